From an optimization exercise on the open Yosys and OpenROAD flow, aimed at small area; shortcuts taken in it are not production practice.
The RTL was checked by simulation tests, not by an equivalence proof against the original design.
Runs are listed by start time; runs that overlapped did not see each other's results, and the first one shown may already differ from the original design.
The series may have gaps, and a smaller design here may also do less where the tests do not look.
Power and IR drop assume default switching activity.

==> flow/design.v <==
`timescale 1ns / 1ps
module decoder(
    input [1:0] in,
    output reg [3:0] out
    );
    always @(*) begin
        case(in)
            2'b00: out = 4'b1000;
            2'b01: out = 4'b0100;
            2'b10: out = 4'b0010;
            2'b11: out = 4'b0001;
        endcase
    end
endmodule
`timescale 1ns / 1ps
module ARITHMATIC_UNIT #(parameter width = 16)(
    input [width - 1:0] A,
    input [width - 1:0] B,
    input [1:0] ALU_FUN,
    input clk,rst,
    input Arith_Enable,
    output reg [width - 1:0] Arith_OUT,
    output reg Carry_OUT,
    output reg Arith_Flag
    );
    always@(posedge clk or negedge rst) begin
        if (!rst) begin
            Arith_OUT <= 0;
            Arith_Flag <= 0;
            Carry_OUT <= 0;        
        end
        else if (Arith_Enable) begin
            Arith_OUT <= 0;
            Carry_OUT <= 0;
            Arith_Flag <= 1;
            case (ALU_FUN)
                2'b00:
                begin
                    {Carry_OUT,Arith_OUT} <= A+B;
                end
                2'b01:
                begin
                    {Carry_OUT,Arith_OUT} <= A-B;
                end
                2'b10:
                begin
                    {Carry_OUT,Arith_OUT} <= A*B;
                end                
                2'b11:
                begin
                    {Carry_OUT,Arith_OUT} <= (B == 0) ? {1'b0, {width{1'b1}}} : A/B;
                end                
            endcase
        end
        else begin
            Arith_OUT <= 0;
            Arith_Flag <= 0;
            Carry_OUT <= 0;            
        end
    end
endmodule
`timescale 1ns / 1ps
module Logic_Unit #(parameter width = 16)(
    input [width - 1:0] A,
    input [width - 1:0] B,
    input [1:0] ALU_FUN,
    input clk,rst,
    input Logic_Enable,
    output reg [width - 1:0] Logic_OUT,
    output reg Logic_Flag
    );
 always@(posedge clk or negedge rst) begin
        if (!rst) begin
            Logic_OUT <= 0;
            Logic_Flag <= 0;
        end
        else if (Logic_Enable) begin
            Logic_OUT <= 0;
            Logic_Flag <= 1;
            case (ALU_FUN)
                2'b00:
                begin
                    Logic_OUT <= A&B;
                end
                2'b01:
                begin
                    Logic_OUT <= A|B;
                end
                2'b10:
                begin
                    Logic_OUT <= ~(A&B);
                end                
                2'b11:
                begin
                    Logic_OUT <= ~(A|B);
                end                
            endcase
        end
        else begin
            Logic_OUT <= 0;
            Logic_Flag <= 0;
        end
    end
endmodule
`timescale 1ns / 1ps
module CMP_Unit #(parameter width = 16)(
    input [width - 1:0] A,
    input [width - 1:0] B,
    input [1:0] ALU_FUN,
    input clk,rst,
    input CMP_Enable,
    output reg [width - 1:0] CMP_OUT,
    output reg CMP_Flag
    );
always@(posedge clk or negedge rst) begin
        if (!rst) begin
            CMP_OUT <= 0;
            CMP_Flag <= 0;
        end
        else if (CMP_Enable) begin
            CMP_OUT <= 0;
            CMP_Flag <= 1;
            case (ALU_FUN)
                2'b00:
                begin
                    CMP_OUT <= 0;
                end
                2'b01:
                begin
                    CMP_OUT <= (A==B);
                end
                2'b10:
                begin
                    CMP_OUT <= (A>B)? 2:0;
                end                
                2'b11:
                begin
                    CMP_OUT <= (A<B)? 3:0;
                end                
            endcase
        end
        else begin
            CMP_OUT <= 0;
            CMP_Flag <= 0;
        end
    end
endmodule
`timescale 1ns / 1ps
module Shift_Unit #(parameter width = 16)(
    input [width - 1:0] A,
    input [width - 1:0] B,
    input [1:0] ALU_FUN,
    input clk,rst,
    input Shift_Enable,
    output reg [width - 1:0] Shift_OUT,
    output reg Shift_Flag
    );
always@(posedge clk or negedge rst) begin
        if (!rst) begin
            Shift_OUT <= 0;
            Shift_Flag <= 0;
        end
        else if (Shift_Enable) begin
            Shift_OUT <= 0;
            Shift_Flag <= 1;
            case (ALU_FUN)
                2'b00:
                begin
                    Shift_OUT <= A>>1;
                end
                2'b01:
                begin
                    Shift_OUT <= A<<1;
                end
                2'b10:
                begin
                    Shift_OUT <= B>>1;
                end                
                2'b11:
                begin
                    Shift_OUT <= B<<1;
                end                
            endcase
        end
        else begin
            Shift_OUT <= 0;
            Shift_Flag <= 0;
        end
    end
endmodule
`timescale 1ns / 1ps
module ALU_TOP #(parameter width = 16)(
    input [width - 1:0] A,
    input [width - 1:0] B,
    input [3:0] ALU_FUN,
    input clk,rst,
    output  [width - 1:0] Arith_OUT,
    output  Carry_OUT,
    output  Arith_Flag,
    output  [width - 1:0] Logic_OUT,
    output  Logic_Flag,
    output  [width - 1:0] CMP_OUT,
    output  CMP_Flag,
    output  [width - 1:0] Shift_OUT,
    output  Shift_Flag
    );
wire [3:0] enables;
decoder d0 (ALU_FUN[3:2],enables);
ARITHMATIC_UNIT #(width) d1 (A,B,ALU_FUN[1:0],clk,rst,enables[3],Arith_OUT,Carry_OUT,Arith_Flag);
Logic_Unit #(width) d2 (A,B,ALU_FUN[1:0],clk,rst,enables[2],Logic_OUT,Logic_Flag);
CMP_Unit #(width) d3 (A,B,ALU_FUN[1:0],clk,rst,enables[1],CMP_OUT,CMP_Flag);
Shift_Unit #(width) d4 (A,B,ALU_FUN[1:0],clk,rst,enables[0],Shift_OUT,Shift_Flag);
endmodule
==> flow/run.sh <==
#!/bin/bash
# synth_recipe.tcl (not shown) runs the flow's synth.tcl, then flattens the netlist and writes it again
# the make line also repeats each setting of config.mk as NAME=value (left out here)
make -C /OpenROAD-flow-scripts/flow DESIGN_CONFIG=/design/flow/config.mk WORK_HOME=/design/flow/orfs CLKGATE_MAP_FILE= SYNTH_SCRIPT=/design/flow/synth_recipe.tcl finish
==> flow/config.mk <==
export PLATFORM = sky130hd
export DESIGN_NAME = ALU_TOP
export DESIGN_NICKNAME = ALU_TOP
export VERILOG_FILES = /design/flow/design.v
export SDC_FILE = /design/flow/constraint.sdc
export NUM_CORES = 4
export LEC_CHECK = 0
export CAP_MARGIN = 20
export CORE_MARGIN = 2
export CORE_UTILIZATION = 40
export SLEW_MARGIN = 20
==> flow/constraint.sdc <==
create_clock -name core_clock -period 33.0 [get_ports {clk}]
set_input_delay 6.6000 -clock core_clock [delete_from_list [all_inputs] [get_ports {clk}]]
set_output_delay 6.6000 -clock core_clock [all_outputs]
set_load 0.01 [all_outputs]
==> impl_results.md, run 1 <==
- Post-synth top area share: 19.2%
- IO buf count: slightly above 90
- P per Cell Area: around 43 nW/um2
- DRT iter0 DRCs: between 1000 and 1500
- Fin area: 19700 um2
- Die W: 206 um
- Sequential share of power: slightly below 9%
- Crit path DAT: 32.25 ns
- Total power: 0.000847 W
- H-tree Lvls: 2
- Largest net degree at the start of global routing: 67
- Post-route ant nets: 0
- Share of layout cells above drive strength 1: 15.8%
- Final hold vios: 0
- Leakage power: 9.23 nW
- Post-synth EDFFs: 0
- Clock Tree Buf Depth: 2
- CP Max Fanout: 10
- Number of global-route vias before repair: 16200
- Hpwl dp: 47100 um
- Synth cell types: 94
- Synth Warn #: 5
- # rows: 74
- Num CTS Buffers: 5
- Comb pwr share: 84.8%
- Fill count: slightly below 4000
- Setup ws final: around 0.93 ns
- Pre-antenna DRT Iters: 6
- Top-Level Pins: ~110
- Worst VDD drop: 52.6 uV
- Sw Ratio: between 50% and 60%
- Slowest cell on crit path: or4_4
- Crit end category: flop
- Fin. max-slew vios: 0
- Period utilization: a little over nine tenths
- WHS: 6.41 ns
- Ys async rst share: 100%
- Final setup viols: 0
- Relative slew margins: between 20% and 30%
- Core area: between 40000 and 50000 um2
- Outcome: finished clean
- Cell count after synthesis: 2100
- Clock sink count: 55
- GPL Wtd Cong: 0.948
- Maximum clock frequency: 31.2 MHz
- Post-synthesis register bit count: 55
- Internal power: around 0.00041 W
- Routed len/inst: 21.6 um
- Global-route wire length before repair: 91900 um
- Sw Pwr: 0.000433 W
- Fin nets: 2679
- Post-Syn Area: 16400 um2
- Most frequent CP cell: ha_1
- Slew @ Worst Pin: about 1.2 ns
- Area growth syn-to-layout: 20.5%
- DR vias: 16600
- Startpoint types: input pin
- Seq/Total Area, Yosys: 8.41%
- Clock share of power: around 6.4%
- Antenna violations before repair: 0
- Largest cells by area after synthesis: ha_1 (19%), fa_1 (12%), dfrtp_1 (8.4%)
- Hold WC Path Type: in -> async
- Slowest stage delay, CP: 0.54 ns
- DR vias/cell: 5.87
- Final min period: 32.07 ns
- Synth area leader: ha_1
- Die height: 206 um
- GRT overflow: 0
- Initial Util: 40.3%
- Final wirelength: a little over 60000 um
- Final Core Density: roughly 49%
- DP Worst Slack: -0.535 ns
- Die Area: 42600 um2
- Gr usage total: about 28%
- Root Driver: clkbuf_16
- Critical Path RT: between 30 and 40 ns
- Crit Path Category: in -> reg
- DRC viols: 0
- Worst-path clk slew: 0.07 ns
- Max Cap Violations: 0
- CTS tree: done
- Ys flop type: dfrtp_1
- Post-placement cell area: between 15000 and 20000 um2
- Syn avg cell area: approximately 8 um2
- # diodes: 0
[through the flow]
stage / std cells / TNS, ns
2_1_floorplan: 2114 / 0
3_3_place_gp: 2781 / 0
3_5_place_dp: 2781 / -0.535
4_1_cts: 2796 / 0
5_1_grt: 2827 / -0.284
6_report: 2827 / 0
[what timing repair did]
action,CTS,global route
pin swaps,3,54
gates resized for setup,9,117
buffers inserted,7,30
setup endpoints to repair,1,2
cloned,0,1
hold buffers,0,0
[registers in the layout, summed over array words and instances (netlist names)]
signal         count
d1.Arith_Flag      1
d3.CMP_Flag        1
d4.Shift_OUT      16
d4.Shift_Flag      1
d1.Carry_OUT       1
d2.Logic_OUT      16
d2.Logic_Flag      1
d3.CMP_OUT         2
d1.Arith_OUT      16
[per-layer routing]
metal / vias to the layer above / GRT usage (%) / part of all wire [%]
met5: - / 0 / 0
met4: 0 / 11.8 / 3.9
met3: 135 / 4.05 / 8.0
met2: 776 / 46.7 / 46
met1: 7920 / 36.9 / 42
li1: 7750 / - / -
[final cells by class]
cell class / instances / area (um2) / area share [%]
Inverter: 202 / 763 / 3.87
Tap cell: 532 / 666 / 3.37
Clock inverter: 3 / 28.8 / 0.146
Sequential cell: 55 / 1380 / 6.98
Multi-Input combinational cell: 1755 / 14400 / 73.2
Timing Repair Buffer: 275 / 2320 / 11.8
Clock buffer: 5 / 125 / 0.634
[worst max-delay path: cells and delay by family]
family	cells	cell delay (ns)
compound gates	64	12.84
fa+ha+maj	15	4.40
simple gates	30	5.39
buf+inv	10	1.85
mux	4	1.09
[worst paths after layout]
path | start | end | slack, ns
setup / recovery | B[5] | d1.Arith_OUT[0] | 0.93
hold / removal | rst | d1.Arith_OUT[14] | 6.41
max in group asynchronous | rst | d2.Logic_OUT[4] | 26.15
min in group core_clock | ALU_FUN[0] | d1.Arith_OUT[1] | 6.77
[power groups by stage]
stage | Clock, W | Combinational, W | Sequential (W)
2_1_floorplan | 0 | 0.000495 | 0.0000787
3_3_place_gp | 0 | 0.000673 | 0.0000757
3_5_place_dp | 0 | 0.000685 | 0.0000759
4_1_cts | 0.0000561 | 0.000691 | 0.0000746
5_1_grt | 0.0000593 | 0.000783 | 0.0000751
6_report | 0.0000544 | 0.000718 | 0.0000745
[synth_stat cells, types with 40 or more instances]
cell,n
nor2_1,205
a21oi_1,130
o21a_1,44
dfrtp_1,55
ha_1,251
fa_1,96
clkbuf_1,71
xor2_1,40
xnor2_1,99
nor3_1,61
nand2_1,221
o21ai_0,71
inv_1,197
[cell usage in the layout (no fill, tap or decap), types with 8 or more instances in the layout]
master           instances
o21a_1                  44
a31oi_1                 17
o22ai_1                 11
mux4_2                  14
a21oi_1                115
nand3_1                 31
nand2b_1                12
o211ai_1                28
dlymetal6s2s_1           9
xor2_1                  40
nor2b_1                 35
and2_1                  11
nor4_1                   8
xnor2_1                 99
a21boi_0                10
or2_2                   16
ha_4                    14
nor2_1                 201
nor3_1                  57
a21o_1                  35
ha_1                   236
dfrtp_1                 55
nand4_1                 15
clkdlybuf4s50_1         80
a211oi_1                20
fa_1                    96
buf_4                  179
mux2i_1                 19
o31ai_1                  9
conb_1                  15
or3_1                   25
a21oi_2                 14
inv_1                  196
o21bai_1                 8
mux2_2                  18
o21ai_0                 63
nand2_1                218
and3_1                  13
[cell families (layout without fill, tap and decap cells)]
kind of cell | after synthesis | after routing | share of synthesized area [%]
AND/OR/NAND/NOR | 692 | 692 | 19.8
buffers and inverters | 305 | 485 | 7.48
adder cells (fa/ha/maj) | 347 | 347 | 30.9
multiplexers | 56 | 56 | 4.65
AO/OA/AOI/OAI | 505 | 506 | 21.2
XOR/XNOR | 139 | 139 | 7.44
flip-flops | 55 | 55 | 8.41
other | 1 | 15 | 0.0229
## Run 2: large edit since run 1, in outline
flow/design.v: 213 -> 2400 lines; modules unchanged: 1
  hm_nand2: new, 3 lines
  hm_nor2: new, 3 lines
  hm_xor2: new, 3 lines
  hm_xnor2: new, 3 lines
  hm_a21oi: new, 3 lines
  hm_o21ai: new, 3 lines
  hm_inv: new, 3 lines
  hm_mux2i: new, 3 lines
  ARITHMATIC_UNIT: edited, 46 -> 43 lines
  ARITH_ARRAY: new, 2226 lines, shown in part
  Logic_Unit: edited, 42 -> 20 lines
  CMP_Unit: edited, 42 -> 24 lines
  Shift_Unit: edited, 42 -> 21 lines
  ALU_TOP: edited, 22 -> 23 lines
==> module hm_nand2 as of run 2 <==
module hm_nand2 (input A, B, output Y);
  assign Y = ~(A & B);
endmodule
==> module hm_nor2 as of run 2 <==
module hm_nor2 (input A, B, output Y);
  assign Y = ~(A | B);
endmodule
==> module hm_xor2 as of run 2 <==
module hm_xor2 (input A, B, output X);
  assign X = A ^ B;
endmodule
==> module hm_xnor2 as of run 2 <==
module hm_xnor2 (input A, B, output Y);
  assign Y = ~(A ^ B);
endmodule
==> module hm_a21oi as of run 2 <==
module hm_a21oi (input A1, A2, B1, output Y);
  assign Y = ~((A1 & A2) | B1);
endmodule
==> module hm_o21ai as of run 2 <==
module hm_o21ai (input A1, A2, B1, output Y);
  assign Y = ~((A1 | A2) & B1);
endmodule
==> module hm_inv as of run 2 <==
module hm_inv (input A, output Y);
  assign Y = ~A;
endmodule
==> module hm_mux2i as of run 2 <==
module hm_mux2i (input A0, A1, S, output Y);
  assign Y = ~(S ? A1 : A0);
endmodule
==> module ARITHMATIC_UNIT as of run 2 <==
module ARITHMATIC_UNIT #(parameter width = 16)(
    input [width - 1:0] A,
    input [width - 1:0] B,
    input [3:0] ALU_FUN,
    input clk,rst,
    input Arith_Enable,
    output reg [width - 1:0] Arith_OUT,
    output reg Carry_OUT,
    output reg Arith_Flag,
    output A_lt_B,
    output A_eq_B
    );
    wire div = ALU_FUN[1] & ALU_FUN[0];
    wire mul = ALU_FUN[1] & ~ALU_FUN[0];
    wire [15:0] Q;
    wire [16:0] P;
    ARITH_ARRAY arr (.A(A), .B(B), .div(div), .mul(mul), .Q(Q), .P(P));
    wire sub = ALU_FUN[0] | ALU_FUN[3];
    wire [16:0] c;
    wire [15:0] s;
    assign c[0] = sub;
    genvar k;
    generate for (k = 0; k < 16; k = k + 1) begin : add
        wire y = B[k] ^ sub;
        assign s[k] = A[k] ^ y ^ c[k];
        assign c[k+1] = (A[k] & y) | (A[k] & c[k]) | (y & c[k]);
    end endgenerate
    wire s16 = c[16] ^ sub;
    assign A_lt_B = s16;
    assign A_eq_B = ~|s;
    always@(posedge clk or negedge rst) begin
        if (!rst) begin
            Arith_OUT <= 0;
            Arith_Flag <= 0;
            Carry_OUT <= 0;
        end
        else begin
            Arith_Flag <= Arith_Enable;
            Arith_OUT <= {width{Arith_Enable}} & (ALU_FUN[1] ? (ALU_FUN[0] ? Q : P[15:0]) : s);
            Carry_OUT <= Arith_Enable & (ALU_FUN[1] ? (~ALU_FUN[0] & P[16]) : s16);
        end
    end
endmodule
==> module ARITH_ARRAY as of run 2, first 69 of 2226 lines <==
module ARITH_ARRAY (
    input [15:0] A, input [15:0] B, input div, input mul,
    output [15:0] Q, output [16:0] P);
  wire muln = ~mul;
  wire e_1 = div ? B[1] : ~A[1];
  wire en_1 = ~e_1;
  wire e_2 = div ? B[2] : ~A[2];
  wire en_2 = ~e_2;
  wire e_3 = div ? B[3] : ~A[3];
  wire en_3 = ~e_3;
  wire e_4 = div ? B[4] : ~A[4];
  wire en_4 = ~e_4;
  wire e_5 = div ? B[5] : ~A[5];
  wire en_5 = ~e_5;
  wire e_6 = div ? B[6] : ~A[6];
  wire en_6 = ~e_6;
  wire e_7 = div ? B[7] : ~A[7];
  wire en_7 = ~e_7;
  wire e_8 = div ? B[8] : ~A[8];
  wire en_8 = ~e_8;
  wire e_9 = div ? B[9] : ~A[9];
  wire en_9 = ~e_9;
  wire e_10 = div ? B[10] : ~A[10];
  wire en_10 = ~e_10;
  wire e_11 = div ? B[11] : ~A[11];
  wire en_11 = ~e_11;
  wire e_12 = div ? B[12] : ~A[12];
  wire en_12 = ~e_12;
  wire e_13 = div ? B[13] : ~A[13];
  wire en_13 = ~e_13;
  wire e_14 = div ? B[14] : ~A[14];
  wire en_14 = ~e_14;
  wire e_15 = div ? B[15] : ~A[15];
  wire en_15 = ~e_15;
  wire n_0 = ~div & ~B[0];
  wire nn_0 = ~n_0;
  wire hz_0 = 1'b1;
  wire hzn_0 = ~hz_0;
  wire n_1 = ~div & ~B[1];
  wire nn_1 = ~n_1;
  wire hz_1 = ~|B[15:15];
  wire hzn_1 = ~hz_1;
  wire n_2 = ~div & ~B[2];
  wire nn_2 = ~n_2;
  wire hz_2 = ~|B[15:14];
  wire hzn_2 = ~hz_2;
  wire n_3 = ~div & ~B[3];
  wire nn_3 = ~n_3;
  wire hz_3 = ~|B[15:13];
  wire hzn_3 = ~hz_3;
  wire n_4 = ~div & ~B[4];
  wire nn_4 = ~n_4;
  wire hz_4 = ~|B[15:12];
  wire hzn_4 = ~hz_4;
  wire n_5 = ~div & ~B[5];
  wire nn_5 = ~n_5;
  wire hz_5 = ~|B[15:11];
  wire hzn_5 = ~hz_5;
  wire n_6 = ~div & ~B[6];
  wire nn_6 = ~n_6;
  wire hz_6 = ~|B[15:10];
  wire hzn_6 = ~hz_6;
  wire n_7 = ~div & ~B[7];
  wire nn_7 = ~n_7;
  wire hz_7 = ~|B[15:9];
  wire hzn_7 = ~hz_7;
  wire n_8 = ~div & ~B[8];
  wire nn_8 = ~n_8;
  wire hz_8 = ~|B[15:8];
==> module Logic_Unit as of run 2 <==
module Logic_Unit #(parameter width = 16)(
    input [width - 1:0] A,
    input [width - 1:0] B,
    input [1:0] ALU_FUN,
    input clk,rst,
    input Logic_Enable,
    output reg [width - 1:0] Logic_OUT,
    output reg Logic_Flag
    );
 always@(posedge clk or negedge rst) begin
        if (!rst) begin
            Logic_OUT <= 0;
            Logic_Flag <= 0;
        end
        else begin
            Logic_Flag <= Logic_Enable;
            Logic_OUT <= {width{Logic_Enable}} & ((ALU_FUN[0] ? (A | B) : (A & B)) ^ {width{ALU_FUN[1]}});
        end
    end
endmodule
==> module CMP_Unit as of run 2 <==
module CMP_Unit #(parameter width = 16)(
    input [1:0] ALU_FUN,
    input A_lt_B,
    input A_eq_B,
    input clk,rst,
    input CMP_Enable,
    output [width - 1:0] CMP_OUT,
    output reg CMP_Flag
    );
reg [1:0] cmp;
wire A_gt_B = ~A_lt_B & ~A_eq_B;
assign CMP_OUT = {{(width-2){1'b0}}, cmp};
always@(posedge clk or negedge rst) begin
        if (!rst) begin
            cmp <= 0;
            CMP_Flag <= 0;
        end
        else begin
            CMP_Flag <= CMP_Enable;
            cmp[0] <= CMP_Enable & ((ALU_FUN == 2'b01 & A_eq_B) | (ALU_FUN == 2'b11 & A_lt_B));
            cmp[1] <= CMP_Enable & ((ALU_FUN == 2'b10 & A_gt_B) | (ALU_FUN == 2'b11 & A_lt_B));
        end
    end
endmodule
==> module Shift_Unit as of run 2 <==
module Shift_Unit #(parameter width = 16)(
    input [width - 1:0] A,
    input [width - 1:0] B,
    input [1:0] ALU_FUN,
    input clk,rst,
    input Shift_Enable,
    output reg [width - 1:0] Shift_OUT,
    output reg Shift_Flag
    );
wire [width - 1:0] u = ALU_FUN[1] ? B : A;
always@(posedge clk or negedge rst) begin
        if (!rst) begin
            Shift_OUT <= 0;
            Shift_Flag <= 0;
        end
        else begin
            Shift_Flag <= Shift_Enable;
            Shift_OUT <= {width{Shift_Enable}} & (ALU_FUN[0] ? {u[width-2:0], 1'b0} : {1'b0, u[width-1:1]});
        end
    end
endmodule
==> module ALU_TOP as of run 2 <==
module ALU_TOP #(parameter width = 16)(
    input [width - 1:0] A,
    input [width - 1:0] B,
    input [3:0] ALU_FUN,
    input clk,rst,
    output  [width - 1:0] Arith_OUT,
    output  Carry_OUT,
    output  Arith_Flag,
    output  [width - 1:0] Logic_OUT,
    output  Logic_Flag,
    output  [width - 1:0] CMP_OUT,
    output  CMP_Flag,
    output  [width - 1:0] Shift_OUT,
    output  Shift_Flag
    );
wire [3:0] enables;
wire A_lt_B, A_eq_B;
decoder d0 (ALU_FUN[3:2],enables);
ARITHMATIC_UNIT #(width) d1 (A,B,ALU_FUN,clk,rst,enables[3],Arith_OUT,Carry_OUT,Arith_Flag,A_lt_B,A_eq_B);
Logic_Unit #(width) d2 (A,B,ALU_FUN[1:0],clk,rst,enables[2],Logic_OUT,Logic_Flag);
CMP_Unit #(width) d3 (ALU_FUN[1:0],A_lt_B,A_eq_B,clk,rst,enables[1],CMP_OUT,CMP_Flag);
Shift_Unit #(width) d4 (A,B,ALU_FUN[1:0],clk,rst,enables[0],Shift_OUT,Shift_Flag);
endmodule
removed: flow/run.sh
==> flow/flow/run.sh (new file) <==
#!/bin/bash
# Own layout flow: the standard flow (standard.sh) with two changes:
#  - synthesis uses flow/my_synth.tcl, which is synth_recipe.tcl plus one step that
#    maps the hm_* gate modules of ARITH_ARRAY onto the matching sky130 cells
#    (flow/hm_map.v) before Yosys's synth, so ABC keeps the array's carry chains;
#  - BUFFER_PORTS_ARGS (if set below) picks the port buffer cell.
# Each tool's full output goes to the ORFS logs under orfs/logs/, and the make
# output to flow_make.log in this folder.
set -euo pipefail
HERE=$(pwd)
export HM_MAP=$HERE/flow/hm_map.v
sed "s#SYNTH_SCRIPT=[^ ]*#SYNTH_SCRIPT=$HERE/flow/my_synth.tcl#" standard.sh > my_standard.sh
grep -q "SYNTH_SCRIPT=$HERE/flow/my_synth.tcl" my_standard.sh
ARGS=()
if [ -f flow/buffer_ports_args ]; then ARGS+=("BUFFER_PORTS_ARGS=$(cat flow/buffer_ports_args)"); fi
bash my_standard.sh "${ARGS[@]}" finish > flow_make.log 2>&1
==> flow/flow/buffer_ports_args (new file) <==
-buffer_cell sky130_fd_sc_hd__buf_1
==> flow/flow/hm_map.v (new file) <==
module hm_nand2 (A, B, Y);
  input A, B;
  output Y;
  sky130_fd_sc_hd__nand2_1 _TECHMAP_REPLACE_ (.A(A), .B(B), .Y(Y));
endmodule

module hm_nor2 (A, B, Y);
  input A, B;
  output Y;
  sky130_fd_sc_hd__nor2_1 _TECHMAP_REPLACE_ (.A(A), .B(B), .Y(Y));
endmodule

module hm_xor2 (A, B, X);
  input A, B;
  output X;
  sky130_fd_sc_hd__xor2_1 _TECHMAP_REPLACE_ (.A(A), .B(B), .X(X));
endmodule

module hm_xnor2 (A, B, Y);
  input A, B;
  output Y;
  sky130_fd_sc_hd__xnor2_1 _TECHMAP_REPLACE_ (.A(A), .B(B), .Y(Y));
endmodule

module hm_a21oi (A1, A2, B1, Y);
  input A1, A2, B1;
  output Y;
  sky130_fd_sc_hd__a21oi_1 _TECHMAP_REPLACE_ (.A1(A1), .A2(A2), .B1(B1), .Y(Y));
endmodule

module hm_o21ai (A1, A2, B1, Y);
  input A1, A2, B1;
  output Y;
  sky130_fd_sc_hd__o21ai_1 _TECHMAP_REPLACE_ (.A1(A1), .A2(A2), .B1(B1), .Y(Y));
endmodule

module hm_inv (A, Y);
  input A;
  output Y;
  sky130_fd_sc_hd__inv_1 _TECHMAP_REPLACE_ (.A(A), .Y(Y));
endmodule

module hm_mux2i (A0, A1, S, Y);
  input A0, A1, S;
  output Y;
  sky130_fd_sc_hd__mux2i_1 _TECHMAP_REPLACE_ (.A0(A0), .A1(A1), .S(S), .Y(Y));
endmodule
==> flow/flow/my_synth.tcl (new file) <==
# Standard synthesis (synth_recipe.tcl) with one extra step: before Yosys's synth
# command, the small gate modules hm_* of ARITH_ARRAY are replaced by the
# matching sky130 cells (flow/hm_map.v), so that ABC keeps the array's structure.
set ::hm_done 0
proc synth {args} {
  if {!$::hm_done} {
    set ::hm_done 1
    yosys techmap -map $::env(HM_MAP)
  }
  yosys synth -nofsm -noshare {*}$args
}
source $::env(SCRIPTS_DIR)/synth.tcl
# left out here: clear keep_hierarchy, flatten, clean up, hide names made inside functions, write 1_2_yosys.v
==> flow/standard.sh (new file) <==
#!/bin/bash
# synth_recipe.tcl (not shown) runs the flow's synth.tcl, then flattens the netlist and writes it again
# the make line also repeats each setting of config.mk as NAME=value (left out here)
make -C /OpenROAD-flow-scripts/flow DESIGN_CONFIG=/design/flow/config.mk WORK_HOME=/design/flow/orfs CLKGATE_MAP_FILE= SYNTH_SCRIPT=/design/flow/synth_recipe.tcl "${@:-finish}"
==> run 2 against run 1 <==
- global-route usage fell by 2.7 points
- critical path depth rose by 25
- sequential cell count stayed put
- cell count decreased by 28%
- critical path type unchanged
- still clean on timing, DRC and antenna
- sequential share of layout area grew 4.4 points
- die area decreased by 38%
- maximum frequency increased by 3.7%
- count of clock-buffer cells in the layout stayed put
- highest routed layer is now met5
- sequential power hardly changed
==> impl_results.md, run 2 <==
- Outcome: finished clean
- Final min period: slightly above 30 ns
- Die height: 162 um
- GPL Wtd Cong: 0.935
- IO buf count: between 90 and 100
- Sw Pwr: roughly 0.00043 W
- Largest regs: d1.Arith_OUT: 16 flops, d2.Logic_OUT: 16 flops, d4.Shift_OUT: 16 flops
- Final wirelength: around 34000 um
- DRC viols: 0
- Most frequent cells in the layout: nor2_1 (328), nand2_1 (312), xnor2_1 (136)
- Crit path DAT: slightly above 30 ns
- DR vias/cell: 5.29
- WP buf/inv: 8
- Seq/Total Area, Yosys: 13.7%
- Area growth syn-to-layout: 20.8%
- Syn avg cell area: 6.40 um2
- Slowest cell on crit path: or3_1
- Largest net degree at the start of global routing: 68
- CTS tree: done
- Share of layout cells above drive strength 1: 13.7%
- P per Cell Area: 66.1 nW/um2
- Synth cell types: 46
- WHS: 6.41 ns
- Synth area leader: dfrtp_1
- Final hold vios: 0
- Clock sink count: 55
- Post-synthesis mux area share: 4.17%
- Sw Ratio: 53.2%
- Ys async rst share: 100%
- Sequential share of power: approximately a tenth
- Worst VDD drop: 56.9 uV
- Critical Path RT: about 33 ns
- Family with the most delay on the worst path: compound AO/OA/AOI/OAI gates
- Ys flop type: dfrtp_1
- Clock share of power: 7.3%
- Root Driver: clkbuf_16
- Final setup viols: 0
- H-tree Lvls: 2
- Comb pwr share: 83.3%
- # diodes: 0
- Routed len/inst: 16.8 um
- Pre-antenna DRT Iters: 8
- Global-route wire length before repair: 53400 um
- Fill count: 2444
- Initial Util: 40.9%
- Hpwl dp: between 20000 and 30000 um
- Worst-path clk slew: 0.07 ns
- Period utilization: approximately 94%
- Post-Synth Adder-Cell Area: around 6.5%
- Compound-cell area share of the yosys netlist: 14.3%
- Most frequent CP cell: a21oi_2
- Crit Path Category: in -> reg
- Fin nets: between 1500 and 2000
- Slowest stage delay, CP: 0.40 ns
- Relative slew margins: 36.4%
- # rows: 57
- Clock Tree Buf Depth: 2
- Maximum clock frequency: 32.3 MHz
- Crit end category: flop
- Top-Level Pins: 107
- Post-placement cell area: 11100 um2
- Multi-input logic area: 8700 um2
- Gr usage total: 25.6%
- Commonest non-fill, non-tap cell in the layout: nor2_1
- GRT overflow: 0
- CP Max Fanout: 12
- Number of global-route vias before repair: 9946
- Synth Warn #: 5
- Fin. max-slew vios: 0
- Synth top cells by count: nor2_1 (328), nand2_1 (313), xnor2_1 (156)
- Startpoint types: input pin
- Register area: between 1000 and 1500 um2
- Post-CTS Hold Fix Bufs: 0
- Post-Syn Area: ~10000 um2
- Core area: 24500 um2
- Die Area: 26300 um2
- Post-synthesis register bit count: 55
- Most frequent cell after synthesis: nor2_1
- Max Cap Violations: 0
- DR vias: 10800
- Post-synth top area share: 13.7%
- Num CTS Buffers: 5
- Largest family of logic cells by synthesized area: simple AND/OR/NAND/NOR gates
- Simple-gate share of the synthesized area: 28.1%
- Hold WC Path Type: in -> async
- Die W: ~160 um
- Fin area: 12100 um2
- DRT iter0 DRCs: 976
- Cell count after synthesis: 1565
- Antenna violations before repair: 1
- Post-route ant nets: 0
- Leakage power: about 5.3 nW
- Slew @ Worst Pin: about 0.95 ns
- Post-Synth XOR/XNOR Area: 26.4%
- Internal power: between 0.0003 and 0.0004 W
- Largest cells by area after synthesis: dfrtp_1 (14%), xnor2_1 (14%), xor2_1 (13%)
- Post-synth EDFFs: 0
-- run 2: cell types whose count changed in the layout (fill, tap and decap cells not counted), moves of 64 or more --
cell / change
ha_1: -218
nor2_1: +127
inv_1: -99
nand2_1: +94
xor2_1: +91
buf_1: +89
buf_4: -81
fa_1: -81
clkdlybuf4s50_1: -80
o21ai_1: +64
-- run 2: logic make-up (layout without fill, tap and decap cells) --
| kind of cell | count (synthesis) | after routing |
|---|---|---|
| muxes | 28 | 28 |
| adders and majority gates | 46 | 46 |
| AOI/OAI and AO/OA | 268 | 268 |
| DFF | 55 | 55 |
| other | 1 | 14 |
| and+or+nand+nor | 704 | 704 |
| xor gates and xnor gates | 302 | 302 |
| buffers and inverters | 161 | 294 |
-- run 2: power groups by stage --
stage                      clock, W  combinational [W]  sequential (W)
after CTS                 0.0000594           0.000612       0.0000748
after global placement            0           0.000591       0.0000761
after global routing      0.0000624           0.000734       0.0000753
after detailed placement          0           0.000595       0.0000761
after floorplan                   0           0.000457       0.0000792
final                     0.0000586           0.000666       0.0000748
-- run 2: cell type report --
| cell class | instances | area share [%] |
|---|---|---|
| multi-input combinational | 1362 | 71.9 |
| inverter | 97 | 3.01 |
| tap | 324 | 3.35 |
| clock buffer | 5 | 1.03 |
| timing repair buffer | 190 | 8.97 |
| sequential | 55 | 11.4 |
| clock inverter | 2 | 0.310 |
-- run 2: metrics by stage --
stage	setup WS (ns)	setup TNS, ns	power [W]	utilization (%)	instances
2_1_floorplan	0.0328	0	0.000536	-	1578
3_3_place_gp	-0.300	-0.300	0.000667	45.4	2007
3_5_place_dp	-1.61	-8.93	0.000671	45.4	2007
4_1_cts	0.0367	0	0.000746	46.6	2019
5_1_grt	-0.157	-0.157	0.000872	49.4	2035
6_report	2.07	0	0.000799	49.4	2035
-- run 2: worst paths after layout --
| check | start | to | slack [ns] | cells past startpoint |
|---|---|---|---|---|
| setup / recovery | B[14] | d1.Carry_OUT | 2.07 | 148 |
| hold / removal | rst | d4.Shift_OUT[12] | 6.41 | 2 |
| max in group asynchronous | rst | d1.Arith_Flag | 26.15 | 2 |
| min in group core_clock | ALU_FUN[2] | d3.CMP_Flag | 6.62 | 2 |
-- run 2: what timing repair did --
| action | CTS | global route |
|---|---|---|
| gates cloned | 0 | 0 |
| buffers inserted | 5 | 16 |
| setup endpoints to repair | 14 | 17 |
| pin swaps | 2 | 8 |
| resized for setup | 18 | 104 |
-- run 2: routing by layer --
metal / part of all wire [%] / track usage [%] / up-vias / wire [um]
li1: - / - / 5262 / -
met1: 43 / 33.9 / 4967 / 14600
met2: 46 / 43.0 / 450 / 15600
met3: 7.5 / 2.76 / 78 / 2570
met4: 4.0 / 9.65 / 2 / 1350
met5: 0.038 / 0 / - / 13
==> run 3, diff against run 2 <==
removed: flow/flow/buffer_ports_args
==> run 3 against run 2 <==
- critical path type unchanged
- non-clock buffer count increased by 7
- synthesized cell count unchanged
- clock power decreased by 6.3%
- cell count increased by 0.39%
- area after synthesis unchanged
- routed wire length increased by 3.0%
- global-route usage increased by 0.29 points
- core utilization increased by 2.1 points
==> impl_results.md, run 3 <==
- Final hold vios: 0
- Die Area: 26300 um2
- Largest regs: d1.Arith_OUT: 16 flops, d2.Logic_OUT: 16 flops, d4.Shift_OUT: 16 flops
- Most frequent cells in the layout: nor2_1 (328), nand2_1 (311), xnor2_1 (139)
- Seq/Total Area, Yosys: between 10% and 20%
- Largest family of logic cells by synthesized area: simple AND/OR/NAND/NOR gates
- Syn avg cell area: 6.40 um2
- Global-route wire length before repair: 54000 um
- Final min period: roughly 31 ns
- IO buf count: slightly above 90
- Placed Cells: slightly above 2000
- Crit Path Category: in -> reg
- Fin. max-slew vios: 0
- Crit end category: flop
- Setup TNS: 0 ns
- Num CTS Buffers: 5
- Sw Ratio: 52.4%
- Fin nets: 1789
- Root Driver: clkbuf_16
- Post-route ant nets: 0
- Final setup viols: 0
- Compound-cell area share of the yosys netlist: between 10 and 15%
- Fill count: 2403
- Non-Filler Instances: between 2000 and 2500
- Synth cell types: 46
- Internal power: 0.000377 W
- Share of layout cells above drive strength 1: around 14%
- Max Cap Violations: 0
- Most frequent CP cell: a21oi_2
- Slew @ Worst Pin: 1.13 ns
- Post-Synth XOR/XNOR Area: 26.4%
- Hpwl dp: approximately 27000 um
- Post-Syn Area: 10000 um2
- # rows: 57
- Post-synth top area share: 13.7%
- Simple-gate share of the synthesized area: between 20 and 30%
- GRT met3 Usage: 3.04%
- Area growth syn-to-layout: 25.8%
- Top-Level Pins: 107
- Period utilization: 94.4%
- Clock sink count: 55
- Maximum clock frequency: 32.1 MHz
- Slowest cell on crit path: clkdlybuf4s50_1
- Post-synth EDFFs: 0
- Hold WC Path Type: in -> async
- Synth area leader: dfrtp_1
- Synth top cells by count: nor2_1 (328), nand2_1 (313), xnor2_1 (156)
- DRC viols: 0
- H-tree Lvls: 2
- Number of global-route vias before repair: 9645
- Worst-path clk slew: 0.08 ns
- Antenna violations before repair: 0
- Sw Pwr: slightly above 0.0004 W
- CP Max Fanout: 14
- GPL Wtd Cong: 0.957
- Outcome: finished clean
- Crit path DAT: 31.29 ns
- Post-CTS Hold Fix Bufs: 0
- Clock share of power: 6.9%
- Most Crowded Layer GR: met2
- P per Cell Area: 62.9 nW/um2
- Gr usage total: 25.9%
- Ys flop type: dfrtp_1
- Post-synthesis register bit count: 55
- Die height: 162 um
- Commonest non-fill, non-tap cell in the layout: nor2_1
- Most frequent cell after synthesis: nor2_1
- DR vias: 10800
- Synth Warn #: 5
- Routed len/inst: 17.2 um
- Met1 global-route usage: 35.5%
- Relative slew margins: roughly 24%
- Largest cells by area after synthesis: dfrtp_1 (14%), xnor2_1 (14%), xor2_1 (13%)
- Pre-antenna DRT Iters: 5
- Core area: 24500 um2
- Largest net degree at the start of global routing: ~70
- Post-Synth Adder-Cell Area: under 10%
- Final wirelength: 35200 um
- Startpoint types: input pin
- Worst VDD drop: between 40 and 50 uV
- Sequential share of power: 9.5%
- GRT overflow: 0
- Critical Path RT: 33.15 ns
- Post-synthesis mux area share: 4.17%
- Clock Tree Buf Depth: 2
- Slowest stage delay, CP: between 0.4 and 0.5 ns
- # diodes: 0
- Grt met2 use: 42.7%
- DRT iter0 DRCs: 879
- Die W: between 150 and 200 um
- Initial Util: 40.9%
- Ys async rst share: 100%
- DR vias/cell: 5.28
- Comb pwr share: 83.6%
- Cell count after synthesis: 1565
- CTS tree: done
- Leakage power: 5.56 nW
[run 3: cell counts after synthesis]
Identical to the previous run, type by type.
[run 3: final cells by class]
cell class	count	area (um2)	area share (%)
timing repair buffer	197	1690	13.5
clock inverter	2	16.3	0.129
tap	324	405	3.22
multi-input combinational	1362	8600	68.3
inverter	97	364	2.89
sequential	55	1380	10.9
clock buffer	6	139	1.10
[run 3: power by group through the flow]
| stage | Clock (W) | Combinational, W | Sequential, W |
|---|---|---|---|
| 6_report | 0.0000549 | 0.000663 | 0.0000749 |
| 5_1_grt | 0.0000581 | 0.000726 | 0.0000754 |
| 4_1_cts | 0.0000556 | 0.000621 | 0.0000749 |
| 3_5_place_dp | 0 | 0.000601 | 0.0000762 |
| 3_3_place_gp | 0 | 0.000595 | 0.0000762 |
| 2_1_floorplan | 0 | 0.000457 | 0.0000792 |
[run 3: final timing paths]
kind / start / endpoint / depth (start not counted)
min in group core_clock: ALU_FUN[0] / d1.Arith_OUT[4] / 5
hold / removal: rst / d4.Shift_OUT[7] / 2
setup / recovery: B[14] / d1.Carry_OUT / 152
max in group asynchronous: rst / d1.Arith_OUT[10] / 2
[run 3: logic make-up (layout without fill, tap and decap cells)]
kind of cell | after synthesis | count (layout)
adder cells (fa/ha/maj) | 46 | 46
flip-flops | 55 | 55
AO/OA/AOI/OAI | 268 | 268
buffers and inverters | 161 | 302
other | 1 | 14
XOR/XNOR | 302 | 302
AND/OR/NAND/NOR | 704 | 704
multiplexers | 28 | 28
[run 3: through the flow]
stage          utilization (%)  total power (W)  cell area (um2)  setup WS, ns  hold WS [ns]
2_1_floorplan                -         0.000536            10100        0.0328          6.30
3_3_place_gp              48.0         0.000672            11700        -0.357          6.76
3_5_place_dp              48.0         0.000677            11700         -1.49          6.77
4_1_cts                   49.1         0.000751            12000        0.0313          6.46
5_1_grt                   51.5         0.000860            12600        -0.274          6.50
6_report                  51.5         0.000793            12600          1.86          6.43
[run 3: timing repair]
item | CTS | global route
resized for setup | 20 | 88
hold endpoints to repair | 0 | 0
endpoints found under the setup margin | 10 | 17
pin swaps | 1 | 17
setup buffers | 4 | 14
[run 3: layer usage]
metal	vias up	wire, um
met4	0	1380
li1	5292	-
met3	71	2540
met2	447	15900
met5	-	0
met1	4979	15300
[run 3: worst max-delay path, delay by kind of cell]
family	cells	cell delay (ns)
and+or+nand+nor	30	4.08
buffers and inverters	9	1.87
AOI/OAI and AO/OA	92	14.25
muxes	5	1.33
xor gates and xnor gates	16	3.11
==> run 4, diff against run 3 <==
==> flow/flow/buffer_ports_args (new file) <==
-buffer_cell sky130_fd_sc_hd__buf_1
--- a/flow/config.mk
+++ b/flow/config.mk
@@ -10,2 +10,3 @@
 export CORE_UTILIZATION = 40
+export GPL_TIMING_DRIVEN = 0
 export SLEW_MARGIN = 20
==> run 4 against run 3 <==
- critical endpoint unchanged
- total power increased by 6.9%
- die area unchanged
- still clean on timing, DRC and antenna
- cell count increased by 0.88%
- sequential cell count unchanged
- setup slack got worse by 0.69 ns
==> impl_results.md, run 4 <==
- Post-synth top area share: between 10% and 20%
- Worst-path clk slew: about 0.07 ns
- Top-Level Pins: 107
- Most frequent cells in the layout: nor2_1 (325), nand2_1 (312), xnor2_1 (130)
- DR vias: 10900
- Slew @ Worst Pin: 0.869 ns
- CTS tree: done
- Metal3 WL: 2140 um
- Synth Warn #: 5
- Family with the most delay on the worst path: compound AO/OA/AOI/OAI gates
- Critical Path RT: 33.15 ns
- Final setup viols: 0
- Max Cap Violations: 0
- WP buf/inv: 15
- GRT overflow: 0
- Post-placement cell area: 10800 um2
- IO buf count: 79
- Post-Syn Area: 10000 um2
- DRC viols: 0
- DRT iter0 DRCs: 793
- Largest regs: d1.Arith_OUT: 16 flops, d2.Logic_OUT: 16 flops, d4.Shift_OUT: 16 flops
- Antenna violations before repair: 1
- Post-Synth XOR/XNOR Area: 26.4%
- Placed Cells: 1985
- Simple-gate share of the synthesized area: about 28%
- Commonest non-fill, non-tap cell in the layout: nor2_1
- Slowest stage delay, CP: 0.32 ns
- Ys async rst share: 100%
- DR vias/cell: about 5.3
- Largest family of logic cells by synthesized area: simple AND/OR/NAND/NOR gates
- Hold WC Path Type: in -> async
- Crit Path Category: in -> reg
- DP Worst Slack: -8.22 ns
- Post-synthesis register bit count: 55
- Number of global-route vias before repair: 9826
- Final min period: 31.83 ns
- Fill count: around 2400
- Final wirelength: 34600 um
- Clock Tree Buf Depth: 2
- Hpwl dp: 26100 um
- Compound-cell area share of the yosys netlist: 14.3%
- CP Max Fanout: 10
- Seq/Total Area, Yosys: 13.7%
- Gr usage total: 25.4%
- Area growth syn-to-layout: 26.2%
- Post-route ant nets: 0
- Cell count after synthesis: around 1600
- Non-Filler Instances: 2061
- Startpoint types: input pin
- Die Area: ~26000 um2
- DR top layer: met5
- Crit path DAT: 31.98 ns
- Period utilization: 96.5%
- Slowest cell on crit path: or3_1
- # diodes: 0
- Largest net degree at the start of global routing: 34
- Post-synth EDFFs: 0
- Synth top cells by count: nor2_1 (328), nand2_1 (313), xnor2_1 (156)
- Fin. max-slew vios: 0
- Routed len/inst: approximately 17 um
- Syn avg cell area: approximately 6.4 um2
- Fin area: 12600 um2
- Die W: 162 um
- Wl on met1: 15100 um
- Synth area leader: dfrtp_1
- Synth cell types: 46
- Most frequent cell after synthesis: nor2_1
- Total power: about 0.00085 W
- Global-route wire length before repair: 53200 um
- Share of layout cells above drive strength 1: 15.7%
- Root Driver: clkbuf_16
- Num CTS Buffers: 5
- Die height: 162 um
- Initial Util: 40.9%
- Worst VDD drop: 59.6 uV
- Post-synthesis mux area share: 4.17%
- Fin nets: 1807
- Post-Synth Adder-Cell Area: around 6.5%
- Setup ws final: 1.17 ns
- Relative slew margins: 42.1%
- H-tree Lvls: 2
- Ys flop type: dfrtp_1
- Clock sink count: 55
- Metal2 WL: 16200 um
- Pre-antenna DRT Iters: 5
- Final hold vios: 0
- P per Cell Area: 67.1 nW/um2
- Crit end category: flop
- GPL Wtd Cong: 0.956
- # rows: 57
- Core area: 24500 um2
- Leakage power: between 5 and 6 nW
- Final Core Density: 51.7%
- Maximum clock frequency: ~31 MHz
- Outcome: finished clean
- Most frequent CP cell: a21oi_4
- Largest cells by area after synthesis: dfrtp_1 (14%), xnor2_1 (14%), xor2_1 (13%)
run 4: cell counts after synthesis:
No cell type changed its count.
run 4: through the flow:
stage | TNS (ns) | hold WS (ns)
after detailed placement | -114.03 | 6.60
after CTS | 0 | 6.29
after global placement | -109.46 | 6.92
after global routing | -0.343 | 6.32
after floorplan | 0 | 6.30
final | 0 | 6.27
run 4: logic make-up (layout without fill, tap and decap cells):
logic type               after synthesis  in the layout
flip-flops                            55             55
AO/OA/AOI/OAI                        268            268
multiplexers                          28             28
adder cells (fa/ha/maj)               46             46
XOR/XNOR                             302            302
AND/OR/NAND/NOR                      704            704
other                                  1             14
buffers and inverters                161            320
run 4: repair_timing:
item,4_1_cts,5_1_grt
endpoints found under the hold margin,0,0
endpoints found under the setup margin,17,17
gates resized for setup,110,89
cloned,0,0
pin swaps,16,42
setup buffers,24,44
hold buffers,0,0
run 4: final cells by class:
cell class / count / area, um2 / share of cell area, %
plain buffers: 64 / 307 / 2.43
clock buffers: 5 / 125 / 0.990
clock inverters: 3 / 22.5 / 0.178
inverters: 97 / 368 / 2.91
multi-input cells: 1362 / 9160 / 72.5
flip-flops and latches: 55 / 1380 / 10.9
well taps: 324 / 405 / 3.21
repair buffers: 151 / 872 / 6.90
run 4: path summary, 6_finish.rpt:
check,start,endpoint,cells past startpoint,slack [ns]
min in group core_clock,ALU_FUN[2],d3.CMP_Flag,2,6.61
hold / removal,rst,d2.Logic_OUT[7],1,6.27
setup / recovery,B[15],d1.Carry_OUT,150,1.17
max in group asynchronous,rst,d1.Arith_OUT[11],2,26.19
run 4: where the power goes:
part	switching [W]	internal, W	leakage, nW
registers	0.00000162	0.0000732	0.740
clock network	0.0000230	0.0000285	0.0746
logic	0.000433	0.000289	4.64
run 4: per-layer routing:
layer / up-vias / GRT usage (%)
li1: 5302 / -
met1: 5107 / 34.2
met2: 392 / 43.3
met3: 76 / 1.69
met4: 2 / 8.53
met5: - / 0
==> run 5, diff against run 4 <==
--- a/flow/config.mk
+++ b/flow/config.mk
@@ -9,3 +9,3 @@
 export CORE_MARGIN = 2
-export CORE_UTILIZATION = 40
+export CORE_UTILIZATION = 60
 export GPL_TIMING_DRIVEN = 0
==> run 5 against run 4 <==
- count of clock-buffer cells in the layout unchanged
- first-iteration DRC count is 30% higher
- synthesized cell count unchanged
- sequential share of layout area up 0.13 points
- cell count down 4.6%
- combinational power fell by 1%
- die area is 33% lower
- via count increased by 4.5%
==> impl_results.md, run 5 <==
- Critical Path Start: B[15]
- Num CTS Buffers: 5
- Seq/Total Area, Yosys: 13.7%
- Top-Level Pins: around 110
- Largest cells by area after synthesis: dfrtp_1 (14%), xnor2_1 (14%), xor2_1 (13%)
- Largest family of logic cells by synthesized area: simple AND/OR/NAND/NOR gates
- Period utilization: 97.2%
- Fill count: 1361
- # diodes: 0
- Clock Tree Buf Depth: 2
- Final min period: 32.07 ns
- DR vias/cell: 5.78
- Synth cell types: 46
- Ys flop type: dfrtp_1
- Core area: 16500 um2
- Post-synthesis mux area share: 4.17%
- Pre-antenna DRT Iters: 5
- Slew @ Worst Pin: 0.975 ns
- Sequential share of power: 8.9%
- Post-Syn Area: roughly 10000 um2
- Slowest cell on crit path: mux2i_2
- Worst VDD drop: 71.1 uV
- Share of layout cells above drive strength 1: about 16%
- Max Cap Violations: 0
- Most frequent CP cell: a21oi_2
- Post-Synth Adder-Cell Area: 6.55%
- Fin nets: 1817
- Clock share of power: 6.3%
- CP Max Fanout: 8
- Synth Warn #: 5
- Post-synth top area share: a little over an eighth
- Setup TNS: 0 ns
- Final setup viols: 0
- Die height: 133 um
- GRT overflow: 0
- Synth area leader: dfrtp_1
- IO buf count: 79
- Die Area: about 18000 um2
- WHS: 6.25 ns
- Non-Filler Instances: 1967
- DRT iter0 DRCs: 1032
- Placed Cells: about 1900
- Leakage power: approximately 5.5 nW
- Initial Util: ~60%
- Outcome: finished clean
- Post-synth EDFFs: 0
- Worst-path clk slew: 0.07 ns
- Largest net degree at the start of global routing: 36
- Setup ws final: 0.927 ns
- Gr usage total: 36.6%
- Antenna violations before repair: 0
- Post-route ant nets: 0
- Largest regs: d1.Arith_OUT: 16 flops, d2.Logic_OUT: 16 flops, d4.Shift_OUT: 16 flops
- Relative slew margins: between 30% and 40%
- Root Driver: clkbuf_16
- Maximum clock frequency: 31.2 MHz
- Crit Path Category: in -> reg
- Cell count after synthesis: approximately 1600
- DP Worst Slack: -7.72 ns
- Ys async rst share: 100%
- Critical Path RT: roughly 33 ns
- Global-route wire length before repair: a little over 50000 um
- Simple-gate share of the synthesized area: 28.1%
- Crit path DAT: 32.22 ns
- GPL Wtd Cong: 0.984
- Slowest stage delay, CP: 0.34 ns
- Clock sink count: 55
- # rows: between 40 and 50
- Final wirelength: between 30000 and 40000 um
- Synth top cells by count: nor2_1 (328), nand2_1 (313), xnor2_1 (156)
- Hold WC Path Type: in -> async
- H-tree Lvls: 2
- Sw Ratio: 53.5%
- Hpwl dp: 24800 um
- Post-Synth XOR/XNOR Area: 26.4%
- Number of global-route vias before repair: 10300
- Sw Pwr: around 0.00045 W
- DR vias: 11400
- Most frequent cell after synthesis: nor2_1
- Comb pwr share: 84.8%
- P per Cell Area: 67.3 nW/um2
- Internal power: approximately 0.00039 W
- Most frequent cells in the layout: nor2_1 (327), nand2_1 (312), xnor2_1 (134)
- Startpoint types: input pin
- Compound-cell area share of the yosys netlist: 14.3%
- DRC viols: 0
- Post-synthesis register bit count: 55
- Post-CTS Hold Fix Bufs: 0
- Commonest non-fill, non-tap cell in the layout: nor2_1
- Crit end category: flop
- Syn avg cell area: around 6.4 um2
- Area growth syn-to-layout: 24.7%
- Routed len/inst: 17.4 um
- Final hold vios: 0
- CTS tree: done
- Die W: 133 um
- Fin. max-slew vios: 0
==> run 5: changes by cell type in the layout (fill, tap and decap cells not counted), moves of 3 or more <==
cell     change
buf_4        +8
o21ai_2      +8
a21oi_2      +7
a21oi_4      -7
o21ai_4      -7
xnor2_1      +4
xnor2_2      -4
mux2i_2      -3
mux2i_4      +3
==> run 5: worst max-delay path by stage <==
stage / end
after floorplan: d1.Carry_OUT
after global placement: d1.Carry_OUT
after detailed placement: d1.Carry_OUT
after CTS: d1.Carry_OUT
after global routing: d1.Carry_OUT
final: d1.Carry_OUT
==> run 5: power by group through the flow <==
stage          clock (W)  combinational (W)  sequential (W)
3_5_place_dp           0           0.000581       0.0000758
2_1_floorplan          0           0.000457       0.0000792
4_1_cts        0.0000541           0.000628       0.0000746
3_3_place_gp           0           0.000571       0.0000758
5_1_grt        0.0000573           0.000770       0.0000750
6_report       0.0000534           0.000713       0.0000745
==> run 5: kinds of logic after synthesis <==
group           Yosys count
compound gates          268
simple gates            704
other cells               1
buf+inv                 161
flops                    55
mux                      28
xor+xnor                302
fa+ha+maj                46
==> run 5: worst max-delay path: cells and delay by family <==
kind / cells / cell delay [ns]
compound gates: 90 / 15.00
simple gates: 30 / 4.23
xor+xnor: 15 / 3.11
mux: 6 / 1.88
buf+inv: 8 / 1.36
==> run 5: stage by stage <==
stage	util [%]	power, W	instance area (um2)
final	75.9	0.000841	12500
after global routing	75.9	0.000902	12500
after CTS	70.0	0.000756	11500
after detailed placement	65.1	0.000657	10700
after global placement	64.6	0.000647	10600
after floorplan	-	0.000536	10100
==> run 5: area by class of cell <==
cell class | count | area, um2 | share of cell area, %
inverter | 97 | 368 | 2.95
multi-input combinational | 1362 | 9050 | 72.4
buffer | 64 | 307 | 2.45
tap | 220 | 275 | 2.20
clock buffer | 5 | 125 | 1.00
timing repair buffer | 161 | 963 | 7.71
sequential | 55 | 1380 | 11.0
clock inverter | 3 | 28.8 | 0.230
==> run 5: what timing repair did <==
item	in CTS	in global routing
resized for setup	102	81
setup endpoints to repair	17	17
buffers inserted	22	55
pin swaps	13	56
==> run 5: per-layer routing <==
| layer | up-vias | wire length (um) | share of wire, % | GRT usage, % |
|---|---|---|---|---|
| met1 | 5284 | 13800 | 40 | 48.2 |
| met3 | 155 | 3190 | 9.3 | 5.33 |
| met2 | 613 | 15400 | 45 | 60.4 |
| met4 | 0 | 1840 | 5.4 | 15.4 |
| li1 | 5316 | - | - | - |
| met5 | - | 0 | 0 | 0 |
==> run 6, diff against run 5 <==
--- a/flow/config.mk
+++ b/flow/config.mk
@@ -9,4 +9,4 @@
 export CORE_MARGIN = 2
-export CORE_UTILIZATION = 60
-export GPL_TIMING_DRIVEN = 0
+export CORE_UTILIZATION = 40
+export SETUP_SLACK_MARGIN = -1.0
 export SLEW_MARGIN = 20
==> run 6 against run 5 <==
- area after synthesis is the same
- hold slack gained 0.17 ns
- critical path type unchanged
- critical endpoint unchanged
- critical path depth grew 3
- non-clock buffer count shrank 57
- total power shrank 10%
- still clean
==> impl_results.md, run 6 <==
- Final hold vios: 0
- Routed len/inst: 17.0 um
- Crit Path Category: in -> reg
- Seq/Total Area, Yosys: 13.7%
- Post-Synth XOR/XNOR Area: a little over a quarter
- Leakage power: 5.14 nW
- Clock Tree Buf Depth: 2
- Cell count after synthesis: 1565
- CTS tree: done
- IO buf count: 92
- Most frequent cells in the layout: nor2_1 (328), nand2_1 (312), xnor2_1 (146)
- Slowest cell on crit path: or3_1
- Commonest non-fill, non-tap cell in the layout: nor2_1
- Pre-antenna DRT Iters: 6
- CP Max Fanout: 14
- Post-placement cell area: roughly 11000 um2
- DR vias: 10700
- Outcome: finished clean
- Slew @ Worst Pin: 1.00 ns
- Post-route ant nets: 0
- Max Cap Violations: 0
- Core area: between 20000 and 25000 um2
- Final min period: 31.74 ns
- DRC viols: 0
- Crit end category: flop
- Setup TNS: 0 ns
- Final setup viols: 0
- Maximum clock frequency: ~32 MHz
- Non-Filler Instances: 2013
- Num CTS Buffers: 5
- Crit path DAT: 31.88 ns
- Die Area: 26300 um2
- Ys async rst share: 100%
- Most frequent cell after synthesis: nor2_1
- Antenna violations before repair: 1
- # rows: 57
- GPL Wtd Cong: 0.939
- Largest family of logic cells by synthesized area: simple AND/OR/NAND/NOR gates
- Startpoint types: input pin
- Period utilization: a little over nine tenths
- Synth Warn #: 5
- Global-route wire length before repair: 53500 um
- Hold WC Path Type: in -> async
- Fin area: 11700 um2
- Post-synth top area share: 13.7%
- Post-synthesis register bit count: 55
- Post-Synth Adder-Cell Area: ~6.5%
- Top-Level Pins: 107
- Critical Path RT: 33.14 ns
- Gr usage total: approximately 26%
- Final Core Density: 47.7%
- Clock sink count: 55
- Placed Cells: 2003
- Most frequent CP cell: a21oi_2
- P per Cell Area: 64.9 nW/um2
- Worst-path clk slew: 0.07 ns
- Number of global-route vias before repair: 10000
- Post-Syn Area: 10000 um2
- Area growth syn-to-layout: 16.5%
- Fin nets: roughly 1800
- Total power: approximately 0.00076 W
- Share of layout cells above drive strength 1: 11.0%
- Post-synthesis mux area share: 4.17%
- Synth top cells by count: nor2_1 (328), nand2_1 (313), xnor2_1 (156)
- Synth area leader: dfrtp_1
- Syn avg cell area: 6.40 um2
- Final wirelength: 34100 um
- Slowest stage delay, CP: 0.39 ns
- Relative slew margins: 32.6%
- Post-synth EDFFs: 0
- Largest net degree at the start of global routing: 68
- Simple-gate share of the synthesized area: 28.1%
- Worst VDD drop: 45.2 uV
- Largest regs: d1.Arith_OUT: 16 flops, d2.Logic_OUT: 16 flops, d4.Shift_OUT: 16 flops
- GRT overflow: 0
- DR vias/cell: approximately 5.3
- Root Driver: clkbuf_16
- Ys flop type: dfrtp_1
- Initial Util: 40.9%
- Fin. max-slew vios: 0
- H-tree Lvls: 2
- Largest cells by area after synthesis: dfrtp_1 (14%), xnor2_1 (14%), xor2_1 (13%)
- Hpwl dp: 26400 um
- DRT iter0 DRCs: 874
- Die height: roughly 160 um
- # diodes: 0
- Compound-cell area share of the yosys netlist: 14.3%
- Die W: 162 um
- Synth cell types: 46
## run 6: changes by cell type in the layout (fill, tap and decap cells not counted), moves of 7 or more
cell      before  now
a21oi_1       67   87
a21oi_2       35   28
a21oi_4       13    0
buf_4         91   76
clkbuf_1      40    0
mux2i_4       12    3
o21ai_1       60   76
o21ai_4       12    0
xnor2_1      134  146
xnor2_2       22    9
xor2_1       124  138
xor2_2        22    7
## run 6: cell families after synthesis
group           count (synthesis)
mux                            28
compound gates                268
flops                          55
xor+xnor                      302
simple gates                  704
buf+inv                       161
other cells                     1
fa+ha+maj                      46
## run 6: final timing paths
check / start / endpoint
max in group asynchronous: rst / d2.Logic_OUT[0]
min in group core_clock: ALU_FUN[2] / d3.CMP_Flag
max: B[14] / d1.Carry_OUT
min: rst / d4.Shift_OUT[12]
## run 6: critical path, delay by kind of cell
| kind | cells | cell delay [ns] |
|---|---|---|
| AOI/OAI and AO/OA | 93 | 14.75 |
| xor gates and xnor gates | 14 | 2.89 |
| buffers and inverters | 9 | 1.61 |
| muxes | 7 | 2.02 |
| and+or+nand+nor | 29 | 3.97 |
## run 6: report_power, final
part	total [W]	switching, W	internal (W)
sequential	0.0000746	0.00000144	0.0000732
combinational	0.000625	0.000381	0.000243
clock	0.0000576	0.0000222	0.0000353
## run 6: routing by layer
layer / share of wire [%] / GRT usage (%) / up-vias
met4: 4.1 / 9.53 / 2
met1: 44 / 34.2 / 4959
li1: - / - / 5219
met2: 45 / 42.8 / 446
met3: 6.9 / 2.43 / 90
met5: 0.038 / 0 / -
## run 6: area by class of cell
cell class / instances / area [um2]
flip-flops and latches: 55 / 1380
multi-input cells: 1362 / 8440
clock buffers: 5 / 125
inverters: 97 / 364
clock inverters: 2 / 37.5
fillers: 2486 / 12800
well taps: 324 / 405
repair buffers: 168 / 920
## run 6: repair_timing
action / CTS / global route
pin swaps: 0 / 2
gates resized for setup: 9 / 76
setup endpoints to repair: 1 / 17
hold buffers: 0 / 0
buffers inserted: 0 / 3
## run 6: through the flow
step | worst slack [ns] | hold slack, ns
after global routing | -1.24 | 6.50
after detailed placement | -1.48 | 6.76
after CTS | -0.922 | 6.44
after floorplan | -0.612 | 6.30
after global placement | -0.283 | 6.76
final | 1.26 | 6.43
==> run 7, diff against run 6 <==
--- a/flow/config.mk
+++ b/flow/config.mk
@@ -10,3 +10,3 @@
 export CORE_UTILIZATION = 40
-export SETUP_SLACK_MARGIN = -1.0
+export PLACE_DENSITY = 0.75
 export SLEW_MARGIN = 20
==> run 7 against run 6 <==
- combinational power increased by 4.3%
- final area is 1.7% higher
- sequential share of layout area shrank 0.20 points
- largest power group unchanged
- cell count is 0.25% higher
- still clean
- sequential power rose by 0.5%
- hold slack got worse by 0.023 ns
- non-clock buffer count rose by 3
- critical endpoint unchanged
- sequential cell count is the same
- critical path type unchanged
- highest routed layer is now met4
==> impl_results.md, run 7 <==
- Root Driver: clkbuf_16
- Relative slew margins: 18.9%
- Critical Path RT: 33.16 ns
- Post-synthesis register bit count: 55
- Synth cell types: 46
- GRT overflow: 0
- DR vias/cell: 5.45
- Max Cap Violations: 0
- DRC viols: 0
- Final hold vios: 0
- Post-route ant nets: 0
- Largest cells by area after synthesis: dfrtp_1 (14%), xnor2_1 (14%), xor2_1 (13%)
- Setup ws final: 1.60 ns
- DR vias: 11000
- Clock Tree Buf Depth: 2
- IO buf count: 92
- Final Core Density: 48.5%
- Number of global-route vias before repair: 9846
- DP Worst Slack: -1.38 ns
- Slew @ Worst Pin: ~1.2 ns
- Seq/Total Area, Yosys: 13.7%
- Outcome: finished clean
- Worst VDD drop: 60.2 uV
- Post-CTS Hold Fix Bufs: 0
- Antenna violations before repair: 0
- Num CTS Buffers: 5
- Die Area: 26300 um2
- Ys async rst share: 100%
- P per Cell Area: ~66 nW/um2
- Initial Util: 40.9%
- Synth Warn #: 5
- Global-route wire length before repair: 50500 um
- Hpwl dp: 24900 um
- Synth area leader: dfrtp_1
- Setup TNS: 0 ns
- Worst-path clk slew: about 0.07 ns
- Startpoint types: input pin
- Synth top cells by count: nor2_1 (328), nand2_1 (313), xnor2_1 (156)
- Clock sink count: 55
- Most frequent cells in the layout: nor2_1 (328), nand2_1 (312), xnor2_1 (141)
- Pre-antenna DRT Iters: 5
- Crit path DAT: 31.56 ns
- Non-Filler Instances: about 2000
- Share of layout cells above drive strength 1: 12.2%
- Final setup viols: 0
- Placed Cells: 2000
- # rows: 57
- Largest regs: d1.Arith_OUT: 16 flops, d2.Logic_OUT: 16 flops, d4.Shift_OUT: 16 flops
- Most frequent CP cell: a21oi_2
- Die height: 162 um
- Leakage power: 5.21 nW
- Slowest cell on crit path: or3_1
- GPL Wtd Cong: 1.03
- CP Max Fanout: 12
- CTS tree: done
- Commonest non-fill, non-tap cell in the layout: nor2_1
- Final min period: 31.40 ns
- Syn avg cell area: roughly 6.4 um2
- Fin. max-slew vios: 0
- Crit Path Category: in -> reg
- Largest net degree at the start of global routing: 57
- Core area: 24500 um2
- Maximum clock frequency: 31.8 MHz
- Fin nets: around 1800
- Top-Level Pins: 107
- Die W: around 160 um
- Most frequent cell after synthesis: nor2_1
- Hold WC Path Type: in -> async
- Gr usage total: 24.0%
- Cell count after synthesis: 1565
- Ys flop type: dfrtp_1
- Post-synth EDFFs: 0
- DRT iter0 DRCs: 1129
- Fill count: ~2300
- Final wirelength: between 30000 and 40000 um
- Routed len/inst: roughly 16 um
- Post-synth top area share: 13.7%
- H-tree Lvls: 2
- Crit end category: flop
- Post-Syn Area: between 10000 and 15000 um2
- Period utilization: 95.2%
- Slowest stage delay, CP: 0.40 ns
- Area growth syn-to-layout: 18.5%
-- run 7: cell counts after synthesis --
No cell type changed its count.
-- run 7: path summary, 6_finish.rpt --
| path | from | endpoint | slack, ns | cells past startpoint |
|---|---|---|---|---|
| worst max-delay path | B[14] | d1.Carry_OUT | 1.60 | 155 |
| worst min-delay path | rst | d3.CMP_Flag | 6.40 | 2 |
| max in group asynchronous | rst | d2.Logic_Flag | 26.16 | 2 |
| min in group core_clock | ALU_FUN[2] | d3.CMP_Flag | 6.63 | 2 |
-- run 7: kinds of logic (layout without fill, tap and decap cells) --
group           count (synthesis)  after routing  synth area share, %
fa+ha+maj                      46             46                 6.55
xor+xnor                      302            302                 26.4
compound gates                268            268                 14.3
buf+inv                       161            276                 6.70
other cells                     1             15               0.0375
mux                            28             28                 4.17
flops                          55             55                 13.7
simple gates                  704            704                 28.1
-- run 7: where the power goes --
group / internal (W) / total [W] / switching [W] / leakage (nW)
Combinational: 0.000257 / 0.000652 / 0.000395 / 4.40
Sequential: 0.0000731 / 0.0000750 / 0.00000185 / 0.740
Clock: 0.0000289 / 0.0000538 / 0.0000248 / 0.0723
-- run 7: final cells by class --
type | instances | area, um2 | share of cell area (%)
Clock buffer | 5 | 125 | 1.05
Timing Repair Buffer | 171 | 942 | 7.94
Antenna cell | 1 | 2.50 | 0.0211
Clock inverter | 3 | 27.5 | 0.232
Inverter | 97 | 364 | 3.07
Sequential cell | 55 | 1380 | 11.6
Tap cell | 324 | 405 | 3.42
Multi-Input combinational cell | 1362 | 8620 | 72.7
-- run 7: metrics by stage --
stage,area (um2),hold slack (ns),total power [W]
global placement,11000,6.75,0.000649
CTS,11300,6.43,0.000731
detailed placement,11000,6.75,0.000659
finish,11900,6.40,0.000781
floorplan,10100,6.30,0.000536
global route,11900,6.48,0.000842
-- run 7: critical path: cells and delay by family --
kind                   cells  cell delay, ns
AO/OA/AOI/OAI             92           14.17
XOR/XNOR                  17            3.40
multiplexers               4            1.21
buffers and inverters     11            1.98
AND/OR/NAND/NOR           31            4.10
-- run 7: per-layer routing --
layer | track usage [%] | wire length, um | share of wire [%]
met1 | 31.1 | 13500 | 41
met2 | 39.5 | 15000 | 45
met3 | 2.78 | 2910 | 8.7
met4 | 12.3 | 1860 | 5.6
met5 | 0 | 0 | 0
-- run 7: repair_timing --
| item | in CTS | in global routing |
|---|---|---|
| setup buffers | 5 | 4 |
| pin swaps | 2 | 5 |
| gates resized for setup | 20 | 90 |
| endpoints found under the hold margin | 0 | 0 |
| setup endpoints to repair | 9 | 17 |
==> run 8, diff against run 7 <==
--- a/flow/config.mk
+++ b/flow/config.mk
@@ -11,2 +11,3 @@
 export PLACE_DENSITY = 0.75
+export SETUP_SLACK_MARGIN = -1.0
 export SLEW_MARGIN = 20
==> run 8 against run 7 <==
- combinational power down 4.0%
- largest power group unchanged
- critical path type unchanged
- clock power about the same
- non-clock buffer count down 11
- die area unchanged
==> impl_results.md, run 8 <==
- Core area: 24500 um2
- Final setup viols: 0
- # rows: 57
- Final wirelength: 33000 um
- Ys flop type: dfrtp_1
- Area growth syn-to-layout: 15.5%
- Period utilization: 96.5%
- Die W: 162 um
- Clock Tree Buf Depth: 2
- GRT overflow: 0
- Gr usage total: 24.3%
- Post-placement cell area: approximately 11000 um2
- Final hold vios: 0
- Crit Path Category: in -> reg
- Relative slew margins: 30.9%
- Max Cap Violations: 0
- Slowest cell on crit path: or3_1
- Post-synthesis register bit count: 55
- Crit end category: flop
- CP Max Fanout: 14
- Slew @ Worst Pin: 1.03 ns
- IO buf count: 92
- Setup ws final: about 1.1 ns
- Most frequent CP cell: o21ai_1
- Routed len/inst: 16.4 um
- Post-route ant nets: 0
- DRC viols: 0
- Post-CTS Hold Fix Bufs: 0
- Fin. max-slew vios: 0
- Most frequent cells in the layout: nor2_1 (328), nand2_1 (312), xnor2_1 (147)
- Largest cells by area after synthesis: dfrtp_1 (14%), xnor2_1 (14%), xor2_1 (13%)
- Post-synth top area share: 13.7%
- Syn avg cell area: ~6.4 um2
- Top-Level Pins: 107
- Crit path DAT: around 32 ns
- Setup TNS: 0 ns
- Total power: 0.000754 W
- Largest net degree at the start of global routing: 68
- Worst VDD drop: approximately 60 uV
- Synth Warn #: 5
- Fill count: between 2000 and 2500
- DR vias/cell: ~5.4
- Leakage power: 5.09 nW
- Final min period: 31.86 ns
- Seq/Total Area, Yosys: 13.7%
- Die Area: 26300 um2
- Non-Filler Instances: between 2000 and 2500
- DR vias: 10900
- Synth cell types: 46
- DP Worst Slack: -1.11 ns
- Global-route wire length before repair: 51200 um
- Hold WC Path Type: in -> async
- Antenna violations before repair: 0
- Startpoint types: input pin
- Cell count after synthesis: 1565
- Post-synth EDFFs: 0
- Commonest non-fill, non-tap cell in the layout: nor2_1
- Die height: around 160 um
- # diodes: 0
- Placed Cells: approximately 2000
- Critical Path RT: 33.15 ns
- Number of global-route vias before repair: around 10000
- H-tree Lvls: 2
- Slowest stage delay, CP: 0.39 ns
- DRT iter0 DRCs: 986
- Synth top cells by count: nor2_1 (328), nand2_1 (313), xnor2_1 (156)
- Outcome: finished clean
- Share of layout cells above drive strength 1: 10.2%
- GPL Wtd Cong: 0.993
- Num CTS Buffers: 5
- Most frequent cell after synthesis: nor2_1
- Post-Syn Area: 10000 um2
- Maximum clock frequency: approximately 31 MHz
- Fin area: 11600 um2
- Pre-antenna DRT Iters: 7
- Hpwl dp: 25400 um
- Largest regs: d1.Arith_OUT: 16 flops, d2.Logic_OUT: 16 flops, d4.Shift_OUT: 16 flops
- Synth area leader: dfrtp_1
- Root Driver: clkbuf_16
- Initial Util: 40.9%
- Worst-path clk slew: 0.07 ns
- Fin nets: 1752
- Ys async rst share: 100%
- P per Cell Area: 65.2 nW/um2
- Clock sink count: 55
- CTS tree: done
==> run 8: layout make-up <==
type / instances / area, um2 / area share (%)
clock inverter: 3 / 27.5 / 0.238
inverter: 97 / 364 / 3.15
tap: 324 / 405 / 3.51
timing repair buffer: 160 / 860 / 7.44
sequential: 55 / 1380 / 11.9
clock buffer: 5 / 125 / 1.08
multi-input combinational: 1362 / 8400 / 72.7
==> run 8: cell families (layout without fill, tap and decap cells) <==
kind of cell / after synthesis / count (layout) / synth area share [%]
multiplexers: 28 / 28 / 4.17
AO/OA/AOI/OAI: 268 / 268 / 14.3
other: 1 / 14 / 0.0375
flip-flops: 55 / 55 / 13.7
XOR/XNOR: 302 / 302 / 26.4
adder cells (fa/ha/maj): 46 / 46 / 6.55
buffers and inverters: 161 / 265 / 6.70
AND/OR/NAND/NOR: 704 / 704 / 28.1
==> run 8: what timing repair did <==
item | CTS | global route
setup endpoints to repair | 0 | 17
buffers inserted | 0 | 1
gates resized for setup | 0 | 77
==> run 8: worst paths after layout <==
kind | end | slack [ns] | cells after the start | startpoint
min in group core_clock | d3.CMP_Flag | 6.63 | 2 | ALU_FUN[2]
min | d1.Arith_OUT[4] | 6.40 | 2 | rst
max in group asynchronous | d4.Shift_OUT[7] | 26.17 | 2 | rst
max | d1.Carry_OUT | 1.14 | 154 | B[14]
==> run 8: layer usage <==
metal	GRT usage, %	vias up	wire (um)
li1	-	5220	-
met1	31.3	4957	13200
met2	40.4	553	15000
met3	2.63	121	3060
met4	12.3	0	1690
met5	0	-	0
==> run 8: power by group <==
part	internal (W)	total (W)	switching (W)	leakage [nW]
Sequential	0.0000732	0.0000750	0.00000182	0.740
Clock	0.0000289	0.0000535	0.0000246	0.0723
Combinational	0.000242	0.000626	0.000384	4.28
==> run 8: worst max-delay path, delay by kind of cell <==
kind | cells | cell delay [ns]
AO/OA/AOI/OAI | 93 | 15.13
XOR/XNOR | 17 | 3.45
buffers and inverters | 9 | 1.63
multiplexers | 4 | 1.07
AND/OR/NAND/NOR | 31 | 4.14
==> run 8: per-stage QoR <==
stage | hold WS, ns | util, %
final | 6.40 | 47.3
after global routing | 6.48 | 47.3
after CTS | 6.43 | 45.7
after detailed placement | 6.74 | 45.0
after global placement | 6.75 | 45.0
after floorplan | 6.30 | -
## Run 9: large edit since run 8, in outline
flow/design.v: 2400 -> 2493 lines; modules unchanged: 13
  ARITHMATIC_UNIT: edited, 43 -> 35 lines
  ARITH_ARRAY: edited, 2226 -> 2327 lines, shown in part
==> module ARITHMATIC_UNIT as of run 9 <==
module ARITHMATIC_UNIT #(parameter width = 16)(
    input [width - 1:0] A,
    input [width - 1:0] B,
    input [3:0] ALU_FUN,
    input clk,rst,
    input Arith_Enable,
    output reg [width - 1:0] Arith_OUT,
    output reg Carry_OUT,
    output reg Arith_Flag,
    output A_lt_B,
    output A_eq_B
    );
    wire div = ALU_FUN[1] & ALU_FUN[0];
    wire mul = ALU_FUN[1] & ~ALU_FUN[0];
    wire as0 = ~ALU_FUN[1] | ALU_FUN[3];
    wire mul0 = mul & ~ALU_FUN[3];
    wire sub = ALU_FUN[0] | ALU_FUN[3];
    wire [15:0] Q;
    wire [16:0] P;
    ARITH_ARRAY arr (.A(A), .B(B), .div(div), .mul(mul), .as0(as0), .mul0(mul0), .sub(sub), .Q(Q), .P(P));
    assign A_lt_B = P[16];
    assign A_eq_B = ~|P[15:0];
    always@(posedge clk or negedge rst) begin
        if (!rst) begin
            Arith_OUT <= 0;
            Arith_Flag <= 0;
            Carry_OUT <= 0;
        end
        else begin
            Arith_Flag <= Arith_Enable;
            Arith_OUT <= {width{Arith_Enable}} & (div ? Q : P[15:0]);
            Carry_OUT <= Arith_Enable & ~div & P[16];
        end
    end
endmodule
==> module ARITH_ARRAY, changes in run 9, first 50 of 2600 lines <==
@@ -1,5 +1,41 @@
 module ARITH_ARRAY (
-    input [15:0] A, input [15:0] B, input div, input mul,
+    input [15:0] A, input [15:0] B, input div, input mul, input as0, input mul0, input sub,
     output [15:0] Q, output [16:0] P);
   wire muln = ~mul;
+  wire [15:0] An = ~A;
+  wire x0_0 = A[0] & ~mul0;
+  wire y0_0 = mul0 ? (A[0] & B[0]) : (B[0] ^ sub);
+  wire y0n_0 = ~y0_0;
+  wire y0_1 = mul0 ? (A[1] & B[0]) : (B[1] ^ sub);
+  wire y0n_1 = ~y0_1;
+  wire y0_2 = mul0 ? (A[2] & B[0]) : (B[2] ^ sub);
+  wire y0n_2 = ~y0_2;
+  wire y0_3 = mul0 ? (A[3] & B[0]) : (B[3] ^ sub);
+  wire y0n_3 = ~y0_3;
+  wire y0_4 = mul0 ? (A[4] & B[0]) : (B[4] ^ sub);
+  wire y0n_4 = ~y0_4;
+  wire y0_5 = mul0 ? (A[5] & B[0]) : (B[5] ^ sub);
+  wire y0n_5 = ~y0_5;
+  wire y0_6 = mul0 ? (A[6] & B[0]) : (B[6] ^ sub);
+  wire y0n_6 = ~y0_6;
+  wire y0_7 = mul0 ? (A[7] & B[0]) : (B[7] ^ sub);
+  wire y0n_7 = ~y0_7;
+  wire y0_8 = mul0 ? (A[8] & B[0]) : (B[8] ^ sub);
+  wire y0n_8 = ~y0_8;
+  wire y0_9 = mul0 ? (A[9] & B[0]) : (B[9] ^ sub);
+  wire y0n_9 = ~y0_9;
+  wire y0_10 = mul0 ? (A[10] & B[0]) : (B[10] ^ sub);
+  wire y0n_10 = ~y0_10;
+  wire y0_11 = mul0 ? (A[11] & B[0]) : (B[11] ^ sub);
+  wire y0n_11 = ~y0_11;
+  wire y0_12 = mul0 ? (A[12] & B[0]) : (B[12] ^ sub);
+  wire y0n_12 = ~y0_12;
+  wire y0_13 = mul0 ? (A[13] & B[0]) : (B[13] ^ sub);
+  wire y0n_13 = ~y0_13;
+  wire y0_14 = mul0 ? (A[14] & B[0]) : (B[14] ^ sub);
+  wire y0n_14 = ~y0_14;
+  wire y0_15 = mul0 ? (A[15] & B[0]) : (B[15] ^ sub);
+  wire y0n_15 = ~y0_15;
+  wire e_0 = div ? ~B[0] : ~A[0];
+  wire en_0 = ~e_0;
   wire e_1 = div ? B[1] : ~A[1];
@@ -38,2 +74,3 @@
   wire hzn_0 = ~hz_0;
+  wire xa_0 = A[0] & div;
   wire n_1 = ~div & ~B[1];
@@ -42,2 +79,3 @@
   wire hzn_1 = ~hz_1;
+  wire xa_1 = A[1] & div;
--- a/flow/config.mk
+++ b/flow/config.mk
@@ -11,3 +11,3 @@
 export PLACE_DENSITY = 0.75
-export SETUP_SLACK_MARGIN = -1.0
+export SETUP_SLACK_MARGIN = -0.5
 export SLEW_MARGIN = 20
==> run 9 against run 8 <==
- largest cell class unchanged
- maximum frequency up 1.3%
- global-route usage up 0.62 points
- total power up 0.72%
- still clean on timing, DRC and antenna
- core utilization up 1.6 points
==> impl_results.md, run 9 <==
- Largest regs: d1.Arith_OUT: 16 flops, d2.Logic_OUT: 16 flops, d4.Shift_OUT: 16 flops
- Initial Util: 40.6%
- Clock share of power: 7.9%
- Commonest non-fill, non-tap cell in the layout: nand2_1
- Global-route wire length before repair: 49800 um
- Post-Syn Area: 9510 um2
- P per Cell Area: 66.4 nW/um2
- Sw Ratio: 53.2%
- Root Driver: clkbuf_16
- Hold WC Path Type: in -> async
- Hpwl dp: ~25000 um
- Fin nets: 1741
- # rows: 56
- Seq/Total Area, Yosys: approximately 14%
- GPL Wtd Cong: 1.02
- Relative slew margins: between 20 and 30%
- Routed len/inst: 16.2 um
- Most Crowded Layer GR: met2
- Placed Cells: 2000
- Final setup viols: 0
- Number of global-route vias before repair: 9946
- Post-synthesis register bit count: 55
- Worst VDD drop: 47.8 uV
- CP Max Fanout: 9
- Clock Tree Buf Depth: 2
- Die height: 158 um
- Share of layout cells above drive strength 1: 12.5%
- Post-synth EDFFs: 0
- Gr usage total: 24.9%
- Worst-path clk slew: 0.07 ns
- Largest cells by area after synthesis: dfrtp_1 (14%), xor2_1 (14%), xnor2_1 (14%)
- Post-CTS Hold Fix Bufs: 0
- Critical Path RT: 33.22 ns
- # diodes: 0
- Comb pwr share: 82.1%
- IO buf count: 92
- Fin. max-slew vios: 0
- Synth cell types: 42
- DRT iter0 DRCs: between 1000 and 1500
- Core area: 23400 um2
- Synth Warn #: 5
- Period utilization: 95.3%
- Post-synth top area share: roughly 14%
- Die W: 158 um
- Crit end category: flop
- Synth area leader: dfrtp_1
- Sw Pwr: a little over 0.0004 W
- Area growth syn-to-layout: 20.4%
- GRT met3 Usage: 3.09%
- Startpoint types: input pin
- DR vias: around 11000
- Final hold vios: 0
- Cell count after synthesis: roughly 1500
- DR vias/cell: 5.42
- WHS: 6.43 ns
- Final wirelength: 32700 um
- Maximum clock frequency: 31.8 MHz
- Outcome: finished clean
- H-tree Lvls: 2
- Final min period: 31.45 ns
- Leakage power: 5.24 nW
- Internal power: 0.000356 W
- Die Area: 25000 um2
- Most frequent cells in the layout: nand2_1 (321), nor2_1 (318), xor2_1 (138)
- Num CTS Buffers: 5
- Post-route ant nets: 0
- Slowest stage delay, CP: approximately 0.5 ns
- Pre-antenna DRT Iters: 6
- Syn avg cell area: 6.22 um2
- GRT overflow: 0
- Met1 global-route usage: a little under a third
- Ys flop type: dfrtp_1
- Ys async rst share: 100%
- Final Core Density: about half
- CTS tree: done
- Slew @ Worst Pin: 1.08 ns
- Antenna violations before repair: 0
- Largest net degree at the start of global routing: 56
- Max Cap Violations: 0
- Most frequent cell after synthesis: nand2_1
- Crit Path Category: in -> reg
- Clock sink count: 55
- Non-Filler Instances: 2021
- DRC viols: 0
- Crit path DAT: 31.67 ns
- Synth top cells by count: nand2_1 (322), nor2_1 (319), xor2_1 (153)
- Grt met2 use: 42.1%
- Most frequent CP cell: a21oi_1
- Slowest cell on crit path: or3_1
- Sequential share of power: roughly a tenth
- Total power: 0.000760 W
- Top-Level Pins: 107
==> run 9: changes by cell type after synthesis, sizes merged, moves of 8 or more <==
| cell | delta |
|---|---|
| ha | -18 |
| a21oi | +15 |
| fa | -14 |
| clkbuf | -13 |
| a211oi | +12 |
| a31oi | -12 |
| nand2 | +10 |
| nor2 | -9 |
| xnor2 | -8 |
==> run 9: layout make-up <==
cell class | instances | area [um2]
Fill cell | 2276 | 12000
Multi-Input combinational cell | 1336 | 7930
Sequential cell | 55 | 1380
Timing Repair Buffer | 207 | 1210
Tap cell | 319 | 399
Inverter | 97 | 364
Clock buffer | 5 | 125
Clock inverter | 2 | 37.5
==> run 9: timing repair <==
action / 4_1_cts / 5_1_grt
gates resized for setup: 2 / 68
buffers inserted: 0 / 14
endpoints found under the hold margin: 0 / 0
pin swaps: 0 / 6
endpoints found under the setup margin: 1 / 19
==> run 9: cell families after synthesis <==
| family | after synthesis | share of synthesized area, % |
|---|---|---|
| buffers and inverters | 151 | 6.70 |
| and+or+nand+nor | 701 | 29.5 |
| AOI/OAI and AO/OA | 278 | 15.5 |
| xor gates and xnor gates | 301 | 27.7 |
| other | 1 | 0.0394 |
| muxes | 30 | 4.68 |
| adders and majority gates | 12 | 1.37 |
| DFF | 55 | 14.5 |
==> run 9: layer usage <==
layer | vias up | wire [um]
met5 | - | 0
met4 | 0 | 1810
met3 | 153 | 3240
met2 | 596 | 14700
met1 | 5008 | 13000
li1 | 5205 | -
==> run 9: worst max path at each step <==
stage | from | endpoint | slack, ns
6_report | B[6] | d3.cmp[1] | 1.55
4_1_cts | B[6] | d3.cmp[1] | -0.39
5_1_grt | B[6] | d3.cmp[1] | -0.84
3_5_place_dp | B[6] | d3.cmp[1] | -0.74
3_3_place_gp | B[6] | d3.cmp[1] | 0.31
2_1_floorplan | ALU_FUN[1] | d3.cmp[1] | -0.39
==> run 9: per-stage QoR <==
stage / worst slack, ns / setup TNS (ns) / area, um2
floorplan: -0.394 / -0.628 / 9560
global placement: 0.309 / 0 / 10800
detailed placement: -0.741 / -2.61 / 10800
CTS: -0.386 / -0.617 / 11000
global route: -0.844 / -3.93 / 11400
finish: 1.55 / 0 / 11400
==> run 9: power groups by stage <==
stage,sequential [W],clock (W),combinational (W)
2_1_floorplan,0.0000812,0,0.000432
3_3_place_gp,0.0000775,0,0.000566
3_5_place_dp,0.0000774,0,0.000571
4_1_cts,0.0000761,0.0000602,0.000576
5_1_grt,0.0000770,0.0000631,0.000675
6_report,0.0000761,0.0000598,0.000624
==> run 9: worst max-delay path, delay by kind of cell <==
kind	cells	cell delay (ns)
AOI/OAI and AO/OA	90	14.26
and+or+nand+nor	36	5.17
xor gates and xnor gates	17	3.81
buffers and inverters	9	1.50
muxes	1	0.27
--- run 10: outline of the changes from run 9 ---
flow/design.v: 2493 -> 2523 lines; modules unchanged: 14
  ARITH_ARRAY: edited, 2327 -> 2357 lines, shown in part
==> module ARITH_ARRAY, changes in run 10, first 86 of 2056 lines <==
@@ -254,6 +254,5 @@
   wire r11_R5;
-  wire r10_yb1;
+  wire r10_y1;
   wire r10_g1;
   wire r10_p1;
-  wire r10_c2;
   wire r10_y2;
@@ -261,3 +260,7 @@
   wire r10_p2;
+  wire r10_G1;
+  wire r10_P1;
   wire r10_c3;
+  wire r10_ci1;
+  wire r10_c2;
   wire r10_yb3;
@@ -265,7 +268,10 @@
   wire r10_p3;
-  wire r10_c4;
-  wire r10_y4;
+  wire r10_yb4;
   wire r10_g4;
   wire r10_p4;
+  wire r10_G3;
+  wire r10_P3;
   wire r10_c5;
+  wire r10_ci3;
+  wire r10_c4;
   wire r10_yb5;
@@ -296,6 +302,5 @@
   wire r10_R6;
-  wire r9_yb1;
+  wire r9_y1;
   wire r9_g1;
   wire r9_p1;
-  wire r9_c2;
   wire r9_y2;
@@ -303,3 +308,7 @@
   wire r9_p2;
+  wire r9_G1;
+  wire r9_P1;
   wire r9_c3;
+  wire r9_ci1;
+  wire r9_c2;
   wire r9_yb3;
@@ -307,11 +316,13 @@
   wire r9_p3;
-  wire r9_c4;
-  wire r9_y4;
+  wire r9_yb4;
   wire r9_g4;
   wire r9_p4;
+  wire r9_G3;
+  wire r9_P3;
   wire r9_c5;
-  wire r9_yb5;
+  wire r9_ci3;
+  wire r9_c4;
+  wire r9_y5;
   wire r9_g5;
   wire r9_p5;
-  wire r9_c6;
   wire r9_y6;
@@ -319,4 +330,8 @@
   wire r9_p6;
+  wire r9_G5;
+  wire r9_P5;
   wire r9_c7;
-  wire r9_seln;
+  wire r9_ci5;
+  wire r9_c6;
+  wire r9_sel;
   wire r9_t0;
@@ -1318,3 +1333,3 @@
   hm_nor2 u88 (.A(r11_seln), .B(r11_t0), .Y(r11_u0));
-  hm_xnor2 u89 (.A(xa_11), .B(r11_u0), .Y(r11_R0));
+  hm_xor2 u89 (.A(xa_11), .B(r11_u0), .X(r11_R0));
   hm_xor2 u90 (.A(r11_yb1), .B(r11_c1), .X(r11_t1));
@@ -1327,3 +1342,3 @@
   hm_nor2 u97 (.A(r11_seln), .B(r11_t3), .Y(r11_u3));
-  hm_xnor2 u98 (.A(r12_R2), .B(r11_u3), .Y(r11_R3));
+  hm_xor2 u98 (.A(r12_R2), .B(r11_u3), .X(r11_R3));
   hm_xor2 u99 (.A(r11_y4), .B(r11_c4), .X(r11_t4));
@@ -1335,990 +1350,1005 @@
   wire r10_c1 = div & (A[10] | ~B[0]);
-  hm_nand2 u105 (.A(en_1), .B(nn_10), .Y(r10_yb1));
==> run 10 against run 9 <==
- critical path depth down 2
- clock power up 2%
- sequential share of layout area rose by 0.21 points
- setup slack got worse by 0.0072 ns
- cell count down 0.69%
- via count is 0.82% lower
- maximum frequency about the same
- total power shrank 1.2%
- combinational power shrank 2%
- hold slack lost 0.0054 ns
- final area down 1.7%
- largest cell class unchanged
- largest power group unchanged
==> impl_results.md, run 10 <==
- Syn avg cell area: 6.18 um2
- Synth cell types: 40
- Die W: 159 um
- Gr usage total: between 20% and 30%
- Die height: between 150 and 200 um
- Post-route ant nets: 0
- Sw Ratio: a little over half
- CTS tree: done
- H-tree Lvls: 2
- Final hold vios: 0
- Maximum clock frequency: around 32 MHz
- Share of layout cells above drive strength 1: 10.9%
- Max Cap Violations: 0
- Fill count: around 2300
- Startpoint types: input pin
- Comb pwr share: 81.8%
- DR vias: 10900
- Number of global-route vias before repair: 9658
- Final Core Density: 47.9%
- Fin area: 11200 um2
- Final setup viols: 0
- Worst VDD drop: roughly 31 uV
- Antenna violations before repair: 0
- Crit path DAT: between 30 and 40 ns
- Synth top cells by count: nand2_1 (330), nor2_1 (316), xor2_1 (153)
- Largest cells by area after synthesis: dfrtp_1 (14%), xor2_1 (14%), xnor2_1 (14%)
- Top-Level Pins: 107
- Post-placement cell area: 10700 um2
- Commonest non-fill, non-tap cell in the layout: nand2_1
- GRT overflow: 0
- Synth area leader: dfrtp_1
- Largest regs: d1.Arith_OUT: 16 flops, d2.Logic_OUT: 16 flops, d4.Shift_OUT: 16 flops
- Ys flop type: dfrtp_1
- Initial Util: 40.7%
- Critical Path RT: 33.22 ns
- Core area: 23500 um2
- # rows: 56
- Leakage power: 5.13 nW
- Root Driver: clkbuf_16
- Hpwl dp: 24600 um
- DR vias/cell: 5.42
- Ys async rst share: 100%
- WHS: 6.43 ns
- DRT iter0 DRCs: roughly 1100
- Relative slew margins: 34.6%
- Num CTS Buffers: 5
- Worst-path clk slew: around 0.08 ns
- Area growth syn-to-layout: 17.8%
- Crit end category: flop
- Most frequent cells in the layout: nand2_1 (329), nor2_1 (315), xor2_1 (147)
- Routed len/inst: approximately 16 um
- Internal power: 0.000345 W
- Post-synth EDFFs: 0
- Slowest stage delay, CP: 0.51 ns
- Seq/Total Area, Yosys: 14.4%
- Most frequent CP cell: o21ai_1
- P per Cell Area: 66.8 nW/um2
- IO buf count: 92
- GPL Wtd Cong: 1.03
- CP Max Fanout: 13
- # diodes: 0
- Slowest cell on crit path: or4_1
- Setup TNS: 0 ns
- Clock sink count: 55
- Post-synthesis register bit count: 55
- Largest net degree at the start of global routing: a little under 60
- Fin. max-slew vios: 0
- Global-route wire length before repair: 49100 um
- Outcome: finished clean
- Sw Pwr: 0.000406 W
- Most frequent cell after synthesis: nand2_1
- Fin nets: 1727
- Clock share of power: 8.1%
- Final wirelength: 32400 um
- Final min period: ~31 ns
- Synth Warn #: 5
- Period utilization: 95.3%
- Crit Path Category: in -> reg
- Sequential share of power: roughly 10%
- Hold WC Path Type: in -> async
- Clock Tree Buf Depth: 2
- Post-Syn Area: ~9600 um2
- Slew @ Worst Pin: 0.971 ns
- DRC viols: 0
- Pre-antenna DRT Iters: 5
- Cell count after synthesis: 1545
- Post-synth top area share: 14.4%
- Die Area: 25100 um2
-- run 10: cell count changes in the layout (fill, tap and decap cells not counted), sizes merged, moves of 2 or more --
cell   delta
a21oi     +2
buf      -29
inv       +4
nand2     +8
nor2      -3
o21ai     +4
-- run 10: logic make-up after synthesis --
kind of cell             count (synthesis)  synth area share, %
buffers and inverters                  156                 6.83
AND/OR/NAND/NOR                        707                 29.5
adder cells (fa/ha/maj)                 12                 1.36
XOR/XNOR                               301                 27.6
multiplexers                            30                 4.59
other                                    1               0.0393
flip-flops                              55                 14.4
AO/OA/AOI/OAI                          283                 15.7
-- run 10: final cells by class --
cell class | instances | area, um2 | area share (%)
clock buffer | 5 | 125 | 1.11
clock inverter | 2 | 37.5 | 0.334
inverter | 101 | 379 | 3.37
multi-input combinational | 1347 | 7930 | 70.5
sequential | 55 | 1380 | 12.2
tap | 319 | 399 | 3.55
timing repair buffer | 178 | 995 | 8.85
-- run 10: power by group through the flow --
stage | Combinational (W) | Sequential (W) | Clock [W]
2_1_floorplan | 0.000434 | 0.0000813 | 0
3_3_place_gp | 0.000570 | 0.0000777 | 0
3_5_place_dp | 0.000574 | 0.0000777 | 0
4_1_cts | 0.000584 | 0.0000763 | 0.0000607
5_1_grt | 0.000664 | 0.0000772 | 0.0000636
6_report | 0.000614 | 0.0000763 | 0.0000607
-- run 10: worst max path at each step --
stage / depth (start not counted) / slack, ns / startpoint / endpoint
after floorplan: 152 / -0.37 / ALU_FUN[1] / d3.cmp[1]
after global placement: 150 / -0.31 / B[4] / d3.cmp[1]
after detailed placement: 150 / -1.53 / B[4] / d3.cmp[1]
after CTS: 150 / -0.43 / B[4] / d3.cmp[1]
after global routing: 151 / -0.75 / B[4] / d3.cmp[0]
final: 151 / 1.54 / B[4] / d3.cmp[0]
-- run 10: routing by layer --
| layer | track usage (%) | share of wire [%] | vias to the layer above |
|---|---|---|---|
| met5 | 0 | 0 | - |
| met1 | 31.7 | 40 | 4951 |
| met4 | 12.6 | 5.4 | 0 |
| met2 | 41.0 | 45 | 587 |
| met3 | 2.53 | 9.6 | 136 |
| li1 | - | - | 5198 |
-- run 10: repair_timing --
item	4_1_cts	5_1_grt
endpoints found under the hold margin	0	0
pin swaps	1	4
hold buffers	0	0
endpoints found under the setup margin	9	19
resized for setup	6	63
setup buffers	2	4
-- run 10: critical path: cells and delay by family --
kind | cells | cell delay [ns]
XOR/XNOR | 17 | 3.73
AND/OR/NAND/NOR | 36 | 5.21
AO/OA/AOI/OAI | 91 | 14.75
buffers and inverters | 5 | 0.82
multiplexers | 2 | 0.47
-- run 10: per-stage QoR --
| stage | power (W) | instances | worst slack [ns] |
|---|---|---|---|
| floorplan | 0.000515 | 1558 | -0.368 |
| global placement | 0.000648 | 1994 | -0.314 |
| detailed placement | 0.000651 | 1994 | -1.53 |
| CTS | 0.000721 | 2003 | -0.430 |
| global route | 0.000804 | 2007 | -0.749 |
| finish | 0.000751 | 2007 | 1.54 |
==> run 11, diff against run 10 <==
--- a/flow/config.mk
+++ b/flow/config.mk
@@ -11,3 +11,3 @@
 export PLACE_DENSITY = 0.75
-export SETUP_SLACK_MARGIN = -0.5
+export SETUP_SLACK_MARGIN = -0.8
 export SLEW_MARGIN = 20
==> run 11 against run 10 <==
- die area stayed put
- synthesized cell count did not move
- final area rose by 0.39%
- first-iteration DRC count is 8.0% lower
- critical path type unchanged
- global-route usage up 0.18 points
- non-clock buffer count grew 9
- maximum frequency is essentially flat
- highest routed layer unchanged
- count of clock-buffer cells in the layout did not move
- sequential cell count unchanged
- critical path depth fell by 2
- core utilization increased by 0.19 points
- sequential share of layout area about the same
==> impl_results.md, run 11 <==
- Maximum clock frequency: 31.8 MHz
- Fin. max-slew vios: 0
- DRT iter0 DRCs: 983
- Largest regs: d1.Arith_OUT: 16 flops, d2.Logic_OUT: 16 flops, d4.Shift_OUT: 16 flops
- # diodes: 0
- Fin area: 11300 um2
- Most frequent cells in the layout: nand2_1 (329), nor2_1 (315), xor2_1 (144)
- Area growth syn-to-layout: 18.2%
- Final Core Density: 48.1%
- Relative slew margins: 31.5%
- Most frequent CP cell: o21ai_1
- Core area: 23500 um2
- Post-route ant nets: 0
- Sequential share of power: 10.3%
- Slowest cell on crit path: or3_1
- Internal power: about 0.00035 W
- Clock Tree Buf Depth: 2
- Cell count after synthesis: 1545
- Post-placement cell area: around 11000 um2
- Clock share of power: 8.2%
- Largest net degree at the start of global routing: 59
- Outcome: finished clean
- Post-synth top area share: 14.4%
- H-tree Lvls: 2
- Total power: approximately 0.00074 W
- Fin nets: 1736
- DR vias: 10800
- Comb pwr share: between 80 and 90%
- Synth top cells by count: nand2_1 (330), nor2_1 (316), xor2_1 (153)
- Ys async rst share: 100%
- WHS: ~6.4 ns
- Hold WC Path Type: in -> async
- Synth area leader: dfrtp_1
- Post-synth EDFFs: 0
- CP Max Fanout: 11
- Die height: ~160 um
- Crit path DAT: 31.69 ns
- Antenna violations before repair: 0
- Share of layout cells above drive strength 1: 10.9%
- P per Cell Area: 65.9 nW/um2
- Leakage power: between 5 and 6 nW
- Most frequent cell after synthesis: nand2_1
- Crit end category: flop
- IO buf count: 92
- Startpoint types: input pin
- Syn avg cell area: 6.18 um2
- CTS tree: done
- Synth Warn #: 5
- Slowest stage delay, CP: 0.54 ns
- Die Area: ~25000 um2
- Seq/Total Area, Yosys: 14.4%
- Worst-path clk slew: ~0.07 ns
- Die W: 159 um
- Post-Syn Area: 9550 um2
- Initial Util: 40.7%
- # rows: 56
- Critical Path RT: between 30 and 40 ns
- Final min period: 31.49 ns
- Global-route wire length before repair: 49100 um
- Worst VDD drop: 52.6 uV
- Clock sink count: 55
- Period utilization: 95.4%
- Crit Path Category: in -> reg
- Routed len/inst: 15.9 um
- Pre-antenna DRT Iters: 8
- Commonest non-fill, non-tap cell in the layout: nand2_1
- Gr usage total: 24.8%
- Setup ws final: 1.51 ns
- DP Worst Slack: -1.21 ns
- GPL Wtd Cong: 1.01
- Max Cap Violations: 0
- DRC viols: 0
- Final setup viols: 0
- Hpwl dp: between 20000 and 25000 um
- DR vias/cell: 5.37
- Sw Ratio: 53.2%
- GRT overflow: 0
- Ys flop type: dfrtp_1
- Number of global-route vias before repair: roughly 9600
- Root Driver: clkbuf_16
- Sw Pwr: 0.000396 W
- Synth cell types: 40
- Post-synthesis register bit count: 55
- Final hold vios: 0
- Critical Path Start: B[6]
- Final wirelength: 32000 um
- Largest cells by area after synthesis: dfrtp_1 (14%), xor2_1 (14%), xnor2_1 (14%)
- Top-Level Pins: 107
- Num CTS Buffers: 5
- Slew @ Worst Pin: about 1.0 ns
## run 11: worst paths after layout
path | cells after the start | endpoint | slack, ns
setup / recovery | 149 | d3.cmp[1] | 1.51
hold / removal | 2 | d3.cmp[1] | 6.42
max in group asynchronous | 2 | d1.Arith_OUT[12] | 26.12
min in group core_clock | 2 | d3.CMP_Flag | 6.64
## run 11: per-layer routing
metal	routed length (um)	track usage [%]	up-vias
met3	3290	3.62	109
met1	12800	31.6	4909
met2	14300	41.2	609
li1	-	-	5205
met5	0	0	-
met4	1520	12.1	0
## run 11: logic make-up (layout without fill, tap and decap cells)
logic type      after synthesis  after routing  share of synthesized area [%]
flops                        55             55                           14.4
mux                          30             30                           4.59
other cells                   1             14                         0.0393
simple gates                707            707                           29.5
xor+xnor                    301            301                           27.6
compound gates              283            283                           15.7
fa+ha+maj                    12             12                           1.36
buf+inv                     156            295                           6.83
## run 11: what timing repair did
| item | in CTS | in global routing |
|---|---|---|
| endpoints found under the setup margin | 2 | 19 |
| pin swaps | 0 | 4 |
| setup buffers | 0 | 5 |
| hold buffers | 0 | 0 |
| gates resized for setup | 2 | 61 |
| endpoints found under the hold margin | 0 | 0 |
## run 11: power by group through the flow
stage          clock network (W)  registers (W)  logic, W
2_1_floorplan                  0      0.0000813  0.000433
3_3_place_gp                   0      0.0000776  0.000567
4_1_cts                0.0000615      0.0000762  0.000575
3_5_place_dp                   0      0.0000776  0.000571
6_report               0.0000607      0.0000763  0.000607
5_1_grt                0.0000642      0.0000770  0.000663
## run 11: critical path, delay by kind of cell
kind | cells | cell delay [ns]
AND/OR/NAND/NOR | 38 | 5.58
AO/OA/AOI/OAI | 89 | 14.61
buffers and inverters | 4 | 0.72
XOR/XNOR | 17 | 4.05
multiplexers | 1 | 0.13
## run 11: metrics by stage
stage,TNS (ns),std cells
global placement,-0.0949,2004
floorplan,-1.27,1558
global route,-4.02,2016
detailed placement,-5.95,2004
CTS,-1.22,2011
finish,0,2016
## run 11: final cells by class
cell class,count,area [um2]
clock buffers,5,125
clock inverters,2,37.5
fillers,2320,12200
inverters,101,379
multi-input cells,1347,7910
flip-flops and latches,55,1380
well taps,319,399
repair buffers,187,1060
==> run 12, diff against run 11 <==
--- a/flow/config.mk
+++ b/flow/config.mk
@@ -10,4 +10,5 @@
 export CORE_UTILIZATION = 40
+export GPL_TIMING_DRIVEN = 0
 export PLACE_DENSITY = 0.75
-export SETUP_SLACK_MARGIN = -0.8
+export SETUP_SLACK_MARGIN = -0.5
 export SLEW_MARGIN = 20
==> run 12 against run 11 <==
- die area unchanged
- critical path depth unchanged
- via count increased by 2.1%
- core utilization increased by 1.6 points
- sequential share of layout area decreased by 0.39 points
- highest routed layer unchanged
- global-route usage increased by 0.47 points
- routed wire length increased by 4.2%
- non-clock buffer count increased by 12
- maximum frequency decreased by 1.5%
- final area increased by 3.3%
==> impl_results.md, run 12 <==
- Outcome: finished clean
- Hold WC Path Type: in -> async
- Slowest stage delay, CP: between 0.6 and 0.7 ns
- Die W: 159 um
- Pre-antenna DRT Iters: 6
- Relative slew margins: between 20% and 30%
- Critical Path RT: between 30 and 40 ns
- # diodes: 0
- IO buf count: 91
- # rows: 56
- Cell count after synthesis: approximately 1500
- Slowest cell on crit path: buf_1
- Fin nets: 1748
- Crit Path Category: in -> reg
- Slew @ Worst Pin: around 1.1 ns
- Largest regs: d1.Arith_OUT: 16 flops, d2.Logic_OUT: 16 flops, d4.Shift_OUT: 16 flops
- Most frequent CP cell: a21oi_2
- Startpoint types: input pin
- Num CTS Buffers: 5
- Post-synth top area share: 14.4%
- DRC viols: 0
- Period utilization: 96.9%
- Synth Warn #: 5
- Largest net degree at the start of global routing: 34
- GRT overflow: 0
- Hpwl dp: 24400 um
- Worst VDD drop: 37.7 uV
- Register area: 1380 um2
- GPL Wtd Cong: 0.972
- Ys flop type: dfrtp_1
- Routed len/inst: roughly 16 um
- Gr usage total: between 20 and 30%
- Final hold vios: 0
- Post-Syn Area: 9550 um2
- Synth area leader: dfrtp_1
- Largest cells by area after synthesis: dfrtp_1 (14%), xor2_1 (14%), xnor2_1 (14%)
- Final wirelength: 33300 um
- Post-route ant nets: 0
- Max Cap Violations: 0
- Die height: 159 um
- Ys async rst share: 100%
- Die Area: 25100 um2
- Most frequent cells in the layout: nand2_1 (329), nor2_1 (313), xor2_1 (131)
- DP Worst Slack: -8.39 ns
- Final setup viols: 0
- Setup ws final: 1.04 ns
- P per Cell Area: 66.5 nW/um2
- Crit path DAT: approximately 32 ns
- Leakage power: 5.22 nW
- Root Driver: clkbuf_16
- Worst-path clk slew: 0.07 ns
- Commonest non-fill, non-tap cell in the layout: nand2_1
- Post-synth EDFFs: 0
- Number of global-route vias before repair: approximately 9800
- DR vias/cell: 5.45
- Initial Util: about 40%
- Maximum clock frequency: between 30 and 40 MHz
- Multi-input logic area: 8280 um2
- Post-synthesis register bit count: 55
- Global-route wire length before repair: 50200 um
- Share of layout cells above drive strength 1: about 14%
- Total power: a little under 0.0008 W
- Antenna violations before repair: 0
- CP Max Fanout: 15
- Most frequent cell after synthesis: nand2_1
- Fill count: 2274
- Clock sink count: 55
- DRT iter0 DRCs: roughly 1200
- CTS tree: done
- Core area: 23500 um2
- Area growth syn-to-layout: 22.1%
- Synth top cells by count: nand2_1 (330), nor2_1 (316), xor2_1 (153)
- Syn avg cell area: between 6 and 7 um2
- Clock Tree Buf Depth: 2
- Crit end category: flop
- Fin. max-slew vios: 0
- Synth cell types: 40
- Seq/Total Area, Yosys: ~14%
- Final min period: around 32 ns
- Top-Level Pins: 107
- H-tree Lvls: 2
- DR vias: 11100
-- run 12: cell type report --
class                           count  area share (%)
Tap cell                          319            3.42
Multi-Input combinational cell   1347            71.0
Buffer                             53            2.34
Clock buffer                        5            1.07
Sequential cell                    55            11.8
Timing Repair Buffer              146            6.73
Clock inverter                      2           0.322
Inverter                          101            3.28
-- run 12: worst max-delay path: cells and delay by family --
family          cells  cell delay [ns]
buf+inv             4             1.47
simple gates       36             4.62
mux                 1             0.23
xor+xnor           17             3.90
compound gates     91            15.22
-- run 12: worst max-delay path by stage --
stage	startpoint	endpoint	slack (ns)	cells after the start
CTS	B[12]	d3.cmp[1]	-0.45	151
detailed placement	ALU_FUN[0]	d3.cmp[1]	-8.39	151
global placement	ALU_FUN[0]	d3.cmp[1]	-8.60	151
finish	B[0]	d3.cmp[1]	1.04	149
floorplan	ALU_FUN[1]	d3.cmp[1]	-0.37	152
global route	B[14]	d3.cmp[1]	-0.72	153
-- run 12: repair_timing --
item,in CTS,in global routing
endpoints found under the setup margin,19,19
setup buffers,20,32
hold buffers,0,0
pin swaps,10,34
gates resized for setup,70,71
endpoints found under the hold margin,0,0
-- run 12: kinds of logic after synthesis --
family	count (synthesis)	share of synthesized area, %
adders and majority gates	12	1.36
other	1	0.0393
buffers and inverters	156	6.83
DFF	55	14.4
AOI/OAI and AO/OA	283	15.7
muxes	30	4.59
and+or+nand+nor	707	29.5
xor gates and xnor gates	301	27.6
-- run 12: where the power goes --
group | internal (W) | leakage (nW) | total (W) | switching [W]
logic | 0.000245 | 4.40 | 0.000639 | 0.000394
clock network | 0.0000354 | 0.0759 | 0.0000599 | 0.0000244
registers | 0.0000742 | 0.740 | 0.0000762 | 0.00000197
-- run 12: through the flow --
stage / hold slack, ns / instance area, um2 / TNS [ns] / utilization (%) / cells
finish: 6.28 / 11700 / 0 / 49.7 / 2028
floorplan: 6.30 / 9600 / -0.576 / - / 1558
CTS: 6.29 / 11000 / -0.823 / 47.0 / 1996
global route: 6.31 / 11700 / -2.27 / 49.7 / 2028
detailed placement: 6.61 / 10400 / -137.97 / 44.3 / 1971
global placement: 6.91 / 10300 / -141.84 / 44.1 / 1968
-- run 12: layer usage --
| metal | up-vias | wire length [um] | global-route usage, % |
|---|---|---|---|
| met3 | 124 | 3620 | 3.29 |
| li1 | 5228 | - | - |
| met5 | - | 0 | 0 |
| met2 | 661 | 15200 | 42.5 |
| met1 | 5049 | 12800 | 32.2 |
| met4 | 0 | 1640 | 11.9 |
==> run 13, diff against run 12 <==
--- a/flow/design.v
+++ b/flow/design.v
@@ -38,2 +38,8 @@
 endmodule
+module hm_a22o (input A1, A2, B1, B2, output X);
+  assign X = (A1 & A2) | (B1 & B2);
+endmodule
+module hm_a2bb2o (input A1_N, A2_N, B1, B2, output X);
+  assign X = (~A1_N & ~A2_N) | (B1 & B2);
+endmodule
 `timescale 1ns / 1ps
@@ -56,5 +62,8 @@
     wire sub = ALU_FUN[0] | ALU_FUN[3];
-    wire [15:0] Q;
+    wire [15:0] AD;    
     wire [16:0] P;
-    ARITH_ARRAY arr (.A(A), .B(B), .div(div), .mul(mul), .as0(as0), .mul0(mul0), .sub(sub), .Q(Q), .P(P));
+    wire ena_div = Arith_Enable & div;
+    wire ena_nd = Arith_Enable & ~div;
+    ARITH_ARRAY arr (.A(A), .B(B), .div(div), .mul(mul), .as0(as0), .mul0(mul0), .sub(sub),
+                     .ena_div(ena_div), .ena_div_n(~ena_div), .ena_nd(ena_nd), .AD(AD), .P(P));
     assign A_lt_B = P[16];
@@ -69,4 +78,4 @@
             Arith_Flag <= Arith_Enable;
-            Arith_OUT <= {width{Arith_Enable}} & (div ? Q : P[15:0]);
-            Carry_OUT <= Arith_Enable & ~div & P[16];
+            Arith_OUT <= AD;
+            Carry_OUT <= ena_nd & P[16];
         end
@@ -76,4 +85,6 @@
     input [15:0] A, input [15:0] B, input div, input mul, input as0, input mul0, input sub,
-    output [15:0] Q, output [16:0] P);
+    input ena_div, input ena_div_n, input ena_nd,
+    output [15:0] AD, output [16:0] P);
   wire muln = ~mul;
+  wire v0 = div & ~B[0];
   wire [15:0] An = ~A;
@@ -1309,5 +1320,20 @@
   wire r0_R15;
-  wire r15_c1 = div & (A[15] | ~B[0]);
+  wire ad_0;
+  wire ad_1;
+  wire ad_2;
+  wire ad_3;
+  wire ad_4;
+  wire ad_5;
+  wire ad_6;
+  wire ad_7;
+  wire ad_8;
+  wire ad_9;
+  wire ad_10;
+  wire ad_11;
+  wire ad_12;
+  wire ad_13;
+  wire ad_14;
+  wire ad_15;
+  wire r15_c1 = xa_15 | v0;
   hm_a21oi u1 (.A1(hz_15), .A2(r15_c1), .B1(mul), .Y(r15_seln));
-  wire q15 = ~r15_seln;
   hm_nand2 u2 (.A(en_0), .B(nn_15), .Y(r15_t0));
@@ -1317,3 +1343,3 @@
   hm_xnor2 u6 (.A(r15_yb1), .B(r15_c1), .Y(r15_R1));
-  wire r14_c1 = div & (A[14] | ~B[0]);
+  wire r14_c1 = xa_14 | v0;
   hm_nand2 u7 (.A(en_1), .B(nn_14), .Y(r14_yb1));
@@ -1323,3 +1349,2 @@
   hm_o21ai u11 (.A1(hzn_14), .A2(r14_c2), .B1(muln), .Y(r14_sel));
-  wire q14 = r14_sel;
   hm_nor2 u12 (.A(e_0), .B(n_14), .Y(r14_t0));
@@ -1333,3 +1358,3 @@
   hm_xnor2 u20 (.A(r14_h2), .B(r14_c2), .Y(r14_R2));
-  wire r13_c1 = div & (A[13] | ~B[0]);
+  wire r13_c1 = xa_13 | v0;
   hm_nand2 u21 (.A(en_1), .B(nn_13), .Y(r13_yb1));
@@ -1343,3 +1368,2 @@
   hm_a21oi u29 (.A1(hz_13), .A2(r13_c3), .B1(mul), .Y(r13_seln));
-  wire q13 = ~r13_seln;
   hm_nand2 u30 (.A(en_0), .B(nn_13), .Y(r13_t0));
@@ -1356,3 +1380,3 @@
   hm_xor2 u41 (.A(r13_h3), .B(r13_c3), .X(r13_R3));
-  wire r12_c1 = div & (A[12] | ~B[0]);
+  wire r12_c1 = xa_12 | v0;
   hm_nand2 u42 (.A(en_1), .B(nn_12), .Y(r12_yb1));
@@ -1370,3 +1394,2 @@
   hm_o21ai u54 (.A1(hzn_12), .A2(r12_c4), .B1(muln), .Y(r12_sel));
-  wire q12 = r12_sel;
   hm_nor2 u55 (.A(e_0), .B(n_12), .Y(r12_t0));
@@ -1386,3 +1409,3 @@
   hm_xnor2 u69 (.A(r12_h4), .B(r12_c4), .Y(r12_R4));
-  wire r11_c1 = div & (A[11] | ~B[0]);
+  wire r11_c1 = xa_11 | v0;
   hm_nand2 u70 (.A(en_1), .B(nn_11), .Y(r11_yb1));
@@ -1404,3 +1427,2 @@
   hm_a21oi u86 (.A1(hz_11), .A2(r11_c5), .B1(mul), .Y(r11_seln));
-  wire q11 = ~r11_seln;
   hm_nand2 u87 (.A(en_0), .B(nn_11), .Y(r11_t0));
@@ -1423,3 +1445,3 @@
   hm_xor2 u104 (.A(r11_h5), .B(r11_c5), .X(r11_R5));
-  wire r10_c1 = div & (A[10] | ~B[0]);
+  wire r10_c1 = xa_10 | v0;
   hm_nor2 u105 (.A(e_1), .B(n_10), .Y(r10_y1));
@@ -1451,3 +1473,2 @@
   hm_o21ai u131 (.A1(hzn_10), .A2(r10_c6), .B1(muln), .Y(r10_sel));
-  wire q10 = r10_sel;
   hm_nor2 u132 (.A(e_0), .B(n_10), .Y(r10_t0));
@@ -1473,3 +1494,3 @@
   hm_xnor2 u152 (.A(r10_h6), .B(r10_c6), .Y(r10_R6));
-  wire r9_c1 = div & (A[9] | ~B[0]);
+  wire r9_c1 = xa_9 | v0;
   hm_nor2 u153 (.A(e_1), .B(n_9), .Y(r9_y1));
@@ -1508,3 +1529,2 @@
   hm_o21ai u186 (.A1(hzn_9), .A2(r9_c7), .B1(muln), .Y(r9_sel));
-  wire q9 = r9_sel;
   hm_nor2 u187 (.A(e_0), .B(n_9), .Y(r9_t0));
@@ -1533,3 +1553,3 @@
   hm_xnor2 u210 (.A(r9_h7), .B(r9_c7), .Y(r9_R7));
-  wire r8_c1 = div & (A[8] | ~B[0]);
+  wire r8_c1 = xa_8 | v0;
   hm_nor2 u211 (.A(e_1), .B(n_8), .Y(r8_y1));
@@ -1572,3 +1592,2 @@
   hm_a21oi u248 (.A1(hz_8), .A2(r8_c8), .B1(mul), .Y(r8_seln));
-  wire q8 = ~r8_seln;
   hm_nand2 u249 (.A(en_0), .B(nn_8), .Y(r8_t0));
@@ -1600,3 +1619,3 @@
   hm_xor2 u275 (.A(r8_h8), .B(r8_c8), .X(r8_R8));
-  wire r7_c1 = div & (A[7] | ~B[0]);
+  wire r7_c1 = xa_7 | v0;
   hm_nor2 u276 (.A(e_1), .B(n_7), .Y(r7_y1));
@@ -1646,3 +1665,2 @@
   hm_a21oi u320 (.A1(hz_7), .A2(r7_c9), .B1(mul), .Y(r7_seln));
-  wire q7 = ~r7_seln;
   hm_nand2 u321 (.A(en_0), .B(nn_7), .Y(r7_t0));
@@ -1677,3 +1695,3 @@
   hm_xor2 u350 (.A(r7_h9), .B(r7_c9), .X(r7_R9));
-  wire r6_c1 = div & (A[6] | ~B[0]);
+  wire r6_c1 = xa_6 | v0;
   hm_nor2 u351 (.A(e_1), .B(n_6), .Y(r6_y1));
@@ -1727,3 +1745,2 @@
   hm_o21ai u399 (.A1(hzn_6), .A2(r6_c10), .B1(muln), .Y(r6_sel));
-  wire q6 = r6_sel;
   hm_nor2 u400 (.A(e_0), .B(n_6), .Y(r6_t0));
@@ -1761,3 +1778,3 @@
   hm_xnor2 u432 (.A(r6_h10), .B(r6_c10), .Y(r6_R10));
-  wire r5_c1 = div & (A[5] | ~B[0]);
+  wire r5_c1 = xa_5 | v0;
   hm_nor2 u433 (.A(e_1), .B(n_5), .Y(r5_y1));
@@ -1818,3 +1835,2 @@
   hm_o21ai u488 (.A1(hzn_5), .A2(r5_c11), .B1(muln), .Y(r5_sel));
-  wire q5 = r5_sel;
   hm_nor2 u489 (.A(e_0), .B(n_5), .Y(r5_t0));
@@ -1855,3 +1871,3 @@
   hm_xnor2 u524 (.A(r5_h11), .B(r5_c11), .Y(r5_R11));
-  wire r4_c1 = div & (A[4] | ~B[0]);
+  wire r4_c1 = xa_4 | v0;
   hm_nor2 u525 (.A(e_1), .B(n_4), .Y(r4_y1));
@@ -1916,3 +1932,2 @@
   hm_a21oi u584 (.A1(hz_4), .A2(r4_c12), .B1(mul), .Y(r4_seln));
-  wire q4 = ~r4_seln;
   hm_nand2 u585 (.A(en_0), .B(nn_4), .Y(r4_t0));
@@ -1956,3 +1971,3 @@
   hm_xor2 u623 (.A(r4_h12), .B(r4_c12), .X(r4_R12));
-  wire r3_c1 = div & (A[3] | ~B[0]);
+  wire r3_c1 = xa_3 | v0;
   hm_nor2 u624 (.A(e_1), .B(n_3), .Y(r3_y1));
@@ -2024,3 +2039,2 @@
   hm_a21oi u690 (.A1(hz_3), .A2(r3_c13), .B1(mul), .Y(r3_seln));
-  wire q3 = ~r3_seln;
   hm_nand2 u691 (.A(en_0), .B(nn_3), .Y(r3_t0));
@@ -2067,3 +2081,3 @@
   hm_xor2 u732 (.A(r3_h13), .B(r3_c13), .X(r3_R13));
-  wire r2_c1 = div & (A[2] | ~B[0]);
+  wire r2_c1 = xa_2 | v0;
   hm_nor2 u733 (.A(e_1), .B(n_2), .Y(r2_y1));
@@ -2139,3 +2153,2 @@
   hm_o21ai u803 (.A1(hzn_2), .A2(r2_c14), .B1(muln), .Y(r2_sel));
-  wire q2 = r2_sel;
   hm_nor2 u804 (.A(e_0), .B(n_2), .Y(r2_t0));
@@ -2185,3 +2198,3 @@
   hm_xnor2 u848 (.A(r2_h14), .B(r2_c14), .Y(r2_R14));
-  wire r1_c1 = div & (A[1] | ~B[0]);
+  wire r1_c1 = xa_1 | v0;
   hm_nor2 u849 (.A(e_1), .B(n_1), .Y(r1_y1));
@@ -2264,3 +2277,2 @@
   hm_o21ai u926 (.A1(hzn_1), .A2(r1_c15), .B1(muln), .Y(r1_sel));
-  wire q1 = r1_sel;
   hm_nor2 u927 (.A(e_0), .B(n_1), .Y(r1_t0));
@@ -2395,3 +2407,2 @@
   hm_o21ai u1055 (.A1(r0_p15), .A2(r0_c15), .B1(r0_g15), .Y(r0_c16));
-  wire q0 = r0_c16;
   wire r0_R0 = x0_0 ^ y0_0 ^ sub;
@@ -2428,3 +2439,19 @@
   wire r0_R16 = (as0 ? sub : r1_R15) ^ r0_c16;
-  assign Q = {q15, q14, q13, q12, q11, q10, q9, q8, q7, q6, q5, q4, q3, q2, q1, q0};
+  hm_a22o u1086 (.A1(ena_div), .A2(r0_c16), .B1(ena_nd), .B2(r0_R0), .X(ad_0));
+  hm_a22o u1087 (.A1(ena_div), .A2(r1_sel), .B1(ena_nd), .B2(r0_R1), .X(ad_1));
+  hm_a22o u1088 (.A1(ena_div), .A2(r2_sel), .B1(ena_nd), .B2(r0_R2), .X(ad_2));
+  hm_a2bb2o u1089 (.A1_N(r3_seln), .A2_N(ena_div_n), .B1(ena_nd), .B2(r0_R3), .X(ad_3));
+  hm_a2bb2o u1090 (.A1_N(r4_seln), .A2_N(ena_div_n), .B1(ena_nd), .B2(r0_R4), .X(ad_4));
+  hm_a22o u1091 (.A1(ena_div), .A2(r5_sel), .B1(ena_nd), .B2(r0_R5), .X(ad_5));
+  hm_a22o u1092 (.A1(ena_div), .A2(r6_sel), .B1(ena_nd), .B2(r0_R6), .X(ad_6));
+  hm_a2bb2o u1093 (.A1_N(r7_seln), .A2_N(ena_div_n), .B1(ena_nd), .B2(r0_R7), .X(ad_7));
+  hm_a2bb2o u1094 (.A1_N(r8_seln), .A2_N(ena_div_n), .B1(ena_nd), .B2(r0_R8), .X(ad_8));
+  hm_a22o u1095 (.A1(ena_div), .A2(r9_sel), .B1(ena_nd), .B2(r0_R9), .X(ad_9));
+  hm_a22o u1096 (.A1(ena_div), .A2(r10_sel), .B1(ena_nd), .B2(r0_R10), .X(ad_10));
+  hm_a2bb2o u1097 (.A1_N(r11_seln), .A2_N(ena_div_n), .B1(ena_nd), .B2(r0_R11), .X(ad_11));
+  hm_a22o u1098 (.A1(ena_div), .A2(r12_sel), .B1(ena_nd), .B2(r0_R12), .X(ad_12));
+  hm_a2bb2o u1099 (.A1_N(r13_seln), .A2_N(ena_div_n), .B1(ena_nd), .B2(r0_R13), .X(ad_13));
+  hm_a22o u1100 (.A1(ena_div), .A2(r14_sel), .B1(ena_nd), .B2(r0_R14), .X(ad_14));
+  hm_a2bb2o u1101 (.A1_N(r15_seln), .A2_N(ena_div_n), .B1(ena_nd), .B2(r0_R15), .X(ad_15));
+  assign AD = {ad_15, ad_14, ad_13, ad_12, ad_11, ad_10, ad_9, ad_8, ad_7, ad_6, ad_5, ad_4, ad_3, ad_2, ad_1, ad_0};
   assign P = {r0_R16, r0_R15, r0_R14, r0_R13, r0_R12, r0_R11, r0_R10, r0_R9, r0_R8, r0_R7, r0_R6, r0_R5, r0_R4, r0_R3, r0_R2, r0_R1, r0_R0};
--- a/flow/flow/hm_map.v
+++ b/flow/flow/hm_map.v
@@ -47 +47,13 @@
 endmodule
+
+module hm_a22o (A1, A2, B1, B2, X);
+  input A1, A2, B1, B2;
+  output X;
+  sky130_fd_sc_hd__a22o_1 _TECHMAP_REPLACE_ (.A1(A1), .A2(A2), .B1(B1), .B2(B2), .X(X));
+endmodule
+
+module hm_a2bb2o (A1_N, A2_N, B1, B2, X);
+  input A1_N, A2_N, B1, B2;
+  output X;
+  sky130_fd_sc_hd__a2bb2o_1 _TECHMAP_REPLACE_ (.A1_N(A1_N), .A2_N(A2_N), .B1(B1), .B2(B2), .X(X));
+endmodule
--- a/flow/config.mk
+++ b/flow/config.mk
@@ -10,3 +10,2 @@
 export CORE_UTILIZATION = 40
-export GPL_TIMING_DRIVEN = 0
 export PLACE_DENSITY = 0.75
==> run 13 against run 12 <==
- clock power fell by 7.3%
- core utilization is 1.7 points lower
- die area about the same
- final area down 3.5%
- sequential share of layout area increased by 0.42 points
- still clean
- critical path type unchanged
==> impl_results.md, run 13 <==
- Fin nets: 1689
- Sw Pwr: 0.000396 W
- Final hold vios: 0
- Relative slew margins: 31.6%
- Die height: 159 um
- Multi-input logic area: 8040 um2
- # rows: 56
- H-tree Lvls: 2
- Register area: 1380 um2
- Sw Ratio: 54.0%
- Num CTS Buffers: 5
- DR vias: 10600
- Crit end category: flop
- Slew @ Worst Pin: 1.03 ns
- Most frequent cell after synthesis: nand2_1
- # diodes: 0
- Crit Path Category: in -> reg
- GRT overflow: 0
- Antenna violations before repair: 0
- Post-synth EDFFs: 0
- WHS: 6.43 ns
- Largest regs: d1.Arith_OUT: 16 flops, d2.Logic_OUT: 16 flops, d4.Shift_OUT: 16 flops
- Ys async rst share: 100%
- Total power: roughly 0.00073 W
- Top-Level Pins: 107
- Die W: approximately 160 um
- Cell count after synthesis: 1512
- Gr usage total: 24.9%
- Root Driver: clkbuf_16
- Fin. max-slew vios: 0
- Post-synth top area share: 14.4%
- Synth top cells by count: nand2_1 (312), nor2_1 (308), xor2_1 (153)
- Largest cells by area after synthesis: dfrtp_1 (14%), xor2_1 (14%), xnor2_1 (14%)
- Synth cell types: 47
- Worst-path clk slew: 0.07 ns
- Largest net degree at the start of global routing: 58
- Ys flop type: dfrtp_1
- Most frequent cells in the layout: nand2_1 (311), nor2_1 (308), xor2_1 (137)
- Initial Util: 40.7%
- Slowest stage delay, CP: 0.57 ns
- Hpwl dp: 24600 um
- Worst VDD drop: 57.5 uV
- Number of global-route vias before repair: between 9000 and 10000
- Period utilization: between 90% and 100%
- Core area: 23500 um2
- DRC viols: 0
- Post-synthesis register bit count: 55
- Routed len/inst: 16.3 um
- P per Cell Area: around 65 nW/um2
- Startpoint types: input pin
- Die Area: 25100 um2
- Maximum clock frequency: approximately 32 MHz
- Crit path DAT: a little over 30 ns
- Slowest cell on crit path: or4_1
- Syn avg cell area: 6.32 um2
- Internal power: between 0.0003 and 0.0004 W
- Post-route ant nets: 0
- Hold WC Path Type: in -> async
- Comb pwr share: between 80 and 90%
- Area growth syn-to-layout: 17.8%
- CTS tree: done
- Critical Path Start: B[5]
- Post-Syn Area: 9550 um2
- Share of layout cells above drive strength 1: between 10% and 20%
- Seq/Total Area, Yosys: 14.4%
- Max Cap Violations: 0
- Final min period: 30.86 ns
- Final setup viols: 0
- Commonest non-fill, non-tap cell in the layout: nand2_1
- GPL Wtd Cong: 1.01
- Outcome: finished clean
- Sequential share of power: 10.4%
- Clock sink count: 55
- Synth Warn #: 5
- Final wirelength: 32100 um
- CP Max Fanout: 14
- Critical Path RT: about 33 ns
- Clock share of power: 7.6%
- Pre-antenna DRT Iters: 7
- Fill count: between 2000 and 2500
- IO buf count: 92
- DR vias/cell: 5.36
- Global-route wire length before repair: between 40000 and 50000 um
- Synth area leader: dfrtp_1
- Most frequent CP cell: a21oi_1
- DRT iter0 DRCs: 951
- Clock Tree Buf Depth: 2
- Leakage power: 5.12 nW
run 13: cell count changes after synthesis, moves of 5 or more:
cell	delta
a211oi_1	-8
a21oi_1	-11
a22o_1	+9
a2bb2o_1	+7
clkbuf_1	-9
inv_1	-7
maj3_1	+5
nand2_1	-18
nor2_1	-8
run 13: cell type report:
cell class | instances | share of cell area (%)
multi-input combinational | 1324 | 71.4
sequential | 55 | 12.2
timing repair buffer | 170 | 8.30
tap | 319 | 3.55
inverter | 94 | 3.13
clock buffer | 6 | 1.23
clock inverter | 2 | 0.144
run 13: cell families after synthesis:
family | count (synthesis) | synth area share [%]
AOI/OAI and AO/OA | 280 | 16.2
xor gates and xnor gates | 301 | 27.6
adders and majority gates | 17 | 1.89
buffers and inverters | 146 | 6.61
DFF | 55 | 14.4
muxes | 30 | 4.68
other | 1 | 0.0393
and+or+nand+nor | 682 | 28.6
run 13: critical path, delay by kind of cell:
family / cells / cell delay [ns]
AO/OA/AOI/OAI: 86 / 14.02
AND/OR/NAND/NOR: 34 / 4.33
XOR/XNOR: 17 / 3.97
buffers and inverters: 10 / 1.76
multiplexers: 1 / 0.25
run 13: per-layer routing:
layer / share of wire (%) / wire length, um / global-route usage (%) / up-vias
met5: 0 / 0 / 0 / -
met4: 6.8 / 2200 / 15.4 / 0
met3: 9.3 / 2970 / 2.61 / 142
met2: 45 / 14300 / 40.8 / 568
met1: 39 / 12600 / 31.3 / 4738
li1: - / - / - / 5113
run 13: how the worst max path moves through the flow:
stage                 to  slack, ns
6_report       d3.cmp[1]       2.14
5_1_grt        d3.cmp[1]      -0.72
4_1_cts        d3.cmp[1]      -0.14
3_5_place_dp   d3.cmp[1]      -0.29
3_3_place_gp   d3.cmp[1]       0.72
2_1_floorplan  d3.cmp[1]       0.02
run 13: repair_timing:
action                     4_1_cts  5_1_grt
gates resized for setup          0       83
setup endpoints to repair        0       19
hold buffers                     0        0
buffers inserted                 0        5
run 13: stage by stage:
stage / cell area [um2] / std cells / util [%] / TNS [ns] / setup WS (ns)
finish: 11300 / 1970 / 48.0 / 0 / 2.14
CTS: 10800 / 1965 / 45.9 / -0.215 / -0.141
floorplan: 9600 / 1525 / - / 0 / 0.0151
global placement: 10600 / 1957 / 45.3 / 0 / 0.719
detailed placement: 10600 / 1957 / 45.3 / -0.556 / -0.290
global route: 11300 / 1970 / 48.0 / -2.93 / -0.721
run 13: power by group through the flow:
| stage | sequential (W) | clock [W] | combinational, W |
|---|---|---|---|
| floorplan | 0.0000811 | 0 | 0.000431 |
| global placement | 0.0000773 | 0 | 0.000560 |
| detailed placement | 0.0000774 | 0 | 0.000563 |
| CTS | 0.0000760 | 0.0000562 | 0.000566 |
| global route | 0.0000769 | 0.0000598 | 0.000655 |
| finish | 0.0000760 | 0.0000555 | 0.000601 |
==> run 14: too many edits to list; what changed since run 13 <==
flow/design.v: 2550 -> 2568 lines; modules unchanged: 16
  ARITH_ARRAY: edited, 2375 -> 2393 lines, shown in part
==> module ARITH_ARRAY, changes in run 14, first 71 of 2208 lines <==
@@ -193,6 +193,5 @@
   wire r13_R3;
-  wire r12_yb1;
+  wire r12_y1;
   wire r12_g1;
   wire r12_p1;
-  wire r12_c2;
   wire r12_y2;
@@ -200,4 +199,8 @@
   wire r12_p2;
+  wire r12_G1;
+  wire r12_P1;
   wire r12_c3;
-  wire r12_yb3;
+  wire r12_ci1;
+  wire r12_c2;
+  wire r12_y3;
   wire r12_g3;
@@ -205,3 +208,3 @@
   wire r12_c4;
-  wire r12_sel;
+  wire r12_seln;
   wire r12_t0;
@@ -221,6 +224,5 @@
   wire r12_R4;
-  wire r11_yb1;
+  wire r11_y1;
   wire r11_g1;
   wire r11_p1;
-  wire r11_c2;
   wire r11_y2;
@@ -228,3 +230,7 @@
   wire r11_p2;
+  wire r11_G1;
+  wire r11_P1;
   wire r11_c3;
+  wire r11_ci1;
+  wire r11_c2;
   wire r11_yb3;
@@ -232,7 +238,10 @@
   wire r11_p3;
-  wire r11_c4;
-  wire r11_y4;
+  wire r11_yb4;
   wire r11_g4;
   wire r11_p4;
+  wire r11_G3;
+  wire r11_P3;
   wire r11_c5;
+  wire r11_ci3;
+  wire r11_c4;
   wire r11_seln;
@@ -1287,3 +1296,3 @@
   hm_nor2 u31 (.A(r13_seln), .B(r13_t0), .Y(r13_u0));
-  hm_xnor2 u32 (.A(xa_13), .B(r13_u0), .Y(r13_R0));
+  hm_xor2 u32 (.A(xa_13), .B(r13_u0), .X(r13_R0));
   hm_xor2 u33 (.A(r13_yb1), .B(r13_c1), .X(r13_t1));
@@ -1293,3 +1302,3 @@
   hm_nor2 u37 (.A(r13_seln), .B(r13_t2), .Y(r13_u2));
-  hm_xnor2 u38 (.A(r14_R1), .B(r13_u2), .Y(r13_R2));
+  hm_xor2 u38 (.A(r14_R1), .B(r13_u2), .X(r13_R2));
   hm_nand2 u39 (.A(A[3]), .B(B[13]), .Y(r13_yb3));
@@ -1298,1076 +1307,1085 @@
   wire r12_c1 = xa_12 | v0;
-  hm_nand2 u42 (.A(en_1), .B(nn_12), .Y(r12_yb1));
-  hm_nor2 u43 (.A(r13_R0), .B(r12_yb1), .Y(r12_g1));
-  hm_nand2 u44 (.A(r13_R0), .B(r12_yb1), .Y(r12_p1));
-  hm_a21oi u45 (.A1(r12_p1), .A2(r12_c1), .B1(r12_g1), .Y(r12_c2));
-  hm_nor2 u46 (.A(e_2), .B(n_12), .Y(r12_y2));
-  hm_nand2 u47 (.A(r13_R1), .B(r12_y2), .Y(r12_g2));
-  hm_nor2 u48 (.A(r13_R1), .B(r12_y2), .Y(r12_p2));
==> run 14 against run 13 <==
- clock power about the same
- die area rose by 0.51%
- critical path type unchanged
- via count is 1.1% higher
- sequential share of layout area is 0.061 points higher
- still clean on timing, DRC and antenna
- highest routed layer unchanged
- hold slack worse by 0.0043 ns
- core utilization is 0.38 points lower
==> impl_results.md, run 14 <==
- Hold WC Path Type: in -> async
- Crit path DAT: 31.60 ns
- Post-Syn Area: 9600 um2
- H-tree Lvls: 2
- Post-synthesis register bit count: 55
- Relative slew margins: 31.0%
- Final setup viols: 0
- GPL Wtd Cong: 0.967
- Routed len/inst: 16.6 um
- Most frequent CP cell: a21oi_2
- WHS: 6.43 ns
- DP Worst Slack: -1.20 ns
- Startpoint types: input pin
- Ys flop type: dfrtp_1
- Gr usage total: 24.4%
- GRT overflow: 0
- Slowest stage delay, CP: 0.60 ns
- Worst-path clk slew: approximately 0.070 ns
- Fin. max-slew vios: 0
- Post-CTS Hold Fix Bufs: 0
- Num CTS Buffers: 5
- Worst VDD drop: around 45 uV
- Synth Warn #: 5
- Crit end category: flop
- Synth cell types: 47
- IO buf count: 92
- DRC viols: 0
- Die W: 159 um
- Initial Util: 40.8%
- Final min period: around 31 ns
- Outcome: finished clean
- Post-synth top area share: 14.3%
- Post-Synth XOR/XNOR Area: 27.5%
- Clock sink count: 55
- DR vias: 10700
- Fin nets: 1689
- Crit Path Category: in -> reg
- Max Cap Violations: 0
- Seq/Total Area, Yosys: 14.3%
- # rows: 56
- Period utilization: 95.2%
- Slowest cell on crit path: or4_1
- Synth top cells by count: nor2_1 (315), nand2_1 (308), xor2_1 (153)
- Final wirelength: 32700 um
- Final hold vios: 0
- DR vias/cell: 5.42
- Synth area leader: dfrtp_1
- Number of global-route vias before repair: 9653
- Die height: around 160 um
- Top-Level Pins: 107
- # diodes: 0
- CP Max Fanout: 13
- Global-route wire length before repair: about 50000 um
- Post-synth EDFFs: 0
- Largest regs: d1.Arith_OUT: 16 flops, d2.Logic_OUT: 16 flops, d4.Shift_OUT: 16 flops
- Fill count: 2327
- Largest net degree at the start of global routing: 56
- Core area: ~24000 um2
- Post-Synth Adder-Cell Area: under 10%
- Share of layout cells above drive strength 1: 10.4%
- Register area: ~1400 um2
- Slew @ Worst Pin: 1.03 ns
- Clock Tree Buf Depth: 2
- Commonest non-fill, non-tap cell in the layout: nor2_1
- P per Cell Area: 65.2 nW/um2
- Setup ws final: 1.59 ns
- DRT iter0 DRCs: 906
- Antenna violations before repair: 0
- Maximum clock frequency: 31.8 MHz
- Die Area: 25300 um2
- Most frequent cells in the layout: nor2_1 (315), nand2_1 (307), xor2_1 (141)
- Hpwl dp: roughly 25000 um
- Syn avg cell area: 6.31 um2
- Ys async rst share: 100%
- Critical Path RT: between 30 and 40 ns
- Largest cells by area after synthesis: dfrtp_1 (14%), xor2_1 (14%), xnor2_1 (13%)
- Pre-antenna DRT Iters: 6
- Multi-input logic area: roughly 8000 um2
- CTS tree: done
- Simple-gate share of the synthesized area: 28.5%
- Area growth syn-to-layout: 16.6%
- Root Driver: clkbuf_16
- Most frequent cell after synthesis: nor2_1
- Post-route ant nets: 0
- Cell count after synthesis: 1521
- Compound-cell area share of the yosys netlist: 16.3%
- Largest family of logic cells by synthesized area: simple AND/OR/NAND/NOR gates
- Post-synthesis mux area share: about 4.7%
- Leakage power: approximately 5.1 nW
[run 14: cell type report]
class                   count  area share (%)
clock buffers               6            1.24
clock inverters             2           0.145
inverters                  97            3.25
multi-input cells        1330            71.8
flip-flops and latches     55            12.3
well taps                 319            3.56
repair buffers            161            7.74
[run 14: layer usage]
metal | global-route usage [%] | part of all wire, % | up-vias
li1 | - | - | 5122
met1 | 31.5 | 41 | 4892
met2 | 41.6 | 47 | 558
met3 | 2.74 | 8.4 | 106
met4 | 10.2 | 4.5 | 0
met5 | 0 | 0 | -
[run 14: worst paths after layout]
path	from	endpoint	slack, ns
max in group asynchronous	rst	d1.Arith_OUT[12]	26.12
worst min-delay path	rst	d4.Shift_OUT[2]	6.43
worst max-delay path	B[5]	d3.cmp[1]	1.59
min in group core_clock	ALU_FUN[2]	d1.Arith_Flag	6.71
[run 14: cell families after synthesis]
group	after synthesis
other	1
muxes	30
adders and majority gates	17
DFF	55
xor gates and xnor gates	301
buffers and inverters	149
AOI/OAI and AO/OA	283
and+or+nand+nor	685
[run 14: report_power, final]
part / internal, W / leakage, nW / switching [W]
registers: 0.0000741 / 0.740 / 0.00000195
clock network: 0.0000304 / 0.0731 / 0.0000252
logic: 0.000230 / 4.30 / 0.000369
[run 14: critical path: cells and delay by family]
family | cells | cell delay, ns
and+or+nand+nor | 36 | 5.23
xor gates and xnor gates | 17 | 3.91
muxes | 1 | 0.14
buffers and inverters | 9 | 1.38
AOI/OAI and AO/OA | 84 | 14.32
[run 14: repair_timing]
action	CTS	global route
pin swaps	0	2
setup endpoints to repair	7	19
setup buffers	0	4
resized for setup	3	76
gates cloned	0	0
[run 14: metrics by stage]
stage	setup TNS, ns	std cells	power (W)	utilization, %	area (um2)
global route	-3.51	1970	0.000786	47.6	11200
CTS	-1.08	1966	0.000702	45.7	10800
detailed placement	-8.13	1958	0.000643	45.0	10600
floorplan	0	1534	0.000513	-	9650
global placement	0	1958	0.000640	45.0	10600
finish	0	1970	0.000731	47.6	11200
--- run 15: outline of the changes from run 14 ---
flow/design.v: 2568 -> 2584 lines; modules unchanged: 15
  hm_nor2b: new, 3 lines
  ARITHMATIC_UNIT: edited, 38 -> 37 lines
  ARITH_ARRAY: edited, 2393 -> 2407 lines, shown in part
==> module hm_nor2b as of run 15 <==
module hm_nor2b (input A, B_N, output Y);
  assign Y = ~A & B_N;
endmodule
==> module ARITHMATIC_UNIT, changes in run 15 <==
@@ -22,5 +22,4 @@
     ARITH_ARRAY arr (.A(A), .B(B), .div(div), .mul(mul), .as0(as0), .mul0(mul0), .sub(sub),
-                     .ena_div(ena_div), .ena_div_n(~ena_div), .ena_nd(ena_nd), .AD(AD), .P(P));
-    assign A_lt_B = P[16];
-    assign A_eq_B = ~|P[15:0];
+                     .ena_div(ena_div), .ena_div_n(~ena_div), .ena_nd(ena_nd), .AD(AD), .P(P),
+                     .eqo(A_eq_B), .lto(A_lt_B));
     always@(posedge clk or negedge rst) begin
==> module ARITH_ARRAY, changes in run 15, first 84 of 2248 lines <==
@@ -3,3 +3,3 @@
     input ena_div, input ena_div_n, input ena_nd,
-    output [15:0] AD, output [16:0] P);
+    output [15:0] AD, output [16:0] P, output eqo, output lto);
   wire muln = ~mul;
@@ -193,5 +193,6 @@
   wire r13_R3;
-  wire r12_y1;
+  wire r12_yb1;
   wire r12_g1;
   wire r12_p1;
+  wire r12_c2;
   wire r12_y2;
@@ -199,8 +200,4 @@
   wire r12_p2;
-  wire r12_G1;
-  wire r12_P1;
   wire r12_c3;
-  wire r12_ci1;
-  wire r12_c2;
-  wire r12_y3;
+  wire r12_yb3;
   wire r12_g3;
@@ -208,3 +205,3 @@
   wire r12_c4;
-  wire r12_seln;
+  wire r12_sel;
   wire r12_t0;
@@ -224,5 +221,6 @@
   wire r12_R4;
-  wire r11_y1;
+  wire r11_yb1;
   wire r11_g1;
   wire r11_p1;
+  wire r11_c2;
   wire r11_y2;
@@ -230,7 +228,3 @@
   wire r11_p2;
-  wire r11_G1;
-  wire r11_P1;
   wire r11_c3;
-  wire r11_ci1;
-  wire r11_c2;
   wire r11_yb3;
@@ -238,10 +232,7 @@
   wire r11_p3;
-  wire r11_yb4;
+  wire r11_c4;
+  wire r11_y4;
   wire r11_g4;
   wire r11_p4;
-  wire r11_G3;
-  wire r11_P3;
   wire r11_c5;
-  wire r11_ci3;
-  wire r11_c4;
   wire r11_seln;
@@ -1216,2 +1207,17 @@
   wire r0_c16;
+  wire h0_1;
+  wire h0_2;
+  wire h0_3;
+  wire h0_4;
+  wire h0_5;
+  wire h0_6;
+  wire h0_7;
+  wire h0_8;
+  wire h0_9;
+  wire h0_10;
+  wire h0_11;
+  wire h0_12;
+  wire h0_13;
+  wire h0_14;
+  wire h0_15;
   wire r0_t1;
@@ -1296,3 +1302,3 @@
   hm_nor2 u31 (.A(r13_seln), .B(r13_t0), .Y(r13_u0));
-  hm_xor2 u32 (.A(xa_13), .B(r13_u0), .X(r13_R0));
+  hm_xnor2 u32 (.A(xa_13), .B(r13_u0), .Y(r13_R0));
   hm_xor2 u33 (.A(r13_yb1), .B(r13_c1), .X(r13_t1));
@@ -1302,3 +1308,3 @@
   hm_nor2 u37 (.A(r13_seln), .B(r13_t2), .Y(r13_u2));
-  hm_xor2 u38 (.A(r14_R1), .B(r13_u2), .X(r13_R2));
+  hm_xnor2 u38 (.A(r14_R1), .B(r13_u2), .Y(r13_R2));
--- a/flow/flow/hm_map.v
+++ b/flow/flow/hm_map.v
@@ -54,2 +54,8 @@
 
+module hm_nor2b (A, B_N, Y);
+  input A, B_N;
+  output Y;
+  sky130_fd_sc_hd__nor2b_1 _TECHMAP_REPLACE_ (.A(A), .B_N(B_N), .Y(Y));
+endmodule
+
 module hm_a2bb2o (A1_N, A2_N, B1, B2, X);
==> run 15 against run 14 <==
- core utilization grew 0.32 points
- global-route usage shrank 0.27 points
- sequential power is essentially flat
- routed wire length shrank 0.95%
- sequential share of layout area shrank 0.12 points
- setup slack gained 0.11 ns
- area after synthesis grew 0.85%
- first-iteration DRC count grew 24%
- sequential cell count is the same
- synthesized cell count grew 0.53%
- die area grew 0.82%
==> impl_results.md, run 15 <==
- Syn avg cell area: 6.33 um2
- Area growth syn-to-layout: 16.8%
- Critical Path RT: 33.19 ns
- Initial Util: 41.0%
- P per Cell Area: around 65 nW/um2
- Final wirelength: 32400 um
- Fin nets: 1715
- Total power: 0.000741 W
- Max Cap Violations: 0
- Routed len/inst: ~16 um
- Gr usage total: 24.2%
- Clock share of power: 7.4%
- Post-route ant nets: 0
- Synth cell types: 47
- H-tree Lvls: 2
- Post-synth EDFFs: 0
- DRC viols: 0
- Most frequent CP cell: o21ai_1
- Root Driver: clkbuf_16
- Slew @ Worst Pin: 0.894 ns
- Number of global-route vias before repair: 9870
- Metal3 WL: 2970 um
- DR top layer: met4
- Largest net degree at the start of global routing: 59
- Largest cells by area after synthesis: dfrtp_1 (14%), xor2_1 (14%), xnor2_1 (13%)
- Antenna violations before repair: 0
- Clock Tree Buf Depth: 2
- Sw Pwr: 0.000398 W
- Comb pwr share: 82.3%
- Startpoint types: input pin
- # rows: 56
- Crit end category: flop
- Setup ws final: 1.70 ns
- Most frequent cells in the layout: nand2_1 (311), nor2_1 (306), xor2_1 (143)
- Post-synth top area share: 14.2%
- Period utilization: a little over nine tenths
- Hpwl dp: 24300 um
- Share of layout cells above drive strength 1: 10.3%
- Wl on met1: 12900 um
- Final hold vios: 0
- Hold WC Path Type: in -> async
- Die Area: 25500 um2
- Ys flop type: dfrtp_1
- Worst VDD drop: between 40 and 50 uV
- IO buf count: 92
- Cell count after synthesis: approximately 1500
- DRT iter0 DRCs: 1127
- Maximum clock frequency: 31.9 MHz
- Relative slew margins: around two fifths
- DR vias/cell: roughly 5.4
- Final min period: approximately 31 ns
- Final setup viols: 0
- Slowest stage delay, CP: approximately 0.32 ns
- Core area: between 20000 and 25000 um2
- Outcome: finished clean
- Seq/Total Area, Yosys: 14.2%
- CP Max Fanout: 14
- CTS tree: done
- Num CTS Buffers: 5
- Die W: between 150 and 200 um
- Crit Path Category: in -> reg
- Fill count: 2318
- Sequential share of power: 10.3%
- Pre-antenna DRT Iters: 6
- Worst-path clk slew: roughly 0.080 ns
- Slowest cell on crit path: xnor2_1
- DR vias: 10800
- Metal2 WL: 14500 um
- Crit path DAT: 31.50 ns
- Top-Level Pins: 107
- # diodes: 0
- Synth Warn #: 5
- Post-synthesis register bit count: between 50 and 60
- Commonest non-fill, non-tap cell in the layout: nand2_1
- Global-route wire length before repair: approximately 50000 um
- Sw Ratio: roughly 54%
- GRT overflow: 0
- Die height: 160 um
- Clock sink count: 55
- Synth top cells by count: nand2_1 (312), nor2_1 (306), xor2_1 (153)
- Leakage power: ~5.2 nW
- GPL Wtd Cong: 0.989
- Internal power: 0.000342 W
- Most frequent cell after synthesis: nand2_1
- Synth area leader: dfrtp_1
- Post-Syn Area: about 9700 um2
- Fin. max-slew vios: 0
- Post-CTS Hold Fix Bufs: 0
- Ys async rst share: between 90% and 100%
- Largest regs: d1.Arith_OUT: 16 flops, d2.Logic_OUT: 16 flops, d4.Shift_OUT: 16 flops
- DP Worst Slack: -0.785 ns
-- run 15: cell count changes after synthesis, moves of 4 or more --
cell | previous run | this run
nor2b_1 | 1 | 16
nor2_1 | 315 | 306
nor4_1 | 7 | 1
buf_1 | 4 | 0
nand2_1 | 308 | 312
-- run 15: worst max path at each step --
stage	startpoint	endpoint	slack [ns]	cells after the start
2_1_floorplan	ALU_FUN[1]	d1.Carry_OUT	0.29	148
3_3_place_gp	B[8]	d1.Carry_OUT	0.48	150
3_5_place_dp	B[9]	d1.Carry_OUT	-0.79	150
4_1_cts	B[9]	d1.Carry_OUT	-0.40	150
5_1_grt	B[9]	d1.Carry_OUT	-0.83	150
6_report	B[9]	d1.Carry_OUT	1.70	150
-- run 15: worst max-delay path, delay by kind of cell --
family                    cells  cell delay, ns
xor gates and xnor gates     15            3.41
AOI/OAI and AO/OA            89           15.27
and+or+nand+nor              38            4.70
muxes                         1            0.25
buffers and inverters         7            1.21
-- run 15: logic make-up after synthesis --
logic type | share of synthesized area (%)
simple gates | 29.1
xor+xnor | 27.2
compound gates | 16.1
buf+inv | 6.80
flops | 14.2
mux | 4.53
fa+ha+maj | 1.99
other cells | 0.0387
-- run 15: metal layers --
metal  vias up  GRT usage (%)
li1       5182              -
met1      4906           30.4
met2       554           40.1
met3       125           2.84
met4         0           13.5
met5         -              0
-- run 15: cell type report --
class,count,area (um2),area share [%]
Timing Repair Buffer,175,985,8.71
Clock inverter,3,22.5,0.199
Multi-Input combinational cell,1342,8040,71.1
Tap cell,319,399,3.53
Inverter,96,360,3.19
Sequential cell,55,1380,12.2
Clock buffer,5,125,1.11
-- run 15: per-stage QoR --
| stage | util (%) | setup TNS [ns] | area [um2] | hold slack [ns] | instances |
|---|---|---|---|---|---|
| finish | 47.9 | 0 | 11300 | 6.43 | 1995 |
| global route | 47.9 | -6.87 | 11300 | 6.50 | 1995 |
| CTS | 46.2 | -1.73 | 10900 | 6.45 | 1989 |
| detailed placement | 45.6 | -5.40 | 10800 | 6.77 | 1981 |
| global placement | 45.6 | 0 | 10800 | 6.76 | 1981 |
| floorplan | - | 0 | 9730 | 6.30 | 1542 |
-- run 15: repair_timing --
action | 4_1_cts | 5_1_grt
setup buffers | 0 | 6
gates resized for setup | 1 | 61
pin swaps | 0 | 2
setup endpoints to repair | 4 | 19
-- run 15: power by group through the flow --
stage / sequential [W] / clock, W / combinational (W)
finish: 0.0000762 / 0.0000551 / 0.000609
global route: 0.0000767 / 0.0000595 / 0.000657
CTS: 0.0000763 / 0.0000558 / 0.000574
detailed placement: 0.0000776 / 0 / 0.000569
global placement: 0.0000777 / 0 / 0.000564
floorplan: 0.0000811 / 0 / 0.000432
==> run 16, diff against run 15 <==
--- a/flow/config.mk
+++ b/flow/config.mk
@@ -10,2 +10,3 @@
 export CORE_UTILIZATION = 40
+export CTS_BUF_LIST = sky130_fd_sc_hd__clkbuf_4 sky130_fd_sc_hd__clkbuf_8
 export PLACE_DENSITY = 0.75
==> run 16 against run 15 <==
- maximum frequency about the same
- largest cell class unchanged
- total power decreased by 2.2%
- count of clock-buffer cells in the layout unchanged
- core utilization decreased by 0.24 points
- routed wire length decreased by 0.42%
- hold slack got worse by 0.031 ns
- synthesized cell count unchanged
- still clean
- sequential cell count unchanged
- cell count unchanged
- clock power decreased by 27%
- non-clock buffer count unchanged
- die area unchanged
==> impl_results.md, run 16 <==
- Outcome: finished clean
- IO buf count: 92
- Max Cap Violations: 0
- Most frequent cells in the layout: nand2_1 (311), nor2_1 (306), xor2_1 (143)
- Post-placement cell area: 10800 um2
- Fin area: 11300 um2
- Slowest stage delay, CP: 0.31 ns
- Syn avg cell area: 6.33 um2
- Ys async rst share: between 90% and 100%
- Initial Util: 41.0%
- Most frequent cell after synthesis: nand2_1
- Post-synthesis mux area share: 4.53%
- Maximum clock frequency: 32.0 MHz
- P per Cell Area: 64.4 nW/um2
- Largest family of logic cells by synthesized area: simple AND/OR/NAND/NOR gates
- Slowest cell on crit path: a21oi_1
- Synth area leader: dfrtp_1
- Global-route wire length before repair: 50000 um
- # rows: 56
- Post-synth top area share: approximately 14%
- Die height: 160 um
- Post-CTS Hold Fix Bufs: 0
- Critical Path RT: approximately 33 ns
- Final Core Density: 47.7%
- Area growth syn-to-layout: 16.2%
- Ys flop type: dfrtp_1
- Synth top cells by count: nand2_1 (312), nor2_1 (306), xor2_1 (153)
- Met1 global-route usage: 30.4%
- Num CTS Buffers: 5
- Synth cell types: 47
- Hpwl dp: ~24000 um
- Commonest non-fill, non-tap cell in the layout: nand2_1
- Final wirelength: roughly 32000 um
- Die W: 160 um
- CTS tree: done
- Startpoint types: input pin
- Gr usage total: 24.1%
- Crit Path Category: in -> reg
- Pre-antenna DRT Iters: 6
- H-tree Lvls: 2
- Clock sink count: 55
- Clock Tree Buf Depth: 2
- Routed len/inst: 16.2 um
- DRT iter0 DRCs: 1114
- Die Area: 25500 um2
- Antenna violations before repair: 0
- Period utilization: 94.8%
- Compound-cell area share of the yosys netlist: 16.1%
- Cell count after synthesis: approximately 1500
- Synth Warn #: 5
- Post-Syn Area: 9680 um2
- Largest net degree at the start of global routing: 59
- Number of global-route vias before repair: 9902
- Setup ws final: roughly 1.7 ns
- WHS: 6.40 ns
- Largest cells by area after synthesis: dfrtp_1 (14%), xor2_1 (14%), xnor2_1 (13%)
- Fin. max-slew vios: 0
- DR vias: 10800
- Final hold vios: 0
- CP Max Fanout: 14
- Share of layout cells above drive strength 1: 10.3%
- Crit path DAT: approximately 32 ns
- Final min period: 31.28 ns
- Most Crowded Layer GR: met2
- Fin nets: about 1700
- Worst-path clk slew: roughly 0.11 ns
- Post-route ant nets: 0
- Hold WC Path Type: in -> async
- Largest regs: d1.Arith_OUT: 16 flops, d2.Logic_OUT: 16 flops, d4.Shift_OUT: 16 flops
- DR vias/cell: between 5 and 6
- Post-synthesis register bit count: 55
- Final setup viols: 0
- GRT overflow: 0
- Crit end category: flop
- Root Driver: clkbuf_8
- Slew @ Worst Pin: 0.908 ns
- Post-Synth Adder-Cell Area: 1.99%
- Post-synth EDFFs: 0
- # diodes: 0
- Setup TNS: 0 ns
- Post-Synth XOR/XNOR Area: between 20% and 30%
- Worst VDD drop: 42.8 uV
- DRC viols: 0
- Leakage power: between 5 and 6 nW
- Core area: 23600 um2
- Top-Level Pins: 107
- Grt met2 use: between 40% and 50%
- GRT met3 Usage: 2.74%
- Relative slew margins: slightly below 40%
- Fill count: ~2300
- Simple-gate share of the synthesized area: 29.1%
- DP Worst Slack: -0.785 ns
- Seq/Total Area, Yosys: 14.2%
- GPL Wtd Cong: a little under 1
[run 16: logic make-up after synthesis]
kind of cell	after synthesis
compound gates	282
flops	55
buf+inv	145
xor+xnor	301
mux	30
fa+ha+maj	18
simple gates	697
other cells	1
[run 16: worst paths after layout]
check	to	slack, ns	depth (start not counted)	from
setup / recovery	d1.Carry_OUT	1.72	149	A[15]
hold / removal	d3.cmp[0]	6.40	2	rst
max in group asynchronous	d4.Shift_OUT[8]	26.15	2	rst
min in group core_clock	d1.Arith_Flag	6.69	2	ALU_FUN[2]
[run 16: layer usage]
layer / up-vias / share of wire (%)
met5: - / 0
met4: 0 / 5.3
met3: 120 / 9.5
met2: 555 / 46
met1: 4906 / 39
li1: 5178 / -
[run 16: per-stage QoR]
stage / power [W] / std cells
finish: 0.000725 / 1995
detailed placement: 0.000647 / 1981
global placement: 0.000642 / 1981
CTS: 0.000690 / 1989
global route: 0.000778 / 1995
floorplan: 0.000513 / 1542
[run 16: power breakdown]
group          leakage, nW  switching, W  total (W)  internal [W]
registers            0.740    0.00000208  0.0000762     0.0000741
logic                 4.37      0.000368   0.000608      0.000240
clock network       0.0485     0.0000249  0.0000402     0.0000153
total                 5.16      0.000395   0.000725      0.000329
[run 16: repair_timing]
item | CTS | global route
pin swaps | 0 | 2
endpoints found under the setup margin | 4 | 19
cloned | 0 | 0
gates resized for setup | 1 | 61
buffers inserted | 0 | 6
[run 16: final cells by class]
class                           instances  area, um2  share of cell area (%)
Sequential cell                        55       1380                    12.2
Inverter                               96        360                    3.20
Timing Repair Buffer                  175        985                    8.75
Multi-Input combinational cell       1342       8040                    71.5
Clock inverter                          3       22.5                   0.200
Clock buffer                            5       68.8                   0.612
Tap cell                              319        399                    3.55
[run 16: worst max-delay path: cells and delay by family]
kind	cells	cell delay, ns
buffers and inverters	9	1.71
and+or+nand+nor	33	3.66
xor gates and xnor gates	15	3.38
AOI/OAI and AO/OA	91	15.81
muxes	1	0.27
==> run 17, diff against run 16 <==
==> flow/design.v: back to that of run 13 <==
--- a/flow/flow/hm_map.v
+++ b/flow/flow/hm_map.v
@@ -54,8 +54,2 @@
 
-module hm_nor2b (A, B_N, Y);
-  input A, B_N;
-  output Y;
-  sky130_fd_sc_hd__nor2b_1 _TECHMAP_REPLACE_ (.A(A), .B_N(B_N), .Y(Y));
-endmodule
-
 module hm_a2bb2o (A1_N, A2_N, B1, B2, X);
--- a/flow/config.mk
+++ b/flow/config.mk
@@ -11,3 +11,3 @@
 export CTS_BUF_LIST = sky130_fd_sc_hd__clkbuf_4 sky130_fd_sc_hd__clkbuf_8
-export PLACE_DENSITY = 0.75
+export PLACE_DENSITY = 0.85
 export SETUP_SLACK_MARGIN = -0.5
==> run 17 against run 16 <==
- clock power up 14%
- largest cell class unchanged
- total power up 0.26%
- sequential power about the same
- combinational power down 0.7%
- routed wire length about the same
- cell count down 1.8%
- synthesized cell count down 1.1%
- setup slack worse by 0.80 ns
- sequential share of layout area up 0.13 points
- non-clock buffer count down 15
- count of clock-buffer cells in the layout unchanged
- critical endpoint is now d3.cmp[1]
==> impl_results.md, run 17 <==
- Worst-path clk slew: 0.11 ns
- DRC viols: 0
- CP Max Fanout: 13
- Hpwl dp: 24000 um
- Final setup viols: 0
- Top-Level Pins: 107
- Setup ws final: 0.920 ns
- Fin. max-slew vios: 0
- Largest net degree at the start of global routing: 58
- DR vias: between 10000 and 15000
- Slowest stage delay, CP: approximately 0.64 ns
- Worst VDD drop: ~55 uV
- Final hold vios: 0
- Gr usage total: 24.2%
- Fin nets: 1679
- Maximum clock frequency: just over 30 MHz
- Slew @ Worst Pin: 1.02 ns
- Crit path DAT: 32.31 ns
- Ys flop type: dfrtp_1
- CTS tree: done
- Syn avg cell area: 6.32 um2
- Critical Path RT: approximately 33 ns
- Die height: 159 um
- Synth top cells by count: nand2_1 (312), nor2_1 (308), xor2_1 (153)
- Clock Tree Buf Depth: 2
- Synth area leader: dfrtp_1
- # diodes: 0
- Synth Warn #: 5
- Clock sink count: between 50 and 60
- Post-CTS Hold Fix Bufs: 0
- Root Driver: clkbuf_8
- Seq/Total Area, Yosys: 14.4%
- Slowest cell on crit path: or4_1
- H-tree Lvls: 2
- Most frequent cells in the layout: nand2_1 (311), nor2_1 (308), xor2_1 (138)
- Non-Filler Instances: 1959
- Antenna violations before repair: 0
- Fin area: about 11000 um2
- Die Area: 25100 um2
- Global-route wire length before repair: around 48000 um
- Largest cells by area after synthesis: dfrtp_1 (14%), xor2_1 (14%), xnor2_1 (14%)
- Startpoint types: input pin
- Period utilization: roughly 100%
- Crit end category: flop
- Synth cell types: 47
- Leakage power: ~5.0 nW
- Relative slew margins: about a third
- Pre-antenna DRT Iters: 6
- P per Cell Area: 65.2 nW/um2
- DP Worst Slack: -1.75 ns
- Post-route ant nets: 0
- Post-synth EDFFs: 0
- Post-synth top area share: 14.4%
- Most frequent cell after synthesis: nand2_1
- Largest regs: d1.Arith_OUT: 16 flops, d2.Logic_OUT: 16 flops, d4.Shift_OUT: 16 flops
- Register area: 1380 um2
- Multi-input logic area: 8040 um2
- Cell count after synthesis: 1512
- Crit Path Category: in -> reg
- Post-synthesis register bit count: 55
- Post-Syn Area: around 9600 um2
- Final min period: approximately 32 ns
- Routed len/inst: 16.5 um
- Share of layout cells above drive strength 1: 10.5%
- Ys async rst share: 100%
- GRT overflow: 0
- GPL Wtd Cong: 1.03
- IO buf count: 92
- DR vias/cell: 5.59
- Most frequent CP cell: o21ai_1
- Initial Util: between 40 and 50%
- Core area: roughly 23000 um2
- Num CTS Buffers: 5
- Post-placement cell area: 10500 um2
- Outcome: finished clean
- Die W: 159 um
- # rows: 56
- DRT iter0 DRCs: 1223
- Fill count: 2203
- Placed Cells: 1943
- Number of global-route vias before repair: 9846
- Final Core Density: 47.4%
- Total power: 0.000726 W
- Commonest non-fill, non-tap cell in the layout: nand2_1
- Final wirelength: about 32000 um
- Max Cap Violations: 0
- Area growth syn-to-layout: 16.5%
- Hold WC Path Type: in -> async
-- run 17: cell count changes in the layout (fill, tap and decap cells not counted), sizes merged, moves of 2 or more --
| cell | before | now |
|---|---|---|
| nor2b | 16 | 1 |
| inv | 97 | 94 |
| or4 | 0 | 2 |
| nor2 | 306 | 308 |
| o21ai | 120 | 117 |
| nand4 | 4 | 1 |
| nor3 | 9 | 5 |
| clkinv | 2 | 0 |
| buf | 172 | 157 |
| nor4 | 1 | 7 |
| and2b | 2 | 0 |
-- run 17: critical path, delay by kind of cell --
family	cells	cell delay, ns
buf+inv	4	0.68
compound gates	90	15.32
mux	1	0.15
simple gates	35	5.23
xor+xnor	17	4.30
-- run 17: cell type report --
cell class / instances / share of cell area (%)
Inverter: 94 / 3.17
Sequential cell: 55 / 12.4
Tap cell: 319 / 3.59
Timing Repair Buffer: 160 / 7.72
Clock inverter: 2 / 0.337
Multi-Input combinational cell: 1324 / 72.2
Clock buffer: 5 / 0.618
-- run 17: worst paths after layout --
path,endpoint,cells after the start,start
hold / removal,d3.CMP_Flag,2,rst
max in group asynchronous,d2.Logic_OUT[7],2,rst
min in group core_clock,d1.Arith_Flag,2,ALU_FUN[2]
setup / recovery,d3.cmp[1],147,B[6]
-- run 17: repair_timing --
action,4_1_cts,5_1_grt
pin swaps,1,3
endpoints found under the setup margin,10,19
endpoints found under the hold margin,0,0
buffers inserted,3,6
gates resized for setup,8,74
-- run 17: stage by stage --
step	hold slack, ns	TNS, ns
3_5_place_dp	6.78	-14.23
2_1_floorplan	6.30	0
5_1_grt	6.46	-6.14
4_1_cts	6.42	-0.732
3_3_place_gp	6.77	-0.0457
6_report	6.39	0
-- run 17: cells by family after synthesis --
family | Yosys count | synth area share [%]
AO/OA/AOI/OAI | 280 | 16.2
XOR/XNOR | 301 | 27.6
adder cells (fa/ha/maj) | 17 | 1.89
buffers and inverters | 146 | 6.61
flip-flops | 55 | 14.4
multiplexers | 30 | 4.68
other | 1 | 0.0393
AND/OR/NAND/NOR | 682 | 28.6
-- run 17: report_power, final --
group / internal, W / switching [W]
combinational: 0.000232 / 0.000372
sequential: 0.0000741 / 0.00000215
clock: 0.0000222 / 0.0000235
-- run 17: routing by layer --
metal	global-route usage [%]	wire length, um	vias to the layer above
met5	0	0	-
met4	14.0	2040	0
met3	4.41	3650	175
met2	40.1	14700	729
met1	29.4	11900	4940
li1	-	-	5099
==> run 18, diff against run 17 <==
--- a/flow/config.mk
+++ b/flow/config.mk
@@ -9,3 +9,3 @@
 export CORE_MARGIN = 2
-export CORE_UTILIZATION = 40
+export CORE_UTILIZATION = 55
 export CTS_BUF_LIST = sky130_fd_sc_hd__clkbuf_4 sky130_fd_sc_hd__clkbuf_8
==> run 18 against run 17 <==
- non-clock buffer count up 15
- core utilization up 17 points
- critical path depth down 1
- routed wire length up 3.5%
- critical path type unchanged
- area after synthesis unchanged
- first-iteration DRC count up 24%
- cell count down 3.9%
- highest routed layer unchanged
- largest power group unchanged
==> impl_results.md, run 18 <==
- Final min period: 31.52 ns
- Share of layout cells above drive strength 1: 11.0%
- DR vias/cell: 5.91
- Largest net degree at the start of global routing: 58
- Period utilization: 95.5%
- Top-Level Pins: between 100 and 150
- Ys async rst share: 100%
- Hold WC Path Type: in -> async
- Num CTS Buffers: 5
- Slew @ Worst Pin: around 1.0 ns
- GPL Wtd Cong: 1.05
- Root Driver: clkbuf_8
- Post-synth EDFFs: 0
- Die Area: 18400 um2
- Die W: roughly 140 um
- # rows: 48
- Die height: 136 um
- Startpoint types: input pin
- Area growth syn-to-layout: 16.1%
- Post-Syn Area: 9550 um2
- CTS tree: done
- Synth top cells by count: nand2_1 (312), nor2_1 (308), xor2_1 (153)
- Relative slew margins: 32.5%
- Fin. max-slew vios: 0
- Post-synthesis register bit count: between 50 and 60
- Core area: ~17000 um2
- Initial Util: 55.8%
- Worst VDD drop: 57.1 uV
- Final wirelength: approximately 33000 um
- Gr usage total: 34.5%
- Pre-antenna DRT Iters: 8
- Outcome: finished clean
- Largest regs: d1.Arith_OUT: 16 flops, d2.Logic_OUT: 16 flops, d4.Shift_OUT: 16 flops
- DRC viols: 0
- Worst-path clk slew: 0.11 ns
- Fill count: roughly 1400
- Hpwl dp: 24600 um
- Ys flop type: dfrtp_1
- CP Max Fanout: 12
- Number of global-route vias before repair: 9933
- Cell count after synthesis: 1512
- Post-route ant nets: 0
- Synth area leader: dfrtp_1
- Most frequent cells in the layout: nand2_1 (311), nor2_1 (307), xor2_1 (139)
- Crit end category: flop
- Multi-input logic area: roughly 8000 um2
- Most frequent cell after synthesis: nand2_1
- Slowest cell on crit path: or4_1
- Maximum clock frequency: around 32 MHz
- # diodes: 0
- Clock sink count: 55
- Max Cap Violations: 0
- Register area: 1380 um2
- Largest cells by area after synthesis: dfrtp_1 (14%), xor2_1 (14%), xnor2_1 (14%)
- Most frequent CP cell: a21oi_1
- DRT iter0 DRCs: between 1500 and 2000
- Critical Path RT: 33.23 ns
- Antenna violations before repair: 0
- Setup TNS: 0 ns
- Final setup viols: 0
- Post-placement cell area: 10500 um2
- DR vias: 11100
- Post-CTS Hold Fix Bufs: 0
- Commonest non-fill, non-tap cell in the layout: nand2_1
- Clock Tree Buf Depth: 2
- IO buf count: 92
- Routed len/inst: 17.7 um
- GRT overflow: 0
- Global-route wire length before repair: 50200 um
- Seq/Total Area, Yosys: between 10 and 15%
- Crit Path Category: in -> reg
- Fin nets: 1695
- Synth Warn #: 5
- Post-synth top area share: 14.4%
- H-tree Lvls: 2
- Fin area: between 10000 and 15000 um2
- Slowest stage delay, CP: roughly 0.61 ns
- Final hold vios: 0
- Synth cell types: 47
- Crit path DAT: about 32 ns
- P per Cell Area: between 60 and 70 nW/um2
- Syn avg cell area: 6.32 um2
- Leakage power: 5.10 nW
[run 18: cell counts after synthesis]
No cell type changed its count.
[run 18: final timing paths]
path / startpoint / end / slack (ns) / depth (start not counted)
worst max-delay path: B[6] / d3.cmp[1] / 1.48 / 146
worst min-delay path: rst / d3.CMP_Flag / 6.39 / 2
max in group asynchronous: rst / d1.Arith_OUT[6] / 26.15 / 2
min in group core_clock: ALU_FUN[2] / d3.CMP_Flag / 6.66 / 2
[run 18: metrics by stage]
stage	worst slack [ns]	power, W	util, %	std cells	hold slack [ns]
final	1.48	0.000733	64.8	1882	6.39
after floorplan	0.0151	0.000512	-	1525	6.30
after global routing	-0.844	0.000781	64.8	1882	6.45
after global placement	0.334	0.000633	61.5	1866	6.75
after CTS	-0.466	0.000685	62.1	1874	6.42
after detailed placement	-0.920	0.000640	61.5	1866	6.77
[run 18: cell type report]
| type | count | share of cell area, % |
|---|---|---|
| clock buffers | 6 | 0.745 |
| clock inverters | 2 | 0.147 |
| inverters | 94 | 3.18 |
| multi-input cells | 1325 | 72.2 |
| flip-flops and latches | 55 | 12.4 |
| well taps | 225 | 2.54 |
| repair buffers | 175 | 8.77 |
[run 18: cells by family (layout without fill, tap and decap cells)]
group	after synthesis	after routing	synth area share, %
DFF	55	55	14.4
buffers and inverters	146	277	6.61
other	1	14	0.0393
xor gates and xnor gates	301	301	27.6
muxes	30	30	4.68
adders and majority gates	17	17	1.89
and+or+nand+nor	682	682	28.6
AOI/OAI and AO/OA	280	281	16.2
[run 18: metal layers]
metal  GRT usage, %  vias to the layer above  part of all wire, %
li1               -                     5125                    -
met1           42.7                     4962                   36
met5              0                        -                    0
met3           5.46                      222                   12
met2           56.1                      817                   45
met4           21.4                        0                  7.6
[run 18: critical path, delay by kind of cell]
family,cells,cell delay [ns]
multiplexers,1,0.26
XOR/XNOR,17,3.98
AO/OA/AOI/OAI,85,14.61
AND/OR/NAND/NOR,36,5.09
buffers and inverters,7,1.15
[run 18: repair_timing]
item	in CTS	in global routing
gates resized for setup	1	73
gates cloned	0	1
setup buffers	0	7
setup endpoints to repair	2	19
endpoints found under the hold margin	0	0
pin swaps	0	5
[run 18: power breakdown]
| group | leakage, nW | total (W) | switching (W) | internal (W) |
|---|---|---|---|---|
| Combinational | 4.32 | 0.000614 | 0.000377 | 0.000238 |
| Sequential | 0.740 | 0.0000762 | 0.00000207 | 0.0000741 |
| Clock | 0.0474 | 0.0000428 | 0.0000255 | 0.0000172 |
## Run 19: large edit since run 18, in outline
flow/design.v: 2550 -> 2620 lines; modules unchanged: 15
  hm_nor2b: new, 3 lines
  ARITHMATIC_UNIT: edited, 38 -> 37 lines
  ARITH_ARRAY: edited, 2375 -> 2443 lines, shown in part
==> module hm_nor2b as of run 19 <==
module hm_nor2b (input A, B_N, output Y);
  assign Y = ~A & B_N;
endmodule
==> module ARITHMATIC_UNIT, changes in run 19 <==
@@ -22,5 +22,4 @@
     ARITH_ARRAY arr (.A(A), .B(B), .div(div), .mul(mul), .as0(as0), .mul0(mul0), .sub(sub),
-                     .ena_div(ena_div), .ena_div_n(~ena_div), .ena_nd(ena_nd), .AD(AD), .P(P));
-    assign A_lt_B = P[16];
-    assign A_eq_B = ~|P[15:0];
+                     .ena_div(ena_div), .ena_div_n(~ena_div), .ena_nd(ena_nd), .AD(AD), .P(P),
+                     .eqo(A_eq_B), .lto(A_lt_B));
     always@(posedge clk or negedge rst) begin
==> module ARITH_ARRAY, changes in run 19, first 106 of 2141 lines <==
@@ -3,3 +3,3 @@
     input ena_div, input ena_div_n, input ena_nd,
-    output [15:0] AD, output [16:0] P);
+    output [15:0] AD, output [16:0] P, output eqo, output lto);
   wire muln = ~mul;
@@ -502,13 +502,8 @@
   wire r7_R9;
-  wire r6_y1;
+  wire r6_yb1;
   wire r6_g1;
   wire r6_p1;
-  wire r6_y2;
+  wire r6_yb2;
   wire r6_g2;
   wire r6_p2;
-  wire r6_G1;
-  wire r6_P1;
-  wire r6_c3;
-  wire r6_ci1;
-  wire r6_c2;
   wire r6_yb3;
@@ -519,6 +514,12 @@
   wire r6_p4;
-  wire r6_G3;
-  wire r6_P3;
+  wire r6_G1a;
+  wire r6_P1a;
+  wire r6_G1b;
+  wire r6_P1b;
+  wire r6_G1q;
+  wire r6_P1q;
   wire r6_c5;
-  wire r6_ci3;
+  wire r6_c2;
+  wire r6_ci1;
+  wire r6_c3;
   wire r6_c4;
@@ -530,17 +531,18 @@
   wire r6_p6;
-  wire r6_G5;
-  wire r6_P5;
-  wire r6_c7;
-  wire r6_ci5;
-  wire r6_c6;
-  wire r6_yb7;
+  wire r6_y7;
   wire r6_g7;
   wire r6_p7;
-  wire r6_yb8;
+  wire r6_y8;
   wire r6_g8;
   wire r6_p8;
-  wire r6_G7;
-  wire r6_P7;
+  wire r6_G5a;
+  wire r6_P5a;
+  wire r6_G5b;
+  wire r6_P5b;
+  wire r6_G5q;
+  wire r6_P5q;
   wire r6_c9;
-  wire r6_ci7;
+  wire r6_c6;
+  wire r6_ci5;
+  wire r6_c7;
   wire r6_c8;
@@ -584,13 +586,8 @@
   wire r6_R10;
-  wire r5_y1;
+  wire r5_yb1;
   wire r5_g1;
   wire r5_p1;
-  wire r5_y2;
+  wire r5_yb2;
   wire r5_g2;
   wire r5_p2;
-  wire r5_G1;
-  wire r5_P1;
-  wire r5_c3;
-  wire r5_ci1;
-  wire r5_c2;
   wire r5_yb3;
@@ -601,6 +598,12 @@
   wire r5_p4;
-  wire r5_G3;
-  wire r5_P3;
+  wire r5_G1a;
+  wire r5_P1a;
+  wire r5_G1b;
+  wire r5_P1b;
+  wire r5_G1q;
+  wire r5_P1q;
   wire r5_c5;
-  wire r5_ci3;
+  wire r5_c2;
+  wire r5_ci1;
+  wire r5_c3;
   wire r5_c4;
@@ -612,17 +615,18 @@
   wire r5_p6;
-  wire r5_G5;
-  wire r5_P5;
-  wire r5_c7;
-  wire r5_ci5;
-  wire r5_c6;
-  wire r5_yb7;
--- a/flow/flow/hm_map.v
+++ b/flow/flow/hm_map.v
@@ -54,2 +54,8 @@
 
+module hm_nor2b (A, B_N, Y);
+  input A, B_N;
+  output Y;
+  sky130_fd_sc_hd__nor2b_1 _TECHMAP_REPLACE_ (.A(A), .B_N(B_N), .Y(Y));
+endmodule
+
 module hm_a2bb2o (A1_N, A2_N, B1, B2, X);
--- a/flow/config.mk
+++ b/flow/config.mk
@@ -9,3 +9,3 @@
 export CORE_MARGIN = 2
-export CORE_UTILIZATION = 55
+export CORE_UTILIZATION = 40
 export CTS_BUF_LIST = sky130_fd_sc_hd__clkbuf_4 sky130_fd_sc_hd__clkbuf_8
==> run 19 against run 18 <==
- highest routed layer unchanged
- total power is 0.12% lower
- sequential share of layout area is essentially flat
- combinational power is essentially flat
- sequential power is essentially flat
- area after synthesis up 3.7%
- non-clock buffer count is 36 lower
- still clean on timing, DRC and antenna
- via count increased by 0.49%
- first-iteration DRC count is 22% lower
- clock power shrank 2%
- synthesized cell count increased by 3.0%
- critical path type unchanged
- setup slack better by 0.31 ns
- count of clock-buffer cells in the layout did not move
==> impl_results.md, run 19 <==
- Outcome: finished clean
- Largest net degree at the start of global routing: between 60 and 70
- Post-CTS Hold Fix Bufs: 0
- Slew @ Worst Pin: 1.02 ns
- Crit path DAT: 31.43 ns
- Maximum clock frequency: 32.0 MHz
- Core area: 24300 um2
- Die height: about 160 um
- DRT iter0 DRCs: 1180
- Num CTS Buffers: 5
- Top-Level Pins: 107
- Post-Synth Adder-Cell Area: 2.06%
- Area growth syn-to-layout: 11.8%
- Internal power: 0.000330 W
- Slowest cell on crit path: xor2_1
- Largest regs: d1.Arith_OUT: 16 flops, d2.Logic_OUT: 16 flops, d4.Shift_OUT: 16 flops
- Post-synthesis register bit count: 55
- Post-route ant nets: 0
- Post-Synth XOR/XNOR Area: between 20% and 30%
- Synth Warn #: 5
- Routed len/inst: about 17 um
- H-tree Lvls: 2
- Cell count after synthesis: 1557
- Period utilization: between 90% and 100%
- Crit end category: flop
- DR vias/cell: between 5 and 6
- Startpoint types: input pin
- Slowest stage delay, CP: 0.40 ns
- Fill count: about 2400
- Hold WC Path Type: in -> async
- Synth top cells by count: nand2_1 (324), nor2_1 (317), xnor2_1 (181)
- GRT overflow: 0
- # rows: 57
- Sw Ratio: between 50 and 60%
- Initial Util: 40.7%
- Share of layout cells above drive strength 1: under 10%
- Die W: around 160 um
- Critical Path RT: 33.22 ns
- P per Cell Area: 66.1 nW/um2
- Clock Tree Buf Depth: 2
- Leakage power: a little under 5 nW
- Largest cells by area after synthesis: xnor2_1 (16%), dfrtp_1 (14%), nand2_1 (12%)
- Fin nets: 1707
- Non-Filler Instances: 1992
- Gr usage total: 24.6%
- Commonest non-fill, non-tap cell in the layout: nand2_1
- Post-Syn Area: 9910 um2
- Critical Path Start: B[14]
- Ys async rst share: 100%
- Largest family of logic cells by synthesized area: simple AND/OR/NAND/NOR gates
- Syn avg cell area: 6.36 um2
- Final hold vios: 0
- Final min period: 31.21 ns
- IO buf count: 92
- GPL Wtd Cong: 1.01
- Post-synth top area share: 16.0%
- Root Driver: clkbuf_8
- CP endpoint: d1.Carry_OUT
- Number of global-route vias before repair: 10500
- Post-synthesis mux area share: 4.43%
- Max Cap Violations: 0
- Clock share of power: roughly 5.7%
- Worst-path clk slew: 0.11 ns
- Worst VDD drop: 40.4 uV
- Ys flop type: dfrtp_1
- WHS: roughly 6.4 ns
- Synth area leader: xnor2_1
- Hpwl dp: around 25000 um
- Synth cell types: 57
- Comb pwr share: 83.8%
- Clock sink count: 55
- DR vias: 11200
- Pre-antenna DRT Iters: 6
- Multi-input logic area: just over 8000 um2
- Most frequent cells in the layout: nand2_1 (324), nor2_1 (317), xnor2_1 (164)
- Final setup viols: 0
- Die Area: 26000 um2
- CP Max Fanout: 15
- Register area: 1380 um2
- Sw Pwr: between 0.0004 and 0.0005 W
- Simple-gate share of the synthesized area: 29.3%
- Placed Cells: 1983
- Most frequent CP cell: o21ai_1
- DRC viols: 0
- Most frequent cell after synthesis: nand2_1
- Sequential share of power: 10.4%
- # diodes: 0
- Antenna violations before repair: 0
- Compound-cell area share of the yosys netlist: 17.0%
- Fin. max-slew vios: 0
- CTS tree: done
- Seq/Total Area, Yosys: approximately 14%
- Final wirelength: about 33000 um
- Relative slew margins: approximately a third
- Global-route wire length before repair: 52200 um
- Crit Path Category: in -> reg
- Post-synth EDFFs: 0
## run 19: changes by cell type after synthesis, sizes merged, moves of 6 or more
cell	change
a21oi	+9
nor4	-6
clkbuf	-14
xnor2	+33
nor2	+10
o21ai	+11
nor2b	+14
xor2	-33
inv	-11
buf	+11
nand2	+14
## run 19: routing by layer
| layer | up-vias | global-route usage [%] | wire [um] |
|---|---|---|---|
| met3 | 158 | 4.65 | 3920 |
| met5 | - | 0 | 0 |
| li1 | 5234 | - | - |
| met4 | 0 | 13.9 | 1940 |
| met2 | 713 | 40.4 | 14900 |
| met1 | 5076 | 30.3 | 12700 |
## run 19: logic make-up (layout without fill, tap and decap cells)
kind of cell	after synthesis	after routing
fa+ha+maj	18	18
mux	30	30
buf+inv	132	230
simple gates	717	717
xor+xnor	301	301
other cells	1	14
compound gates	303	303
flops	55	55
## run 19: worst max-delay path, delay by kind of cell
| family | cells | cell delay [ns] |
|---|---|---|
| multiplexers | 1 | 0.17 |
| XOR/XNOR | 16 | 4.37 |
| AND/OR/NAND/NOR | 41 | 5.07 |
| AO/OA/AOI/OAI | 72 | 13.66 |
| buffers and inverters | 8 | 1.54 |
## run 19: worst min path at each step
stage | startpoint | depth (start not counted) | slack, ns | endpoint
detailed placement | rst | 2 | 6.78 | d2.Logic_OUT[2]
CTS | rst | 2 | 6.42 | d1.Arith_OUT[0]
global route | rst | 2 | 6.46 | d3.CMP_Flag
finish | rst | 2 | 6.40 | d1.Arith_OUT[15]
global placement | rst | 2 | 6.77 | d1.Arith_Flag
floorplan | rst | 0 | 6.30 | d1.Arith_Flag
## run 19: layout make-up
| class | instances | area share, % |
|---|---|---|
| inverter | 83 | 2.81 |
| multi-input combinational | 1383 | 73.9 |
| clock inverter | 2 | 0.147 |
| clock buffer | 6 | 0.745 |
| tap | 324 | 3.66 |
| timing repair buffer | 139 | 6.34 |
| sequential | 55 | 12.4 |
## run 19: per-stage QoR
step	setup TNS (ns)	area [um2]	utilization, %	worst slack (ns)	power [W]
floorplan	0	9960	-	2.23	0.000533
global placement	0	10700	44.0	1.21	0.000653
detailed placement	0	10700	44.0	0.0838	0.000658
CTS	0	10800	44.4	0.364	0.000704
global route	-4.76	11100	45.6	-0.648	0.000787
finish	0	11100	45.6	1.79	0.000732
## run 19: power groups by stage
stage / combinational, W / sequential [W] / clock, W
floorplan: 0.000452 / 0.0000812 / 0
global placement: 0.000575 / 0.0000775 / 0
detailed placement: 0.000580 / 0.0000779 / 0
CTS: 0.000585 / 0.0000765 / 0.0000430
global route: 0.000664 / 0.0000771 / 0.0000451
finish: 0.000614 / 0.0000764 / 0.0000421
## run 19: what timing repair did
item,CTS,global route
setup endpoints to repair,0,19
hold endpoints to repair,0,0
gates resized for setup,0,45
setup buffers,0,1
--- run 20: outline of the changes from run 19 ---
flow/design.v: 2620 -> 2626 lines; modules unchanged: 17
  ARITH_ARRAY: edited, 2443 -> 2449 lines, shown in part
==> module ARITH_ARRAY, changes in run 20, first 111 of 1996 lines <==
@@ -362,13 +362,8 @@
   wire r9_R7;
-  wire r8_y1;
+  wire r8_yb1;
   wire r8_g1;
   wire r8_p1;
-  wire r8_y2;
+  wire r8_yb2;
   wire r8_g2;
   wire r8_p2;
-  wire r8_G1;
-  wire r8_P1;
-  wire r8_c3;
-  wire r8_ci1;
-  wire r8_c2;
   wire r8_yb3;
@@ -379,11 +374,17 @@
   wire r8_p4;
-  wire r8_G3;
-  wire r8_P3;
+  wire r8_G1a;
+  wire r8_P1a;
+  wire r8_G1b;
+  wire r8_P1b;
+  wire r8_G1q;
+  wire r8_P1q;
   wire r8_c5;
-  wire r8_ci3;
+  wire r8_c2;
+  wire r8_ci1;
+  wire r8_c3;
   wire r8_c4;
-  wire r8_y5;
+  wire r8_yb5;
   wire r8_g5;
   wire r8_p5;
-  wire r8_y6;
+  wire r8_yb6;
   wire r8_g6;
@@ -395,3 +396,3 @@
   wire r8_c6;
-  wire r8_y7;
+  wire r8_yb7;
   wire r8_g7;
@@ -399,3 +400,3 @@
   wire r8_c8;
-  wire r8_seln;
+  wire r8_sel;
   wire r8_t0;
@@ -427,13 +428,8 @@
   wire r8_R8;
-  wire r7_y1;
+  wire r7_yb1;
   wire r7_g1;
   wire r7_p1;
-  wire r7_y2;
+  wire r7_yb2;
   wire r7_g2;
   wire r7_p2;
-  wire r7_G1;
-  wire r7_P1;
-  wire r7_c3;
-  wire r7_ci1;
-  wire r7_c2;
   wire r7_yb3;
@@ -444,6 +440,12 @@
   wire r7_p4;
-  wire r7_G3;
-  wire r7_P3;
+  wire r7_G1a;
+  wire r7_P1a;
+  wire r7_G1b;
+  wire r7_P1b;
+  wire r7_G1q;
+  wire r7_P1q;
   wire r7_c5;
-  wire r7_ci3;
+  wire r7_c2;
+  wire r7_ci1;
+  wire r7_c3;
   wire r7_c4;
@@ -455,17 +457,18 @@
   wire r7_p6;
-  wire r7_G5;
-  wire r7_P5;
-  wire r7_c7;
-  wire r7_ci5;
-  wire r7_c6;
-  wire r7_yb7;
+  wire r7_y7;
   wire r7_g7;
   wire r7_p7;
-  wire r7_yb8;
+  wire r7_y8;
   wire r7_g8;
   wire r7_p8;
-  wire r7_G7;
-  wire r7_P7;
+  wire r7_G5a;
+  wire r7_P5a;
+  wire r7_G5b;
+  wire r7_P5b;
+  wire r7_G5q;
+  wire r7_P5q;
   wire r7_c9;
-  wire r7_ci7;
+  wire r7_c6;
+  wire r7_ci5;
+  wire r7_c7;
   wire r7_c8;
@@ -1481,6 +1484,6 @@
==> run 20 against run 19 <==
- critical path type unchanged
- total power increased by 0.34%
- sequential cell count unchanged
- critical endpoint unchanged
- die area decreased by 0.51%
- still clean on timing, DRC and antenna
==> impl_results.md, run 20 <==
- IO buf count: 92
- Crit path DAT: 31.41 ns
- Post-synthesis register bit count: 55
- CP Max Fanout: 11
- Fill count: around 2300
- Fin. max-slew vios: 0
- Synth top cells by count: nand2_1 (340), nor2_1 (305), xnor2_1 (169)
- Sw Ratio: 54.0%
- Initial Util: 40.6%
- Slowest stage delay, CP: 0.36 ns
- Worst-path clk slew: 0.11 ns
- H-tree Lvls: 2
- Post-Synth Adder-Cell Area: 2.07%
- Cell count after synthesis: 1560
- GRT overflow: 0
- Register area: 1380 um2
- Die height: 161 um
- DRC viols: 0
- Slowest cell on crit path: nor3_2
- Seq/Total Area, Yosys: ~14%
- Final setup viols: 0
- Num CTS Buffers: 5
- Final Core Density: a little under half
- Post-placement cell area: 10600 um2
- Largest regs: d1.Arith_OUT: 16 flops, d2.Logic_OUT: 16 flops, d4.Shift_OUT: 16 flops
- Largest cells by area after synthesis: xnor2_1 (15%), dfrtp_1 (14%), nand2_1 (13%)
- P per Cell Area: 66.5 nW/um2
- Share of layout cells above drive strength 1: under 10%
- Setup TNS: 0 ns
- Commonest non-fill, non-tap cell in the layout: nand2_1
- DR vias: ~11000
- Hold WC Path Type: in -> async
- Clock sink count: 55
- CTS tree: done
- Slew @ Worst Pin: 1.10 ns
- # diodes: 0
- Maximum clock frequency: 32.1 MHz
- DR vias/cell: 5.63
- Final min period: 31.19 ns
- Sequential share of power: 10.4%
- Core area: between 20000 and 25000 um2
- Number of global-route vias before repair: 10400
- Synth Warn #: 5
- Outcome: finished clean
- Period utilization: 94.5%
- Worst VDD drop: between 40 and 50 uV
- Simple-gate share of the synthesized area: 29.4%
- Pre-antenna DRT Iters: 6
- Post-synth EDFFs: 0
- Total power: 0.000735 W
- Ys async rst share: 100%
- Sw Pwr: slightly below 0.0004 W
- Largest family of logic cells by synthesized area: simple AND/OR/NAND/NOR gates
- Gr usage total: between 20% and 30%
- Multi-input logic area: 8210 um2
- Post-synth top area share: 15.0%
- Fin nets: 1703
- Die Area: 25900 um2
- Critical Path RT: 33.22 ns
- Post-Syn Area: 9850 um2
- Most frequent cells in the layout: nand2_1 (340), nor2_1 (305), xnor2_1 (156)
- Synth cell types: 52
- Largest net degree at the start of global routing: 63
- Crit end category: flop
- Root Driver: clkbuf_8
- Area growth syn-to-layout: 12.2%
- Die W: ~160 um
- # rows: 57
- Post-Synth XOR/XNOR Area: 26.8%
- Most frequent cell after synthesis: nand2_1
- Top-Level Pins: 107
- WHS: 6.38 ns
- Global-route wire length before repair: 51100 um
- Max Cap Violations: 0
- Hpwl dp: around 24000 um
- Syn avg cell area: 6.32 um2
- Antenna violations before repair: 0
- Relative slew margins: approximately 27%
- Post-CTS Hold Fix Bufs: 0
- DRT iter0 DRCs: roughly 1200
- Leakage power: 4.88 nW
- Synth area leader: xnor2_1
- Routed len/inst: 16.4 um
- Startpoint types: input pin
- Final wirelength: approximately 33000 um
- Clock share of power: 6.5%
- Clock Tree Buf Depth: 2
- Post-synthesis mux area share: around 4.5%
- Final hold vios: 0
- Crit Path Category: in -> reg
- Fin area: 11100 um2
- Internal power: 0.000338 W
- Compound-cell area share of the yosys netlist: 17.2%
- Ys flop type: dfrtp_1
- GPL Wtd Cong: 1.00
- Post-route ant nets: 0
- Comb pwr share: 83.1%
## run 20: worst max-delay path: cells and delay by family
| family | cells | cell delay, ns |
|---|---|---|
| XOR/XNOR | 15 | 3.95 |
| multiplexers | 1 | 0.27 |
| buffers and inverters | 7 | 1.41 |
| AO/OA/AOI/OAI | 76 | 14.04 |
| AND/OR/NAND/NOR | 40 | 5.06 |
## run 20: per-layer routing
layer  vias to the layer above  global-route usage, %  wire [um]
li1                       5241                      -          -
met5                         -                      0          0
met2                       707                   40.0      14700
met4                         0                   13.2       2020
met3                       185                   3.64       3930
met1                      5065                   30.2      12000
## run 20: what timing repair did
action / in CTS / in global routing
setup endpoints to repair: 0 / 19
resized for setup: 0 / 48
setup buffers: 0 / 6
## run 20: path summary, 6_finish.rpt
check | depth (start not counted) | from | to | slack, ns
min in group core_clock | 3 | ALU_FUN[0] | d4.Shift_OUT[11] | 6.58
worst min-delay path | 2 | rst | d1.Arith_Flag | 6.38
worst max-delay path | 139 | B[9] | d1.Carry_OUT | 1.81
max in group asynchronous | 2 | rst | d2.Logic_OUT[9] | 26.16
## run 20: power groups by stage
stage / clock (W) / combinational (W) / sequential [W]
after floorplan: 0 / 0.000452 / 0.0000812
after global placement: 0 / 0.000571 / 0.0000777
after detailed placement: 0 / 0.000577 / 0.0000779
after CTS: 0.0000482 / 0.000581 / 0.0000766
after global routing: 0.0000511 / 0.000665 / 0.0000770
final: 0.0000474 / 0.000611 / 0.0000764
## run 20: kinds of logic after synthesis
group	after synthesis
compound gates	306
xor+xnor	301
fa+ha+maj	18
buf+inv	129
flops	55
mux	30
other cells	1
simple gates	720
## run 20: layout make-up
cell class                      instances  share of cell area, %
Clock buffer                            5                  0.623
Clock inverter                          3                  0.419
Inverter                               80                   2.72
Multi-Input combinational cell       1389                   74.2
Sequential cell                        55                   12.5
Tap cell                              324                   3.67
Timing Repair Buffer                  132                   5.87
## run 20: stage by stage
step,instances,setup WS (ns)
2_1_floorplan,1573,2.53
3_5_place_dp,1974,-0.365
3_3_place_gp,1974,1.02
5_1_grt,1988,-0.724
6_report,1988,1.81
4_1_cts,1982,-0.260
==> run 21, diff against run 20 <==
--- a/flow/design.v
+++ b/flow/design.v
@@ -57,3 +57,4 @@
     output reg Arith_Flag,
-    output A_lt_B,
+    input cm0_d0, cm0_d1, cm1_d0, cm1_d1,
+    output cmp0_d, cmp1_d,
     output A_eq_B
@@ -67,2 +68,3 @@
     wire [16:0] P;
+    wire carry_d;      
     wire ena_div = Arith_Enable & div;
@@ -71,3 +73,4 @@
                      .ena_div(ena_div), .ena_div_n(~ena_div), .ena_nd(ena_nd), .AD(AD), .P(P),
-                     .eqo(A_eq_B), .lto(A_lt_B));
+                     .cm0_d0(cm0_d0), .cm0_d1(cm0_d1), .cm1_d0(cm1_d0), .cm1_d1(cm1_d1),
+                     .carry_d(carry_d), .cmp0_d(cmp0_d), .cmp1_d(cmp1_d), .eqo(A_eq_B));
     always@(posedge clk or negedge rst) begin
@@ -81,3 +84,3 @@
             Arith_OUT <= AD;
-            Carry_OUT <= ena_nd & P[16];
+            Carry_OUT <= carry_d;
         end
@@ -88,3 +91,5 @@
     input ena_div, input ena_div_n, input ena_nd,
-    output [15:0] AD, output [16:0] P, output eqo, output lto);
+    input cm0_d0, input cm0_d1, input cm1_d0, input cm1_d1,
+    output carry_d, output cmp0_d, output cmp1_d,
+    output [15:0] AD, output [16:0] P, output eqo);
   wire muln = ~mul;
@@ -2512,21 +2517,30 @@
   hm_xnor2 u1121 (.A(r0_x15), .B(r0_t15), .Y(r0_R15));
-  wire r0_R16 = (as0 ? sub : r1_R15) ^ ~r0_c16;
-  hm_a2bb2o u1122 (.A1_N(r0_c16), .A2_N(ena_div_n), .B1(ena_nd), .B2(r0_R0), .X(ad_0));
-  hm_a2bb2o u1123 (.A1_N(r1_seln), .A2_N(ena_div_n), .B1(ena_nd), .B2(r0_R1), .X(ad_1));
-  hm_a2bb2o u1124 (.A1_N(r2_seln), .A2_N(ena_div_n), .B1(ena_nd), .B2(r0_R2), .X(ad_2));
-  hm_a22o u1125 (.A1(ena_div), .A2(r3_sel), .B1(ena_nd), .B2(r0_R3), .X(ad_3));
-  hm_a2bb2o u1126 (.A1_N(r4_seln), .A2_N(ena_div_n), .B1(ena_nd), .B2(r0_R4), .X(ad_4));
-  hm_a22o u1127 (.A1(ena_div), .A2(r5_sel), .B1(ena_nd), .B2(r0_R5), .X(ad_5));
-  hm_a22o u1128 (.A1(ena_div), .A2(r6_sel), .B1(ena_nd), .B2(r0_R6), .X(ad_6));
-  hm_a2bb2o u1129 (.A1_N(r7_seln), .A2_N(ena_div_n), .B1(ena_nd), .B2(r0_R7), .X(ad_7));
-  hm_a22o u1130 (.A1(ena_div), .A2(r8_sel), .B1(ena_nd), .B2(r0_R8), .X(ad_8));
-  hm_a22o u1131 (.A1(ena_div), .A2(r9_sel), .B1(ena_nd), .B2(r0_R9), .X(ad_9));
-  hm_a22o u1132 (.A1(ena_div), .A2(r10_sel), .B1(ena_nd), .B2(r0_R10), .X(ad_10));
-  hm_a2bb2o u1133 (.A1_N(r11_seln), .A2_N(ena_div_n), .B1(ena_nd), .B2(r0_R11), .X(ad_11));
-  hm_a22o u1134 (.A1(ena_div), .A2(r12_sel), .B1(ena_nd), .B2(r0_R12), .X(ad_12));
-  hm_a2bb2o u1135 (.A1_N(r13_seln), .A2_N(ena_div_n), .B1(ena_nd), .B2(r0_R13), .X(ad_13));
-  hm_a22o u1136 (.A1(ena_div), .A2(r14_sel), .B1(ena_nd), .B2(r0_R14), .X(ad_14));
-  hm_a2bb2o u1137 (.A1_N(r15_seln), .A2_N(ena_div_n), .B1(ena_nd), .B2(r0_R15), .X(ad_15));
+  wire x16 = (as0 ? sub : r1_R15);
+  wire r0_R16 = x16 ^ ~r0_c16;
+  wire cy_d0n = ~(ena_nd & x16);
+  wire cy_d1n = ~(ena_nd & ~x16);
+  wire cm0_d0n = ~cm0_d0;
+  wire cm0_d1n = ~cm0_d1;
+  wire cm1_d0n = ~cm1_d0;
+  wire cm1_d1n = ~cm1_d1;
+  hm_mux2i u1122 (.A0(cy_d1n), .A1(cy_d0n), .S(r0_c16), .Y(carry_d));
+  hm_mux2i u1123 (.A0(cm0_d1n), .A1(cm0_d0n), .S(r0_c16), .Y(cmp0_d));
+  hm_mux2i u1124 (.A0(cm1_d1n), .A1(cm1_d0n), .S(r0_c16), .Y(cmp1_d));
+  hm_a2bb2o u1125 (.A1_N(r0_c16), .A2_N(ena_div_n), .B1(ena_nd), .B2(r0_R0), .X(ad_0));
+  hm_a2bb2o u1126 (.A1_N(r1_seln), .A2_N(ena_div_n), .B1(ena_nd), .B2(r0_R1), .X(ad_1));
+  hm_a2bb2o u1127 (.A1_N(r2_seln), .A2_N(ena_div_n), .B1(ena_nd), .B2(r0_R2), .X(ad_2));
+  hm_a22o u1128 (.A1(ena_div), .A2(r3_sel), .B1(ena_nd), .B2(r0_R3), .X(ad_3));
+  hm_a2bb2o u1129 (.A1_N(r4_seln), .A2_N(ena_div_n), .B1(ena_nd), .B2(r0_R4), .X(ad_4));
+  hm_a22o u1130 (.A1(ena_div), .A2(r5_sel), .B1(ena_nd), .B2(r0_R5), .X(ad_5));
+  hm_a22o u1131 (.A1(ena_div), .A2(r6_sel), .B1(ena_nd), .B2(r0_R6), .X(ad_6));
+  hm_a2bb2o u1132 (.A1_N(r7_seln), .A2_N(ena_div_n), .B1(ena_nd), .B2(r0_R7), .X(ad_7));
+  hm_a22o u1133 (.A1(ena_div), .A2(r8_sel), .B1(ena_nd), .B2(r0_R8), .X(ad_8));
+  hm_a22o u1134 (.A1(ena_div), .A2(r9_sel), .B1(ena_nd), .B2(r0_R9), .X(ad_9));
+  hm_a22o u1135 (.A1(ena_div), .A2(r10_sel), .B1(ena_nd), .B2(r0_R10), .X(ad_10));
+  hm_a2bb2o u1136 (.A1_N(r11_seln), .A2_N(ena_div_n), .B1(ena_nd), .B2(r0_R11), .X(ad_11));
+  hm_a22o u1137 (.A1(ena_div), .A2(r12_sel), .B1(ena_nd), .B2(r0_R12), .X(ad_12));
+  hm_a2bb2o u1138 (.A1_N(r13_seln), .A2_N(ena_div_n), .B1(ena_nd), .B2(r0_R13), .X(ad_13));
+  hm_a22o u1139 (.A1(ena_div), .A2(r14_sel), .B1(ena_nd), .B2(r0_R14), .X(ad_14));
+  hm_a2bb2o u1140 (.A1_N(r15_seln), .A2_N(ena_div_n), .B1(ena_nd), .B2(r0_R15), .X(ad_15));
   assign eqo = (x0_0 ^ y0_0) & h0_1 & h0_2 & h0_3 & h0_4 & h0_5 & h0_6 & h0_7 & h0_8 & h0_9 & h0_10 & h0_11 & h0_12 & h0_13 & h0_14 & h0_15;
-  assign lto = r0_c16;
   assign AD = {ad_15, ad_14, ad_13, ad_12, ad_11, ad_10, ad_9, ad_8, ad_7, ad_6, ad_5, ad_4, ad_3, ad_2, ad_1, ad_0};
@@ -2558,4 +2572,4 @@
     input [1:0] ALU_FUN,
-    input A_lt_B,
     input A_eq_B,
+    input cmp0_d, cmp1_d,
     input clk,rst,
@@ -2563,7 +2577,11 @@
     output [width - 1:0] CMP_OUT,
-    output reg CMP_Flag
+    output reg CMP_Flag,
+    output cm0_d0, cm0_d1, cm1_d0, cm1_d1
     );
 reg [1:0] cmp;
-wire A_gt_B = ~A_lt_B & ~A_eq_B;
 assign CMP_OUT = {{(width-2){1'b0}}, cmp};
+assign cm0_d0 = CMP_Enable & ((ALU_FUN == 2'b01 & A_eq_B) | ALU_FUN == 2'b11);
+assign cm0_d1 = CMP_Enable & (ALU_FUN == 2'b01 & A_eq_B);
+assign cm1_d0 = CMP_Enable & (ALU_FUN == 2'b11);
+assign cm1_d1 = CMP_Enable & (ALU_FUN == 2'b10 & ~A_eq_B);
 always@(posedge clk or negedge rst) begin
@@ -2575,4 +2593,4 @@
             CMP_Flag <= CMP_Enable;
-            cmp[0] <= CMP_Enable & ((ALU_FUN == 2'b01 & A_eq_B) | (ALU_FUN == 2'b11 & A_lt_B));
-            cmp[1] <= CMP_Enable & ((ALU_FUN == 2'b10 & A_gt_B) | (ALU_FUN == 2'b11 & A_lt_B));
+            cmp[0] <= cmp0_d;
+            cmp[1] <= cmp1_d;
         end
@@ -2619,7 +2637,9 @@
 wire [3:0] enables;
-wire A_lt_B, A_eq_B;
+wire A_eq_B, cmp0_d, cmp1_d, cm0_d0, cm0_d1, cm1_d0, cm1_d1;
 decoder d0 (ALU_FUN[3:2],enables);
-ARITHMATIC_UNIT #(width) d1 (A,B,ALU_FUN,clk,rst,enables[3],Arith_OUT,Carry_OUT,Arith_Flag,A_lt_B,A_eq_B);
+ARITHMATIC_UNIT #(width) d1 (A,B,ALU_FUN,clk,rst,enables[3],Arith_OUT,Carry_OUT,Arith_Flag,
+                             cm0_d0,cm0_d1,cm1_d0,cm1_d1,cmp0_d,cmp1_d,A_eq_B);
 Logic_Unit #(width) d2 (A,B,ALU_FUN[1:0],clk,rst,enables[2],Logic_OUT,Logic_Flag);
-CMP_Unit #(width) d3 (ALU_FUN[1:0],A_lt_B,A_eq_B,clk,rst,enables[1],CMP_OUT,CMP_Flag);
+CMP_Unit #(width) d3 (ALU_FUN[1:0],A_eq_B,cmp0_d,cmp1_d,clk,rst,enables[1],CMP_OUT,CMP_Flag,
+                      cm0_d0,cm0_d1,cm1_d0,cm1_d1);
 Shift_Unit #(width) d4 (A,B,ALU_FUN[1:0],clk,rst,enables[0],Shift_OUT,Shift_Flag);
--- a/flow/config.mk
+++ b/flow/config.mk
@@ -12,3 +12,3 @@
 export PLACE_DENSITY = 0.85
-export SETUP_SLACK_MARGIN = -0.5
+export SETUP_SLACK_MARGIN = -0.8
 export SLEW_MARGIN = 20
==> run 21 against run 20 <==
- count of clock-buffer cells in the layout unchanged
- via count is 0.54% lower
- area after synthesis about the same
- critical path type unchanged
==> impl_results.md, run 21 <==
- Synth top cells by count: nand2_1 (343), nor2_1 (305), xnor2_1 (169)
- Most frequent cell after synthesis: nand2_1
- Worst-path clk slew: 0.11 ns
- GRT overflow: 0
- Synth area leader: xnor2_1
- Core area: 24200 um2
- Critical Path RT: about 33 ns
- Share of layout cells above drive strength 1: 6.78%
- Clock share of power: ~5.7%
- Final hold vios: 0
- Non-Filler Instances: 1991
- Cell count after synthesis: 1558
- IO buf count: 92
- Synth Warn #: 5
- DR vias/cell: around 5.6
- Seq/Total Area, Yosys: 14.0%
- Sequential share of power: 10.4%
- Crit end category: flop
- Post-CTS Hold Fix Bufs: 0
- Largest regs: d1.Arith_OUT: 16 flops, d2.Logic_OUT: 16 flops, d4.Shift_OUT: 16 flops
- Syn avg cell area: 6.32 um2
- Final setup viols: 0
- Post-synth EDFFs: 0
- Sw Pwr: between 0.0004 and 0.0005 W
- Crit Path Category: in -> reg
- DR vias: between 10000 and 15000
- P per Cell Area: 67.2 nW/um2
- Comb pwr share: approximately 84%
- Sw Ratio: 55.1%
- Period utilization: 95.1%
- Hpwl dp: 24800 um
- CP Max Fanout: 14
- Hold WC Path Type: in -> async
- Die Area: approximately 26000 um2
- Ys flop type: dfrtp_1
- Relative slew margins: roughly 30%
- Fin nets: 1706
- DRT iter0 DRCs: roughly 1200
- Post-synth top area share: between 10% and 20%
- Post-route ant nets: 0
- Num CTS Buffers: 5
- Crit path DAT: between 30 and 40 ns
- Final min period: 31.39 ns
- Slew @ Worst Pin: 1.04 ns
- Post-synthesis register bit count: between 50 and 60
- Most frequent cells in the layout: nand2_1 (343), nor2_1 (305), xnor2_1 (165)
- Slowest stage delay, CP: 0.47 ns
- Worst VDD drop: 50.1 uV
- DP Worst Slack: -0.936 ns
- Max Cap Violations: 0
- Routed len/inst: ~16 um
- WHS: 6.38 ns
- Startpoint types: input pin
- Clock sink count: 55
- Synth cell types: between 40 and 50
- Area growth syn-to-layout: 11.0%
- Outcome: finished clean
- Final Core Density: around 45%
- Pre-antenna DRT Iters: 6
- Root Driver: clkbuf_8
- CTS tree: done
- H-tree Lvls: 2
- Leakage power: roughly 4.8 nW
- GPL Wtd Cong: 1.00
- Largest net degree at the start of global routing: 63
- Internal power: around 0.00033 W
- Register area: 1380 um2
- Maximum clock frequency: 31.9 MHz
- Final wirelength: 32700 um
- Die height: 161 um
- # rows: 57
- Fill count: 2421
- Top-Level Pins: 107
- Antenna violations before repair: 0
- Clock Tree Buf Depth: 2
- Commonest non-fill, non-tap cell in the layout: nand2_1
- Multi-input logic area: about 8100 um2
- Largest cells by area after synthesis: xnor2_1 (15%), dfrtp_1 (14%), nand2_1 (13%)
- Ys async rst share: 100%
- Fin. max-slew vios: 0
- Initial Util: 40.6%
- DRC viols: 0
- Global-route wire length before repair: 50500 um
- Post-Syn Area: 9850 um2
- Slowest cell on crit path: o21ai_2
- Setup ws final: 1.61 ns
- Most frequent CP cell: o21ai_1
- Number of global-route vias before repair: 10100
- Placed Cells: about 2000
- # diodes: 0
- Gr usage total: between 20% and 30%
- Die W: 161 um
==> run 21: cell types whose count changed in the layout (fill, tap and decap cells not counted), moves of 7 or more <==
cell	delta
maj3_1	+9
xnor2_2	-9
maj3_2	-9
o21ai_0	-7
xor2_1	+8
xor2_2	-9
xnor2_1	+9
==> run 21: worst max-delay path, delay by kind of cell <==
family          cells  cell delay, ns
mux                 1            0.21
buf+inv             6            0.99
simple gates       35            4.63
xor+xnor           17            4.50
compound gates     78           14.65
==> run 21: metal layers <==
layer | up-vias | part of all wire, % | track usage (%)
li1 | 5260 | - | -
met1 | 5064 | 39 | 30.9
met2 | 655 | 44 | 39.0
met3 | 158 | 10 | 2.74
met4 | 0 | 6.7 | 15.3
met5 | - | 0 | 0
==> run 21: area by class of cell <==
type,instances,share of cell area [%]
Multi-Input combinational cell,1390,73.9
Sequential cell,55,12.6
Timing Repair Buffer,136,6.22
Tap cell,324,3.71
Inverter,78,2.68
Clock buffer,5,0.630
Clock inverter,3,0.252
==> run 21: repair_timing <==
action,4_1_cts,5_1_grt
endpoints found under the hold margin,0,0
buffers inserted,0,10
endpoints found under the setup margin,1,19
gates resized for setup,1,32
pin swaps,0,2
==> run 21: cell families (layout without fill, tap and decap cells) <==
| logic type | count (synthesis) | in the layout | share of synthesized area (%) |
|---|---|---|---|
| adders and majority gates | 18 | 18 | 1.96 |
| buffers and inverters | 126 | 222 | 6.14 |
| xor gates and xnor gates | 300 | 300 | 26.7 |
| muxes | 34 | 34 | 4.87 |
| and+or+nand+nor | 722 | 722 | 29.5 |
| DFF | 55 | 55 | 14.0 |
| AOI/OAI and AO/OA | 302 | 302 | 16.9 |
| other | 1 | 14 | 0.0381 |
==> run 21: worst max-delay path by stage <==
stage | startpoint | to | slack, ns | cells past startpoint
global route | B[7] | d1.Arith_OUT[14] | -0.88 | 139
CTS | B[7] | d1.Arith_OUT[0] | -0.47 | 135
finish | B[7] | d1.Arith_OUT[15] | 1.61 | 137
floorplan | ALU_FUN[0] | d1.Arith_OUT[0] | 2.66 | 134
global placement | B[7] | d1.Arith_OUT[0] | 0.14 | 136
detailed placement | B[7] | d1.Arith_OUT[0] | -0.94 | 135
==> run 21: power by group through the flow <==
| stage | clock [W] | sequential, W | combinational [W] |
|---|---|---|---|
| floorplan | 0 | 0.0000811 | 0.000446 |
| global placement | 0 | 0.0000775 | 0.000567 |
| detailed placement | 0 | 0.0000776 | 0.000573 |
| CTS | 0.0000425 | 0.0000763 | 0.000577 |
| global route | 0.0000465 | 0.0000767 | 0.000667 |
| finish | 0.0000419 | 0.0000762 | 0.000617 |
==> run 21: stage by stage <==
| stage | area (um2) | TNS (ns) | total power, W |
|---|---|---|---|
| after global routing | 10900 | -10.57 | 0.000791 |
| after detailed placement | 10600 | -9.02 | 0.000651 |
| final | 10900 | 0 | 0.000735 |
| after floorplan | 9890 | 0 | 0.000527 |
| after global placement | 10600 | 0 | 0.000645 |
| after CTS | 10700 | -2.77 | 0.000695 |
==> run 22, diff against run 21 <==
--- a/flow/config.mk
+++ b/flow/config.mk
@@ -12,3 +12,3 @@
 export PLACE_DENSITY = 0.85
-export SETUP_SLACK_MARGIN = -0.8
+export SETUP_SLACK_MARGIN = -0.5
 export SLEW_MARGIN = 20
==> run 22 against run 21 <==
- core utilization grew 0.12 points
- first-iteration DRC count grew 4.8%
- maximum frequency grew 1.0%
- critical endpoint unchanged
- highest routed layer unchanged
- non-clock buffer count is the same
- total power is essentially flat
- die area is the same
==> impl_results.md, run 22 <==
- Leakage power: between 4 and 5 nW
- Core area: 24200 um2
- Gr usage total: 24.2%
- Final wirelength: 32800 um
- Hpwl dp: 24800 um
- DR top layer: met4
- Clock sink count: 55
- # rows: 57
- DRT iter0 DRCs: 1276
- Largest regs: d1.Arith_OUT: 16 flops, d2.Logic_OUT: 16 flops, d4.Shift_OUT: 16 flops
- Most frequent CP cell: o21ai_1
- Final hold vios: 0
- Most frequent cell after synthesis: nand2_1
- GRT overflow: 0
- Die W: 161 um
- Hold WC Path Type: in -> async
- DRC viols: 0
- Clock Tree Buf Depth: 2
- Post-CTS Hold Fix Bufs: 0
- Cell count after synthesis: 1558
- Commonest non-fill, non-tap cell in the layout: nand2_1
- Fin area: 11000 um2
- Routed len/inst: about 16 um
- Syn avg cell area: 6.32 um2
- Ys flop type: dfrtp_1
- Initial Util: approximately 40%
- Maximum clock frequency: 32.2 MHz
- Antenna violations before repair: 0
- Synth top cells by count: nand2_1 (343), nor2_1 (305), xnor2_1 (169)
- Seq/Total Area, Yosys: 14.0%
- GPL Wtd Cong: 1.00
- IO buf count: 92
- Metal3 WL: 3360 um
- Number of global-route vias before repair: 10100
- Post-synth top area share: between 15 and 20%
- P per Cell Area: 67.1 nW/um2
- Area growth syn-to-layout: 11.3%
- DR vias/cell: roughly 5.6
- Family with the most delay on the worst path: compound AO/OA/AOI/OAI gates
- WHS: 6.38 ns
- Startpoint types: input pin
- Outcome: finished clean
- Synth area leader: xnor2_1
- Global-route wire length before repair: 50500 um
- Final min period: 31.07 ns
- Fin. max-slew vios: 0
- Num CTS Buffers: 5
- Final setup viols: 0
- Die Area: 25900 um2
- Metal2 WL: 14500 um
- Ys async rst share: 100%
- Post-Syn Area: 9850 um2
- Crit Path Category: in -> reg
- WP buf/inv: 6
- Relative slew margins: a little under a third
- # diodes: 0
- Die height: 161 um
- Wl on met1: 12700 um
- Largest net degree at the start of global routing: 63
- Post-route ant nets: 0
- CTS tree: done
- Slowest cell on crit path: xnor2_1
- Synth cell types: between 40 and 50
- Slowest stage delay, CP: 0.39 ns
- Fin nets: 1706
- H-tree Lvls: 2
- Period utilization: 94.1%
- Pre-antenna DRT Iters: 6
- CP Max Fanout: 14
- Worst-path clk slew: 0.11 ns
- DR vias: 11200
- Placed Cells: 1973
- Post-placement cell area: about 11000 um2
- Share of layout cells above drive strength 1: 7.08%
- Final Core Density: a little under half
- Crit end category: flop
- Most frequent cells in the layout: nand2_1 (343), nor2_1 (305), xnor2_1 (164)
- Post-synthesis register bit count: 55
- Root Driver: clkbuf_8
- Non-Filler Instances: between 1500 and 2000
- Critical Path RT: between 30 and 40 ns
- Max Cap Violations: 0
- Synth Warn #: 5
- Crit path DAT: 31.28 ns
- Largest cells by area after synthesis: xnor2_1 (15%), dfrtp_1 (14%), nand2_1 (13%)
- Worst VDD drop: 49.8 uV
- Slew @ Worst Pin: 1.04 ns
- Post-synth EDFFs: 0
- Top-Level Pins: roughly 110
## run 22: layout make-up
cell class | count | area, um2
Clock buffer | 5 | 68.8
Clock inverter | 3 | 27.5
Fill cell | 2419 | 13300
Inverter | 78 | 293
Multi-Input combinational cell | 1390 | 8110
Sequential cell | 55 | 1380
Tap cell | 324 | 405
Timing Repair Buffer | 136 | 679
## run 22: final timing paths
check | startpoint | endpoint | slack [ns] | cells past startpoint
worst max-delay path | B[7] | d1.Arith_OUT[15] | 1.93 | 137
worst min-delay path | rst | d1.Arith_OUT[15] | 6.38 | 2
max in group asynchronous | rst | d1.Arith_OUT[10] | 26.18 | 2
min in group core_clock | ALU_FUN[2] | d1.Arith_Flag | 6.74 | 2
## run 22: logic make-up (layout without fill, tap and decap cells)
family,after synthesis,in the layout,share of synthesized area [%]
buffers and inverters,126,222,6.14
flip-flops,55,55,14.0
adder cells (fa/ha/maj),18,18,1.96
AND/OR/NAND/NOR,722,722,29.5
AO/OA/AOI/OAI,302,302,16.9
XOR/XNOR,300,300,26.7
multiplexers,34,34,4.87
other,1,14,0.0381
## run 22: through the flow
| stage | setup slack (ns) | TNS, ns | total power, W |
|---|---|---|---|
| final | 1.93 | 0 | 0.000735 |
| after global routing | -0.539 | -5.22 | 0.000792 |
| after CTS | -0.473 | -2.77 | 0.000695 |
| after detailed placement | -0.936 | -9.02 | 0.000651 |
| after global placement | 0.145 | 0 | 0.000645 |
| after floorplan | 2.66 | 0 | 0.000527 |
## run 22: power breakdown
group	switching, W	internal [W]	total [W]
Clock	0.0000262	0.0000157	0.0000419
Combinational	0.000377	0.000240	0.000617
Sequential	0.00000206	0.0000741	0.0000762
## run 22: repair_timing
item / 4_1_cts / 5_1_grt
endpoints found under the setup margin: 8 / 19
buffers inserted: 0 / 10
pin swaps: 0 / 2
gates resized for setup: 1 / 38
## run 22: routing by layer
metal  vias to the layer above  GRT usage [%]
li1                       5254              -
met5                         -              0
met1                      5117           30.9
met2                       655           39.0
met4                         0           15.3
met3                       146           2.74
==> run 23, diff against run 22 <==
--- a/flow/config.mk
+++ b/flow/config.mk
@@ -12,3 +12,3 @@
 export PLACE_DENSITY = 0.85
-export SETUP_SLACK_MARGIN = -0.5
+export SETUP_SLACK_MARGIN = -1.3
 export SLEW_MARGIN = 20
==> run 23 against run 22 <==
- hold slack about the same
- clock power hardly changed
- count of clock-buffer cells in the layout did not move
- critical path type unchanged
- largest cell class unchanged
==> impl_results.md, run 23 <==
- DRT iter0 DRCs: 1157
- Hpwl dp: approximately 25000 um
- Clock sink count: 55
- Leakage power: 4.76 nW
- # diodes: 0
- GPL Wtd Cong: 1.00
- Initial Util: 40.6%
- Commonest non-fill, non-tap cell in the layout: nand2_1
- Final wirelength: about 33000 um
- Post-synth EDFFs: 0
- Non-Filler Instances: 1990
- Share of layout cells above drive strength 1: 6.30%
- Family with the most delay on the worst path: compound AO/OA/AOI/OAI gates
- Final setup viols: 0
- Core area: between 20000 and 25000 um2
- Synth top cells by count: nand2_1 (343), nor2_1 (305), xnor2_1 (169)
- # rows: 57
- Period utilization: 96.0%
- Routed len/inst: 16.3 um
- Top-Level Pins: 107
- Synth cell types: 48
- Post-route ant nets: 0
- Clock Tree Buf Depth: 2
- Num CTS Buffers: 5
- Ys flop type: dfrtp_1
- Syn avg cell area: approximately 6.3 um2
- Final min period: 31.67 ns
- Area growth syn-to-layout: 10.6%
- P per Cell Area: 66.7 nW/um2
- Fin. max-slew vios: 0
- Relative slew margins: between 30% and 40%
- H-tree Lvls: 2
- Seq/Total Area, Yosys: 14.0%
- Worst VDD drop: around 48 uV
- Final Core Density: 44.9%
- Root Driver: clkbuf_8
- Placed Cells: 1973
- Final hold vios: 0
- Slew @ Worst Pin: 1.05 ns
- Cell count after synthesis: 1558
- Critical Path RT: approximately 33 ns
- Hold WC Path Type: in -> async
- Compound-cell area share of the yosys netlist: 16.9%
- Post-Syn Area: between 9000 and 10000 um2
- Gr usage total: 24.2%
- DRC viols: 0
- Post-synthesis mux area share: roughly 4.9%
- Slowest cell on crit path: xnor2_1
- Post-Synth Adder-Cell Area: just under 2%
- Post-synth top area share: 15.0%
- Most frequent cells in the layout: nand2_1 (343), nor2_1 (305), xnor2_1 (167)
- Simple-gate share of the synthesized area: 29.5%
- Slowest stage delay, CP: 0.39 ns
- Crit Path Category: in -> reg
- Largest family of logic cells by synthesized area: simple AND/OR/NAND/NOR gates
- Number of global-route vias before repair: 10100
- Die W: 161 um
- Die height: 161 um
- Largest regs: d1.Arith_OUT: 16 flops, d2.Logic_OUT: 16 flops, d4.Shift_OUT: 16 flops
- GRT overflow: 0
- Fin nets: between 1500 and 2000
- Post-synthesis register bit count: 55
- Startpoint types: input pin
- WP buf/inv: 6
- Largest net degree at the start of global routing: 63
- Antenna violations before repair: 0
- Die Area: 25900 um2
- Worst-path clk slew: 0.11 ns
- Fill count: 2427
- Outcome: finished clean
- Post-Synth XOR/XNOR Area: 26.7%
- CP Max Fanout: 14
- Most frequent cell after synthesis: nand2_1
- Global-route wire length before repair: ~51000 um
- Synth Warn #: 5
- Maximum clock frequency: 31.6 MHz
- Synth area leader: xnor2_1
- Crit path DAT: 31.89 ns
- Setup TNS: 0 ns
- CTS tree: done
- Largest cells by area after synthesis: xnor2_1 (15%), dfrtp_1 (14%), nand2_1 (13%)
- Crit end category: flop
- Post-placement cell area: 10600 um2
- Fin area: ~11000 um2
- Pre-antenna DRT Iters: 6
- Max Cap Violations: 0
- DR vias: 11100
- DR vias/cell: about 5.6
- IO buf count: between 90 and 100
- Ys async rst share: 100%
## run 23: cell counts after synthesis
Identical to the previous run, type by type.
## run 23: report_power, final
group | internal, W | leakage, nW | total [W] | switching (W)
Clock | 0.0000157 | 0.0463 | 0.0000419 | 0.0000262
Sequential | 0.0000741 | 0.740 | 0.0000762 | 0.00000206
Combinational | 0.000237 | 3.98 | 0.000608 | 0.000371
Total | 0.000327 | 4.76 | 0.000726 | 0.000400
## run 23: through the flow
stage	power, W	hold slack [ns]	worst slack (ns)
6_report	0.000726	6.38	1.33
5_1_grt	0.000785	6.45	-1.36
2_1_floorplan	0.000527	6.30	2.66
4_1_cts	0.000695	6.41	-0.834
3_5_place_dp	0.000651	6.77	-0.936
3_3_place_gp	0.000645	6.76	0.145
## run 23: how the worst max path moves through the flow
stage	start	endpoint	slack (ns)	depth (start not counted)
2_1_floorplan	ALU_FUN[0]	d1.Arith_OUT[0]	2.66	134
3_3_place_gp	B[7]	d1.Arith_OUT[0]	0.14	136
3_5_place_dp	B[7]	d1.Arith_OUT[0]	-0.94	135
4_1_cts	B[7]	d1.Arith_OUT[0]	-0.83	135
5_1_grt	B[7]	d1.Arith_OUT[14]	-1.36	139
6_report	B[7]	d1.Arith_OUT[15]	1.33	137
## run 23: final cells by class
class | count | area (um2) | area share, %
inverters | 78 | 293 | 2.69
flip-flops and latches | 55 | 1380 | 12.6
well taps | 324 | 405 | 3.72
repair buffers | 135 | 672 | 6.17
clock inverters | 3 | 27.5 | 0.253
multi-input cells | 1390 | 8040 | 73.9
clock buffers | 5 | 68.8 | 0.632
## run 23: repair_timing
item,in CTS,in global routing
buffers inserted,0,9
endpoints found under the setup margin,0,19
hold endpoints to repair,0,0
hold buffers,0,0
gates resized for setup,0,25
## run 23: cells by family (layout without fill, tap and decap cells)
group / Yosys count / count (layout)
and+or+nand+nor: 722 / 722
adders and majority gates: 18 / 18
DFF: 55 / 55
AOI/OAI and AO/OA: 302 / 302
buffers and inverters: 126 / 221
muxes: 34 / 34
other: 1 / 14
xor gates and xnor gates: 300 / 300
## run 23: layer usage
| layer | global-route usage [%] | part of all wire [%] | vias to the layer above |
|---|---|---|---|
| met4 | 15.3 | 7.1 | 0 |
| li1 | - | - | 5258 |
| met3 | 2.74 | 9.8 | 164 |
| met5 | 0 | 0 | - |
| met1 | 30.9 | 39 | 5068 |
| met2 | 39.0 | 44 | 618 |
## Run 24: large edit since run 23, in outline
flow/design.v: 2646 -> 2650 lines; modules unchanged: 17
  ARITH_ARRAY: edited, 2460 -> 2464 lines, shown in part
==> module ARITH_ARRAY, changes in run 24, first 92 of 2189 lines <==
@@ -258,13 +258,8 @@
   wire r11_R5;
-  wire r10_y1;
+  wire r10_yb1;
   wire r10_g1;
   wire r10_p1;
-  wire r10_y2;
+  wire r10_yb2;
   wire r10_g2;
   wire r10_p2;
-  wire r10_G1;
-  wire r10_P1;
-  wire r10_c3;
-  wire r10_ci1;
-  wire r10_c2;
   wire r10_yb3;
@@ -275,8 +270,14 @@
   wire r10_p4;
-  wire r10_G3;
-  wire r10_P3;
+  wire r10_G1a;
+  wire r10_P1a;
+  wire r10_G1b;
+  wire r10_P1b;
+  wire r10_G1q;
+  wire r10_P1q;
   wire r10_c5;
-  wire r10_ci3;
+  wire r10_c2;
+  wire r10_ci1;
+  wire r10_c3;
   wire r10_c4;
-  wire r10_yb5;
+  wire r10_y5;
   wire r10_g5;
@@ -284,3 +285,3 @@
   wire r10_c6;
-  wire r10_sel;
+  wire r10_seln;
   wire r10_t0;
@@ -306,13 +307,8 @@
   wire r10_R6;
-  wire r9_y1;
+  wire r9_yb1;
   wire r9_g1;
   wire r9_p1;
-  wire r9_y2;
+  wire r9_yb2;
   wire r9_g2;
   wire r9_p2;
-  wire r9_G1;
-  wire r9_P1;
-  wire r9_c3;
-  wire r9_ci1;
-  wire r9_c2;
   wire r9_yb3;
@@ -323,11 +319,17 @@
   wire r9_p4;
-  wire r9_G3;
-  wire r9_P3;
+  wire r9_G1a;
+  wire r9_P1a;
+  wire r9_G1b;
+  wire r9_P1b;
+  wire r9_G1q;
+  wire r9_P1q;
   wire r9_c5;
-  wire r9_ci3;
+  wire r9_c2;
+  wire r9_ci1;
+  wire r9_c3;
   wire r9_c4;
-  wire r9_y5;
+  wire r9_yb5;
   wire r9_g5;
   wire r9_p5;
-  wire r9_y6;
+  wire r9_yb6;
   wire r9_g6;
@@ -339,3 +341,3 @@
   wire r9_c6;
-  wire r9_sel;
+  wire r9_seln;
   wire r9_t0;
@@ -1384,6 +1386,6 @@
   hm_nor2 u88 (.A(r11_seln), .B(r11_t0), .Y(r11_u0));
-  hm_xor2 u89 (.A(xa_11), .B(r11_u0), .X(r11_R0));
+  hm_xnor2 u89 (.A(xa_11), .B(r11_u0), .Y(r11_R0));
   hm_xor2 u90 (.A(r11_yb1), .B(r11_c1), .X(r11_t1));
   hm_nor2 u91 (.A(r11_seln), .B(r11_t1), .Y(r11_u1));
-  hm_xnor2 u92 (.A(r12_R0), .B(r11_u1), .Y(r11_R1));
+  hm_xor2 u92 (.A(r12_R0), .B(r11_u1), .X(r11_R1));
--- a/flow/config.mk
+++ b/flow/config.mk
@@ -12,3 +12,3 @@
 export PLACE_DENSITY = 0.85
-export SETUP_SLACK_MARGIN = -1.3
+export SETUP_SLACK_MARGIN = -0.8
 export SLEW_MARGIN = 20
==> run 24 against run 23 <==
- setup slack improved by 0.18 ns
- largest cell class unchanged
- clock power is 9.3% higher
- count of clock-buffer cells in the layout unchanged
- final area grew 1.0%
- sequential cell count stayed put
- largest power group unchanged
- maximum frequency is 0.57% higher
- critical path depth rose by 1
- routed wire length is essentially flat
- first-iteration DRC count increased by 19%
- critical path type unchanged
- sequential power about the same
==> impl_results.md, run 24 <==
- Final min period: roughly 31 ns
- Post-synth top area share: between 10% and 20%
- Fill count: between 2000 and 2500
- Worst-path clk slew: 0.10 ns
- DRT iter0 DRCs: 1378
- Area growth syn-to-layout: 12.0%
- Outcome: finished clean
- Ys flop type: dfrtp_1
- Crit path DAT: between 30 and 40 ns
- Startpoint types: input pin
- Largest regs: d1.Arith_OUT: 16 flops, d2.Logic_OUT: 16 flops, d4.Shift_OUT: 16 flops
- Most frequent cell after synthesis: nand2_1
- Share of layout cells above drive strength 1: 6.32%
- Clock sink count: 55
- Seq/Total Area, Yosys: 14.0%
- Pre-antenna DRT Iters: 8
- Core area: 24200 um2
- # diodes: 0
- Commonest non-fill, non-tap cell in the layout: nand2_1
- Slowest cell on crit path: or4_4
- Max Cap Violations: 0
- Post-Syn Area: 9820 um2
- Post-synthesis register bit count: 55
- DR vias/cell: 5.56
- Most frequent cells in the layout: nand2_1 (340), nor2_1 (312), xnor2_1 (158)
- # rows: 57
- Post-synth EDFFs: 0
- Worst VDD drop: a little under 40 uV
- Global-route wire length before repair: 51400 um
- Slowest stage delay, CP: between 0.5 and 0.6 ns
- Cell count after synthesis: 1562
- Final setup viols: 0
- DRC viols: 0
- Final wirelength: 32500 um
- Fin. max-slew vios: 0
- DR vias: between 10000 and 15000
- Critical Path RT: 33.21 ns
- Largest cells by area after synthesis: xnor2_1 (15%), dfrtp_1 (14%), nand2_1 (13%)
- Initial Util: just over 40%
- Final Core Density: 45.5%
- Leakage power: roughly 4.8 nW
- CTS tree: done
- Die W: between 150 and 200 um
- Fin nets: 1701
- Syn avg cell area: about 6.3 um2
- Post-placement cell area: 10600 um2
- GPL Wtd Cong: 0.998
- Ys async rst share: 100%
- Hpwl dp: roughly 25000 um
- Root Driver: clkbuf_8
- Gr usage total: 24.5%
- Period utilization: 95.4%
- Clock Tree Buf Depth: 2
- CP Max Fanout: 12
- Hold WC Path Type: in -> async
- Synth Warn #: 5
- Post-route ant nets: 0
- P per Cell Area: 65.7 nW/um2
- GRT overflow: 0
- Routed len/inst: 16.4 um
- Synth area leader: xnor2_1
- Final hold vios: 0
- Number of global-route vias before repair: 10200
- IO buf count: 92
- Antenna violations before repair: 0
- Synth top cells by count: nand2_1 (341), nor2_1 (312), xnor2_1 (169)
- Top-Level Pins: ~110
- Synth cell types: 46
- Crit Path Category: in -> reg
- Slew @ Worst Pin: 1.10 ns
- H-tree Lvls: 2
- Die Area: 25800 um2
- Fin area: approximately 11000 um2
- Relative slew margins: a little over a quarter
- Num CTS Buffers: 5
- Crit end category: flop
- Maximum clock frequency: 31.8 MHz
- Largest net degree at the start of global routing: 63
- Die height: 161 um
- Most frequent CP cell: a21oi_1
==> run 24: cell type report <==
cell class	instances	area (um2)	share of cell area (%)
clock inverter	2	37.5	0.341
multi-input combinational	1394	8190	74.5
sequential	55	1380	12.5
timing repair buffer	128	624	5.68
tap	324	405	3.69
clock buffer	5	68.8	0.626
inverter	77	289	2.63
==> run 24: cell families (layout without fill, tap and decap cells) <==
group           after synthesis  count (layout)  synth area share [%]
simple gates                725             725                  29.5
other cells                   1              14                0.0382
compound gates              303             303                  16.9
buf+inv                     126             212                  5.80
xor+xnor                    300             300                  26.8
flops                        55              55                  14.0
fa+ha+maj                    18              18                  1.96
mux                          34              34                  4.96
==> run 24: worst paths after layout <==
| check | start | endpoint | slack [ns] | cells after the start |
|---|---|---|---|---|
| min | rst | d1.Arith_OUT[1] | 6.39 | 2 |
| max | B[5] | d1.Arith_OUT[12] | 1.51 | 138 |
| min in group core_clock | ALU_FUN[2] | d1.Arith_Flag | 6.72 | 2 |
| max in group asynchronous | rst | d1.Arith_OUT[11] | 26.16 | 2 |
==> run 24: what timing repair did <==
action                     in CTS  in global routing
setup endpoints to repair       0                 19
setup buffers                   0                  0
resized for setup               0                 48
hold buffers                    0                  0
==> run 24: metal layers <==
metal / vias up / wire length, um / GRT usage [%]
li1: 5229 / - / -
met5: - / 0 / 0
met1: 5013 / 12400 / 30.2
met3: 165 / 3320 / 3.36
met4: 0 / 2190 / 15.3
met2: 629 / 14600 / 40.5
==> run 24: metrics by stage <==
step	setup TNS (ns)	instances	total power, W	worst slack [ns]	hold slack [ns]
floorplan	0	1575	0.000526	2.51	6.30
global placement	0	1978	0.000641	0.730	6.76
detailed placement	-2.26	1978	0.000649	-0.468	6.76
CTS	-1.49	1985	0.000697	-0.364	6.42
global route	-10.54	1985	0.000778	-0.907	6.46
finish	0	1985	0.000722	1.51	6.39
==> run 24: report_power, final <==
group          internal (W)  switching [W]  total [W]
Combinational      0.000231       0.000369   0.000600
Clock             0.0000222      0.0000236  0.0000458
Sequential        0.0000742     0.00000207  0.0000762
==> run 24: worst max-delay path, delay by kind of cell <==
kind            cells  cell delay, ns
compound gates     79           14.86
simple gates       34            4.61
buf+inv             7            1.13
xor+xnor           17            4.34
mux                 1            0.14
==> run 25, diff against run 24 <==
==> flow/design.v: back to that of run 21 <==
--- a/flow/config.mk
+++ b/flow/config.mk
@@ -7,3 +7,3 @@
 export LEC_CHECK = 0
-export CAP_MARGIN = 20
+export CAP_MARGIN = 10
 export CORE_MARGIN = 2
@@ -12,3 +12,3 @@
 export PLACE_DENSITY = 0.85
-export SETUP_SLACK_MARGIN = -0.8
-export SLEW_MARGIN = 20
+export SETUP_SLACK_MARGIN = -1.3
+export SLEW_MARGIN = 10
==> run 25 against run 24 <==
- still clean
- final area is 1.0% lower
- first-iteration DRC count is 16% lower
- non-clock buffer count is 7 higher
- area after synthesis is 0.28% higher
- critical path type unchanged
- critical endpoint is now d1.Arith_OUT[15]
- highest routed layer unchanged
==> impl_results.md, run 25 <==
- Outcome: finished clean
- IO buf count: 92
- Final min period: between 30 and 40 ns
- Post-Synth XOR/XNOR Area: 26.7%
- Top-Level Pins: 107
- Fin. max-slew vios: 0
- Post-Syn Area: 9850 um2
- Hpwl dp: 24800 um
- Crit path DAT: 31.89 ns
- Post-synth top area share: 15.0%
- Post-synthesis register bit count: 55
- Fin nets: 1705
- DP Worst Slack: -0.936 ns
- Largest family of logic cells by synthesized area: simple AND/OR/NAND/NOR gates
- Compound-cell area share of the yosys netlist: 16.9%
- GRT overflow: 0
- Largest net degree at the start of global routing: 63
- Final hold vios: 0
- GPL Wtd Cong: 1.00
- Post-synthesis mux area share: a little under 5%
- Slew @ Worst Pin: 1.05 ns
- Relative slew margins: 30.1%
- Final wirelength: 32500 um
- Critical Path RT: 33.22 ns
- Commonest non-fill, non-tap cell in the layout: nand2_1
- Worst-path clk slew: 0.11 ns
- Share of layout cells above drive strength 1: 6.30%
- Period utilization: between 90% and 100%
- Sw Pwr: about 0.0004 W
- Clock sink count: 55
- Synth cell types: 48
- # rows: 57
- Internal power: 0.000327 W
- Startpoint types: input pin
- Setup TNS: 0 ns
- Synth Warn #: 5
- Clock Tree Buf Depth: 2
- Largest regs: d1.Arith_OUT: 16 flops, d2.Logic_OUT: 16 flops, d4.Shift_OUT: 16 flops
- Worst VDD drop: 47.8 uV
- Seq/Total Area, Yosys: 14.0%
- Post-Synth Adder-Cell Area: 1.96%
- Die W: 161 um
- Crit Path Category: in -> reg
- # diodes: 0
- Setup ws final: 1.33 ns
- Global-route wire length before repair: between 50000 and 60000 um
- Post-synth EDFFs: 0
- DRT iter0 DRCs: 1157
- WHS: between 6 and 7 ns
- Most frequent cells in the layout: nand2_1 (343), nor2_1 (305), xnor2_1 (167)
- Comb pwr share: 83.7%
- Die height: 161 um
- Gr usage total: between 20% and 30%
- CP Max Fanout: 14
- Largest cells by area after synthesis: xnor2_1 (15%), dfrtp_1 (14%), nand2_1 (13%)
- Sw Ratio: 55.0%
- Maximum clock frequency: 31.6 MHz
- Max Cap Violations: 0
- Crit end category: flop
- Pre-antenna DRT Iters: 6
- Syn avg cell area: 6.32 um2
- Antenna violations before repair: 0
- CTS tree: done
- Most frequent cell after synthesis: nand2_1
- Synth area leader: xnor2_1
- Cell count after synthesis: 1558
- Final setup viols: 0
- P per Cell Area: 66.7 nW/um2
- Ys async rst share: between 90% and 100%
- DRC viols: 0
- DR vias/cell: ~5.6
- Clock share of power: 5.8%
- H-tree Lvls: 2
- Num CTS Buffers: 5
- Initial Util: between 40% and 50%
- Synth top cells by count: nand2_1 (343), nor2_1 (305), xnor2_1 (169)
- Sequential share of power: around a tenth
- Ys flop type: dfrtp_1
- Core area: 24200 um2
- DR vias: 11100
- Hold WC Path Type: in -> async
- Post-CTS Hold Fix Bufs: 0
- Slowest cell on crit path: xnor2_1
- Slowest stage delay, CP: 0.39 ns
- Root Driver: clkbuf_8
- Routed len/inst: 16.3 um
- Number of global-route vias before repair: 10100
- Area growth syn-to-layout: 10.6%
- Simple-gate share of the synthesized area: 29.5%
- Post-route ant nets: 0
- Die Area: 25900 um2
- Leakage power: approximately 4.8 nW
## run 25: cell types whose count changed in the layout (fill, tap and decap cells not counted), sizes merged, moves of 2 or more
cell    change
nor4        +2
nor2        -7
inv         +3
a21oi       -6
o21ai       +4
a22o        +2
a2bb2o      -2
buf         +8
nand2       +3
## run 25: metal layers
metal  wire [um]  vias up  global-route usage [%]
li1            -     5258                       -
met2       14300      618                    39.0
met5           0        -                       0
met4        2300        0                    15.3
met1       12700     5068                    30.9
met3        3180      164                    2.74
## run 25: through the flow
stage	util [%]	instances	total power [W]	area (um2)
after floorplan	-	1571	0.000527	9890
after global placement	43.7	1973	0.000645	10600
after detailed placement	43.7	1973	0.000651	10600
after CTS	44.1	1981	0.000695	10700
after global routing	44.9	1990	0.000785	10900
final	44.9	1990	0.000726	10900
## run 25: path summary, 6_finish.rpt
| path | depth (start not counted) | endpoint | start |
|---|---|---|---|
| hold / removal | 2 | d1.Arith_OUT[15] | rst |
| setup / recovery | 137 | d1.Arith_OUT[15] | B[7] |
| min in group core_clock | 2 | d1.Arith_Flag | ALU_FUN[2] |
| max in group asynchronous | 2 | d1.Arith_OUT[10] | rst |
## run 25: cell families (layout without fill, tap and decap cells)
| family | after synthesis | count (layout) |
|---|---|---|
| and+or+nand+nor | 722 | 722 |
| AOI/OAI and AO/OA | 302 | 302 |
| xor gates and xnor gates | 300 | 300 |
| buffers and inverters | 126 | 221 |
| DFF | 55 | 55 |
| muxes | 34 | 34 |
| adders and majority gates | 18 | 18 |
| other | 1 | 14 |
## run 25: power by group through the flow
| stage | clock (W) | combinational, W | sequential, W |
|---|---|---|---|
| 6_report | 0.0000419 | 0.000608 | 0.0000762 |
| 5_1_grt | 0.0000465 | 0.000662 | 0.0000767 |
| 4_1_cts | 0.0000425 | 0.000576 | 0.0000763 |
| 3_5_place_dp | 0 | 0.000573 | 0.0000776 |
| 3_3_place_gp | 0 | 0.000567 | 0.0000775 |
| 2_1_floorplan | 0 | 0.000446 | 0.0000811 |
## run 25: worst max-delay path, delay by kind of cell
| kind | cells | cell delay (ns) |
|---|---|---|
| AOI/OAI and AO/OA | 78 | 14.91 |
| xor gates and xnor gates | 17 | 4.60 |
| and+or+nand+nor | 35 | 4.54 |
| buffers and inverters | 6 | 0.97 |
| muxes | 1 | 0.21 |
## run 25: final cells by class
| class | count | area [um2] |
|---|---|---|
| fillers | 2427 | 13400 |
| multi-input cells | 1390 | 8040 |
| inverters | 78 | 293 |
| clock buffers | 5 | 68.8 |
| clock inverters | 3 | 27.5 |
| flip-flops and latches | 55 | 1380 |
| well taps | 324 | 405 |
| repair buffers | 135 | 672 |
## run 25: timing repair
action / 4_1_cts / 5_1_grt
endpoints found under the setup margin: 0 / 19
resized for setup: 0 / 26
buffers inserted: 0 / 9
==> run 26, diff against run 25 <==
--- a/flow/config.mk
+++ b/flow/config.mk
@@ -7,3 +7,3 @@
 export LEC_CHECK = 0
-export CAP_MARGIN = 10
+export CAP_MARGIN = 20
 export CORE_MARGIN = 2
@@ -12,3 +12,3 @@
 export PLACE_DENSITY = 0.85
-export SETUP_SLACK_MARGIN = -1.3
-export SLEW_MARGIN = 10
+export SETUP_SLACK_MARGIN = -1.6
+export SLEW_MARGIN = 20
==> run 26 against run 25 <==
- critical path type unchanged
- cell count is the same
- routed wire length shrank 0.38%
- die area is the same
- still clean
- critical path depth is the same
==> impl_results.md, run 26 <==
- Outcome: finished clean
- P per Cell Area: 66.7 nW/um2
- Global-route wire length before repair: between 50000 and 60000 um
- # diodes: 0
- H-tree Lvls: 2
- Largest cells by area after synthesis: xnor2_1 (15%), dfrtp_1 (14%), nand2_1 (13%)
- Synth Warn #: 5
- Hold WC Path Type: in -> async
- Critical Path Start: B[7]
- Worst-path clk slew: ~0.11 ns
- Post-synthesis mux area share: 4.87%
- Routed len/inst: 16.3 um
- Post-CTS Hold Fix Bufs: 0
- Most frequent cell after synthesis: nand2_1
- Root Driver: clkbuf_8
- Relative slew margins: 29.5%
- Crit end category: flop
- Final wirelength: 32400 um
- DR vias: between 10000 and 15000
- Synth top cells by count: nand2_1 (343), nor2_1 (305), xnor2_1 (169)
- Post-Synth XOR/XNOR Area: 26.7%
- Leakage power: 4.75 nW
- Post-route ant nets: 0
- CP Max Fanout: 14
- Fin area: 10900 um2
- Multi-input logic area: around 8000 um2
- # rows: 57
- Pre-antenna DRT Iters: 6
- Slew @ Worst Pin: 1.06 ns
- Startpoint types: input pin
- Fin. max-slew vios: 0
- Compound-cell area share of the yosys netlist: between 15 and 20%
- DRC viols: 0
- Period utilization: 97.0%
- Final Core Density: 44.8%
- Maximum clock frequency: approximately 31 MHz
- Post-synth top area share: 15.0%
- Num CTS Buffers: 5
- Register area: between 1000 and 1500 um2
- Hpwl dp: 24800 um
- Simple-gate share of the synthesized area: 29.5%
- Synth cell types: 48
- DP Worst Slack: -0.936 ns
- Non-Filler Instances: roughly 2000
- Placed Cells: 1973
- GPL Wtd Cong: between 0.9 and 1
- Number of global-route vias before repair: 10100
- Seq/Total Area, Yosys: 14.0%
- Setup TNS: 0 ns
- Critical Path RT: 33.22 ns
- Die height: approximately 160 um
- Clock sink count: 55
- Share of layout cells above drive strength 1: 6.06%
- Max Cap Violations: 0
- Area growth syn-to-layout: 10.3%
- Top-Level Pins: around 110
- Fin nets: about 1700
- Gr usage total: 24.2%
- Crit Path Category: in -> reg
- Clock Tree Buf Depth: 2
- Post-placement cell area: 10600 um2
- Die W: between 150 and 200 um
- Final hold vios: 0
- Slowest cell on crit path: nor4_2
- Ys async rst share: 100%
- Final setup viols: 0
- IO buf count: 92
- Post-Syn Area: 9850 um2
- CTS tree: done
- Initial Util: 40.6%
- Synth area leader: xnor2_1
- CP endpoint: d1.Arith_OUT[15]
- Worst VDD drop: 47.7 uV
- Post-synth EDFFs: 0
- Core area: 24200 um2
- Ys flop type: dfrtp_1
- Final min period: 32.00 ns
- DR vias/cell: about 5.6
- Largest regs: d1.Arith_OUT: 16 flops, d2.Logic_OUT: 16 flops, d4.Shift_OUT: 16 flops
- Slowest stage delay, CP: 0.36 ns
- GRT overflow: 0
- Post-Synth Adder-Cell Area: 1.96%
- Most frequent cells in the layout: nand2_1 (343), nor2_1 (305), xnor2_1 (168)
- Most frequent CP cell: a21oi_1
- DRT iter0 DRCs: about 1100
- Largest family of logic cells by synthesized area: simple AND/OR/NAND/NOR gates
- Crit path DAT: 32.22 ns
- Largest net degree at the start of global routing: 63
- Post-synthesis register bit count: 55
- Fill count: 2427
- Setup ws final: 0.995 ns
- Die Area: roughly 26000 um2
- Commonest non-fill, non-tap cell in the layout: nand2_1
- Antenna violations before repair: 0
- Cell count after synthesis: 1558
- Syn avg cell area: about 6.3 um2
[run 26: cell counts after synthesis]
No cell type changed its count.
[run 26: worst min-delay path by stage]
stage	slack, ns	from	cells past startpoint	end
final	6.38	rst	2	d1.Arith_OUT[15]
after global routing	6.45	rst	2	d3.cmp[1]
after CTS	6.41	rst	2	d1.Arith_OUT[15]
after detailed placement	6.77	rst	2	d2.Logic_OUT[1]
after global placement	6.76	rst	2	d4.Shift_OUT[0]
after floorplan	6.30	rst	0	d1.Arith_Flag
[run 26: through the flow]
step	power [W]	hold WS [ns]
6_report	0.000725	6.38
5_1_grt	0.000783	6.45
4_1_cts	0.000695	6.41
3_5_place_dp	0.000651	6.77
3_3_place_gp	0.000645	6.76
2_1_floorplan	0.000527	6.30
[run 26: cells by family (layout without fill, tap and decap cells)]
kind of cell,count (synthesis),count (layout)
simple gates,722,722
compound gates,302,302
xor+xnor,300,300
buf+inv,126,221
flops,55,55
mux,34,34
fa+ha+maj,18,18
other cells,1,14
[run 26: layout make-up]
| cell class | count | area share (%) |
|---|---|---|
| multi-input combinational | 1390 | 73.8 |
| sequential | 55 | 12.7 |
| timing repair buffer | 135 | 6.19 |
| tap | 324 | 3.73 |
| inverter | 78 | 2.70 |
| clock buffer | 5 | 0.634 |
| clock inverter | 3 | 0.253 |
[run 26: per-layer routing]
metal  vias to the layer above  track usage [%]  wire, um
met1                      5056             30.9     12600
met2                       626             39.0     14200
met5                         -                0         0
met3                       156             2.74      3250
li1                       5251                -         -
met4                         0             15.3      2280
[run 26: worst max-delay path: cells and delay by family]
family	cells	cell delay, ns
AOI/OAI and AO/OA	78	15.18
xor gates and xnor gates	17	4.59
and+or+nand+nor	35	4.56
buffers and inverters	6	0.98
muxes	1	0.22
[run 26: repair_timing]
| item | 4_1_cts | 5_1_grt |
|---|---|---|
| setup buffers | 0 | 9 |
| resized for setup | 0 | 20 |
| endpoints found under the setup margin | 0 | 19 |
[run 26: power breakdown]
| part | leakage [nW] | internal (W) | switching, W |
|---|---|---|---|
| Combinational | 3.97 | 0.000236 | 0.000371 |
| Sequential | 0.740 | 0.0000741 | 0.00000204 |
| Clock | 0.0463 | 0.0000157 | 0.0000263 |
| Total | 4.75 | 0.000326 | 0.000399 |

-- static timing again, ports no longer ideal --
The flow's constraints put no driver on any port. The routed layouts listed below were extracted and timed again, unchanged, in two steps. Step 1: set_driving_cell puts a clkbuf_16 on clk and a buf_2 on each other input, an assumption about the parent block. Step 2, shift: input delay + t, output delay - t, t = (earliest + latest rising clock arrival at the registers) / 2. This alone moves slack from input paths to output paths. Slacks: ideal ports / drivers / drivers and shift; pairs: ideal ports / drivers.
run | t, ns | setup WS [ns] | hold WS [ns] | slew at the worst register clock pin (ns) | worst data-port slew with drivers (ns)
run 1 | 0.337 | 0.932 / 0.943 / 0.606 | 6.411 / 6.396 / 6.733 | 0.08 / 0.08 | 0.06
run 2 | 0.322 | 2.068 / 2.072 / 1.750 | 6.410 / 6.405 / 6.727 | 0.07 / 0.07 | 0.08
run 3 | 0.322 | 1.858 / 1.857 / 1.535 | 6.429 / 6.420 / 6.742 | 0.08 / 0.08 | 0.05
run 4 | 0.318 | 1.166 / 1.170 / 0.852 | 6.266 / 6.262 / 6.580 | 0.07 / 0.07 | 0.08
run 5 | 0.328 | 0.927 / 0.940 / 0.613 | 6.254 / 6.241 / 6.568 | 0.07 / 0.07 | 0.05
run 6 | 0.315 | 1.263 / 1.256 / 0.942 | 6.426 / 6.424 / 6.738 | 0.07 / 0.07 | 0.04
run 7 | 0.329 | 1.599 / 1.612 / 1.283 | 6.403 / 6.397 / 6.726 | 0.07 / 0.07 | 0.07
run 8 | 0.329 | 1.140 / 1.154 / 0.825 | 6.404 / 6.390 / 6.719 | 0.07 / 0.07 | 0.07
run 9 | 0.332 | 1.548 / 1.568 / 1.236 | 6.433 / 6.419 / 6.751 | 0.08 / 0.08 | 0.04
run 10 | 0.332 | 1.541 / 1.560 / 1.228 | 6.427 / 6.411 / 6.743 | 0.08 / 0.08 | 0.04
run 11 | 0.340 | 1.514 / 1.539 / 1.199 | 6.423 / 6.409 / 6.749 | 0.08 / 0.08 | 0.04
run 12 | 0.336 | 1.036 / 1.039 / 0.703 | 6.280 / 6.260 / 6.595 | 0.07 / 0.07 | 0.04
run 13 | 0.330 | 2.141 / 2.151 / 1.822 | 6.434 / 6.417 / 6.747 | 0.08 / 0.08 | 0.07
run 14 | 0.333 | 1.589 / 1.604 / 1.271 | 6.430 / 6.412 / 6.745 | 0.07 / 0.07 | 0.06
run 15 | 0.340 | 1.698 / 1.706 / 1.366 | 6.431 / 6.412 / 6.752 | 0.08 / 0.08 | 0.06
run 16 | 0.355 | 1.723 / 1.730 / 1.375 | 6.401 / 6.387 / 6.742 | 0.11 / 0.11 | 0.06
run 17 | 0.355 | 0.920 / 0.927 / 0.572 | 6.395 / 6.387 / 6.742 | 0.11 / 0.11 | 0.04
run 18 | 0.358 | 1.482 / 1.483 / 1.124 | 6.390 / 6.383 / 6.741 | 0.11 / 0.11 | 0.04
run 19 | 0.354 | 1.791 / 1.807 / 1.453 | 6.398 / 6.385 / 6.739 | 0.11 / 0.11 | 0.06
run 20 | 0.352 | 1.814 / 1.826 / 1.474 | 6.383 / 6.378 / 6.730 | 0.11 / 0.11 | 0.04
run 21 | 0.367 | 1.609 / 1.630 / 1.263 | 6.383 / 6.363 / 6.730 | 0.12 / 0.12 | 0.04
run 22 | 0.367 | 1.935 / 1.955 / 1.588 | 6.382 / 6.362 / 6.729 | 0.12 / 0.12 | 0.04
run 23 | 0.368 | 1.327 / 1.348 / 0.980 | 6.381 / 6.361 / 6.729 | 0.12 / 0.12 | 0.04
run 24 | 0.350 | 1.505 / 1.521 / 1.170 | 6.390 / 6.377 / 6.727 | 0.11 / 0.11 | 0.04
run 25 | 0.368 | 1.327 / 1.348 / 0.980 | 6.381 / 6.361 / 6.729 | 0.12 / 0.12 | 0.04
run 26 | 0.369 | 0.995 / 1.016 / 0.647 | 6.383 / 6.363 / 6.732 | 0.12 / 0.12 | 0.04
After both steps setup and hold are still met in every run listed. For run 18, which loses most, drivers alone change the setup slack by +0.001 ns; drivers and shift together by -0.358 ns.
